This design comes from an exercise in tuning for small area and a short achievable clock period on the open sky130 flow, not from production work.
Where RTL was checked, it was by simulation tests only, not by an equivalence proof against the original.
Runs are listed by start time; runs that overlapped did not see each other's results, and the first one shown may already differ from the original design.
Some runs may be left out. An edit can pass the tests and still lose a function that they never use.
Only the layout flow was run in runs 2 and 3; the RTL was not checked for function there.

`flow/run.sh`:
```
#!/bin/bash
# synth_recipe.tcl (not shown) runs the flow's synth.tcl, then flattens the netlist and writes it again
# the make line also repeats each setting of config.mk as NAME=value (left out here)
make -C /OpenROAD-flow-scripts/flow DESIGN_CONFIG=/design/flow/config.mk WORK_HOME=/design/flow/orfs CLKGATE_MAP_FILE= SYNTH_SCRIPT=/design/flow/synth_recipe.tcl finish
```
`flow/config.mk`:
```
export PLATFORM = sky130hd
export DESIGN_NAME = cordic_top
export DESIGN_NICKNAME = cordic_top
export VERILOG_FILES = /design/flow/design.v
export SDC_FILE = /design/flow/constraint.sdc
export NUM_CORES = 4
export LEC_CHECK = 0
export ABC_CLOCK_PERIOD_IN_PS = 150000
export CAP_MARGIN = 20
export CORE_MARGIN = 2
export CORE_UTILIZATION = 40
export SLEW_MARGIN = 20
```
`flow/constraint.sdc`:
```
create_clock -name core_clock -period 200.0 [get_ports {clk}]
set_input_delay 40.0000 -clock core_clock [delete_from_list [all_inputs] [get_ports {clk}]]
set_output_delay 40.0000 -clock core_clock [all_outputs]
set_load 0.01 [all_outputs]
```
`flow/design.v`:
```
module preprocessing #(parameter WIDTH = 32)(
    input wire signed [WIDTH-1:0] angle, 
    output reg signed [WIDTH-1:0] angle_cordic,  
    output reg sine_sign ,  
    output reg cosine_sign   
) ;
localparam signed [WIDTH-1:0] PI = 32'h1921FB54 ;
localparam signed [WIDTH-1:0] TWO_PI = 32'h3243F6A8;
localparam signed [WIDTH-1:0] PI_2 = 32'h0C90FDAA;
localparam THREE_PI_2 = 32'h25B2F8FE ;
reg signed [WIDTH-1:0] angle_normalized ;  
always @(*) begin
    if (angle < 0 ) begin
        angle_normalized = angle + TWO_PI ;
    end else if (angle >= TWO_PI) begin 
        angle_normalized = angle - TWO_PI ;
    end else angle_normalized = angle ;
        if (angle_normalized <= PI_2) begin 
            angle_cordic = angle_normalized ;
            sine_sign = 0 ;
            cosine_sign = 0 ; 
        end else if (angle_normalized <= PI) begin
            angle_cordic = PI - angle_normalized ;
            sine_sign = 0 ;
            cosine_sign = 1 ;
        end else if (angle_normalized <= THREE_PI_2) begin 
            angle_cordic = angle_normalized - PI ;
            sine_sign = 1 ;
            cosine_sign = 1 ;
        end else begin 
            angle_cordic = TWO_PI - angle_normalized  ;
            sine_sign = 1 ;
            cosine_sign = 0 ;
        end
end
endmodule
module cordic_algorithm #(
parameter WIDTH = 32
)(
    input wire clk,
    input wire signed [WIDTH-1:0] angle_cordic,  
   input wire signed [WIDTH-1:0] x_start ,  
   input wire signed [WIDTH-1:0] y_start ,  
    input wire sine_sign ,  
    input wire cosine_sign ,  
    output reg signed [WIDTH-1:0] sine ,  
    output reg signed [WIDTH-1:0] cosine  
) ;
integer i ;
    reg signed [WIDTH-1:0] atan_table [0:WIDTH-1];
    initial begin
        atan_table[00] = 32'h06487ED5;
        atan_table[01] = 32'h03B58CE1;
        atan_table[02] = 32'h01F5B760;
        atan_table[03] = 32'h00FEADD5;
        atan_table[04] = 32'h007FD56F;
        atan_table[05] = 32'h003FFAAB;
        atan_table[06] = 32'h001FFF55;
        atan_table[07] = 32'h000FFFEB;
        atan_table[08] = 32'h0007FFFD;
        atan_table[09] = 32'h00040000;
        atan_table[10] = 32'h00020000;
        atan_table[11] = 32'h00010000;
        atan_table[12] = 32'h00008000;
        atan_table[13] = 32'h00004000;
        atan_table[14] = 32'h00002000;
        atan_table[15] = 32'h00001000;
        atan_table[16] = 32'h00000800;
        atan_table[17] = 32'h00000400;
        atan_table[18] = 32'h00000200;
        atan_table[19] = 32'h00000100;
        atan_table[20] = 32'h00000080;
        atan_table[21] = 32'h00000040;
        atan_table[22] = 32'h00000020;
        atan_table[23] = 32'h00000010;
        atan_table[24] = 32'h00000008;
        atan_table[25] = 32'h00000004;
        atan_table[26] = 32'h00000002;
        atan_table[27] = 32'h00000001;
        atan_table[28] = 32'h00000000;
        atan_table[29] = 32'h00000000;
        atan_table[30] = 32'h00000000;
        atan_table[31] = 32'h00000000;
    end
    reg signed [WIDTH-1:0] x_reg, y_reg, z_reg;
    reg signed [WIDTH-1:0] x_next, y_next, z_next;
        reg signed [WIDTH-1:0] x_prev, y_prev;
    integer j;
    always @(*) begin 
        x_next = x_start ;
        y_next = y_start ;
        z_next = angle_cordic ;
        for (i=0 ; i<WIDTH ; i=i+1) begin
            x_prev = x_next;
            y_prev = y_next;
            if (z_next >= 0) begin
                x_next = x_prev - (y_prev >>> i);
                y_next = y_prev + (x_prev >>> i);
                z_next = z_next - atan_table[i];
            end else begin 
                x_next = x_prev + (y_prev >>> i);
                y_next = y_prev - (x_prev >>> i);
                z_next = z_next + atan_table[i];
            end
        end
    end
    reg sine_sign_reg, cosine_sign_reg;
    always@(posedge clk) begin 
        x_reg <= x_next ;
        y_reg <= y_next ;
        z_reg <= z_next ;
        sine_sign_reg <= sine_sign ;
        cosine_sign_reg <= cosine_sign ;
    if (sine_sign_reg)begin
        sine <= -y_reg ;
    end else sine <= y_reg ;
        if (cosine_sign_reg) begin 
            cosine <= -x_reg ;
        end else cosine <= x_reg ;
    end 
endmodule
module cordic_top #(
    parameter WIDTH = 32
)(
    input  wire clk,
   input  wire signed [WIDTH-1:0] x_start,
   input  wire signed [WIDTH-1:0] y_start,
    input  wire signed [WIDTH-1:0] angle,  
    output wire signed [WIDTH-1:0] sine ,
    output wire signed [WIDTH-1:0] cosine
);
    wire signed [WIDTH-1:0] angle_cordic; 
    wire sine_sign, cosine_sign;
    preprocessing #(.WIDTH (WIDTH)) U0 (
        .angle(angle), 
        .angle_cordic(angle_cordic), 
        .sine_sign(sine_sign), 
        .cosine_sign(cosine_sign)
    );
    cordic_algorithm #(.WIDTH(WIDTH) ) U1 (
        .clk(clk),
        .angle_cordic(angle_cordic),
        .sine_sign(sine_sign), 
        .cosine_sign(cosine_sign),
        .x_start(x_start), 
        .y_start(y_start),
        .sine(sine),
        .cosine(cosine)
    );
endmodule
```
==> results.json, run 1 <==
{
  "post-route-util_pct": 43.22,
  "syn_area_per_cell_um2": 7.133,
  "ys_ff_latch": 130,
  "r2r_cells": 10,
  "grt_pass1_wl_mm": 703.2,
  "synthCells": 20318,
  "tns_ps": 0,
  "hold_end": "U1.sine[0]",
  "startpoint": "angle[25]",
  "cp-end-kind": "register",
  "drc": 0,
  "cp.arrival_ps": 190110,
  "drt_iter0_markers": 7802,
  "post-route-cell-area_um2": 156200,
  "yosysTopAreaCell": "ha_1",
  "timing.final.crit_share_pct": 94.87,
  "die_area_um2": 367100,
  "worst-path-buf-inv": 42,
  "row_count": 221,
  "cts-root-buf": "clkbuf_16",
  "r2r-end": "U1.cosine[31]",
  "worst_pin_slew_ps": 1138,
  "yosysTopAreaCellShare_pct": 25.57,
  "grt_pass1_vias": 131496,
  "synth_edf_count": 0,
  "yosys.cell_types.count": 133,
  "place.gp.congestion": 0.9537,
  "worstSetupStartpointType": "primary input",
  "placed_area_um2": 152200,
  "io_buffers": 160,
  "clk_pin_slew_ps": 80,
  "first_pass_iters": 6,
  "syn_to_final_growth_pct": 7.788,
  "die_w_um": 605.9,
  "nFillCells": 37470,
  "vias_per_cell": 5.498,
  "hpwl_mm": 386.4,
  "layout_commonest_cell": "ha_1",
  "r2r_setup_slack_ps": 196410,
  "maxCapViolCount": 0,
  "slew_headroom_pct": 23.85,
  "route.final.wire_length_mm": 449.2,
  "io_pins": 161,
  "fmax_mhz": 5.271,
  "synth_area_um2": 144900,
  "nets": 23529,
  "cp_max_fo": 43,
  "hp-start": "U1.y_reg[0]",
  "via_count": 138540,
  "grt_max_degree": 62,
  "overflow": 0,
  "crit_required_ps": 200380,
  "drive_gt1_share_pct": 5.010,
  "core-area_um2": 361400,
  "ys_async_sr_fraction_pct": 0,
  "critPathSlowestCell": "a2111oi_4",
  "wire_per_inst_um": 17.83,
  "cts.sink_count": 130,
  "clock_latency_ps": 480,
  "cp_slowest_stage_delay_ps": 710,
  "grt_use_total_pct": 23.37,
  "critical_path.top_delay_family": "compound AO/OA/AOI/OAI gates",
  "pre_cts_ws_ps": -2980,
  "clockBufferDepth": 2,
  "final_max_slew_viol_count": 0,
  "worst-setup-path-type": "in2reg",
  "fin_worst_skew_ps": 46.04,
  "setup_ws_ps": 10270,
  "finalSetupViolCount": 0,
  "path_depth": 1139,
  "multiInputGateArea_um2": 136300,
  "cts_made_buffers": 17,
  "ys_top_cells_by_area": "ha_1, xnor2_1, a21oi_1, xor2_1, inv_1",
  "ant_nets": 0,
  "status": "no timing/DRC/antenna violations",
  "cts_tree": "yes",
  "hold_path_depth": 0,
  "regArea_um2": 2604,
  "timing.final.crit_period_ps": 189730,
  "final_cell_mix": "ha_1, a21oi_1, xnor2_1",
  "cp_common_cell": "a21o_1",
  "ys.flop_type": "dfxtp_1",
  "yosysSeqAreaShare_pct": 1.796,
  "antenna_found_initial": 11,
  "hold_class": "reg2reg",
  "syn-num-nets": 23460,
  "chipHeight_um": 605.9,
  "cts_max_level": 4,
  "final_hold_viol_count": 0,
  "initial_core_util_pct": 40.10,
  "r2r_start": "U1.x_reg[2]",
  "critPathCapture": "U1.y_reg[31]",
  "ys_warn_count": 2
}
==> synthesized netlist by cell type, types with 221 or more instances <==
cell type  instances
nor3_1           433
a21oi_1         2148
ha_1            2962
nor2_1          1734
clkbuf_1         303
nand2_1         1304
o21ai_0         1263
nand3_1          221
xnor2_1         2095
xor2_1          1101
inv_1           1782
a21o_1           661
o21bai_1         815
or3_1            304
nor2b_1          237
o21a_1           316
nand2b_1         283
==> logic make-up (layout without fill, tap and decap cells) <==
group,after synthesis,after routing,synth area share (%)
compound gates,6289,6291,27.10
simple gates,5219,5222,17.09
xor+xnor,3252,3252,20.13
fa+ha+maj,3059,3059,26.82
buf+inv,2194,2271,5.729
mux,175,175,1.341
flops,130,130,1.796
other cells,0,2,0
==> layout make-up <==
type	count	area share [%]
multi-input cells	17999	87.25
clock inverters	14	0.1249
repair buffers	431	2.466
flip-flops and latches	130	1.667
clock buffers	18	0.2747
inverters	1808	4.373
diodes	2	0.003204
well taps	4794	3.840
==> metal layers <==
metal	GRT usage (%)	part of all wire (%)
met5	0	0.018
met4	9.082	4.5
met3	1.345	2.9
met2	43.74	50
met1	27.62	43
==> per-stage QoR <==
stage / hold WS, ps / instances
4_1_cts: 388.0 / 25063
5_1_grt: 399.4 / 25195
3_3_place_gp: 382.5 / 25029
3_5_place_dp: 386.9 / 25030
2_1_floorplan: 351.9 / 20318
6_report: 386.5 / 25196
==> timing repair <==
action | in CTS | in global routing
hold buffers | 0 | 0
setup buffers | 1 | 121
setup endpoints to repair | 37 | 64
pin swaps | 1 | 65
hold endpoints to repair | 0 | 0
resized for setup | 23 | 512
cloned | 0 | 10
Power of run 1 is not shown: the default activity estimate is doubtful for this run.
==> run 2: too many edits to list; what changed since run 1 <==
flow/design.v: 150 -> 10725 lines; modules unchanged: 0
  preprocessing: edited, 36 -> 21 lines
  cordic_dirs: new, 39 lines
  cordic_top: edited, 29 -> 10665 lines, shown in part
  removed: cordic_algorithm
==> module preprocessing as of run 2 <==
module preprocessing (
    input  wire signed [31:0] angle,
    output reg  signed [31:0] angle_cordic,
    output reg                sine_sign,
    output reg                cosine_sign
);
    localparam signed [31:0] PI         = 32'h1921FB54;
    localparam signed [31:0] TWO_PI     = 32'h3243F6A8;
    localparam signed [31:0] PI_2       = 32'h0C90FDAA;
    localparam signed [31:0] THREE_PI_2 = 32'h25B2F8FE;
    reg signed [31:0] n;
    always @(*) begin
        if (angle < 0)              n = angle + TWO_PI;
        else if (angle >= TWO_PI)   n = angle - TWO_PI;
        else                        n = angle;
        if (n <= PI_2)            begin angle_cordic = n;          sine_sign = 0; cosine_sign = 0; end
        else if (n <= PI)         begin angle_cordic = PI - n;     sine_sign = 0; cosine_sign = 1; end
        else if (n <= THREE_PI_2) begin angle_cordic = n - PI;     sine_sign = 1; cosine_sign = 1; end
        else                      begin angle_cordic = TWO_PI - n; sine_sign = 1; cosine_sign = 0; end
    end
endmodule
==> module cordic_dirs as of run 2 <==
module cordic_dirs #(parameter FIRST = 0) (
    input  wire [31:0] zk,
    output wire [31:0] d
);
    reg [31:0] z [0:9];
    reg [31:0] atan [0:8];
    integer i;
    always @(*) begin
        atan[0] = 32'h06487ED5;
        atan[1] = 32'h03B58CE1;
        atan[2] = 32'h01F5B760;
        atan[3] = 32'h00FEADD5;
        atan[4] = 32'h007FD56F;
        atan[5] = 32'h003FFAAB;
        atan[6] = 32'h001FFF55;
        atan[7] = 32'h000FFFEB;
        atan[8] = 32'h0007FFFD;
        for (i = 0; i <= 9; i = i + 1) z[i] = 32'd0;
        z[FIRST] = zk;
        for (i = FIRST; i < 9; i = i + 1)
            z[i+1] = z[i][31] ? z[i] + atan[i] : z[i] - atan[i];
    end
    genvar g;
    generate for (g = 0; g < 9; g = g + 1) begin : g_lo
        if (g >= FIRST) begin : g_d
            assign d[g] = ~z[g][31];
        end else begin : g_0
            assign d[g] = 1'b0;    
        end
    end endgenerate
    wire [31:0] z9 = z[9];
    wire hi = ~z9[31] & (|z9[30:19]);      
    wire lo =  z9[31] & ~(&z9[30:19]);     
    wire [19:0] t = hi ? 20'hFFFFF : lo ? 20'h00000 : {~z9[19], z9[18:0]};
    generate for (g = 9; g <= 27; g = g + 1) begin : g_hi
        assign d[g] = t[28-g];
    end endgenerate
    assign d[31:28] = {4{t[0]}};
endmodule
==> module cordic_top, changes in run 2, first 48 of 10693 lines <==
@@ -1,29 +1,10665 @@
-module cordic_top #(
-    parameter WIDTH = 32
-)(
-    input  wire clk,
-   input  wire signed [WIDTH-1:0] x_start,
-   input  wire signed [WIDTH-1:0] y_start,
-    input  wire signed [WIDTH-1:0] angle,  
-    output wire signed [WIDTH-1:0] sine ,
-    output wire signed [WIDTH-1:0] cosine
+module cordic_top (
+    input  wire        clk,
+    input  wire [31:0] x_start,
+    input  wire [31:0] y_start,
+    input  wire [31:0] angle,
+    output wire [31:0] sine,
+    output wire [31:0] cosine
 );
-    wire signed [WIDTH-1:0] angle_cordic; 
-    wire sine_sign, cosine_sign;
-    preprocessing #(.WIDTH (WIDTH)) U0 (
-        .angle(angle), 
-        .angle_cordic(angle_cordic), 
-        .sine_sign(sine_sign), 
-        .cosine_sign(cosine_sign)
-    );
-    cordic_algorithm #(.WIDTH(WIDTH) ) U1 (
-        .clk(clk),
-        .angle_cordic(angle_cordic),
-        .sine_sign(sine_sign), 
-        .cosine_sign(cosine_sign),
-        .x_start(x_start), 
-        .y_start(y_start),
-        .sine(sine),
-        .cosine(cosine)
-    );
+    wire [31:0] z0;
+    wire        sn0, cn0;
+    preprocessing U0 (.angle(angle), .angle_cordic(z0), .sine_sign(sn0), .cosine_sign(cn0));
+    wire [31:0] z1 = ~z0[31] ? z0 - 32'h06487ED5 : z0 + 32'h06487ED5;
+    wire [31:0] z2 = ~z1[31] ? z1 - 32'h03B58CE1 : z1 + 32'h03B58CE1;
+    wire [31:0] z3 = ~z2[31] ? z2 - 32'h01F5B760 : z2 + 32'h01F5B760;
+    wire [31:0] z4 = ~z3[31] ? z3 - 32'h00FEADD5 : z3 + 32'h00FEADD5;
+    wire [31:0] z5 = ~z4[31] ? z4 - 32'h007FD56F : z4 + 32'h007FD56F;
+    wire [31:0] xa0 = x_start, ya0 = y_start;
+    wire signed [31:0] xa1_sh = $signed(ya0) >>> 0;
+    wire signed [31:0] ya1_sh = $signed(xa0) >>> 0;
+    wire [31:0] xa1_b = xa1_sh ^ {32{~z0[31]}};
--- a/flow/config.mk
+++ b/flow/config.mk
@@ -5,7 +5,7 @@
 export SDC_FILE = /design/flow/constraint.sdc
 export NUM_CORES = 4
 export LEC_CHECK = 0
-export ABC_CLOCK_PERIOD_IN_PS = 150000
+export ABC_AREA = 1
 export CAP_MARGIN = 20
 export CORE_MARGIN = 2
 export CORE_UTILIZATION = 40
==> run 2 against run 1 <==
Effect of this change:
- still clean on timing, DRC and antenna
- sequential share of layout area is 1.3 points higher
- maximum frequency increased to 2.7 times the previous value
- synthesized cell count shrank 21%
- utilization is 0.62 points lower
- critical endpoint is now cosine[31]
- largest cell class unchanged
==> results.json, run 2 <==
{
  "cp_max_fo": 33,
  "ys.flop_type": "dfxtp_1",
  "muxShareOfSynthArea_pct": 0.06766,
  "r2r-end": "y_r2[17]",
  "via_count": 94837,
  "slew_headroom_pct": 28.36,
  "drive_gt1_share_pct": 2.515,
  "drc": 0,
  "grt_max_degree": 70,
  "layout_commonest_cell": "nand2_1",
  "cp-end-kind": "primary output",
  "clockBufferDepth": 2,
  "timing.final.crit_period_ps": 69130,
  "overflow": 0,
  "ctsResizeCount": 0,
  "chipHeight_um": 521.8,
  "synth_xor_area_share_pct": 21.87,
  "cts_max_level": 4,
  "cp_common_cell": "nand2_1",
  "ctsHoldBuffers": 0,
  "ys_ff_latch": 168,
  "first_pass_iters": 6,
  "r2r_cells": 410,
  "worst-path-buf-inv": 15,
  "final_cell_mix": "nand2_1, inv_1, ha_1",
  "grt_pass1_vias": 90193,
  "hold_path_depth": 0,
  "route.final.wire_length_mm": 269.0,
  "grt_pass1_wl_mm": 446.9,
  "hold_class": "reg2reg",
  "ys_async_sr_fraction_pct": 0,
  "crit_required_ps": 160000,
  "initial_core_util_pct": 40.11,
  "r2r_setup_slack_ps": 132220,
  "synthAdderAreaFrac_pct": 30.41,
  "syn_area_per_cell_um2": 6.681,
  "maxCapViolCount": 0,
  "cp_slowest_stage_delay_ps": 840,
  "synthCells": 16056,
  "syn-num-nets": 18569,
  "grt_use_total_pct": 19.51,
  "cts_tree": "yes",
  "synth_edf_count": 0,
  "worst-setup-path-type": "reg2out",
  "io_buffers": 160,
  "place.gp.congestion": 0.9551,
  "synth_area_um2": 107300,
  "rsz0062_at_grt": "false",
  "clk_pin_slew_ps": 90,
  "synth_top_family_by_area": "adder cells",
  "yosys.cell_types.count": 73,
  "tns_ps": 0,
  "nFillCells": 28577,
  "hpwl_mm": 240.3,
  "synth.top_cells.by_count": "nand2_1, inv_1, ha_1",
  "worstSetupStartpointType": "register",
  "syn_to_final_growth_pct": 6.221,
  "nets": 18682,
  "synth_compound_area_share_pct": 13.27,
  "fmax_mhz": 14.47,
  "cts_made_buffers": 17,
  "ys_top_cells_by_area": "ha_1, xor2_1, nand2_1, inv_1, xnor2_1",
  "timing.final.crit_share_pct": 34.57,
  "clock_latency_ps": 520,
  "ys_warn_count": 5,
  "final_hold_viol_count": 0,
  "wire_per_inst_um": 13.63,
  "yosysTopAreaCellShare_pct": 24.46,
  "yosysMostFrequentCell": "nand2_1",
  "yosysSeqAreaShare_pct": 3.135,
  "row_count": 190,
  "ant_nets": 0,
  "antenna_found_initial": 1,
  "vias_per_cell": 4.806,
  "die_area_um2": 272300,
  "die_w_um": 521.8,
  "cts.sink_count": 168,
  "synth-simple-area-share_pct": 19.50,
  "critPathSlowestCell": "dfxtp_1",
  "hp-start": "cn_r1",
  "worst_pin_slew_ps": 1069,
  "yosysTopAreaCell": "ha_1",
  "cp.arrival_ps": 29130,
  "core-area_um2": 267400,
  "critical_path.top_delay_family": "compound AO/OA/AOI/OAI gates",
  "hold_end": "cn_r2",
  "status": "no timing/DRC/antenna violations",
  "r2r_start": "z_r1[31]",
  "final_max_slew_viol_count": 0,
  "cts_post_setup_buffers_inserted": 0,
  "fin_worst_skew_ps": 25.85,
  "io_pins": 161,
  "finalSetupViolCount": 0,
  "cts-root-buf": "clkbuf_16",
  "drt_iter0_markers": 4312
}
-- run 2: cells by family after synthesis --
kind of cell | Yosys count
AND/OR/NAND/NOR | 4991
buffers and inverters | 3314
XOR/XNOR | 2676
AO/OA/AOI/OAI | 2484
adder cells (fa/ha/maj) | 2416
flip-flops | 168
multiplexers | 7
-- run 2: stage by stage --
| step | hold WS, ps | setup WS (ps) | instances | utilization, % | instance area, µm² |
|---|---|---|---|---|---|
| 2_1_floorplan | 309.6 | 130710 | 16056 | - | 107300 |
| 3_3_place_gp | 482.3 | 131270 | 19701 | 42.37 | 113300 |
| 3_5_place_dp | 481.0 | 130870 | 19701 | 42.37 | 113300 |
| 4_1_cts | 479.8 | 130210 | 19732 | 42.59 | 113900 |
| 5_1_grt | 486.3 | 124070 | 19734 | 42.60 | 113900 |
| 6_report | 497.1 | 130870 | 19735 | 42.60 | 113900 |
-- run 2: worst max path at each step --
| stage | end | depth (start not counted) | slack, ps | from |
|---|---|---|---|---|
| after CTS | cosine[31] | 204 | 130210 | d_r2[25] |
| after floorplan | sine[29] | 193 | 130710 | d_r2[25] |
| after global placement | cosine[31] | 204 | 131270 | d_r2[25] |
| after detailed placement | cosine[31] | 204 | 130870 | d_r2[25] |
| after global routing | y_r2[17] | 409 | 124070 | z_r1[31] |
| final | cosine[31] | 205 | 130870 | d_r2[25] |
-- run 2: cell type report --
type	count	area (µm²)	area share [%]
Timing Repair Buffer	233	2167	1.902
Sequential cell	168	3367	2.955
Inverter	3175	11920	10.46
Clock buffer	19	442.9	0.3887
Tap cell	3552	4444	3.901
Multi-Input combinational cell	12574	91450	80.27
Antenna cell	2	5.005	0.004393
Clock inverter	12	135.1	0.1186
-- run 2: layer usage --
layer,vias to the layer above,global-route usage [%],part of all wire [%],wire length (µm)
li1,51636,-,-,-
met1,41869,25.29,48,129100
met2,1142,35.66,48,129400
met3,190,0.8002,2.0,5279
met4,0,3.822,1.9,5232
met5,-,0,0,0
Power of run 2 is left out: the tool's default activity adds up to more than one toggle a clock period on the data nets, which glitch-free logic cannot reach.
==> inputs of run 3 (changes only) <==
--- a/flow/config.mk
+++ b/flow/config.mk
@@ -9,4 +9,4 @@
 export CAP_MARGIN = 20
 export CORE_MARGIN = 2
 export CORE_UTILIZATION = 40
-export SLEW_MARGIN = 20
+export SLEW_MARGIN = 60
==> run 3 against run 2 <==
Effect of this change:
- via count increased by 0.25%
- critical endpoint unchanged
- first-iteration DRC count decreased by 2.0%
- critical path depth unchanged
- critical path type unchanged
==> results.json, run 3 <==
{
  "wire_per_inst_um": 13.65,
  "synth.top_cells.by_count": "nand2_1, inv_1, ha_1",
  "fin_worst_skew_ps": 27.49,
  "chipHeight_um": 521.8,
  "hold_class": "reg2reg",
  "place.gp.congestion": 0.9551,
  "yosysSeqAreaShare_pct": 3.135,
  "critPathSlowestCell": "ha_1",
  "cts_max_level": 4,
  "cts_tree": "yes",
  "timing.final.crit_period_ps": 68760,
  "ctsHoldBuffers": 0,
  "io_pins": 161,
  "ys_warn_count": 5,
  "grt_max_degree": 64,
  "die_w_um": 521.8,
  "worst-setup-path-type": "reg2out",
  "drive_gt1_share_pct": 3.044,
  "pre_cts_ws_ps": 132240,
  "ys_top_cells_by_area": "ha_1, xor2_1, nand2_1, inv_1, xnor2_1",
  "yosysTopAreaCell": "ha_1",
  "row_count": 190,
  "cts.sink_count": 168,
  "cp.arrival_ps": 28760,
  "worst_pin_slew_ps": 654.7,
  "grt_pass1_vias": 90376,
  "cts_made_buffers": 17,
  "yosysTopAreaCellShare_pct": 24.46,
  "holdWs_ps": 494.3,
  "timing.final.crit_share_pct": 34.38,
  "worstSetupStartpointType": "register",
  "maxCapViolCount": 0,
  "final_cell_mix": "nand2_1, inv_1, ha_1",
  "grt_use_total_pct": 19.47,
  "clockBufferDepth": 2,
  "overflow": 0,
  "cp_max_fo": 33,
  "yosysMostFrequentCell": "nand2_1",
  "setup_ws_ps": 131240,
  "syn_area_per_cell_um2": 6.681,
  "fmax_mhz": 14.54,
  "layout_commonest_cell": "nand2_1",
  "route.final.wire_length_mm": 269.5,
  "status": "no timing/DRC/antenna violations",
  "crit_required_ps": 160000,
  "core-area_um2": 267400,
  "cts-root-buf": "clkbuf_16",
  "vias_per_cell": 4.814,
  "hpwl_mm": 240.6,
  "via_count": 95070,
  "slew_headroom_pct": 55.80,
  "final_max_slew_viol_count": 0,
  "ant_nets": 0,
  "finalSetupViolCount": 0,
  "rsz0062_at_grt": "false",
  "antenna_found_initial": 2,
  "ctsResizeCount": 0,
  "cp-end-kind": "primary output",
  "synth_edf_count": 0,
  "clock_latency_ps": 520,
  "cts_post_setup_buffers_inserted": 0,
  "final_hold_viol_count": 0,
  "grt_pass1_wl_mm": 446.5,
  "nets": 18695,
  "yosys.cell_types.count": 73,
  "synth_area_um2": 107300,
  "ys_async_sr_fraction_pct": 0,
  "syn_to_final_growth_pct": 6.864,
  "io_buffers": 160,
  "initial_core_util_pct": 40.11,
  "clk_pin_slew_ps": 90,
  "tns_ps": 0,
  "first_pass_iters": 6,
  "syn-num-nets": 18569,
  "synthCells": 16056,
  "drt_iter0_markers": 4225,
  "die_area_um2": 272300,
  "cp_common_cell": "nand2_1",
  "nFillCells": 28624,
  "ys_ff_latch": 168,
  "cp_slowest_stage_delay_ps": 530,
  "drc": 0,
  "ys.flop_type": "dfxtp_1"
}
==> run 3: cell counts after synthesis <==
Identical to the previous run, type by type.
==> run 3: path summary, 6_finish.rpt <==
kind                end  cells after the start  startpoint  slack (ps)
min reg2reg       cn_r2                      0       cn_r1         490
min               cn_r2                      0       cn_r1         490
max          cosine[31]                    205    d_r2[25]      131240
max reg2reg    y_r2[17]                    412    z_r1[31]      133640
==> run 3: logic make-up (layout without fill, tap and decap cells) <==
group | after synthesis | in the layout | synth area share [%]
AOI/OAI and AO/OA | 2484 | 2484 | 13.27
xor gates and xnor gates | 2676 | 2676 | 21.87
adders and majority gates | 2416 | 2416 | 30.41
buffers and inverters | 3314 | 3452 | 11.74
DFF | 168 | 168 | 3.136
muxes | 7 | 7 | 0.06766
other | 0 | 2 | 0
and+or+nand+nor | 4991 | 4991 | 19.50
==> run 3: worst max-delay path, delay by kind of cell, from the launching register on <==
kind / cells / cell delay, ps
compound gates: 52 / 10340
simple gates: 123 / 9570
fa+ha+maj: 7 / 2960
buf+inv: 14 / 2760
xor+xnor: 8 / 1760
flops: 1 / 450
mux: 1 / 330
==> run 3: area by class of cell <==
type,count,area [µm²],share of cell area (%)
antenna,2,5.005,0.004366
timing repair buffer,246,2365,2.063
clock buffer,19,452.9,0.3951
clock inverter,12,156.4,0.1364
tap,3552,4444,3.877
inverter,3175,11930,10.41
multi-input combinational,12574,91900,80.18
sequential,168,3368,2.938
==> run 3: routing by layer <==
layer / GRT usage, % / part of all wire (%) / vias to the layer above
met4: 4.342 / 2.3 / 0
met3: 0.8568 / 2.1 / 209
met5: 0 / 0 / -
li1: - / - / 51657
met1: 25.22 / 48 / 42050
met2: 35.35 / 48 / 1154
==> run 3: per-stage QoR <==
stage	instances	cell area, µm²	util [%]
floorplan	16056	107300	-
global placement	19701	113300	42.37
detailed placement	19714	113900	42.58
CTS	19745	114500	42.81
global route	19747	114600	42.86
finish	19748	114600	42.86
Power of run 3 is left out for the same reason.
==> inputs of run 4 (changes only) <==
--- a/flow/design.v
+++ b/flow/design.v
@@ -75,8 +75,8 @@
     wire [31:0] z4 = ~z3[31] ? z3 - 32'h00FEADD5 : z3 + 32'h00FEADD5;
     wire [31:0] z5 = ~z4[31] ? z4 - 32'h007FD56F : z4 + 32'h007FD56F;
     wire [31:0] xa0 = x_start, ya0 = y_start;
-    wire signed [31:0] xa1_sh = $signed(ya0) >>> 0;
-    wire signed [31:0] ya1_sh = $signed(xa0) >>> 0;
+    wire [31:0] xa1_sh = ya0;
+    wire [31:0] ya1_sh = xa0;
     wire [31:0] xa1_b = xa1_sh ^ {32{~z0[31]}};
     wire [31:0] ya1_b = ya1_sh ^ {32{~~z0[31]}};
     wire [31:0] xa1_p = xa0 ^ xa1_b;
@@ -407,8 +407,8 @@
     wire ya1_G4_31 = ya1_G3_31 | (ya1_P3_31 & ya1_G3_15);
     wire ya1_P4_31 = ya1_P3_31 & ya1_P3_15;
     wire [31:0] ya1 = ya1_p ^ {ya1_G4_30, ya1_G4_29, ya1_G4_28, ya1_G4_27, ya1_G4_26, ya1_G4_25, ya1_G4_24, ya1_G4_23, ya1_G4_22, ya1_G4_21, ya1_G4_20, ya1_G4_19, ya1_G4_18, ya1_G4_17, ya1_G4_16, ya1_G3_15, ya1_G3_14, ya1_G3_13, ya1_G3_12, ya1_G3_11, ya1_G3_10, ya1_G3_9, ya1_G3_8, ya1_G2_7, ya1_G2_6, ya1_G2_5, ya1_G2_4, ya1_G1_3, ya1_G1_2, ya1_G0_1, ya1_gc, ~~z0[31]};
-    wire signed [31:0] xa2_sh = $signed(ya1) >>> 1;
-    wire signed [31:0] ya2_sh = $signed(xa1) >>> 1;
+    wire [31:0] xa2_sh = {{1{ya1[31]}}, ya1[31:1]};
+    wire [31:0] ya2_sh = {{1{xa1[31]}}, xa1[31:1]};
     wire [31:0] xa2_b = xa2_sh ^ {32{~z1[31]}};
     wire [31:0] ya2_b = ya2_sh ^ {32{~~z1[31]}};
     wire [31:0] xa2_p = xa1 ^ xa2_b;
@@ -739,8 +739,8 @@
     wire ya2_G4_31 = ya2_G3_31 | (ya2_P3_31 & ya2_G3_15);
     wire ya2_P4_31 = ya2_P3_31 & ya2_P3_15;
     wire [31:0] ya2 = ya2_p ^ {ya2_G4_30, ya2_G4_29, ya2_G4_28, ya2_G4_27, ya2_G4_26, ya2_G4_25, ya2_G4_24, ya2_G4_23, ya2_G4_22, ya2_G4_21, ya2_G4_20, ya2_G4_19, ya2_G4_18, ya2_G4_17, ya2_G4_16, ya2_G3_15, ya2_G3_14, ya2_G3_13, ya2_G3_12, ya2_G3_11, ya2_G3_10, ya2_G3_9, ya2_G3_8, ya2_G2_7, ya2_G2_6, ya2_G2_5, ya2_G2_4, ya2_G1_3, ya2_G1_2, ya2_G0_1, ya2_gc, ~~z1[31]};
-    wire signed [31:0] xa3_sh = $signed(ya2) >>> 2;
-    wire signed [31:0] ya3_sh = $signed(xa2) >>> 2;
+    wire [31:0] xa3_sh = {{2{ya2[31]}}, ya2[31:2]};
+    wire [31:0] ya3_sh = {{2{xa2[31]}}, xa2[31:2]};
     wire [31:0] xa3_b = xa3_sh ^ {32{~z2[31]}};
     wire [31:0] ya3_b = ya3_sh ^ {32{~~z2[31]}};
     wire [31:0] xa3_p = xa2 ^ xa3_b;
@@ -1071,8 +1071,8 @@
     wire ya3_G4_31 = ya3_G3_31 | (ya3_P3_31 & ya3_G3_15);
     wire ya3_P4_31 = ya3_P3_31 & ya3_P3_15;
     wire [31:0] ya3 = ya3_p ^ {ya3_G4_30, ya3_G4_29, ya3_G4_28, ya3_G4_27, ya3_G4_26, ya3_G4_25, ya3_G4_24, ya3_G4_23, ya3_G4_22, ya3_G4_21, ya3_G4_20, ya3_G4_19, ya3_G4_18, ya3_G4_17, ya3_G4_16, ya3_G3_15, ya3_G3_14, ya3_G3_13, ya3_G3_12, ya3_G3_11, ya3_G3_10, ya3_G3_9, ya3_G3_8, ya3_G2_7, ya3_G2_6, ya3_G2_5, ya3_G2_4, ya3_G1_3, ya3_G1_2, ya3_G0_1, ya3_gc, ~~z2[31]};
-    wire signed [31:0] xa4_sh = $signed(ya3) >>> 3;
-    wire signed [31:0] ya4_sh = $signed(xa3) >>> 3;
+    wire [31:0] xa4_sh = {{3{ya3[31]}}, ya3[31:3]};
+    wire [31:0] ya4_sh = {{3{xa3[31]}}, xa3[31:3]};
     wire [31:0] xa4_b = xa4_sh ^ {32{~z3[31]}};
     wire [31:0] ya4_b = ya4_sh ^ {32{~~z3[31]}};
     wire [31:0] xa4_p = xa3 ^ xa4_b;
@@ -1403,8 +1403,8 @@
     wire ya4_G4_31 = ya4_G3_31 | (ya4_P3_31 & ya4_G3_15);
     wire ya4_P4_31 = ya4_P3_31 & ya4_P3_15;
     wire [31:0] ya4 = ya4_p ^ {ya4_G4_30, ya4_G4_29, ya4_G4_28, ya4_G4_27, ya4_G4_26, ya4_G4_25, ya4_G4_24, ya4_G4_23, ya4_G4_22, ya4_G4_21, ya4_G4_20, ya4_G4_19, ya4_G4_18, ya4_G4_17, ya4_G4_16, ya4_G3_15, ya4_G3_14, ya4_G3_13, ya4_G3_12, ya4_G3_11, ya4_G3_10, ya4_G3_9, ya4_G3_8, ya4_G2_7, ya4_G2_6, ya4_G2_5, ya4_G2_4, ya4_G1_3, ya4_G1_2, ya4_G0_1, ya4_gc, ~~z3[31]};
-    wire signed [31:0] xa5_sh = $signed(ya4) >>> 4;
-    wire signed [31:0] ya5_sh = $signed(xa4) >>> 4;
+    wire [31:0] xa5_sh = {{4{ya4[31]}}, ya4[31:4]};
+    wire [31:0] ya5_sh = {{4{xa4[31]}}, xa4[31:4]};
     wire [31:0] xa5_b = xa5_sh ^ {32{~z4[31]}};
     wire [31:0] ya5_b = ya5_sh ^ {32{~~z4[31]}};
     wire [31:0] xa5_p = xa4 ^ xa5_b;
@@ -1744,8 +1744,8 @@
     wire [31:0] d;
     cordic_dirs #(.FIRST(5)) U1 (.zk(z_r1), .d(d));
     wire [31:0] xb5 = x_r1, yb5 = y_r1;
-    wire signed [31:0] xb6_sh = $signed(yb5) >>> 5;
-    wire signed [31:0] yb6_sh = $signed(xb5) >>> 5;
+    wire [31:0] xb6_sh = {{5{yb5[31]}}, yb5[31:5]};
+    wire [31:0] yb6_sh = {{5{xb5[31]}}, xb5[31:5]};
     wire [31:0] xb6_b = xb6_sh ^ {32{d[5]}};
     wire [31:0] yb6_b = yb6_sh ^ {32{~d[5]}};
     wire [31:0] xb6_p = xb5 ^ xb6_b;
@@ -2076,8 +2076,8 @@
     wire yb6_G4_31 = yb6_G3_31 | (yb6_P3_31 & yb6_G3_15);
     wire yb6_P4_31 = yb6_P3_31 & yb6_P3_15;
     wire [31:0] yb6 = yb6_p ^ {yb6_G4_30, yb6_G4_29, yb6_G4_28, yb6_G4_27, yb6_G4_26, yb6_G4_25, yb6_G4_24, yb6_G4_23, yb6_G4_22, yb6_G4_21, yb6_G4_20, yb6_G4_19, yb6_G4_18, yb6_G4_17, yb6_G4_16, yb6_G3_15, yb6_G3_14, yb6_G3_13, yb6_G3_12, yb6_G3_11, yb6_G3_10, yb6_G3_9, yb6_G3_8, yb6_G2_7, yb6_G2_6, yb6_G2_5, yb6_G2_4, yb6_G1_3, yb6_G1_2, yb6_G0_1, yb6_gc, ~d[5]};
-    wire signed [31:0] xb7_sh = $signed(yb6) >>> 6;
-    wire signed [31:0] yb7_sh = $signed(xb6) >>> 6;
+    wire [31:0] xb7_sh = {{6{yb6[31]}}, yb6[31:6]};
+    wire [31:0] yb7_sh = {{6{xb6[31]}}, xb6[31:6]};
     wire [31:0] xb7_b = xb7_sh ^ {32{d[6]}};
     wire [31:0] yb7_b = yb7_sh ^ {32{~d[6]}};
     wire [31:0] xb7_p = xb6 ^ xb7_b;
@@ -2408,8 +2408,8 @@
     wire yb7_G4_31 = yb7_G3_31 | (yb7_P3_31 & yb7_G3_15);
     wire yb7_P4_31 = yb7_P3_31 & yb7_P3_15;
     wire [31:0] yb7 = yb7_p ^ {yb7_G4_30, yb7_G4_29, yb7_G4_28, yb7_G4_27, yb7_G4_26, yb7_G4_25, yb7_G4_24, yb7_G4_23, yb7_G4_22, yb7_G4_21, yb7_G4_20, yb7_G4_19, yb7_G4_18, yb7_G4_17, yb7_G4_16, yb7_G3_15, yb7_G3_14, yb7_G3_13, yb7_G3_12, yb7_G3_11, yb7_G3_10, yb7_G3_9, yb7_G3_8, yb7_G2_7, yb7_G2_6, yb7_G2_5, yb7_G2_4, yb7_G1_3, yb7_G1_2, yb7_G0_1, yb7_gc, ~d[6]};
-    wire signed [31:0] xb8_sh = $signed(yb7) >>> 7;
-    wire signed [31:0] yb8_sh = $signed(xb7) >>> 7;
+    wire [31:0] xb8_sh = {{7{yb7[31]}}, yb7[31:7]};
+    wire [31:0] yb8_sh = {{7{xb7[31]}}, xb7[31:7]};
     wire [31:0] xb8_b = xb8_sh ^ {32{d[7]}};
     wire [31:0] yb8_b = yb8_sh ^ {32{~d[7]}};
     wire [31:0] xb8_p = xb7 ^ xb8_b;
@@ -2740,8 +2740,8 @@
     wire yb8_G4_31 = yb8_G3_31 | (yb8_P3_31 & yb8_G3_15);
     wire yb8_P4_31 = yb8_P3_31 & yb8_P3_15;
     wire [31:0] yb8 = yb8_p ^ {yb8_G4_30, yb8_G4_29, yb8_G4_28, yb8_G4_27, yb8_G4_26, yb8_G4_25, yb8_G4_24, yb8_G4_23, yb8_G4_22, yb8_G4_21, yb8_G4_20, yb8_G4_19, yb8_G4_18, yb8_G4_17, yb8_G4_16, yb8_G3_15, yb8_G3_14, yb8_G3_13, yb8_G3_12, yb8_G3_11, yb8_G3_10, yb8_G3_9, yb8_G3_8, yb8_G2_7, yb8_G2_6, yb8_G2_5, yb8_G2_4, yb8_G1_3, yb8_G1_2, yb8_G0_1, yb8_gc, ~d[7]};
-    wire signed [31:0] xb9_sh = $signed(yb8) >>> 8;
-    wire signed [31:0] yb9_sh = $signed(xb8) >>> 8;
+    wire [31:0] xb9_sh = {{8{yb8[31]}}, yb8[31:8]};
+    wire [31:0] yb9_sh = {{8{xb8[31]}}, xb8[31:8]};
     wire [31:0] xb9_b = xb9_sh ^ {32{d[8]}};
     wire [31:0] yb9_b = yb9_sh ^ {32{~d[8]}};
     wire [31:0] xb9_p = xb8 ^ xb9_b;
@@ -3072,8 +3072,8 @@
     wire yb9_G4_31 = yb9_G3_31 | (yb9_P3_31 & yb9_G3_15);
     wire yb9_P4_31 = yb9_P3_31 & yb9_P3_15;
     wire [31:0] yb9 = yb9_p ^ {yb9_G4_30, yb9_G4_29, yb9_G4_28, yb9_G4_27, yb9_G4_26, yb9_G4_25, yb9_G4_24, yb9_G4_23, yb9_G4_22, yb9_G4_21, yb9_G4_20, yb9_G4_19, yb9_G4_18, yb9_G4_17, yb9_G4_16, yb9_G3_15, yb9_G3_14, yb9_G3_13, yb9_G3_12, yb9_G3_11, yb9_G3_10, yb9_G3_9, yb9_G3_8, yb9_G2_7, yb9_G2_6, yb9_G2_5, yb9_G2_4, yb9_G1_3, yb9_G1_2, yb9_G0_1, yb9_gc, ~d[8]};
-    wire signed [31:0] xb10_sh = $signed(yb9) >>> 9;
-    wire signed [31:0] yb10_sh = $signed(xb9) >>> 9;
+    wire [31:0] xb10_sh = {{9{yb9[31]}}, yb9[31:9]};
+    wire [31:0] yb10_sh = {{9{xb9[31]}}, xb9[31:9]};
     wire [31:0] xb10_b = xb10_sh ^ {32{d[9]}};
     wire [31:0] yb10_b = yb10_sh ^ {32{~d[9]}};
     wire [31:0] xb10_p = xb9 ^ xb10_b;
@@ -3404,8 +3404,8 @@
     wire yb10_G4_31 = yb10_G3_31 | (yb10_P3_31 & yb10_G3_15);
     wire yb10_P4_31 = yb10_P3_31 & yb10_P3_15;
     wire [31:0] yb10 = yb10_p ^ {yb10_G4_30, yb10_G4_29, yb10_G4_28, yb10_G4_27, yb10_G4_26, yb10_G4_25, yb10_G4_24, yb10_G4_23, yb10_G4_22, yb10_G4_21, yb10_G4_20, yb10_G4_19, yb10_G4_18, yb10_G4_17, yb10_G4_16, yb10_G3_15, yb10_G3_14, yb10_G3_13, yb10_G3_12, yb10_G3_11, yb10_G3_10, yb10_G3_9, yb10_G3_8, yb10_G2_7, yb10_G2_6, yb10_G2_5, yb10_G2_4, yb10_G1_3, yb10_G1_2, yb10_G0_1, yb10_gc, ~d[9]};
-    wire signed [31:0] xb11_sh = $signed(yb10) >>> 10;
-    wire signed [31:0] yb11_sh = $signed(xb10) >>> 10;
+    wire [31:0] xb11_sh = {{10{yb10[31]}}, yb10[31:10]};
+    wire [31:0] yb11_sh = {{10{xb10[31]}}, xb10[31:10]};
     wire [31:0] xb11_b = xb11_sh ^ {32{d[10]}};
     wire [31:0] yb11_b = yb11_sh ^ {32{~d[10]}};
     wire [31:0] xb11_p = xb10 ^ xb11_b;
@@ -3736,8 +3736,8 @@
     wire yb11_G4_31 = yb11_G3_31 | (yb11_P3_31 & yb11_G3_15);
     wire yb11_P4_31 = yb11_P3_31 & yb11_P3_15;
     wire [31:0] yb11 = yb11_p ^ {yb11_G4_30, yb11_G4_29, yb11_G4_28, yb11_G4_27, yb11_G4_26, yb11_G4_25, yb11_G4_24, yb11_G4_23, yb11_G4_22, yb11_G4_21, yb11_G4_20, yb11_G4_19, yb11_G4_18, yb11_G4_17, yb11_G4_16, yb11_G3_15, yb11_G3_14, yb11_G3_13, yb11_G3_12, yb11_G3_11, yb11_G3_10, yb11_G3_9, yb11_G3_8, yb11_G2_7, yb11_G2_6, yb11_G2_5, yb11_G2_4, yb11_G1_3, yb11_G1_2, yb11_G0_1, yb11_gc, ~d[10]};
-    wire signed [31:0] xb12_sh = $signed(yb11) >>> 11;
-    wire signed [31:0] yb12_sh = $signed(xb11) >>> 11;
+    wire [31:0] xb12_sh = {{11{yb11[31]}}, yb11[31:11]};
+    wire [31:0] yb12_sh = {{11{xb11[31]}}, xb11[31:11]};
     wire [31:0] xb12_b = xb12_sh ^ {32{d[11]}};
     wire [31:0] yb12_b = yb12_sh ^ {32{~d[11]}};
     wire [31:0] xb12_p = xb11 ^ xb12_b;
@@ -4068,8 +4068,8 @@
     wire yb12_G4_31 = yb12_G3_31 | (yb12_P3_31 & yb12_G3_15);
     wire yb12_P4_31 = yb12_P3_31 & yb12_P3_15;
     wire [31:0] yb12 = yb12_p ^ {yb12_G4_30, yb12_G4_29, yb12_G4_28, yb12_G4_27, yb12_G4_26, yb12_G4_25, yb12_G4_24, yb12_G4_23, yb12_G4_22, yb12_G4_21, yb12_G4_20, yb12_G4_19, yb12_G4_18, yb12_G4_17, yb12_G4_16, yb12_G3_15, yb12_G3_14, yb12_G3_13, yb12_G3_12, yb12_G3_11, yb12_G3_10, yb12_G3_9, yb12_G3_8, yb12_G2_7, yb12_G2_6, yb12_G2_5, yb12_G2_4, yb12_G1_3, yb12_G1_2, yb12_G0_1, yb12_gc, ~d[11]};
-    wire signed [31:0] xb13_sh = $signed(yb12) >>> 12;
-    wire signed [31:0] yb13_sh = $signed(xb12) >>> 12;
+    wire [31:0] xb13_sh = {{12{yb12[31]}}, yb12[31:12]};
+    wire [31:0] yb13_sh = {{12{xb12[31]}}, xb12[31:12]};
     wire [31:0] xb13_b = xb13_sh ^ {32{d[12]}};
     wire [31:0] yb13_b = yb13_sh ^ {32{~d[12]}};
     wire [31:0] xb13_p = xb12 ^ xb13_b;
@@ -4400,8 +4400,8 @@
     wire yb13_G4_31 = yb13_G3_31 | (yb13_P3_31 & yb13_G3_15);
     wire yb13_P4_31 = yb13_P3_31 & yb13_P3_15;
     wire [31:0] yb13 = yb13_p ^ {yb13_G4_30, yb13_G4_29, yb13_G4_28, yb13_G4_27, yb13_G4_26, yb13_G4_25, yb13_G4_24, yb13_G4_23, yb13_G4_22, yb13_G4_21, yb13_G4_20, yb13_G4_19, yb13_G4_18, yb13_G4_17, yb13_G4_16, yb13_G3_15, yb13_G3_14, yb13_G3_13, yb13_G3_12, yb13_G3_11, yb13_G3_10, yb13_G3_9, yb13_G3_8, yb13_G2_7, yb13_G2_6, yb13_G2_5, yb13_G2_4, yb13_G1_3, yb13_G1_2, yb13_G0_1, yb13_gc, ~d[12]};
-    wire signed [31:0] xb14_sh = $signed(yb13) >>> 13;
-    wire signed [31:0] yb14_sh = $signed(xb13) >>> 13;
+    wire [31:0] xb14_sh = {{13{yb13[31]}}, yb13[31:13]};
+    wire [31:0] yb14_sh = {{13{xb13[31]}}, xb13[31:13]};
     wire [31:0] xb14_b = xb14_sh ^ {32{d[13]}};
     wire [31:0] yb14_b = yb14_sh ^ {32{~d[13]}};
     wire [31:0] xb14_p = xb13 ^ xb14_b;
@@ -4732,8 +4732,8 @@
     wire yb14_G4_31 = yb14_G3_31 | (yb14_P3_31 & yb14_G3_15);
     wire yb14_P4_31 = yb14_P3_31 & yb14_P3_15;
     wire [31:0] yb14 = yb14_p ^ {yb14_G4_30, yb14_G4_29, yb14_G4_28, yb14_G4_27, yb14_G4_26, yb14_G4_25, yb14_G4_24, yb14_G4_23, yb14_G4_22, yb14_G4_21, yb14_G4_20, yb14_G4_19, yb14_G4_18, yb14_G4_17, yb14_G4_16, yb14_G3_15, yb14_G3_14, yb14_G3_13, yb14_G3_12, yb14_G3_11, yb14_G3_10, yb14_G3_9, yb14_G3_8, yb14_G2_7, yb14_G2_6, yb14_G2_5, yb14_G2_4, yb14_G1_3, yb14_G1_2, yb14_G0_1, yb14_gc, ~d[13]};
-    wire signed [31:0] xb15_sh = $signed(yb14) >>> 14;
-    wire signed [31:0] yb15_sh = $signed(xb14) >>> 14;
+    wire [31:0] xb15_sh = {{14{yb14[31]}}, yb14[31:14]};
+    wire [31:0] yb15_sh = {{14{xb14[31]}}, xb14[31:14]};
     wire [31:0] xb15_b = xb15_sh ^ {32{d[14]}};
     wire [31:0] yb15_b = yb15_sh ^ {32{~d[14]}};
     wire [31:0] xb15_p = xb14 ^ xb15_b;
@@ -5064,8 +5064,8 @@
     wire yb15_G4_31 = yb15_G3_31 | (yb15_P3_31 & yb15_G3_15);
     wire yb15_P4_31 = yb15_P3_31 & yb15_P3_15;
     wire [31:0] yb15 = yb15_p ^ {yb15_G4_30, yb15_G4_29, yb15_G4_28, yb15_G4_27, yb15_G4_26, yb15_G4_25, yb15_G4_24, yb15_G4_23, yb15_G4_22, yb15_G4_21, yb15_G4_20, yb15_G4_19, yb15_G4_18, yb15_G4_17, yb15_G4_16, yb15_G3_15, yb15_G3_14, yb15_G3_13, yb15_G3_12, yb15_G3_11, yb15_G3_10, yb15_G3_9, yb15_G3_8, yb15_G2_7, yb15_G2_6, yb15_G2_5, yb15_G2_4, yb15_G1_3, yb15_G1_2, yb15_G0_1, yb15_gc, ~d[14]};
-    wire signed [31:0] xb16_sh = $signed(yb15) >>> 15;
-    wire signed [31:0] yb16_sh = $signed(xb15) >>> 15;
+    wire [31:0] xb16_sh = {{15{yb15[31]}}, yb15[31:15]};
+    wire [31:0] yb16_sh = {{15{xb15[31]}}, xb15[31:15]};
     wire [31:0] xb16_b = xb16_sh ^ {32{d[15]}};
     wire [31:0] yb16_b = yb16_sh ^ {32{~d[15]}};
     wire [31:0] xb16_p = xb15 ^ xb16_b;
@@ -5396,8 +5396,8 @@
     wire yb16_G4_31 = yb16_G3_31 | (yb16_P3_31 & yb16_G3_15);
     wire yb16_P4_31 = yb16_P3_31 & yb16_P3_15;
     wire [31:0] yb16 = yb16_p ^ {yb16_G4_30, yb16_G4_29, yb16_G4_28, yb16_G4_27, yb16_G4_26, yb16_G4_25, yb16_G4_24, yb16_G4_23, yb16_G4_22, yb16_G4_21, yb16_G4_20, yb16_G4_19, yb16_G4_18, yb16_G4_17, yb16_G4_16, yb16_G3_15, yb16_G3_14, yb16_G3_13, yb16_G3_12, yb16_G3_11, yb16_G3_10, yb16_G3_9, yb16_G3_8, yb16_G2_7, yb16_G2_6, yb16_G2_5, yb16_G2_4, yb16_G1_3, yb16_G1_2, yb16_G0_1, yb16_gc, ~d[15]};
-    wire signed [31:0] xb17_sh = $signed(yb16) >>> 16;
-    wire signed [31:0] yb17_sh = $signed(xb16) >>> 16;
+    wire [31:0] xb17_sh = {{16{yb16[31]}}, yb16[31:16]};
+    wire [31:0] yb17_sh = {{16{xb16[31]}}, xb16[31:16]};
     wire [31:0] xb17_b = xb17_sh ^ {32{d[16]}};
     wire [31:0] yb17_b = yb17_sh ^ {32{~d[16]}};
     wire [31:0] xb17_p = xb16 ^ xb17_b;
@@ -5728,8 +5728,8 @@
     wire yb17_G4_31 = yb17_G3_31 | (yb17_P3_31 & yb17_G3_15);
     wire yb17_P4_31 = yb17_P3_31 & yb17_P3_15;
     wire [31:0] yb17 = yb17_p ^ {yb17_G4_30, yb17_G4_29, yb17_G4_28, yb17_G4_27, yb17_G4_26, yb17_G4_25, yb17_G4_24, yb17_G4_23, yb17_G4_22, yb17_G4_21, yb17_G4_20, yb17_G4_19, yb17_G4_18, yb17_G4_17, yb17_G4_16, yb17_G3_15, yb17_G3_14, yb17_G3_13, yb17_G3_12, yb17_G3_11, yb17_G3_10, yb17_G3_9, yb17_G3_8, yb17_G2_7, yb17_G2_6, yb17_G2_5, yb17_G2_4, yb17_G1_3, yb17_G1_2, yb17_G0_1, yb17_gc, ~d[16]};
-    wire signed [31:0] xb18_sh = $signed(yb17) >>> 17;
-    wire signed [31:0] yb18_sh = $signed(xb17) >>> 17;
+    wire [31:0] xb18_sh = {{17{yb17[31]}}, yb17[31:17]};
+    wire [31:0] yb18_sh = {{17{xb17[31]}}, xb17[31:17]};
     wire [31:0] xb18_b = xb18_sh ^ {32{d[17]}};
     wire [31:0] yb18_b = yb18_sh ^ {32{~d[17]}};
     wire [31:0] xb18_p = xb17 ^ xb18_b;
@@ -6060,8 +6060,8 @@
     wire yb18_G4_31 = yb18_G3_31 | (yb18_P3_31 & yb18_G3_15);
     wire yb18_P4_31 = yb18_P3_31 & yb18_P3_15;
     wire [31:0] yb18 = yb18_p ^ {yb18_G4_30, yb18_G4_29, yb18_G4_28, yb18_G4_27, yb18_G4_26, yb18_G4_25, yb18_G4_24, yb18_G4_23, yb18_G4_22, yb18_G4_21, yb18_G4_20, yb18_G4_19, yb18_G4_18, yb18_G4_17, yb18_G4_16, yb18_G3_15, yb18_G3_14, yb18_G3_13, yb18_G3_12, yb18_G3_11, yb18_G3_10, yb18_G3_9, yb18_G3_8, yb18_G2_7, yb18_G2_6, yb18_G2_5, yb18_G2_4, yb18_G1_3, yb18_G1_2, yb18_G0_1, yb18_gc, ~d[17]};
-    wire signed [31:0] xb19_sh = $signed(yb18) >>> 18;
-    wire signed [31:0] yb19_sh = $signed(xb18) >>> 18;
+    wire [31:0] xb19_sh = {{18{yb18[31]}}, yb18[31:18]};
+    wire [31:0] yb19_sh = {{18{xb18[31]}}, xb18[31:18]};
     wire [31:0] xb19_b = xb19_sh ^ {32{d[18]}};
     wire [31:0] yb19_b = yb19_sh ^ {32{~d[18]}};
     wire [31:0] xb19_p = xb18 ^ xb19_b;
@@ -6392,8 +6392,8 @@
     wire yb19_G4_31 = yb19_G3_31 | (yb19_P3_31 & yb19_G3_15);
     wire yb19_P4_31 = yb19_P3_31 & yb19_P3_15;
     wire [31:0] yb19 = yb19_p ^ {yb19_G4_30, yb19_G4_29, yb19_G4_28, yb19_G4_27, yb19_G4_26, yb19_G4_25, yb19_G4_24, yb19_G4_23, yb19_G4_22, yb19_G4_21, yb19_G4_20, yb19_G4_19, yb19_G4_18, yb19_G4_17, yb19_G4_16, yb19_G3_15, yb19_G3_14, yb19_G3_13, yb19_G3_12, yb19_G3_11, yb19_G3_10, yb19_G3_9, yb19_G3_8, yb19_G2_7, yb19_G2_6, yb19_G2_5, yb19_G2_4, yb19_G1_3, yb19_G1_2, yb19_G0_1, yb19_gc, ~d[18]};
-    wire signed [31:0] xb20_sh = $signed(yb19) >>> 19;
-    wire signed [31:0] yb20_sh = $signed(xb19) >>> 19;
+    wire [31:0] xb20_sh = {{19{yb19[31]}}, yb19[31:19]};
+    wire [31:0] yb20_sh = {{19{xb19[31]}}, xb19[31:19]};
     wire [31:0] xb20_b = xb20_sh ^ {32{d[19]}};
     wire [31:0] yb20_b = yb20_sh ^ {32{~d[19]}};
     wire [31:0] xb20_p = xb19 ^ xb20_b;
@@ -6724,8 +6724,8 @@
     wire yb20_G4_31 = yb20_G3_31 | (yb20_P3_31 & yb20_G3_15);
     wire yb20_P4_31 = yb20_P3_31 & yb20_P3_15;
     wire [31:0] yb20 = yb20_p ^ {yb20_G4_30, yb20_G4_29, yb20_G4_28, yb20_G4_27, yb20_G4_26, yb20_G4_25, yb20_G4_24, yb20_G4_23, yb20_G4_22, yb20_G4_21, yb20_G4_20, yb20_G4_19, yb20_G4_18, yb20_G4_17, yb20_G4_16, yb20_G3_15, yb20_G3_14, yb20_G3_13, yb20_G3_12, yb20_G3_11, yb20_G3_10, yb20_G3_9, yb20_G3_8, yb20_G2_7, yb20_G2_6, yb20_G2_5, yb20_G2_4, yb20_G1_3, yb20_G1_2, yb20_G0_1, yb20_gc, ~d[19]};
-    wire signed [31:0] xb21_sh = $signed(yb20) >>> 20;
-    wire signed [31:0] yb21_sh = $signed(xb20) >>> 20;
+    wire [31:0] xb21_sh = {{20{yb20[31]}}, yb20[31:20]};
+    wire [31:0] yb21_sh = {{20{xb20[31]}}, xb20[31:20]};
     wire [31:0] xb21_b = xb21_sh ^ {32{d[20]}};
     wire [31:0] yb21_b = yb21_sh ^ {32{~d[20]}};
     wire [31:0] xb21_p = xb20 ^ xb21_b;
@@ -7056,8 +7056,8 @@
     wire yb21_G4_31 = yb21_G3_31 | (yb21_P3_31 & yb21_G3_15);
     wire yb21_P4_31 = yb21_P3_31 & yb21_P3_15;
     wire [31:0] yb21 = yb21_p ^ {yb21_G4_30, yb21_G4_29, yb21_G4_28, yb21_G4_27, yb21_G4_26, yb21_G4_25, yb21_G4_24, yb21_G4_23, yb21_G4_22, yb21_G4_21, yb21_G4_20, yb21_G4_19, yb21_G4_18, yb21_G4_17, yb21_G4_16, yb21_G3_15, yb21_G3_14, yb21_G3_13, yb21_G3_12, yb21_G3_11, yb21_G3_10, yb21_G3_9, yb21_G3_8, yb21_G2_7, yb21_G2_6, yb21_G2_5, yb21_G2_4, yb21_G1_3, yb21_G1_2, yb21_G0_1, yb21_gc, ~d[20]};
-    wire signed [31:0] xb22_sh = $signed(yb21) >>> 21;
-    wire signed [31:0] yb22_sh = $signed(xb21) >>> 21;
+    wire [31:0] xb22_sh = {{21{yb21[31]}}, yb21[31:21]};
+    wire [31:0] yb22_sh = {{21{xb21[31]}}, xb21[31:21]};
     wire [31:0] xb22_b = xb22_sh ^ {32{d[21]}};
     wire [31:0] yb22_b = yb22_sh ^ {32{~d[21]}};
     wire [31:0] xb22_p = xb21 ^ xb22_b;
@@ -7388,8 +7388,8 @@
     wire yb22_G4_31 = yb22_G3_31 | (yb22_P3_31 & yb22_G3_15);
     wire yb22_P4_31 = yb22_P3_31 & yb22_P3_15;
     wire [31:0] yb22 = yb22_p ^ {yb22_G4_30, yb22_G4_29, yb22_G4_28, yb22_G4_27, yb22_G4_26, yb22_G4_25, yb22_G4_24, yb22_G4_23, yb22_G4_22, yb22_G4_21, yb22_G4_20, yb22_G4_19, yb22_G4_18, yb22_G4_17, yb22_G4_16, yb22_G3_15, yb22_G3_14, yb22_G3_13, yb22_G3_12, yb22_G3_11, yb22_G3_10, yb22_G3_9, yb22_G3_8, yb22_G2_7, yb22_G2_6, yb22_G2_5, yb22_G2_4, yb22_G1_3, yb22_G1_2, yb22_G0_1, yb22_gc, ~d[21]};
-    wire signed [31:0] xb23_sh = $signed(yb22) >>> 22;
-    wire signed [31:0] yb23_sh = $signed(xb22) >>> 22;
+    wire [31:0] xb23_sh = {{22{yb22[31]}}, yb22[31:22]};
+    wire [31:0] yb23_sh = {{22{xb22[31]}}, xb22[31:22]};
     wire [31:0] xb23_b = xb23_sh ^ {32{d[22]}};
     wire [31:0] yb23_b = yb23_sh ^ {32{~d[22]}};
     wire [31:0] xb23_p = xb22 ^ xb23_b;
@@ -7720,8 +7720,8 @@
     wire yb23_G4_31 = yb23_G3_31 | (yb23_P3_31 & yb23_G3_15);
     wire yb23_P4_31 = yb23_P3_31 & yb23_P3_15;
     wire [31:0] yb23 = yb23_p ^ {yb23_G4_30, yb23_G4_29, yb23_G4_28, yb23_G4_27, yb23_G4_26, yb23_G4_25, yb23_G4_24, yb23_G4_23, yb23_G4_22, yb23_G4_21, yb23_G4_20, yb23_G4_19, yb23_G4_18, yb23_G4_17, yb23_G4_16, yb23_G3_15, yb23_G3_14, yb23_G3_13, yb23_G3_12, yb23_G3_11, yb23_G3_10, yb23_G3_9, yb23_G3_8, yb23_G2_7, yb23_G2_6, yb23_G2_5, yb23_G2_4, yb23_G1_3, yb23_G1_2, yb23_G0_1, yb23_gc, ~d[22]};
-    wire signed [31:0] xb24_sh = $signed(yb23) >>> 23;
-    wire signed [31:0] yb24_sh = $signed(xb23) >>> 23;
+    wire [31:0] xb24_sh = {{23{yb23[31]}}, yb23[31:23]};
+    wire [31:0] yb24_sh = {{23{xb23[31]}}, xb23[31:23]};
     wire [31:0] xb24_b = xb24_sh ^ {32{d[23]}};
     wire [31:0] yb24_b = yb24_sh ^ {32{~d[23]}};
     wire [31:0] xb24_p = xb23 ^ xb24_b;
@@ -8052,8 +8052,8 @@
     wire yb24_G4_31 = yb24_G3_31 | (yb24_P3_31 & yb24_G3_15);
     wire yb24_P4_31 = yb24_P3_31 & yb24_P3_15;
     wire [31:0] yb24 = yb24_p ^ {yb24_G4_30, yb24_G4_29, yb24_G4_28, yb24_G4_27, yb24_G4_26, yb24_G4_25, yb24_G4_24, yb24_G4_23, yb24_G4_22, yb24_G4_21, yb24_G4_20, yb24_G4_19, yb24_G4_18, yb24_G4_17, yb24_G4_16, yb24_G3_15, yb24_G3_14, yb24_G3_13, yb24_G3_12, yb24_G3_11, yb24_G3_10, yb24_G3_9, yb24_G3_8, yb24_G2_7, yb24_G2_6, yb24_G2_5, yb24_G2_4, yb24_G1_3, yb24_G1_2, yb24_G0_1, yb24_gc, ~d[23]};
-    wire signed [31:0] xb25_sh = $signed(yb24) >>> 24;
-    wire signed [31:0] yb25_sh = $signed(xb24) >>> 24;
+    wire [31:0] xb25_sh = {{24{yb24[31]}}, yb24[31:24]};
+    wire [31:0] yb25_sh = {{24{xb24[31]}}, xb24[31:24]};
     wire [31:0] xb25_b = xb25_sh ^ {32{d[24]}};
     wire [31:0] yb25_b = yb25_sh ^ {32{~d[24]}};
     wire [31:0] xb25_p = xb24 ^ xb25_b;
@@ -8392,8 +8392,8 @@
         sn_r2 <= sn_r1; cn_r2 <= cn_r1;
     end
     wire [31:0] xc25 = x_r2, yc25 = y_r2;
-    wire signed [31:0] xc26_sh = $signed(yc25) >>> 25;
-    wire signed [31:0] yc26_sh = $signed(xc25) >>> 25;
+    wire [31:0] xc26_sh = {{25{yc25[31]}}, yc25[31:25]};
+    wire [31:0] yc26_sh = {{25{xc25[31]}}, xc25[31:25]};
     wire [31:0] xc26_b = xc26_sh ^ {32{d_r2[25]}};
     wire [31:0] yc26_b = yc26_sh ^ {32{~d_r2[25]}};
     wire [31:0] xc26_p = xc25 ^ xc26_b;
@@ -8724,8 +8724,8 @@
     wire yc26_G4_31 = yc26_G3_31 | (yc26_P3_31 & yc26_G3_15);
     wire yc26_P4_31 = yc26_P3_31 & yc26_P3_15;
     wire [31:0] yc26 = yc26_p ^ {yc26_G4_30, yc26_G4_29, yc26_G4_28, yc26_G4_27, yc26_G4_26, yc26_G4_25, yc26_G4_24, yc26_G4_23, yc26_G4_22, yc26_G4_21, yc26_G4_20, yc26_G4_19, yc26_G4_18, yc26_G4_17, yc26_G4_16, yc26_G3_15, yc26_G3_14, yc26_G3_13, yc26_G3_12, yc26_G3_11, yc26_G3_10, yc26_G3_9, yc26_G3_8, yc26_G2_7, yc26_G2_6, yc26_G2_5, yc26_G2_4, yc26_G1_3, yc26_G1_2, yc26_G0_1, yc26_gc, ~d_r2[25]};
-    wire signed [31:0] xc27_sh = $signed(yc26) >>> 26;
-    wire signed [31:0] yc27_sh = $signed(xc26) >>> 26;
+    wire [31:0] xc27_sh = {{26{yc26[31]}}, yc26[31:26]};
+    wire [31:0] yc27_sh = {{26{xc26[31]}}, xc26[31:26]};
     wire [31:0] xc27_b = xc27_sh ^ {32{d_r2[26]}};
     wire [31:0] yc27_b = yc27_sh ^ {32{~d_r2[26]}};
     wire [31:0] xc27_p = xc26 ^ xc27_b;
@@ -9056,8 +9056,8 @@
     wire yc27_G4_31 = yc27_G3_31 | (yc27_P3_31 & yc27_G3_15);
     wire yc27_P4_31 = yc27_P3_31 & yc27_P3_15;
     wire [31:0] yc27 = yc27_p ^ {yc27_G4_30, yc27_G4_29, yc27_G4_28, yc27_G4_27, yc27_G4_26, yc27_G4_25, yc27_G4_24, yc27_G4_23, yc27_G4_22, yc27_G4_21, yc27_G4_20, yc27_G4_19, yc27_G4_18, yc27_G4_17, yc27_G4_16, yc27_G3_15, yc27_G3_14, yc27_G3_13, yc27_G3_12, yc27_G3_11, yc27_G3_10, yc27_G3_9, yc27_G3_8, yc27_G2_7, yc27_G2_6, yc27_G2_5, yc27_G2_4, yc27_G1_3, yc27_G1_2, yc27_G0_1, yc27_gc, ~d_r2[26]};
-    wire signed [31:0] xc28_sh = $signed(yc27) >>> 27;
-    wire signed [31:0] yc28_sh = $signed(xc27) >>> 27;
+    wire [31:0] xc28_sh = {{27{yc27[31]}}, yc27[31:27]};
+    wire [31:0] yc28_sh = {{27{xc27[31]}}, xc27[31:27]};
     wire [31:0] xc28_b = xc28_sh ^ {32{d_r2[27]}};
     wire [31:0] yc28_b = yc28_sh ^ {32{~d_r2[27]}};
     wire [31:0] xc28_p = xc27 ^ xc28_b;
@@ -9388,8 +9388,8 @@
     wire yc28_G4_31 = yc28_G3_31 | (yc28_P3_31 & yc28_G3_15);
     wire yc28_P4_31 = yc28_P3_31 & yc28_P3_15;
     wire [31:0] yc28 = yc28_p ^ {yc28_G4_30, yc28_G4_29, yc28_G4_28, yc28_G4_27, yc28_G4_26, yc28_G4_25, yc28_G4_24, yc28_G4_23, yc28_G4_22, yc28_G4_21, yc28_G4_20, yc28_G4_19, yc28_G4_18, yc28_G4_17, yc28_G4_16, yc28_G3_15, yc28_G3_14, yc28_G3_13, yc28_G3_12, yc28_G3_11, yc28_G3_10, yc28_G3_9, yc28_G3_8, yc28_G2_7, yc28_G2_6, yc28_G2_5, yc28_G2_4, yc28_G1_3, yc28_G1_2, yc28_G0_1, yc28_gc, ~d_r2[27]};
-    wire signed [31:0] xc29_sh = $signed(yc28) >>> 28;
-    wire signed [31:0] yc29_sh = $signed(xc28) >>> 28;
+    wire [31:0] xc29_sh = {{28{yc28[31]}}, yc28[31:28]};
+    wire [31:0] yc29_sh = {{28{xc28[31]}}, xc28[31:28]};
     wire [31:0] xc29_b = xc29_sh ^ {32{d_r2[28]}};
     wire [31:0] yc29_b = yc29_sh ^ {32{~d_r2[28]}};
     wire [31:0] xc29_p = xc28 ^ xc29_b;
@@ -9720,8 +9720,8 @@
     wire yc29_G4_31 = yc29_G3_31 | (yc29_P3_31 & yc29_G3_15);
     wire yc29_P4_31 = yc29_P3_31 & yc29_P3_15;
     wire [31:0] yc29 = yc29_p ^ {yc29_G4_30, yc29_G4_29, yc29_G4_28, yc29_G4_27, yc29_G4_26, yc29_G4_25, yc29_G4_24, yc29_G4_23, yc29_G4_22, yc29_G4_21, yc29_G4_20, yc29_G4_19, yc29_G4_18, yc29_G4_17, yc29_G4_16, yc29_G3_15, yc29_G3_14, yc29_G3_13, yc29_G3_12, yc29_G3_11, yc29_G3_10, yc29_G3_9, yc29_G3_8, yc29_G2_7, yc29_G2_6, yc29_G2_5, yc29_G2_4, yc29_G1_3, yc29_G1_2, yc29_G0_1, yc29_gc, ~d_r2[28]};
-    wire signed [31:0] xc30_sh = $signed(yc29) >>> 29;
-    wire signed [31:0] yc30_sh = $signed(xc29) >>> 29;
+    wire [31:0] xc30_sh = {{29{yc29[31]}}, yc29[31:29]};
+    wire [31:0] yc30_sh = {{29{xc29[31]}}, xc29[31:29]};
     wire [31:0] xc30_b = xc30_sh ^ {32{d_r2[29]}};
     wire [31:0] yc30_b = yc30_sh ^ {32{~d_r2[29]}};
     wire [31:0] xc30_p = xc29 ^ xc30_b;
@@ -10052,8 +10052,8 @@
     wire yc30_G4_31 = yc30_G3_31 | (yc30_P3_31 & yc30_G3_15);
     wire yc30_P4_31 = yc30_P3_31 & yc30_P3_15;
     wire [31:0] yc30 = yc30_p ^ {yc30_G4_30, yc30_G4_29, yc30_G4_28, yc30_G4_27, yc30_G4_26, yc30_G4_25, yc30_G4_24, yc30_G4_23, yc30_G4_22, yc30_G4_21, yc30_G4_20, yc30_G4_19, yc30_G4_18, yc30_G4_17, yc30_G4_16, yc30_G3_15, yc30_G3_14, yc30_G3_13, yc30_G3_12, yc30_G3_11, yc30_G3_10, yc30_G3_9, yc30_G3_8, yc30_G2_7, yc30_G2_6, yc30_G2_5, yc30_G2_4, yc30_G1_3, yc30_G1_2, yc30_G0_1, yc30_gc, ~d_r2[29]};
-    wire signed [31:0] xc31_sh = $signed(yc30) >>> 30;
-    wire signed [31:0] yc31_sh = $signed(xc30) >>> 30;
+    wire [31:0] xc31_sh = {{30{yc30[31]}}, yc30[31:30]};
+    wire [31:0] yc31_sh = {{30{xc30[31]}}, xc30[31:30]};
     wire [31:0] xc31_b = xc31_sh ^ {32{d_r2[30]}};
     wire [31:0] yc31_b = yc31_sh ^ {32{~d_r2[30]}};
     wire [31:0] xc31_p = xc30 ^ xc31_b;
--- a/flow/config.mk
+++ b/flow/config.mk
@@ -9,4 +9,4 @@
 export CAP_MARGIN = 20
 export CORE_MARGIN = 2
 export CORE_UTILIZATION = 40
-export SLEW_MARGIN = 60
+export SLEW_MARGIN = 20
==> run 4 against run 3 <==
Effect of this change:
- still clean
- utilization fell by 0.26 points
- clock-buffer cell count did not move
- maximum frequency fell by 0.42%
- non-clock buffer count fell by 14
- synthesized area did not move
- setup slack got worse by 290 ps
- register-to-register slack got worse by 780 ps
- flip-flop and latch count did not move
- critical endpoint unchanged
- highest routed layer unchanged
==> results.json, run 4 <==
{
  "yosysTopAreaCell": "ha_1",
  "status": "no timing/DRC/antenna violations",
  "cp_max_fo": 33,
  "nFillCells": 28573,
  "hold_class": "reg2reg",
  "yosys.cell_types.count": 73,
  "die_w_um": 521.8,
  "clk_pin_slew_ps": 90,
  "syn_area_per_cell_um2": 6.681,
  "synth_edf_count": 0,
  "fmax_mhz": 14.48,
  "yosysMostFrequentCell": "nand2_1",
  "clock_latency_ps": 520,
  "grt_pass1_wl_mm": 451.8,
  "cts_max_level": 4,
  "tns_ps": 0,
  "ctsHoldBuffers": 0,
  "cp-end-kind": "primary output",
  "regArea_um2": 3367,
  "grt_pass1_vias": 91007,
  "initial_core_util_pct": 40.11,
  "nets": 18681,
  "final_hold_viol_count": 0,
  "syn_to_final_growth_pct": 6.224,
  "r2r_cells": 404,
  "worst_pin_slew_ps": 1148,
  "io_pins": 161,
  "grt_max_degree": 66,
  "clockBufferDepth": 2,
  "ant_nets": 0,
  "cp_common_cell": "nand2_1",
  "critPathSlowestCell": "dfxtp_1",
  "final_max_slew_viol_count": 0,
  "cp.arrival_ps": 29050,
  "cts_tree": "yes",
  "maxCapViolCount": 0,
  "startpoint": "d_r2[25]",
  "cts_made_buffers": 17,
  "overflow": 0,
  "hold_path_depth": 0,
  "cts_post_setup_buffers_inserted": 0,
  "vias_per_cell": 4.811,
  "drt_iter0_markers": 3956,
  "slew_headroom_pct": 22.94,
  "layout_commonest_cell": "nand2_1",
  "timing.final.crit_period_ps": 69060,
  "chipHeight_um": 521.8,
  "synth_area_um2": 107300,
  "hp-start": "sn_r1",
  "drc": 0,
  "row_count": 190,
  "io_buffers": 160,
  "antenna_found_initial": 5,
  "ys_async_sr_fraction_pct": 0,
  "post-route-util_pct": 42.60,
  "via_count": 94936,
  "synth.top_cells.by_count": "nand2_1, inv_1, ha_1",
  "yosysSeqAreaShare_pct": 3.135,
  "final_cell_mix": "nand2_1, inv_1, ha_1",
  "hpwl_mm": 242.2,
  "fin_worst_skew_ps": 22.84,
  "ys_warn_count": 5,
  "syn-num-nets": 18569,
  "first_pass_iters": 6,
  "die_area_um2": 272300,
  "rsz0062_at_grt": "false",
  "ys_top_cells_by_area": "ha_1, xor2_1, nand2_1, inv_1, xnor2_1",
  "wire_per_inst_um": 13.71,
  "r2r_start": "z_r1[31]",
  "cts.sink_count": 168,
  "route.final.wire_length_mm": 270.5,
  "worst-setup-path-type": "reg2out",
  "ys.flop_type": "dfxtp_1",
  "ctsResizeCount": 0,
  "drive_gt1_share_pct": 2.522,
  "cts-root-buf": "clkbuf_16",
  "finalSetupViolCount": 0,
  "synthCells": 16056,
  "place.gp.congestion": 0.9158,
  "grt_use_total_pct": 19.74,
  "multiInputGateArea_um2": 91460,
  "ys_ff_latch": 168,
  "cp_slowest_stage_delay_ps": 870,
  "yosysTopAreaCellShare_pct": 24.46,
  "core-area_um2": 267400,
  "crit_required_ps": 160000,
  "timing.final.crit_share_pct": 34.53,
  "worstSetupStartpointType": "register"
}
[run 4: worst paths after layout]
check / endpoint / slack (ps)
max: cosine[31] / 130950
min reg2reg: sn_r2 / 500
max reg2reg: y_r2[17] / 132860
min: sn_r2 / 500
[run 4: routing by layer]
layer  GRT usage [%]  vias up  share of wire, %
met5               0        -                 0
met4           4.503        0               2.3
met3          0.8238      215               1.7
met2           35.75     1037                48
met1           25.63    42005                48
li1                -    51679                 -
[run 4: layout make-up]
cell class	count	share of cell area [%]
Antenna cell	2	0.004393
Timing Repair Buffer	232	1.883
Sequential cell	168	2.955
Inverter	3175	10.46
Clock buffer	19	0.3887
Tap cell	3552	3.901
Clock inverter	12	0.1384
Multi-Input combinational cell	12574	80.27
[run 4: per-stage QoR]
stage	hold WS (ps)	setup WS (ps)	instance area, µm²	std cells
2_1_floorplan	309.6	130710	107300	16056
3_3_place_gp	503.3	131370	113300	19700
3_5_place_dp	508.9	131050	113300	19700
4_1_cts	506.3	130410	113900	19731
5_1_grt	528.8	125030	113900	19733
6_report	504.6	130950	113900	19734
[run 4: logic make-up after synthesis]
family | share of synthesized area, %
fa+ha+maj | 30.41
buf+inv | 11.74
flops | 3.136
compound gates | 13.27
mux | 0.06766
simple gates | 19.50
xor+xnor | 21.87
[run 4: worst max-delay path, delay by kind of cell (launching register included)]
family | cells | cell delay [ps]
xor+xnor | 8 | 1700
fa+ha+maj | 7 | 3040
flops | 1 | 870
buf+inv | 13 | 3430
simple gates | 123 | 9640
compound gates | 52 | 9800
Power of run 4 is left out for the same reason.
==> inputs of run 5 (changes only) <==
--- a/flow/config.mk
+++ b/flow/config.mk
@@ -8,5 +8,5 @@
 export ABC_AREA = 1
 export CAP_MARGIN = 20
 export CORE_MARGIN = 2
-export CORE_UTILIZATION = 40
+export CORE_UTILIZATION = 65
 export SLEW_MARGIN = 20
==> run 5 against run 4 <==
Effect of this change:
- still clean
- setup slack worse by 80 ps
- first-iteration DRC count grew 26%
- via count rose by 1.0%
- clock-buffer cell count is 2 lower
- critical path depth unchanged
- die area down 38%
- synthesized area is the same
- utilization up 26 points
- final cell count down 6.9%
==> results.json, run 5 <==
{
  "rsz0062_at_grt": "false",
  "ys_async_sr_fraction_pct": 0,
  "row_count": 149,
  "worstSetupStartpointType": "register",
  "die_w_um": 410.2,
  "synth_area_um2": 107300,
  "post-route-util_pct": 68.24,
  "cts_max_level": 4,
  "cp_slowest_stage_delay_ps": 860,
  "status": "no timing/DRC/antenna violations",
  "fin_worst_skew_ps": 16.79,
  "syn_area_per_cell_um2": 6.681,
  "fmax_mhz": 14.46,
  "route.final.wire_length_mm": 253.2,
  "overflow": 0,
  "timing.final.crit_period_ps": 69130,
  "regArea_um2": 3367,
  "drive_gt1_share_pct": 2.479,
  "tns_ps": 0,
  "synth_edf_count": 0,
  "yosysTopAreaCellShare_pct": 24.46,
  "die_area_um2": 168300,
  "cts_post_setup_buffers_inserted": 0,
  "ctsResizeCount": 0,
  "cp-end-kind": "primary output",
  "cp_max_fo": 33,
  "ant_nets": 0,
  "grt_pass1_wl_mm": 427.5,
  "initial_core_util_pct": 65.23,
  "grt_pass1_vias": 90179,
  "io_buffers": 160,
  "drt_iter0_markers": 4988,
  "synthCells": 16056,
  "maxCapViolCount": 0,
  "ctsHoldBuffers": 0,
  "clock_latency_ps": 520,
  "worst-setup-path-type": "reg2out",
  "antenna_found_initial": 1,
  "final_hold_viol_count": 0,
  "finalSetupViolCount": 0,
  "ys_warn_count": 5,
  "place.gp.congestion": 0.9745,
  "ys_top_cells_by_area": "ha_1, xor2_1, nand2_1, inv_1, xnor2_1",
  "nFillCells": 15683,
  "clk_pin_slew_ps": 90,
  "cts.sink_count": 168,
  "ys.flop_type": "dfxtp_1",
  "synth.top_cells.by_count": "nand2_1, inv_1, ha_1",
  "core-area_um2": 164400,
  "syn_to_final_growth_pct": 4.606,
  "grt_use_total_pct": 29.69,
  "cp_common_cell": "nand2_1",
  "multiInputGateArea_um2": 91430,
  "yosys.cell_types.count": 73,
  "io_pins": 161,
  "yosysSeqAreaShare_pct": 3.135,
  "yosysMostFrequentCell": "nand2_1",
  "syn-num-nets": 18569,
  "grt_max_degree": 65,
  "worst_pin_slew_ps": 1039,
  "ys_ff_latch": 168,
  "final_cell_mix": "nand2_1, inv_1, ha_1",
  "slew_headroom_pct": 30.27,
  "cp.arrival_ps": 29140,
  "via_count": 95904,
  "clockBufferDepth": 2,
  "final_max_slew_viol_count": 0,
  "cts_tree": "yes",
  "cts-root-buf": "clkbuf_16",
  "vias_per_cell": 5.222,
  "drc": 0,
  "hpwl_mm": 224.2,
  "layout_commonest_cell": "nand2_1",
  "hold_class": "reg2reg",
  "timing.final.crit_share_pct": 34.57,
  "critPathSlowestCell": "dfxtp_1",
  "nets": 18677,
  "first_pass_iters": 6,
  "yosysTopAreaCell": "ha_1",
  "cts_made_buffers": 17,
  "chipHeight_um": 410.2,
  "crit_required_ps": 160000,
  "wire_per_inst_um": 13.79
}
[run 5: cell counts after synthesis]
No cell type changed its count.
[run 5: layout make-up]
type                    count  share of cell area, %
clock inverters            15                 0.1762
multi-input cells       12574                  81.49
repair buffers            228                  1.889
inverters                3175                  10.62
clock buffers              17                 0.3791
diodes                      1               0.002230
well taps                2189                  2.441
flip-flops and latches    168                  3.001
[run 5: cells by family (layout without fill, tap and decap cells)]
kind of cell,Yosys count,count (layout),share of synthesized area [%]
other,0,1,0
buffers and inverters,3314,3435,11.74
xor gates and xnor gates,2676,2676,21.87
muxes,7,7,0.06766
AOI/OAI and AO/OA,2484,2484,13.27
and+or+nand+nor,4991,4991,19.50
DFF,168,168,3.136
adders and majority gates,2416,2416,30.41
[run 5: path summary, 6_finish.rpt]
kind	startpoint	to	slack, ps	cells past startpoint
min	sn_r1	sn_r2	340	0
max	d_r2[25]	cosine[31]	130870	203
max reg2reg	z_r1[31]	x_r2[17]	132570	394
min reg2reg	sn_r1	sn_r2	340	0
[run 5: critical path: cells and delay by family (launching register included)]
kind	cells	cell delay [ps]
adder cells (fa/ha/maj)	7	3090
flip-flops	1	860
buffers and inverters	12	2870
AO/OA/AOI/OAI	53	10340
AND/OR/NAND/NOR	124	10050
XOR/XNOR	7	1330
[run 5: routing by layer]
layer	wire, µm	global-route usage (%)
met1	125200	40.64
met2	114700	50.93
met3	7380	1.460
met4	5874	7.182
met5	0	0
[run 5: through the flow]
step	worst slack (ps)	hold slack [ps]	cells	cell area, µm²
global placement	131290	315.7	18333	111600
finish	130870	338.2	18367	112200
detailed placement	130900	319.3	18333	111600
CTS	130260	339.4	18365	112200
floorplan	130710	309.6	16056	107300
global route	125090	347.7	18366	112200
Power of run 5 is left out for the same reason.
==> inputs of run 6 (changes only) <==
==> flow/flow/run.sh (new file) <==
#!/bin/bash
# Standard ORFS layout, with the repair_timing passes that ORFS already runs
# (after CTS and after global routing) asked for extra setup margin, so that
# they size and buffer the long datapath below the 200 ns clock.
set -euo pipefail
MARGIN=145
sed -e "s/\"\${@:-finish}\"/SETUP_SLACK_MARGIN=$MARGIN \"\${@:-finish}\"/" standard.sh > standard_margin.sh
grep -q "SETUP_SLACK_MARGIN=$MARGIN" standard_margin.sh
bash standard_margin.sh > standard.log 2>&1
==> flow/standard.sh (new file) <==
#!/bin/bash
# synth_recipe.tcl (not shown) runs the flow's synth.tcl, then flattens the netlist and writes it again
# the make line also repeats each setting of config.mk as NAME=value (left out here)
make -C /OpenROAD-flow-scripts/flow DESIGN_CONFIG=/design/flow/config.mk WORK_HOME=/design/flow/orfs CLKGATE_MAP_FILE= SYNTH_SCRIPT=/design/flow/synth_recipe.tcl "${@:-finish}"
--- a/flow/config.mk
+++ b/flow/config.mk
@@ -8,5 +8,5 @@
 export ABC_AREA = 1
 export CAP_MARGIN = 20
 export CORE_MARGIN = 2
-export CORE_UTILIZATION = 65
+export CORE_UTILIZATION = 40
 export SLEW_MARGIN = 20
removed: flow/run.sh
==> run 6 against run 5 <==
Effect of this change:
- final cell count up 17%
- synthesized cell count unchanged
- maximum frequency up 5.4%
- global-route usage down 7.5 points
- clock-buffer cell count unchanged
- utilization down 16 points
- critical path depth down 8
- sequential share of layout area down 0.56 points
- cell area up 24%
- flip-flop and latch count unchanged
==> results.json, run 6 <==
{
  "hold_class": "reg2reg",
  "grt_pass1_wl_mm": 503.1,
  "die_area_um2": 272300,
  "critPathSlowestCell": "o31ai_4",
  "via_count": 108359,
  "grt_pass1_vias": 101784,
  "cts_made_buffers": 17,
  "ys_async_sr_fraction_pct": 0,
  "worst_pin_slew_ps": 1367,
  "yosysTopAreaCellShare_pct": 24.46,
  "io_buffers": 160,
  "ant_nets": 0,
  "core-area_um2": 267400,
  "vias_per_cell": 5.064,
  "worstSetupStartpointType": "register",
  "synth_edf_count": 0,
  "cp_max_fo": 5,
  "nets": 20339,
  "ys_warn_count": 5,
  "yosysSeqAreaShare_pct": 3.135,
  "grt_max_degree": 52,
  "fin_worst_skew_ps": 32.61,
  "initial_core_util_pct": 40.11,
  "cp_common_cell": "buf_4",
  "row_count": 190,
  "ys_ff_latch": 168,
  "hold_path_depth": 0,
  "synth.top_cells.by_count": "nand2_1, inv_1, ha_1",
  "drt_iter0_markers": 5637,
  "timing.final.crit_share_pct": 32.80,
  "yosysTopAreaCell": "ha_1",
  "syn-num-nets": 18569,
  "wire_per_inst_um": 15.95,
  "cp.arrival_ps": 25600,
  "syn_area_per_cell_um2": 6.681,
  "status": "no timing/DRC/antenna violations",
  "tns_ps": 0,
  "worst-path-buf-inv": 74,
  "yosysMostFrequentCell": "nand2_1",
  "clockBufferDepth": 2,
  "drc": 0,
  "hpwl_mm": 246.0,
  "yosys.cell_types.count": 73,
  "timing.final.crit_period_ps": 65600,
  "cts_tree": "yes",
  "path_depth": 195,
  "cts.sink_count": 168,
  "cts-root-buf": "clkbuf_16",
  "ys_top_cells_by_area": "ha_1, xor2_1, nand2_1, inv_1, xnor2_1",
  "nFillCells": 25500,
  "worst-setup-path-type": "reg2out",
  "route.final.wire_length_mm": 341.4,
  "r2r_cells": 430,
  "synthCells": 16056,
  "layout_commonest_cell": "inv_1",
  "maxCapViolCount": 0,
  "antenna_found_initial": 15,
  "final_hold_viol_count": 0,
  "cp_slowest_stage_delay_ps": 660,
  "ys.flop_type": "dfxtp_1",
  "first_pass_iters": 17,
  "clk_pin_slew_ps": 110,
  "die_w_um": 521.8,
  "rsz0062_at_grt": "true",
  "fmax_mhz": 15.24,
  "synth_area_um2": 107300,
  "critical_path.top_delay_family": "buffers and inverters",
  "chipHeight_um": 521.8,
  "final_max_slew_viol_count": 0,
  "syn_to_final_growth_pct": 29.34,
  "cp-end-kind": "primary output",
  "overflow": 0,
  "drive_gt1_share_pct": 23.62,
  "grt_use_total_pct": 22.19,
  "slew_headroom_pct": 8.190,
  "final_cell_mix": "inv_1, nand2_1, ha_1",
  "io_pins": 161,
  "cts_max_level": 4,
  "crit_required_ps": 160000,
  "place.gp.congestion": 0.9403,
  "ctsHoldBuffers": 0,
  "clock_latency_ps": 550,
  "finalSetupViolCount": 0
}
[run 6: layer usage]
metal | wire length, µm | GRT usage, %
met5 | 55 | 0
met4 | 17830 | 8.675
met3 | 14050 | 1.548
met2 | 168700 | 41.29
met1 | 140800 | 26.22
[run 6: path summary, 6_finish.rpt]
check                           startpoint  endpoint  slack (ps)
worst max-delay path              d_r2[25]  sine[31]      134400
worst min-delay path                 sn_r1     sn_r2         490
worst max register to register    z_r1[31]  y_r2[23]      146940
worst min register to register       sn_r1     sn_r2         490
[run 6: kinds of logic after synthesis]
kind of cell,after synthesis,synth area share [%]
buffers and inverters,3314,11.74
xor gates and xnor gates,2676,21.87
DFF,168,3.136
and+or+nand+nor,4991,19.50
muxes,7,0.06766
AOI/OAI and AO/OA,2484,13.27
adders and majority gates,2416,30.41
[run 6: area by class of cell]
cell class / count / area, µm² / area share, %
clock buffer: 17 / 425.4 / 0.3066
timing repair inverter: 8 / 50.05 / 0.03607
antenna: 9 / 22.52 / 0.01623
sequential: 168 / 3379 / 2.436
inverter: 3175 / 12160 / 8.764
multi-input combinational: 12586 / 102400 / 73.81
clock inverter: 15 / 157.7 / 0.1136
timing repair buffer: 1870 / 15690 / 11.31
tap: 3552 / 4444 / 3.203
[run 6: stage by stage]
stage / worst slack [ps] / cell area, µm² / utilization [%] / hold WS (ps) / instances
4_1_cts: 137170 / 126000 / 47.10 / 488.6 / 20697
6_report: 134400 / 138700 / 51.88 / 491.5 / 21400
3_5_place_dp: 132640 / 114200 / 42.70 / 491.7 / 19688
5_1_grt: 133190 / 138700 / 51.87 / 493.2 / 21398
3_3_place_gp: 132890 / 114200 / 42.70 / 484.9 / 19688
2_1_floorplan: 136530 / 108400 / - / 309.6 / 16056
[run 6: repair_timing]
item | in CTS | in global routing
pin swaps | 505 | 1287
cloned | 33 | 14
gates resized for setup | 1205 | 1875
endpoints found under the setup margin | 223 | 187
buffers inserted | 944 | 679
Power of run 6 is left out for the same reason.
## Run 7: large edit since run 6, in outline
flow/design.v: 10725 -> 10930 lines; modules unchanged: 0
  preprocessing: edited, 21 -> 24 lines
  cordic_dirs_fast: new, 75 lines
  cordic_dirs_hi: new, 13 lines
  cordic_dirs: edited, 39 -> 34 lines
  cordic_top: edited, 10665 -> 7364 lines, shown in part
  cordic_iter0: new, 342 lines
  cordic_iter1: new, 342 lines, not shown
  cordic_iter2: new, 342 lines, not shown
  cordic_iter3: new, 342 lines, not shown
  cordic_iter4: new, 342 lines, not shown
  cordic_iter26: new, 342 lines, not shown
  cordic_iter27: new, 342 lines, not shown
  cordic_iter28: new, 342 lines, not shown
  cordic_iter29: new, 342 lines, not shown
  cordic_iter30: new, 342 lines, not shown
==> module preprocessing as of run 7 <==
module preprocessing (
    input  wire signed [31:0] angle,
    output wire signed [31:0] angle_cordic,
    output wire               sine_sign,
    output wire               cosine_sign
);
    localparam signed [31:0] PI         = 32'h1921FB54;
    localparam signed [31:0] TWO_PI     = 32'h3243F6A8;
    localparam signed [31:0] PI_2       = 32'h0C90FDAA;
    localparam signed [31:0] THREE_PI_2 = 32'h25B2F8FE;
    wire neg = angle[31];
    wire big = ~neg & (angle >= TWO_PI);
    wire signed [31:0] off = neg ? TWO_PI : big ? -TWO_PI : 32'sd0;
    wire signed [31:0] n = angle + off;
    wire q0 = (n <= PI_2);
    wire q1 = ~q0 & (n <= PI);
    wire q2 = ~q0 & ~q1 & (n <= THREE_PI_2);
    wire q3 = ~q0 & ~q1 & ~q2;
    wire m = q1 | q3;                                     
    wire [31:0] c = q1 ? PI + 32'sd1 : q2 ? -PI : q3 ? TWO_PI + 32'sd1 : 32'sd0;
    assign angle_cordic = (n ^ {32{m}}) + c;
    assign sine_sign   = q2 | q3;
    assign cosine_sign = q1 | q2;
endmodule
==> module cordic_dirs_fast as of run 7 <==
module cordic_dirs_fast (
    input  wire [31:0] z0,
    output wire [31:0] d
);
    wire signed [31:0] zg0 = z0;
    assign d[0] = ~zg0[31];
    assign d[1] = d[0] ? (zg0 >= 32'sh06487ED5) : (zg0 >= 32'shF9B7812B);
    wire zg0_c00 = (zg0 >= 32'shF601F44A);
    wire zg0_c01 = (zg0 >= 32'shFD6D0E0C);
    wire zg0_c10 = (zg0 >= 32'sh0292F1F4);
    wire zg0_c11 = (zg0 >= 32'sh09FE0BB6);
    assign d[2] = d[0] ? (d[1] ? zg0_c11 : zg0_c10) : (d[1] ? zg0_c01 : zg0_c00);
    reg signed [31:0] zg0_k;
    always @(*) begin
        case (d[2:0])
            3'd0: zg0_k = 32'sh0BF3C316;
            3'd1: zg0_k = 32'shFF62C56C;
            3'd2: zg0_k = 32'sh0488A954;
            3'd3: zg0_k = 32'shF7F7ABAA;
            3'd4: zg0_k = 32'sh08085456;
            3'd5: zg0_k = 32'shFB7756AC;
            3'd6: zg0_k = 32'sh009D3A94;
            3'd7: zg0_k = 32'shF40C3CEA;
            default: zg0_k = 32'sd0;
        endcase
    end
    wire signed [31:0] zg1 = zg0 + zg0_k;
    assign d[3] = ~zg1[31];
    assign d[4] = d[3] ? (zg1 >= 32'sh00FEADD5) : (zg1 >= 32'shFF01522B);
    wire zg1_c00 = (zg1 >= 32'shFE817CBC);
    wire zg1_c01 = (zg1 >= 32'shFF81279A);
    wire zg1_c10 = (zg1 >= 32'sh007ED866);
    wire zg1_c11 = (zg1 >= 32'sh017E8344);
    assign d[5] = d[3] ? (d[4] ? zg1_c11 : zg1_c10) : (d[4] ? zg1_c01 : zg1_c00);
    reg signed [31:0] zg1_k;
    always @(*) begin
        case (d[5:3])
            3'd0: zg1_k = 32'sh01BE7DEF;
            3'd1: zg1_k = 32'shFFC12245;
            3'd2: zg1_k = 32'sh00BED311;
            3'd3: zg1_k = 32'shFEC17767;
            3'd4: zg1_k = 32'sh013E8899;
            3'd5: zg1_k = 32'shFF412CEF;
            3'd6: zg1_k = 32'sh003EDDBB;
            3'd7: zg1_k = 32'shFE418211;
            default: zg1_k = 32'sd0;
        endcase
    end
    wire signed [31:0] zg2 = zg1 + zg1_k;
    assign d[6] = ~zg2[31];
    assign d[7] = d[6] ? (zg2 >= 32'sh001FFF55) : (zg2 >= 32'shFFE000AB);
    wire zg2_c00 = (zg2 >= 32'shFFD000C0);
    wire zg2_c01 = (zg2 >= 32'shFFF00096);
    wire zg2_c10 = (zg2 >= 32'sh000FFF6A);
    wire zg2_c11 = (zg2 >= 32'sh002FFF40);
    assign d[8] = d[6] ? (d[7] ? zg2_c11 : zg2_c10) : (d[7] ? zg2_c01 : zg2_c00);
    reg signed [31:0] zg2_k;
    always @(*) begin
        case (d[8:6])
            3'd0: zg2_k = 32'sh0037FF3D;
            3'd1: zg2_k = 32'shFFF80093;
            3'd2: zg2_k = 32'sh0017FF67;
            3'd3: zg2_k = 32'shFFD800BD;
            3'd4: zg2_k = 32'sh0027FF43;
            3'd5: zg2_k = 32'shFFE80099;
            3'd6: zg2_k = 32'sh0007FF6D;
            3'd7: zg2_k = 32'shFFC800C3;
            default: zg2_k = 32'sd0;
        endcase
    end
    wire signed [31:0] zg3 = zg2 + zg2_k;
    wire [31:9] dh;
    cordic_dirs_hi U0 (.z9(zg3), .d(dh));
    assign d[31:9] = dh;
endmodule
==> module cordic_dirs_hi as of run 7 <==
module cordic_dirs_hi (
    input  wire [31:0] z9,
    output wire [31:9] d
);
    wire hi = ~z9[31] & (|z9[30:19]);      
    wire lo =  z9[31] & ~(&z9[30:19]);     
    wire [19:0] t = hi ? 20'hFFFFF : lo ? 20'h00000 : {~z9[19], z9[18:0]};
    genvar g;
    generate for (g = 9; g <= 27; g = g + 1) begin : g_hi
        assign d[g] = t[28-g];
    end endgenerate
    assign d[31:28] = {4{t[0]}};
endmodule
==> module cordic_dirs, changes in run 7 <==
@@ -28,12 +28,7 @@
             assign d[g] = 1'b0;    
         end
     end endgenerate
-    wire [31:0] z9 = z[9];
-    wire hi = ~z9[31] & (|z9[30:19]);      
-    wire lo =  z9[31] & ~(&z9[30:19]);     
-    wire [19:0] t = hi ? 20'hFFFFF : lo ? 20'h00000 : {~z9[19], z9[18:0]};
-    generate for (g = 9; g <= 27; g = g + 1) begin : g_hi
-        assign d[g] = t[28-g];
-    end endgenerate
-    assign d[31:28] = {4{t[0]}};
+    wire [31:9] dh;
+    cordic_dirs_hi U0 (.z9(z[9]), .d(dh));
+    assign d[31:9] = dh;
 endmodule
==> module cordic_top, changes in run 7, first 36 of 4055 lines <==
@@ -9,1680 +9,28 @@
     wire [31:0] z0;
     wire        sn0, cn0;
     preprocessing U0 (.angle(angle), .angle_cordic(z0), .sine_sign(sn0), .cosine_sign(cn0));
-    wire [31:0] z1 = ~z0[31] ? z0 - 32'h06487ED5 : z0 + 32'h06487ED5;
-    wire [31:0] z2 = ~z1[31] ? z1 - 32'h03B58CE1 : z1 + 32'h03B58CE1;
-    wire [31:0] z3 = ~z2[31] ? z2 - 32'h01F5B760 : z2 + 32'h01F5B760;
-    wire [31:0] z4 = ~z3[31] ? z3 - 32'h00FEADD5 : z3 + 32'h00FEADD5;
-    wire [31:0] z5 = ~z4[31] ? z4 - 32'h007FD56F : z4 + 32'h007FD56F;
+    wire [31:0] dall;
+    cordic_dirs_fast U1 (.z0(z0), .d(dall));
     wire [31:0] xa0 = x_start, ya0 = y_start;
-    wire [31:0] xa1_sh = ya0;
-    wire [31:0] ya1_sh = xa0;
-    wire [31:0] xa1_b = xa1_sh ^ {32{~z0[31]}};
-    wire [31:0] ya1_b = ya1_sh ^ {32{~~z0[31]}};
-    wire [31:0] xa1_p = xa0 ^ xa1_b;
-    wire [31:0] xa1_g = xa0 & xa1_b;
-    wire xa1_gc = xa1_g[0] | (xa1_p[0] & ~z0[31]);
-    wire xa1_G0_1 = xa1_g[1] | (xa1_p[1] & xa1_gc);
-    wire xa1_P0_1 = xa1_p[1] & xa1_p[0];
-    wire xa1_G0_3 = xa1_g[3] | (xa1_p[3] & xa1_g[2]);
-    wire xa1_P0_3 = xa1_p[3] & xa1_p[2];
-    wire xa1_G0_5 = xa1_g[5] | (xa1_p[5] & xa1_g[4]);
-    wire xa1_P0_5 = xa1_p[5] & xa1_p[4];
-    wire xa1_G0_7 = xa1_g[7] | (xa1_p[7] & xa1_g[6]);
-    wire xa1_P0_7 = xa1_p[7] & xa1_p[6];
-    wire xa1_G0_9 = xa1_g[9] | (xa1_p[9] & xa1_g[8]);
-    wire xa1_P0_9 = xa1_p[9] & xa1_p[8];
-    wire xa1_G0_11 = xa1_g[11] | (xa1_p[11] & xa1_g[10]);
-    wire xa1_P0_11 = xa1_p[11] & xa1_p[10];
-    wire xa1_G0_13 = xa1_g[13] | (xa1_p[13] & xa1_g[12]);
-    wire xa1_P0_13 = xa1_p[13] & xa1_p[12];
-    wire xa1_G0_15 = xa1_g[15] | (xa1_p[15] & xa1_g[14]);
-    wire xa1_P0_15 = xa1_p[15] & xa1_p[14];
-    wire xa1_G0_17 = xa1_g[17] | (xa1_p[17] & xa1_g[16]);
==> module cordic_iter0 as of run 7 <==
module cordic_iter0 (
    input  wire [31:0] xi,
    input  wire [31:0] yi,
    input  wire        d,
    output wire [31:0] xo_w,
    output wire [31:0] yo_w
);
    wire [31:0] xo_sh = yi;
    wire [31:0] yo_sh = xi;
    wire [31:0] xo_b = xo_sh ^ {32{d}};
    wire [31:0] yo_b = yo_sh ^ {32{~d}};
    wire [31:0] xo_p = xi ^ xo_b;
    wire [31:0] xo_g = xi & xo_b;
    wire xo_gc = xo_g[0] | (xo_p[0] & d);
    wire xo_G0_1 = xo_g[1] | (xo_p[1] & xo_gc);
    wire xo_P0_1 = xo_p[1] & xo_p[0];
    wire xo_G0_3 = xo_g[3] | (xo_p[3] & xo_g[2]);
    wire xo_P0_3 = xo_p[3] & xo_p[2];
    wire xo_G0_5 = xo_g[5] | (xo_p[5] & xo_g[4]);
    wire xo_P0_5 = xo_p[5] & xo_p[4];
    wire xo_G0_7 = xo_g[7] | (xo_p[7] & xo_g[6]);
    wire xo_P0_7 = xo_p[7] & xo_p[6];
    wire xo_G0_9 = xo_g[9] | (xo_p[9] & xo_g[8]);
    wire xo_P0_9 = xo_p[9] & xo_p[8];
    wire xo_G0_11 = xo_g[11] | (xo_p[11] & xo_g[10]);
    wire xo_P0_11 = xo_p[11] & xo_p[10];
    wire xo_G0_13 = xo_g[13] | (xo_p[13] & xo_g[12]);
    wire xo_P0_13 = xo_p[13] & xo_p[12];
    wire xo_G0_15 = xo_g[15] | (xo_p[15] & xo_g[14]);
    wire xo_P0_15 = xo_p[15] & xo_p[14];
    wire xo_G0_17 = xo_g[17] | (xo_p[17] & xo_g[16]);
    wire xo_P0_17 = xo_p[17] & xo_p[16];
    wire xo_G0_19 = xo_g[19] | (xo_p[19] & xo_g[18]);
    wire xo_P0_19 = xo_p[19] & xo_p[18];
    wire xo_G0_21 = xo_g[21] | (xo_p[21] & xo_g[20]);
    wire xo_P0_21 = xo_p[21] & xo_p[20];
    wire xo_G0_23 = xo_g[23] | (xo_p[23] & xo_g[22]);
    wire xo_P0_23 = xo_p[23] & xo_p[22];
    wire xo_G0_25 = xo_g[25] | (xo_p[25] & xo_g[24]);
    wire xo_P0_25 = xo_p[25] & xo_p[24];
    wire xo_G0_27 = xo_g[27] | (xo_p[27] & xo_g[26]);
    wire xo_P0_27 = xo_p[27] & xo_p[26];
    wire xo_G0_29 = xo_g[29] | (xo_p[29] & xo_g[28]);
    wire xo_P0_29 = xo_p[29] & xo_p[28];
    wire xo_G0_31 = xo_g[31] | (xo_p[31] & xo_g[30]);
    wire xo_P0_31 = xo_p[31] & xo_p[30];
    wire xo_G1_2 = xo_g[2] | (xo_p[2] & xo_G0_1);
    wire xo_P1_2 = xo_p[2] & xo_P0_1;
    wire xo_G1_3 = xo_G0_3 | (xo_P0_3 & xo_G0_1);
    wire xo_P1_3 = xo_P0_3 & xo_P0_1;
    wire xo_G1_6 = xo_g[6] | (xo_p[6] & xo_G0_5);
    wire xo_P1_6 = xo_p[6] & xo_P0_5;
    wire xo_G1_7 = xo_G0_7 | (xo_P0_7 & xo_G0_5);
    wire xo_P1_7 = xo_P0_7 & xo_P0_5;
    wire xo_G1_10 = xo_g[10] | (xo_p[10] & xo_G0_9);
    wire xo_P1_10 = xo_p[10] & xo_P0_9;
    wire xo_G1_11 = xo_G0_11 | (xo_P0_11 & xo_G0_9);
    wire xo_P1_11 = xo_P0_11 & xo_P0_9;
    wire xo_G1_14 = xo_g[14] | (xo_p[14] & xo_G0_13);
    wire xo_P1_14 = xo_p[14] & xo_P0_13;
    wire xo_G1_15 = xo_G0_15 | (xo_P0_15 & xo_G0_13);
    wire xo_P1_15 = xo_P0_15 & xo_P0_13;
    wire xo_G1_18 = xo_g[18] | (xo_p[18] & xo_G0_17);
    wire xo_P1_18 = xo_p[18] & xo_P0_17;
    wire xo_G1_19 = xo_G0_19 | (xo_P0_19 & xo_G0_17);
    wire xo_P1_19 = xo_P0_19 & xo_P0_17;
    wire xo_G1_22 = xo_g[22] | (xo_p[22] & xo_G0_21);
    wire xo_P1_22 = xo_p[22] & xo_P0_21;
    wire xo_G1_23 = xo_G0_23 | (xo_P0_23 & xo_G0_21);
    wire xo_P1_23 = xo_P0_23 & xo_P0_21;
    wire xo_G1_26 = xo_g[26] | (xo_p[26] & xo_G0_25);
    wire xo_P1_26 = xo_p[26] & xo_P0_25;
    wire xo_G1_27 = xo_G0_27 | (xo_P0_27 & xo_G0_25);
    wire xo_P1_27 = xo_P0_27 & xo_P0_25;
    wire xo_G1_30 = xo_g[30] | (xo_p[30] & xo_G0_29);
    wire xo_P1_30 = xo_p[30] & xo_P0_29;
    wire xo_G1_31 = xo_G0_31 | (xo_P0_31 & xo_G0_29);
    wire xo_P1_31 = xo_P0_31 & xo_P0_29;
    wire xo_G2_4 = xo_g[4] | (xo_p[4] & xo_G1_3);
    wire xo_P2_4 = xo_p[4] & xo_P1_3;
    wire xo_G2_5 = xo_G0_5 | (xo_P0_5 & xo_G1_3);
    wire xo_P2_5 = xo_P0_5 & xo_P1_3;
    wire xo_G2_6 = xo_G1_6 | (xo_P1_6 & xo_G1_3);
    wire xo_P2_6 = xo_P1_6 & xo_P1_3;
    wire xo_G2_7 = xo_G1_7 | (xo_P1_7 & xo_G1_3);
    wire xo_P2_7 = xo_P1_7 & xo_P1_3;
    wire xo_G2_12 = xo_g[12] | (xo_p[12] & xo_G1_11);
    wire xo_P2_12 = xo_p[12] & xo_P1_11;
    wire xo_G2_13 = xo_G0_13 | (xo_P0_13 & xo_G1_11);
    wire xo_P2_13 = xo_P0_13 & xo_P1_11;
    wire xo_G2_14 = xo_G1_14 | (xo_P1_14 & xo_G1_11);
    wire xo_P2_14 = xo_P1_14 & xo_P1_11;
    wire xo_G2_15 = xo_G1_15 | (xo_P1_15 & xo_G1_11);
    wire xo_P2_15 = xo_P1_15 & xo_P1_11;
    wire xo_G2_20 = xo_g[20] | (xo_p[20] & xo_G1_19);
    wire xo_P2_20 = xo_p[20] & xo_P1_19;
    wire xo_G2_21 = xo_G0_21 | (xo_P0_21 & xo_G1_19);
    wire xo_P2_21 = xo_P0_21 & xo_P1_19;
    wire xo_G2_22 = xo_G1_22 | (xo_P1_22 & xo_G1_19);
    wire xo_P2_22 = xo_P1_22 & xo_P1_19;
    wire xo_G2_23 = xo_G1_23 | (xo_P1_23 & xo_G1_19);
    wire xo_P2_23 = xo_P1_23 & xo_P1_19;
    wire xo_G2_28 = xo_g[28] | (xo_p[28] & xo_G1_27);
    wire xo_P2_28 = xo_p[28] & xo_P1_27;
    wire xo_G2_29 = xo_G0_29 | (xo_P0_29 & xo_G1_27);
    wire xo_P2_29 = xo_P0_29 & xo_P1_27;
    wire xo_G2_30 = xo_G1_30 | (xo_P1_30 & xo_G1_27);
    wire xo_P2_30 = xo_P1_30 & xo_P1_27;
    wire xo_G2_31 = xo_G1_31 | (xo_P1_31 & xo_G1_27);
    wire xo_P2_31 = xo_P1_31 & xo_P1_27;
    wire xo_G3_8 = xo_g[8] | (xo_p[8] & xo_G2_7);
    wire xo_P3_8 = xo_p[8] & xo_P2_7;
    wire xo_G3_9 = xo_G0_9 | (xo_P0_9 & xo_G2_7);
    wire xo_P3_9 = xo_P0_9 & xo_P2_7;
    wire xo_G3_10 = xo_G1_10 | (xo_P1_10 & xo_G2_7);
    wire xo_P3_10 = xo_P1_10 & xo_P2_7;
    wire xo_G3_11 = xo_G1_11 | (xo_P1_11 & xo_G2_7);
    wire xo_P3_11 = xo_P1_11 & xo_P2_7;
    wire xo_G3_12 = xo_G2_12 | (xo_P2_12 & xo_G2_7);
    wire xo_P3_12 = xo_P2_12 & xo_P2_7;
    wire xo_G3_13 = xo_G2_13 | (xo_P2_13 & xo_G2_7);
    wire xo_P3_13 = xo_P2_13 & xo_P2_7;
    wire xo_G3_14 = xo_G2_14 | (xo_P2_14 & xo_G2_7);
    wire xo_P3_14 = xo_P2_14 & xo_P2_7;
    wire xo_G3_15 = xo_G2_15 | (xo_P2_15 & xo_G2_7);
    wire xo_P3_15 = xo_P2_15 & xo_P2_7;
    wire xo_G3_24 = xo_g[24] | (xo_p[24] & xo_G2_23);
    wire xo_P3_24 = xo_p[24] & xo_P2_23;
    wire xo_G3_25 = xo_G0_25 | (xo_P0_25 & xo_G2_23);
    wire xo_P3_25 = xo_P0_25 & xo_P2_23;
    wire xo_G3_26 = xo_G1_26 | (xo_P1_26 & xo_G2_23);
    wire xo_P3_26 = xo_P1_26 & xo_P2_23;
    wire xo_G3_27 = xo_G1_27 | (xo_P1_27 & xo_G2_23);
    wire xo_P3_27 = xo_P1_27 & xo_P2_23;
    wire xo_G3_28 = xo_G2_28 | (xo_P2_28 & xo_G2_23);
    wire xo_P3_28 = xo_P2_28 & xo_P2_23;
    wire xo_G3_29 = xo_G2_29 | (xo_P2_29 & xo_G2_23);
    wire xo_P3_29 = xo_P2_29 & xo_P2_23;
    wire xo_G3_30 = xo_G2_30 | (xo_P2_30 & xo_G2_23);
    wire xo_P3_30 = xo_P2_30 & xo_P2_23;
    wire xo_G3_31 = xo_G2_31 | (xo_P2_31 & xo_G2_23);
    wire xo_P3_31 = xo_P2_31 & xo_P2_23;
    wire xo_G4_16 = xo_g[16] | (xo_p[16] & xo_G3_15);
    wire xo_P4_16 = xo_p[16] & xo_P3_15;
    wire xo_G4_17 = xo_G0_17 | (xo_P0_17 & xo_G3_15);
    wire xo_P4_17 = xo_P0_17 & xo_P3_15;
    wire xo_G4_18 = xo_G1_18 | (xo_P1_18 & xo_G3_15);
    wire xo_P4_18 = xo_P1_18 & xo_P3_15;
    wire xo_G4_19 = xo_G1_19 | (xo_P1_19 & xo_G3_15);
    wire xo_P4_19 = xo_P1_19 & xo_P3_15;
    wire xo_G4_20 = xo_G2_20 | (xo_P2_20 & xo_G3_15);
    wire xo_P4_20 = xo_P2_20 & xo_P3_15;
    wire xo_G4_21 = xo_G2_21 | (xo_P2_21 & xo_G3_15);
    wire xo_P4_21 = xo_P2_21 & xo_P3_15;
    wire xo_G4_22 = xo_G2_22 | (xo_P2_22 & xo_G3_15);
    wire xo_P4_22 = xo_P2_22 & xo_P3_15;
    wire xo_G4_23 = xo_G2_23 | (xo_P2_23 & xo_G3_15);
    wire xo_P4_23 = xo_P2_23 & xo_P3_15;
    wire xo_G4_24 = xo_G3_24 | (xo_P3_24 & xo_G3_15);
    wire xo_P4_24 = xo_P3_24 & xo_P3_15;
    wire xo_G4_25 = xo_G3_25 | (xo_P3_25 & xo_G3_15);
    wire xo_P4_25 = xo_P3_25 & xo_P3_15;
    wire xo_G4_26 = xo_G3_26 | (xo_P3_26 & xo_G3_15);
    wire xo_P4_26 = xo_P3_26 & xo_P3_15;
    wire xo_G4_27 = xo_G3_27 | (xo_P3_27 & xo_G3_15);
    wire xo_P4_27 = xo_P3_27 & xo_P3_15;
    wire xo_G4_28 = xo_G3_28 | (xo_P3_28 & xo_G3_15);
    wire xo_P4_28 = xo_P3_28 & xo_P3_15;
    wire xo_G4_29 = xo_G3_29 | (xo_P3_29 & xo_G3_15);
    wire xo_P4_29 = xo_P3_29 & xo_P3_15;
    wire xo_G4_30 = xo_G3_30 | (xo_P3_30 & xo_G3_15);
    wire xo_P4_30 = xo_P3_30 & xo_P3_15;
    wire xo_G4_31 = xo_G3_31 | (xo_P3_31 & xo_G3_15);
    wire xo_P4_31 = xo_P3_31 & xo_P3_15;
    wire [31:0] xo = xo_p ^ {xo_G4_30, xo_G4_29, xo_G4_28, xo_G4_27, xo_G4_26, xo_G4_25, xo_G4_24, xo_G4_23, xo_G4_22, xo_G4_21, xo_G4_20, xo_G4_19, xo_G4_18, xo_G4_17, xo_G4_16, xo_G3_15, xo_G3_14, xo_G3_13, xo_G3_12, xo_G3_11, xo_G3_10, xo_G3_9, xo_G3_8, xo_G2_7, xo_G2_6, xo_G2_5, xo_G2_4, xo_G1_3, xo_G1_2, xo_G0_1, xo_gc, d};
    wire [31:0] yo_p = yi ^ yo_b;
    wire [31:0] yo_g = yi & yo_b;
    wire yo_gc = yo_g[0] | (yo_p[0] & ~d);
    wire yo_G0_1 = yo_g[1] | (yo_p[1] & yo_gc);
    wire yo_P0_1 = yo_p[1] & yo_p[0];
    wire yo_G0_3 = yo_g[3] | (yo_p[3] & yo_g[2]);
    wire yo_P0_3 = yo_p[3] & yo_p[2];
    wire yo_G0_5 = yo_g[5] | (yo_p[5] & yo_g[4]);
    wire yo_P0_5 = yo_p[5] & yo_p[4];
    wire yo_G0_7 = yo_g[7] | (yo_p[7] & yo_g[6]);
    wire yo_P0_7 = yo_p[7] & yo_p[6];
    wire yo_G0_9 = yo_g[9] | (yo_p[9] & yo_g[8]);
    wire yo_P0_9 = yo_p[9] & yo_p[8];
    wire yo_G0_11 = yo_g[11] | (yo_p[11] & yo_g[10]);
    wire yo_P0_11 = yo_p[11] & yo_p[10];
    wire yo_G0_13 = yo_g[13] | (yo_p[13] & yo_g[12]);
    wire yo_P0_13 = yo_p[13] & yo_p[12];
    wire yo_G0_15 = yo_g[15] | (yo_p[15] & yo_g[14]);
    wire yo_P0_15 = yo_p[15] & yo_p[14];
    wire yo_G0_17 = yo_g[17] | (yo_p[17] & yo_g[16]);
    wire yo_P0_17 = yo_p[17] & yo_p[16];
    wire yo_G0_19 = yo_g[19] | (yo_p[19] & yo_g[18]);
    wire yo_P0_19 = yo_p[19] & yo_p[18];
    wire yo_G0_21 = yo_g[21] | (yo_p[21] & yo_g[20]);
    wire yo_P0_21 = yo_p[21] & yo_p[20];
    wire yo_G0_23 = yo_g[23] | (yo_p[23] & yo_g[22]);
    wire yo_P0_23 = yo_p[23] & yo_p[22];
    wire yo_G0_25 = yo_g[25] | (yo_p[25] & yo_g[24]);
    wire yo_P0_25 = yo_p[25] & yo_p[24];
    wire yo_G0_27 = yo_g[27] | (yo_p[27] & yo_g[26]);
    wire yo_P0_27 = yo_p[27] & yo_p[26];
    wire yo_G0_29 = yo_g[29] | (yo_p[29] & yo_g[28]);
    wire yo_P0_29 = yo_p[29] & yo_p[28];
    wire yo_G0_31 = yo_g[31] | (yo_p[31] & yo_g[30]);
    wire yo_P0_31 = yo_p[31] & yo_p[30];
    wire yo_G1_2 = yo_g[2] | (yo_p[2] & yo_G0_1);
    wire yo_P1_2 = yo_p[2] & yo_P0_1;
    wire yo_G1_3 = yo_G0_3 | (yo_P0_3 & yo_G0_1);
    wire yo_P1_3 = yo_P0_3 & yo_P0_1;
    wire yo_G1_6 = yo_g[6] | (yo_p[6] & yo_G0_5);
    wire yo_P1_6 = yo_p[6] & yo_P0_5;
    wire yo_G1_7 = yo_G0_7 | (yo_P0_7 & yo_G0_5);
    wire yo_P1_7 = yo_P0_7 & yo_P0_5;
    wire yo_G1_10 = yo_g[10] | (yo_p[10] & yo_G0_9);
    wire yo_P1_10 = yo_p[10] & yo_P0_9;
    wire yo_G1_11 = yo_G0_11 | (yo_P0_11 & yo_G0_9);
    wire yo_P1_11 = yo_P0_11 & yo_P0_9;
    wire yo_G1_14 = yo_g[14] | (yo_p[14] & yo_G0_13);
    wire yo_P1_14 = yo_p[14] & yo_P0_13;
    wire yo_G1_15 = yo_G0_15 | (yo_P0_15 & yo_G0_13);
    wire yo_P1_15 = yo_P0_15 & yo_P0_13;
    wire yo_G1_18 = yo_g[18] | (yo_p[18] & yo_G0_17);
    wire yo_P1_18 = yo_p[18] & yo_P0_17;
    wire yo_G1_19 = yo_G0_19 | (yo_P0_19 & yo_G0_17);
    wire yo_P1_19 = yo_P0_19 & yo_P0_17;
    wire yo_G1_22 = yo_g[22] | (yo_p[22] & yo_G0_21);
    wire yo_P1_22 = yo_p[22] & yo_P0_21;
    wire yo_G1_23 = yo_G0_23 | (yo_P0_23 & yo_G0_21);
    wire yo_P1_23 = yo_P0_23 & yo_P0_21;
    wire yo_G1_26 = yo_g[26] | (yo_p[26] & yo_G0_25);
    wire yo_P1_26 = yo_p[26] & yo_P0_25;
    wire yo_G1_27 = yo_G0_27 | (yo_P0_27 & yo_G0_25);
    wire yo_P1_27 = yo_P0_27 & yo_P0_25;
    wire yo_G1_30 = yo_g[30] | (yo_p[30] & yo_G0_29);
    wire yo_P1_30 = yo_p[30] & yo_P0_29;
    wire yo_G1_31 = yo_G0_31 | (yo_P0_31 & yo_G0_29);
    wire yo_P1_31 = yo_P0_31 & yo_P0_29;
    wire yo_G2_4 = yo_g[4] | (yo_p[4] & yo_G1_3);
    wire yo_P2_4 = yo_p[4] & yo_P1_3;
    wire yo_G2_5 = yo_G0_5 | (yo_P0_5 & yo_G1_3);
    wire yo_P2_5 = yo_P0_5 & yo_P1_3;
    wire yo_G2_6 = yo_G1_6 | (yo_P1_6 & yo_G1_3);
    wire yo_P2_6 = yo_P1_6 & yo_P1_3;
    wire yo_G2_7 = yo_G1_7 | (yo_P1_7 & yo_G1_3);
    wire yo_P2_7 = yo_P1_7 & yo_P1_3;
    wire yo_G2_12 = yo_g[12] | (yo_p[12] & yo_G1_11);
    wire yo_P2_12 = yo_p[12] & yo_P1_11;
    wire yo_G2_13 = yo_G0_13 | (yo_P0_13 & yo_G1_11);
    wire yo_P2_13 = yo_P0_13 & yo_P1_11;
    wire yo_G2_14 = yo_G1_14 | (yo_P1_14 & yo_G1_11);
    wire yo_P2_14 = yo_P1_14 & yo_P1_11;
    wire yo_G2_15 = yo_G1_15 | (yo_P1_15 & yo_G1_11);
    wire yo_P2_15 = yo_P1_15 & yo_P1_11;
    wire yo_G2_20 = yo_g[20] | (yo_p[20] & yo_G1_19);
    wire yo_P2_20 = yo_p[20] & yo_P1_19;
    wire yo_G2_21 = yo_G0_21 | (yo_P0_21 & yo_G1_19);
    wire yo_P2_21 = yo_P0_21 & yo_P1_19;
    wire yo_G2_22 = yo_G1_22 | (yo_P1_22 & yo_G1_19);
    wire yo_P2_22 = yo_P1_22 & yo_P1_19;
    wire yo_G2_23 = yo_G1_23 | (yo_P1_23 & yo_G1_19);
    wire yo_P2_23 = yo_P1_23 & yo_P1_19;
    wire yo_G2_28 = yo_g[28] | (yo_p[28] & yo_G1_27);
    wire yo_P2_28 = yo_p[28] & yo_P1_27;
    wire yo_G2_29 = yo_G0_29 | (yo_P0_29 & yo_G1_27);
    wire yo_P2_29 = yo_P0_29 & yo_P1_27;
    wire yo_G2_30 = yo_G1_30 | (yo_P1_30 & yo_G1_27);
    wire yo_P2_30 = yo_P1_30 & yo_P1_27;
    wire yo_G2_31 = yo_G1_31 | (yo_P1_31 & yo_G1_27);
    wire yo_P2_31 = yo_P1_31 & yo_P1_27;
    wire yo_G3_8 = yo_g[8] | (yo_p[8] & yo_G2_7);
    wire yo_P3_8 = yo_p[8] & yo_P2_7;
    wire yo_G3_9 = yo_G0_9 | (yo_P0_9 & yo_G2_7);
    wire yo_P3_9 = yo_P0_9 & yo_P2_7;
    wire yo_G3_10 = yo_G1_10 | (yo_P1_10 & yo_G2_7);
    wire yo_P3_10 = yo_P1_10 & yo_P2_7;
    wire yo_G3_11 = yo_G1_11 | (yo_P1_11 & yo_G2_7);
    wire yo_P3_11 = yo_P1_11 & yo_P2_7;
    wire yo_G3_12 = yo_G2_12 | (yo_P2_12 & yo_G2_7);
    wire yo_P3_12 = yo_P2_12 & yo_P2_7;
    wire yo_G3_13 = yo_G2_13 | (yo_P2_13 & yo_G2_7);
    wire yo_P3_13 = yo_P2_13 & yo_P2_7;
    wire yo_G3_14 = yo_G2_14 | (yo_P2_14 & yo_G2_7);
    wire yo_P3_14 = yo_P2_14 & yo_P2_7;
    wire yo_G3_15 = yo_G2_15 | (yo_P2_15 & yo_G2_7);
    wire yo_P3_15 = yo_P2_15 & yo_P2_7;
    wire yo_G3_24 = yo_g[24] | (yo_p[24] & yo_G2_23);
    wire yo_P3_24 = yo_p[24] & yo_P2_23;
    wire yo_G3_25 = yo_G0_25 | (yo_P0_25 & yo_G2_23);
    wire yo_P3_25 = yo_P0_25 & yo_P2_23;
    wire yo_G3_26 = yo_G1_26 | (yo_P1_26 & yo_G2_23);
    wire yo_P3_26 = yo_P1_26 & yo_P2_23;
    wire yo_G3_27 = yo_G1_27 | (yo_P1_27 & yo_G2_23);
    wire yo_P3_27 = yo_P1_27 & yo_P2_23;
    wire yo_G3_28 = yo_G2_28 | (yo_P2_28 & yo_G2_23);
    wire yo_P3_28 = yo_P2_28 & yo_P2_23;
    wire yo_G3_29 = yo_G2_29 | (yo_P2_29 & yo_G2_23);
    wire yo_P3_29 = yo_P2_29 & yo_P2_23;
    wire yo_G3_30 = yo_G2_30 | (yo_P2_30 & yo_G2_23);
    wire yo_P3_30 = yo_P2_30 & yo_P2_23;
    wire yo_G3_31 = yo_G2_31 | (yo_P2_31 & yo_G2_23);
    wire yo_P3_31 = yo_P2_31 & yo_P2_23;
    wire yo_G4_16 = yo_g[16] | (yo_p[16] & yo_G3_15);
    wire yo_P4_16 = yo_p[16] & yo_P3_15;
    wire yo_G4_17 = yo_G0_17 | (yo_P0_17 & yo_G3_15);
    wire yo_P4_17 = yo_P0_17 & yo_P3_15;
    wire yo_G4_18 = yo_G1_18 | (yo_P1_18 & yo_G3_15);
    wire yo_P4_18 = yo_P1_18 & yo_P3_15;
    wire yo_G4_19 = yo_G1_19 | (yo_P1_19 & yo_G3_15);
    wire yo_P4_19 = yo_P1_19 & yo_P3_15;
    wire yo_G4_20 = yo_G2_20 | (yo_P2_20 & yo_G3_15);
    wire yo_P4_20 = yo_P2_20 & yo_P3_15;
    wire yo_G4_21 = yo_G2_21 | (yo_P2_21 & yo_G3_15);
    wire yo_P4_21 = yo_P2_21 & yo_P3_15;
    wire yo_G4_22 = yo_G2_22 | (yo_P2_22 & yo_G3_15);
    wire yo_P4_22 = yo_P2_22 & yo_P3_15;
    wire yo_G4_23 = yo_G2_23 | (yo_P2_23 & yo_G3_15);
    wire yo_P4_23 = yo_P2_23 & yo_P3_15;
    wire yo_G4_24 = yo_G3_24 | (yo_P3_24 & yo_G3_15);
    wire yo_P4_24 = yo_P3_24 & yo_P3_15;
    wire yo_G4_25 = yo_G3_25 | (yo_P3_25 & yo_G3_15);
    wire yo_P4_25 = yo_P3_25 & yo_P3_15;
    wire yo_G4_26 = yo_G3_26 | (yo_P3_26 & yo_G3_15);
    wire yo_P4_26 = yo_P3_26 & yo_P3_15;
    wire yo_G4_27 = yo_G3_27 | (yo_P3_27 & yo_G3_15);
    wire yo_P4_27 = yo_P3_27 & yo_P3_15;
    wire yo_G4_28 = yo_G3_28 | (yo_P3_28 & yo_G3_15);
    wire yo_P4_28 = yo_P3_28 & yo_P3_15;
    wire yo_G4_29 = yo_G3_29 | (yo_P3_29 & yo_G3_15);
    wire yo_P4_29 = yo_P3_29 & yo_P3_15;
    wire yo_G4_30 = yo_G3_30 | (yo_P3_30 & yo_G3_15);
    wire yo_P4_30 = yo_P3_30 & yo_P3_15;
    wire yo_G4_31 = yo_G3_31 | (yo_P3_31 & yo_G3_15);
    wire yo_P4_31 = yo_P3_31 & yo_P3_15;
    wire [31:0] yo = yo_p ^ {yo_G4_30, yo_G4_29, yo_G4_28, yo_G4_27, yo_G4_26, yo_G4_25, yo_G4_24, yo_G4_23, yo_G4_22, yo_G4_21, yo_G4_20, yo_G4_19, yo_G4_18, yo_G4_17, yo_G4_16, yo_G3_15, yo_G3_14, yo_G3_13, yo_G3_12, yo_G3_11, yo_G3_10, yo_G3_9, yo_G3_8, yo_G2_7, yo_G2_6, yo_G2_5, yo_G2_4, yo_G1_3, yo_G1_2, yo_G0_1, yo_gc, ~d};
    assign xo_w = xo;
    assign yo_w = yo;
endmodule
removed: flow/flow/run.sh
removed: flow/standard.sh
==> flow/run.sh (new file) <==
#!/bin/bash
# synth_recipe.tcl (not shown) runs the flow's synth.tcl, then flattens the netlist and writes it again
# the make line also repeats each setting of config.mk as NAME=value (left out here)
make -C /OpenROAD-flow-scripts/flow DESIGN_CONFIG=/design/flow/config.mk WORK_HOME=/design/flow/orfs CLKGATE_MAP_FILE= SYNTH_SCRIPT=/design/flow/synth_recipe.tcl finish
--- a/flow/config.mk
+++ b/flow/config.mk
@@ -10,3 +10,4 @@
 export CORE_MARGIN = 2
 export CORE_UTILIZATION = 40
 export SLEW_MARGIN = 20
+export SYNTH_HIERARCHICAL = 1
==> run 7 against run 6 <==
Effect of this change:
- flip-flop and latch count shrank 9
- maximum frequency shrank 2.5%
- utilization shrank 9.4 points
- register-to-register slack lost 14000 ps
- via count shrank 0.65%
- sequential share of layout area grew 0.19 points
- die area grew 6.9%
- synthesized area grew 7.0%
- clock-buffer cell count grew 1
- final cell count grew 5.1%
- synthesized cell count grew 16%
- routed wire length shrank 11%
==> results.json, run 7 <==
{
  "finalSetupViolCount": 0,
  "synthCells": 18621,
  "hpwl_mm": 270.5,
  "fin_worst_skew_ps": 24.15,
  "grt_pass1_vias": 102478,
  "antenna_found_initial": 4,
  "route.final.wire_length_mm": 302.4,
  "nFillCells": 30923,
  "post-route-cell-area_um2": 121200,
  "first_pass_iters": 7,
  "grt_pass1_wl_mm": 504.6,
  "cts.sink_count": 159,
  "ys_warn_count": 8,
  "worst_pin_slew_ps": 1006,
  "routed.top_layer": "met4",
  "fmax_mhz": 14.87,
  "worstSetupStartpointType": "register",
  "worst-setup-path-type": "reg2reg",
  "cp-end-kind": "register",
  "cp_slowest_stage_delay_ps": 710,
  "met3_length_mm": 6.331,
  "io_pins": 161,
  "rsz0062_at_grt": "false",
  "route.met2.wl_mm": 148.4,
  "synth_area_um2": 114800,
  "ctsHoldBuffers": 0,
  "final_hold_viol_count": 0,
  "ant_nets": 0,
  "nets": 21065,
  "syn_area_per_cell_um2": 6.163,
  "syn_to_final_growth_pct": 5.624,
  "hold_class": "reg2reg",
  "grt_max_degree": 75,
  "cts_made_buffers": 17,
  "cts_max_level": 4,
  "cp.arrival_ps": 67610,
  "vias_per_cell": 4.788,
  "setup_ws_ps": 132750,
  "met1_length_mm": 142.1,
  "timing.final.crit_period_ps": 67250,
  "chipHeight_um": 539.6,
  "clockBufferDepth": 2,
  "grt_use_total_pct": 20.52,
  "io_buffers": 160,
  "pre_cts_ws_ps": 132760,
  "via_count": 107651,
  "place.gp.congestion": 0.9120,
  "timing.final.crit_share_pct": 33.63,
  "maxCapViolCount": 0,
  "syn-num-nets": 20979,
  "drt_iter0_markers": 5050,
  "overflow": 0,
  "drc": 0,
  "final_max_slew_viol_count": 0,
  "tns_ps": 0,
  "cts_post_setup_buffers_inserted": 0,
  "cp_max_fo": 54,
  "core-area_um2": 285200,
  "cts_tree": "yes",
  "ctsResizeCount": 0,
  "initial_core_util_pct": 40.24,
  "row_count": 196,
  "wire_per_inst_um": 13.45,
  "slew_headroom_pct": 31.17,
  "status": "no timing/DRC/antenna violations",
  "clk_pin_slew_ps": 70,
  "layout_commonest_cell": "nand2_1",
  "die_w_um": 539.6,
  "placed_area_um2": 120600,
  "cts-root-buf": "clkbuf_16",
  "die_area_um2": 291200,
  "critPathSlowestCell": "o31ai_1",
  "drive_gt1_share_pct": 4.952,
  "clock_latency_ps": 490,
  "crit_required_ps": 200360,
  "final_cell_mix": "nand2_1, inv_1, ha_1",
  "cp_common_cell": "nand2_1"
}
==> run 7: layout make-up <==
| type | count | area [µm²] | share of cell area (%) |
|---|---|---|---|
| inverters | 3684 | 13840 | 11.41 |
| clock inverters | 14 | 126.4 | 0.1043 |
| flip-flops and latches | 159 | 3187 | 2.629 |
| multi-input cells | 14622 | 96820 | 79.87 |
| diodes | 3 | 7.507 | 0.006193 |
| clock buffers | 18 | 429.2 | 0.3541 |
| repair buffers | 223 | 2102 | 1.734 |
| well taps | 3762 | 4707 | 3.883 |
==> run 7: critical path: cells and delay by family, from the launching register on <==
family | cells | cell delay [ps]
AOI/OAI and AO/OA | 112 | 24460
and+or+nand+nor | 260 | 21920
adders and majority gates | 28 | 10470
xor gates and xnor gates | 31 | 7050
buffers and inverters | 23 | 2710
DFF | 1 | 320
muxes | 1 | 150
==> run 7: worst paths after layout <==
check	from	cells past startpoint	endpoint	slack, ps
worst max-delay path	d_r1[5]	455	y_r2[17]	132750
worst min-delay path	d_r1[27]	0	d_r2[27]	340
worst min register to register	d_r1[27]	0	d_r2[27]	340
worst max register to register	d_r1[5]	455	y_r2[17]	132750
==> run 7: per-stage QoR <==
stage / instances / hold slack, ps / utilization [%]
final: 22485 / 338.0 / 42.50
after global routing: 22484 / 354.1 / 42.50
after CTS: 22480 / 344.6 / 42.47
after detailed placement: 22448 / 315.4 / 42.27
after global placement: 22448 / 313.2 / 42.27
after floorplan: 18621 / 309.6 / -
==> run 7: layer usage <==
metal,GRT usage (%),up-vias
met5,0,-
met4,3.656,0
met3,0.9250,239
met2,38.29,1167
met1,26.03,47781
li1,-,58464
Power of run 7 is left out for the same reason.
==> inputs of run 8 (changes only) <==
==> flow/design.v (replaced) <==
module preprocessing (
    input  wire signed [31:0] angle,
    output wire signed [31:0] angle_cordic,
    output wire               sine_sign,
    output wire               cosine_sign
);
    localparam signed [31:0] PI         = 32'h1921FB54;
    localparam signed [31:0] TWO_PI     = 32'h3243F6A8;
    localparam signed [31:0] PI_2       = 32'h0C90FDAA;
    localparam signed [31:0] THREE_PI_2 = 32'h25B2F8FE;
    wire neg = angle[31];
    wire big = ~neg & (angle >= TWO_PI);
    wire signed [31:0] off = neg ? TWO_PI : big ? -TWO_PI : 32'sd0;
    wire signed [31:0] n = angle + off;
    wire q0 = (n <= PI_2);
    wire q1 = ~q0 & (n <= PI);
    wire q2 = ~q0 & ~q1 & (n <= THREE_PI_2);
    wire q3 = ~q0 & ~q1 & ~q2;
    wire m = q1 | q3;                                     
    wire [31:0] c = q1 ? PI + 32'sd1 : q2 ? -PI : q3 ? TWO_PI + 32'sd1 : 32'sd0;
    assign angle_cordic = (n ^ {32{m}}) + c;
    assign sine_sign   = q2 | q3;
    assign cosine_sign = q1 | q2;
endmodule
module cordic_dirs_fast (
    input  wire [31:0] z0,
    output wire [31:0] d
);
    wire signed [31:0] zg0 = z0;
    assign d[0] = ~zg0[31];
    assign d[1] = d[0] ? (zg0 >= 32'sh06487ED5) : (zg0 >= 32'shF9B7812B);
    wire c0_00 = (zg0 >= 32'shF601F44A);
    wire c0_01 = (zg0 >= 32'shFD6D0E0C);
    wire c0_10 = (zg0 >= 32'sh0292F1F4);
    wire c0_11 = (zg0 >= 32'sh09FE0BB6);
    assign d[2] = d[0] ? (d[1] ? c0_11 : c0_10) : (d[1] ? c0_01 : c0_00);
    reg signed [31:0] k0;
    always @(*) begin
        case (d[2:0])
            3'd0: k0 = 32'sh0BF3C316;
            3'd1: k0 = 32'shFF62C56C;
            3'd2: k0 = 32'sh0488A954;
            3'd3: k0 = 32'shF7F7ABAA;
            3'd4: k0 = 32'sh08085456;
            3'd5: k0 = 32'shFB7756AC;
            3'd6: k0 = 32'sh009D3A94;
            3'd7: k0 = 32'shF40C3CEA;
            default: k0 = 32'sd0;
        endcase
    end
    wire signed [31:0] zg1 = zg0 + k0;
    assign d[3] = ~zg1[31];
    assign d[4] = d[3] ? (zg1 >= 32'sh00FEADD5) : (zg1 >= 32'shFF01522B);
    wire c1_00 = (zg1 >= 32'shFE817CBC);
    wire c1_01 = (zg1 >= 32'shFF81279A);
    wire c1_10 = (zg1 >= 32'sh007ED866);
    wire c1_11 = (zg1 >= 32'sh017E8344);
    assign d[5] = d[3] ? (d[4] ? c1_11 : c1_10) : (d[4] ? c1_01 : c1_00);
    reg signed [31:0] k1;
    always @(*) begin
        case (d[5:3])
            3'd0: k1 = 32'sh01BE7DEF;
            3'd1: k1 = 32'shFFC12245;
            3'd2: k1 = 32'sh00BED311;
            3'd3: k1 = 32'shFEC17767;
            3'd4: k1 = 32'sh013E8899;
            3'd5: k1 = 32'shFF412CEF;
            3'd6: k1 = 32'sh003EDDBB;
            3'd7: k1 = 32'shFE418211;
            default: k1 = 32'sd0;
        endcase
    end
    wire signed [31:0] zg2 = zg1 + k1;
    assign d[6] = ~zg2[31];
    assign d[7] = d[6] ? (zg2 >= 32'sh001FFF55) : (zg2 >= 32'shFFE000AB);
    wire c2_00 = (zg2 >= 32'shFFD000C0);
    wire c2_01 = (zg2 >= 32'shFFF00096);
    wire c2_10 = (zg2 >= 32'sh000FFF6A);
    wire c2_11 = (zg2 >= 32'sh002FFF40);
    assign d[8] = d[6] ? (d[7] ? c2_11 : c2_10) : (d[7] ? c2_01 : c2_00);
    reg signed [31:0] k2;
    always @(*) begin
        case (d[8:6])
            3'd0: k2 = 32'sh0037FF3D;
            3'd1: k2 = 32'shFFF80093;
            3'd2: k2 = 32'sh0017FF67;
            3'd3: k2 = 32'shFFD800BD;
            3'd4: k2 = 32'sh0027FF43;
            3'd5: k2 = 32'shFFE80099;
            3'd6: k2 = 32'sh0007FF6D;
            3'd7: k2 = 32'shFFC800C3;
            default: k2 = 32'sd0;
        endcase
    end
    wire signed [31:0] zg3 = zg2 + k2;
    wire [31:9] dh;
    cordic_dirs_hi U0 (.z9(zg3), .d(dh));
    assign d[31:9] = dh;
endmodule
module cordic_dirs_front (
    input  wire [31:0] z0,
    output wire [5:0]  d,
    output wire [31:0] z6
);
    wire signed [31:0] zg0 = z0;
    assign d[0] = ~zg0[31];
    assign d[1] = d[0] ? (zg0 >= 32'sh06487ED5) : (zg0 >= 32'shF9B7812B);
    wire c0_00 = (zg0 >= 32'shF601F44A);
    wire c0_01 = (zg0 >= 32'shFD6D0E0C);
    wire c0_10 = (zg0 >= 32'sh0292F1F4);
    wire c0_11 = (zg0 >= 32'sh09FE0BB6);
    assign d[2] = d[0] ? (d[1] ? c0_11 : c0_10) : (d[1] ? c0_01 : c0_00);
    reg signed [31:0] k0;
    always @(*) begin
        case (d[2:0])
            3'd0: k0 = 32'sh0BF3C316;
            3'd1: k0 = 32'shFF62C56C;
            3'd2: k0 = 32'sh0488A954;
            3'd3: k0 = 32'shF7F7ABAA;
            3'd4: k0 = 32'sh08085456;
            3'd5: k0 = 32'shFB7756AC;
            3'd6: k0 = 32'sh009D3A94;
            3'd7: k0 = 32'shF40C3CEA;
            default: k0 = 32'sd0;
        endcase
    end
    wire signed [31:0] zg1 = zg0 + k0;
    assign d[3] = ~zg1[31];
    assign d[4] = d[3] ? (zg1 >= 32'sh00FEADD5) : (zg1 >= 32'shFF01522B);
    wire c1_00 = (zg1 >= 32'shFE817CBC);
    wire c1_01 = (zg1 >= 32'shFF81279A);
    wire c1_10 = (zg1 >= 32'sh007ED866);
    wire c1_11 = (zg1 >= 32'sh017E8344);
    assign d[5] = d[3] ? (d[4] ? c1_11 : c1_10) : (d[4] ? c1_01 : c1_00);
    reg signed [31:0] k1;
    always @(*) begin
        case (d[5:3])
            3'd0: k1 = 32'sh01BE7DEF;
            3'd1: k1 = 32'shFFC12245;
            3'd2: k1 = 32'sh00BED311;
            3'd3: k1 = 32'shFEC17767;
            3'd4: k1 = 32'sh013E8899;
            3'd5: k1 = 32'shFF412CEF;
            3'd6: k1 = 32'sh003EDDBB;
            3'd7: k1 = 32'shFE418211;
            default: k1 = 32'sd0;
        endcase
    end
    wire signed [31:0] zg2 = zg1 + k1;
    assign z6 = zg2;
endmodule
module cordic_dirs_back (
    input  wire [31:0] z6,
    output wire [31:6] d
);
    wire signed [31:0] zg2 = z6;
    assign d[6] = ~zg2[31];
    assign d[7] = d[6] ? (zg2 >= 32'sh001FFF55) : (zg2 >= 32'shFFE000AB);
    wire c2_00 = (zg2 >= 32'shFFD000C0);
    wire c2_01 = (zg2 >= 32'shFFF00096);
    wire c2_10 = (zg2 >= 32'sh000FFF6A);
    wire c2_11 = (zg2 >= 32'sh002FFF40);
    assign d[8] = d[6] ? (d[7] ? c2_11 : c2_10) : (d[7] ? c2_01 : c2_00);
    reg signed [31:0] k2;
    always @(*) begin
        case (d[8:6])
            3'd0: k2 = 32'sh0037FF3D;
            3'd1: k2 = 32'shFFF80093;
            3'd2: k2 = 32'sh0017FF67;
            3'd3: k2 = 32'shFFD800BD;
            3'd4: k2 = 32'sh0027FF43;
            3'd5: k2 = 32'shFFE80099;
            3'd6: k2 = 32'sh0007FF6D;
            3'd7: k2 = 32'shFFC800C3;
            default: k2 = 32'sd0;
        endcase
    end
    wire signed [31:0] zg3 = zg2 + k2;
    wire [31:9] dh;
    cordic_dirs_hi U0 (.z9(zg3), .d(dh));
    assign d[31:9] = dh;
endmodule
module cordic_dirs_hi (
    input  wire [31:0] z9,
    output wire [31:9] d
);
    wire hi = ~z9[31] & (|z9[30:19]);      
    wire lo =  z9[31] & ~(&z9[30:19]);     
    wire [19:0] t = hi ? 20'hFFFFF : lo ? 20'h00000 : {~z9[19], z9[18:0]};
    genvar g;
    generate for (g = 9; g <= 27; g = g + 1) begin : g_hi
        assign d[g] = t[28-g];
    end endgenerate
    assign d[31:28] = {4{t[0]}};
endmodule
module cordic_dirs #(parameter FIRST = 0) (
    input  wire [31:0] zk,
    output wire [31:0] d
);
    reg [31:0] z [0:9];
    reg [31:0] atan [0:8];
    integer i;
    always @(*) begin
        atan[0] = 32'h06487ED5;
        atan[1] = 32'h03B58CE1;
        atan[2] = 32'h01F5B760;
        atan[3] = 32'h00FEADD5;
        atan[4] = 32'h007FD56F;
        atan[5] = 32'h003FFAAB;
        atan[6] = 32'h001FFF55;
        atan[7] = 32'h000FFFEB;
        atan[8] = 32'h0007FFFD;
        for (i = 0; i <= 9; i = i + 1) z[i] = 32'd0;
        z[FIRST] = zk;
        for (i = FIRST; i < 9; i = i + 1)
            z[i+1] = z[i][31] ? z[i] + atan[i] : z[i] - atan[i];
    end
    genvar g;
    generate for (g = 0; g < 9; g = g + 1) begin : g_lo
        if (g >= FIRST) begin : g_d
            assign d[g] = ~z[g][31];
        end else begin : g_0
            assign d[g] = 1'b0;    
        end
    end endgenerate
    wire [31:9] dh;
    cordic_dirs_hi U0 (.z9(z[9]), .d(dh));
    assign d[31:9] = dh;
endmodule
module cordic_top (
    input  wire        clk,
    input  wire [31:0] x_start,
    input  wire [31:0] y_start,
    input  wire [31:0] angle,
    output wire [31:0] sine,
    output wire [31:0] cosine
);
    wire [31:0] z0;
    wire        sn0, cn0;
    preprocessing U0 (.angle(angle), .angle_cordic(z0), .sine_sign(sn0), .cosine_sign(cn0));
    wire [5:0]  dall;
    wire [31:0] z6;
    cordic_dirs_front U1 (.z0(z0), .d(dall), .z6(z6));
    wire [31:0] x0 = x_start, y0 = y_start;
    wire [31:0] x1_sh = y0;
    wire [31:0] y1_sh = x0;
    wire [31:0] x1_b = x1_sh ^ {32{dall[0]}};
    wire [31:0] y1_b = y1_sh ^ {32{~dall[0]}};
    wire [31:0] x1;
    add32_sk x1_add (.a(x0), .b(x1_b), .ci(dall[0]), .s(x1));
    wire [31:0] y1;
    add32_sk y1_add (.a(y0), .b(y1_b), .ci(~dall[0]), .s(y1));
    wire [31:0] x2_sh = {{1{y1[31]}}, y1[31:1]};
    wire [31:0] y2_sh = {{1{x1[31]}}, x1[31:1]};
    wire [31:0] x2_b = x2_sh ^ {32{dall[1]}};
    wire [31:0] y2_b = y2_sh ^ {32{~dall[1]}};
    wire [31:0] x2;
    add32_sk x2_add (.a(x1), .b(x2_b), .ci(dall[1]), .s(x2));
    wire [31:0] y2;
    add32_sk y2_add (.a(y1), .b(y2_b), .ci(~dall[1]), .s(y2));
    wire [31:0] x3_sh = {{2{y2[31]}}, y2[31:2]};
    wire [31:0] y3_sh = {{2{x2[31]}}, x2[31:2]};
    wire [31:0] x3_b = x3_sh ^ {32{dall[2]}};
    wire [31:0] y3_b = y3_sh ^ {32{~dall[2]}};
    wire [31:0] x3;
    add32_sk x3_add (.a(x2), .b(x3_b), .ci(dall[2]), .s(x3));
    wire [31:0] y3;
    add32_sk y3_add (.a(y2), .b(y3_b), .ci(~dall[2]), .s(y3));
    wire [31:0] x4_sh = {{3{y3[31]}}, y3[31:3]};
    wire [31:0] y4_sh = {{3{x3[31]}}, x3[31:3]};
    wire [31:0] x4_b = x4_sh ^ {32{dall[3]}};
    wire [31:0] y4_b = y4_sh ^ {32{~dall[3]}};
    wire [31:0] x4;
    add32_sk x4_add (.a(x3), .b(x4_b), .ci(dall[3]), .s(x4));
    wire [31:0] y4;
    add32_sk y4_add (.a(y3), .b(y4_b), .ci(~dall[3]), .s(y4));
    wire [31:0] x5_sh = {{4{y4[31]}}, y4[31:4]};
    wire [31:0] y5_sh = {{4{x4[31]}}, x4[31:4]};
    wire [31:0] x5_b = x5_sh ^ {32{dall[4]}};
    wire [31:0] y5_b = y5_sh ^ {32{~dall[4]}};
    wire [31:0] x5;
    add32_sk x5_add (.a(x4), .b(x5_b), .ci(dall[4]), .s(x5));
    wire [31:0] y5;
    add32_sk y5_add (.a(y4), .b(y5_b), .ci(~dall[4]), .s(y5));
    wire [31:0] x6_sh = {{5{y5[31]}}, y5[31:5]};
    wire [31:0] y6_sh = {{5{x5[31]}}, x5[31:5]};
    wire [31:0] x6_b = x6_sh ^ {32{dall[5]}};
    wire [31:0] y6_b = y6_sh ^ {32{~dall[5]}};
    wire [31:0] x6;
    add32_sk x6_add (.a(x5), .b(x6_b), .ci(dall[5]), .s(x6));
    wire [31:0] y6;
    add32_sk y6_add (.a(y5), .b(y6_b), .ci(~dall[5]), .s(y6));
    reg [31:0] x_r1, y_r1, z6_r1;
    reg        sn_r1, cn_r1;
    always @(posedge clk) begin
        x_r1 <= x6; y_r1 <= y6; z6_r1 <= z6;
        sn_r1 <= sn0; cn_r1 <= cn0;
    end
    wire [31:6] db;
    cordic_dirs_back U2 (.z6(z6_r1), .d(db));
    wire [31:6] d1 = {db};
    wire [31:0] x7_sh = {{6{y_r1[31]}}, y_r1[31:6]};
    wire [31:0] y7_sh = {{6{x_r1[31]}}, x_r1[31:6]};
    wire [31:0] x7_b = x7_sh ^ {32{d1[6]}};
    wire [31:0] y7_b = y7_sh ^ {32{~d1[6]}};
    wire [31:0] x7;
    add32_sk x7_add (.a(x_r1), .b(x7_b), .ci(d1[6]), .s(x7));
    wire [31:0] y7;
    add32_sk y7_add (.a(y_r1), .b(y7_b), .ci(~d1[6]), .s(y7));
    wire [31:0] x8_sh = {{7{y7[31]}}, y7[31:7]};
    wire [31:0] y8_sh = {{7{x7[31]}}, x7[31:7]};
    wire [31:0] x8_b = x8_sh ^ {32{d1[7]}};
    wire [31:0] y8_b = y8_sh ^ {32{~d1[7]}};
    wire [31:0] x8;
    add32_sk x8_add (.a(x7), .b(x8_b), .ci(d1[7]), .s(x8));
    wire [31:0] y8;
    add32_sk y8_add (.a(y7), .b(y8_b), .ci(~d1[7]), .s(y8));
    wire [31:0] x9_sh = {{8{y8[31]}}, y8[31:8]};
    wire [31:0] y9_sh = {{8{x8[31]}}, x8[31:8]};
    wire [31:0] x9_b = x9_sh ^ {32{d1[8]}};
    wire [31:0] y9_b = y9_sh ^ {32{~d1[8]}};
    wire [31:0] x9;
    add32_sk x9_add (.a(x8), .b(x9_b), .ci(d1[8]), .s(x9));
    wire [31:0] y9;
    add32_sk y9_add (.a(y8), .b(y9_b), .ci(~d1[8]), .s(y9));
    wire [31:0] x10_sh = {{9{y9[31]}}, y9[31:9]};
    wire [31:0] y10_sh = {{9{x9[31]}}, x9[31:9]};
    wire [31:0] x10_b = x10_sh ^ {32{d1[9]}};
    wire [31:0] y10_b = y10_sh ^ {32{~d1[9]}};
    wire [31:0] x10;
    add32_sk x10_add (.a(x9), .b(x10_b), .ci(d1[9]), .s(x10));
    wire [31:0] y10;
    add32_sk y10_add (.a(y9), .b(y10_b), .ci(~d1[9]), .s(y10));
    wire [31:0] x11_sh = {{10{y10[31]}}, y10[31:10]};
    wire [31:0] y11_sh = {{10{x10[31]}}, x10[31:10]};
    wire [31:0] x11_b = x11_sh ^ {32{d1[10]}};
    wire [31:0] y11_b = y11_sh ^ {32{~d1[10]}};
    wire [31:0] x11;
    add32_sk x11_add (.a(x10), .b(x11_b), .ci(d1[10]), .s(x11));
    wire [31:0] y11;
    add32_sk y11_add (.a(y10), .b(y11_b), .ci(~d1[10]), .s(y11));
    wire [31:0] x12_sh = {{11{y11[31]}}, y11[31:11]};
    wire [31:0] y12_sh = {{11{x11[31]}}, x11[31:11]};
    wire [31:0] x12_b = x12_sh ^ {32{d1[11]}};
    wire [31:0] y12_b = y12_sh ^ {32{~d1[11]}};
    wire [31:0] x12;
    add32_sk x12_add (.a(x11), .b(x12_b), .ci(d1[11]), .s(x12));
    wire [31:0] y12;
    add32_sk y12_add (.a(y11), .b(y12_b), .ci(~d1[11]), .s(y12));
    wire [31:0] x13_sh = {{12{y12[31]}}, y12[31:12]};
    wire [31:0] y13_sh = {{12{x12[31]}}, x12[31:12]};
    wire [31:0] x13_b = x13_sh ^ {32{d1[12]}};
    wire [31:0] y13_b = y13_sh ^ {32{~d1[12]}};
    wire [31:0] x13;
    add32_sk x13_add (.a(x12), .b(x13_b), .ci(d1[12]), .s(x13));
    wire [31:0] y13;
    add32_sk y13_add (.a(y12), .b(y13_b), .ci(~d1[12]), .s(y13));
    wire [31:0] x14_sh = {{13{y13[31]}}, y13[31:13]};
    wire [31:0] y14_sh = {{13{x13[31]}}, x13[31:13]};
    wire [31:0] x14_b = x14_sh ^ {32{d1[13]}};
    wire [31:0] y14_b = y14_sh ^ {32{~d1[13]}};
    wire [31:0] x14;
    add32_sk x14_add (.a(x13), .b(x14_b), .ci(d1[13]), .s(x14));
    wire [31:0] y14;
    add32_sk y14_add (.a(y13), .b(y14_b), .ci(~d1[13]), .s(y14));
    wire [31:0] x15_sh = {{14{y14[31]}}, y14[31:14]};
    wire [31:0] y15_sh = {{14{x14[31]}}, x14[31:14]};
    wire [31:0] x15_b = x15_sh ^ {32{d1[14]}};
    wire [31:0] y15_b = y15_sh ^ {32{~d1[14]}};
    wire [31:0] x15;
    add32_sk x15_add (.a(x14), .b(x15_b), .ci(d1[14]), .s(x15));
    wire [31:0] y15;
    add32_sk y15_add (.a(y14), .b(y15_b), .ci(~d1[14]), .s(y15));
    wire [31:0] x16_sh = {{15{y15[31]}}, y15[31:15]};
    wire [31:0] y16_sh = {{15{x15[31]}}, x15[31:15]};
    wire [31:0] x16_b = x16_sh ^ {32{d1[15]}};
    wire [31:0] y16_b = y16_sh ^ {32{~d1[15]}};
    wire [31:0] x16;
    add32_sk x16_add (.a(x15), .b(x16_b), .ci(d1[15]), .s(x16));
    wire [31:0] y16;
    add32_sk y16_add (.a(y15), .b(y16_b), .ci(~d1[15]), .s(y16));
    wire [31:0] x17_sh = {{16{y16[31]}}, y16[31:16]};
    wire [31:0] y17_sh = {{16{x16[31]}}, x16[31:16]};
    wire [31:0] x17_b = x17_sh ^ {32{d1[16]}};
    wire [31:0] y17_b = y17_sh ^ {32{~d1[16]}};
    wire [31:0] x17;
    add32_sk x17_add (.a(x16), .b(x17_b), .ci(d1[16]), .s(x17));
    wire [31:0] y17;
    add32_sk y17_add (.a(y16), .b(y17_b), .ci(~d1[16]), .s(y17));
    wire [31:0] x18_sh = {{17{y17[31]}}, y17[31:17]};
    wire [31:0] y18_sh = {{17{x17[31]}}, x17[31:17]};
    wire [31:0] x18_b = x18_sh ^ {32{d1[17]}};
    wire [31:0] y18_b = y18_sh ^ {32{~d1[17]}};
    wire [31:0] x18;
    add32_sk x18_add (.a(x17), .b(x18_b), .ci(d1[17]), .s(x18));
    wire [31:0] y18;
    add32_sk y18_add (.a(y17), .b(y18_b), .ci(~d1[17]), .s(y18));
    wire [31:0] x19_sh = {{18{y18[31]}}, y18[31:18]};
    wire [31:0] y19_sh = {{18{x18[31]}}, x18[31:18]};
    wire [31:0] x19_b = x19_sh ^ {32{d1[18]}};
    wire [31:0] y19_b = y19_sh ^ {32{~d1[18]}};
    wire [31:0] x19;
    add32_sk x19_add (.a(x18), .b(x19_b), .ci(d1[18]), .s(x19));
    wire [31:0] y19;
    add32_sk y19_add (.a(y18), .b(y19_b), .ci(~d1[18]), .s(y19));
    wire [31:0] x20_sh = {{19{y19[31]}}, y19[31:19]};
    wire [31:0] y20_sh = {{19{x19[31]}}, x19[31:19]};
    wire [31:0] x20_b = x20_sh ^ {32{d1[19]}};
    wire [31:0] y20_b = y20_sh ^ {32{~d1[19]}};
    wire [31:0] x20;
    add32_sk x20_add (.a(x19), .b(x20_b), .ci(d1[19]), .s(x20));
    wire [31:0] y20;
    add32_sk y20_add (.a(y19), .b(y20_b), .ci(~d1[19]), .s(y20));
    wire [31:0] x21_sh = {{20{y20[31]}}, y20[31:20]};
    wire [31:0] y21_sh = {{20{x20[31]}}, x20[31:20]};
    wire [31:0] x21_b = x21_sh ^ {32{d1[20]}};
    wire [31:0] y21_b = y21_sh ^ {32{~d1[20]}};
    wire [31:0] x21;
    add32_sk x21_add (.a(x20), .b(x21_b), .ci(d1[20]), .s(x21));
    wire [31:0] y21;
    add32_sk y21_add (.a(y20), .b(y21_b), .ci(~d1[20]), .s(y21));
    wire [31:0] x22_sh = {{21{y21[31]}}, y21[31:21]};
    wire [31:0] y22_sh = {{21{x21[31]}}, x21[31:21]};
    wire [31:0] x22_b = x22_sh ^ {32{d1[21]}};
    wire [31:0] y22_b = y22_sh ^ {32{~d1[21]}};
    wire [31:0] x22;
    add32_sk x22_add (.a(x21), .b(x22_b), .ci(d1[21]), .s(x22));
    wire [31:0] y22;
    add32_sk y22_add (.a(y21), .b(y22_b), .ci(~d1[21]), .s(y22));
    wire [31:0] x23_sh = {{22{y22[31]}}, y22[31:22]};
    wire [31:0] y23_sh = {{22{x22[31]}}, x22[31:22]};
    wire [31:0] x23_b = x23_sh ^ {32{d1[22]}};
    wire [31:0] y23_b = y23_sh ^ {32{~d1[22]}};
    wire [31:0] x23;
    add32_sk x23_add (.a(x22), .b(x23_b), .ci(d1[22]), .s(x23));
    wire [31:0] y23;
    add32_sk y23_add (.a(y22), .b(y23_b), .ci(~d1[22]), .s(y23));
    wire [31:0] x24_sh = {{23{y23[31]}}, y23[31:23]};
    wire [31:0] y24_sh = {{23{x23[31]}}, x23[31:23]};
    wire [31:0] x24_b = x24_sh ^ {32{d1[23]}};
    wire [31:0] y24_b = y24_sh ^ {32{~d1[23]}};
    wire [31:0] x24;
    add32_sk x24_add (.a(x23), .b(x24_b), .ci(d1[23]), .s(x24));
    wire [31:0] y24;
    add32_sk y24_add (.a(y23), .b(y24_b), .ci(~d1[23]), .s(y24));
    reg [31:0] x_r2, y_r2;
    reg [28:24] d_r2;
    reg        sn_r2, cn_r2;
    always @(posedge clk) begin
        x_r2 <= x24; y_r2 <= y24;
        d_r2 <= d1[28:24];
        sn_r2 <= sn_r1; cn_r2 <= cn_r1;
    end
    wire [31:24] d2 = {{3{d_r2[28]}}, d_r2};
    wire [10:0] xt_r24 = {2'b00, x_r2[8:0]};
    wire [22:0] xt_u = x_r2[31:9];
    wire [10:0] yt_r24 = {2'b00, y_r2[8:0]};
    wire [22:0] yt_u = y_r2[31:9];
    wire xt_mo = &xt_u[14:0];      
    wire xt_mz = ~|xt_u[14:0];     
    wire [7:0] xt_t  = xt_u[22:15];
    wire [7:0] xt_tp = xt_t + 1'b1;
    wire [7:0] xt_tm = xt_t - 1'b1;
    wire yt_mo = &yt_u[14:0];      
    wire yt_mz = ~|yt_u[14:0];     
    wire [7:0] yt_t  = yt_u[22:15];
    wire [7:0] yt_tp = yt_t + 1'b1;
    wire [7:0] yt_tm = yt_t - 1'b1;
    wire [7:0] rx25_tx_t = (xt_r24[10:9] == 2'b01 && xt_mo) ? xt_tp :
                       (xt_r24[10:9] == 2'b11 && xt_mz) ? xt_tm : xt_t;
    wire [10:0] rx25_tx = {{3{rx25_tx_t[7]}}, rx25_tx_t[7:0]};
    wire [7:0] ry25_ty_t = (yt_r24[10:9] == 2'b01 && yt_mo) ? yt_tp :
                       (yt_r24[10:9] == 2'b11 && yt_mz) ? yt_tm : yt_t;
    wire [10:0] ry25_ty = {{3{ry25_ty_t[7]}}, ry25_ty_t[7:0]};
    wire [10:0] rx25_b = ry25_ty ^ {11{d2[24]}};
    wire [10:0] ry25_b = rx25_tx ^ {11{~d2[24]}};
    wire [10:0] rx25;
    add11_sk rx25_add (.a(xt_r24), .b(rx25_b), .ci(d2[24]), .s(rx25));
    wire [10:0] ry25;
    add11_sk ry25_add (.a(yt_r24), .b(ry25_b), .ci(~d2[24]), .s(ry25));
    wire [7:0] rx26_tx_t = (rx25[10:9] == 2'b01 && xt_mo) ? xt_tp :
                       (rx25[10:9] == 2'b11 && xt_mz) ? xt_tm : xt_t;
    wire [10:0] rx26_tx = {{4{rx26_tx_t[7]}}, rx26_tx_t[7:1]};
    wire [7:0] ry26_ty_t = (ry25[10:9] == 2'b01 && yt_mo) ? yt_tp :
                       (ry25[10:9] == 2'b11 && yt_mz) ? yt_tm : yt_t;
    wire [10:0] ry26_ty = {{4{ry26_ty_t[7]}}, ry26_ty_t[7:1]};
    wire [10:0] rx26_b = ry26_ty ^ {11{d2[25]}};
    wire [10:0] ry26_b = rx26_tx ^ {11{~d2[25]}};
    wire [10:0] rx26;
    add11_sk rx26_add (.a(rx25), .b(rx26_b), .ci(d2[25]), .s(rx26));
    wire [10:0] ry26;
    add11_sk ry26_add (.a(ry25), .b(ry26_b), .ci(~d2[25]), .s(ry26));
    wire [7:0] rx27_tx_t = (rx26[10:9] == 2'b01 && xt_mo) ? xt_tp :
                       (rx26[10:9] == 2'b11 && xt_mz) ? xt_tm : xt_t;
    wire [10:0] rx27_tx = {{5{rx27_tx_t[7]}}, rx27_tx_t[7:2]};
    wire [7:0] ry27_ty_t = (ry26[10:9] == 2'b01 && yt_mo) ? yt_tp :
                       (ry26[10:9] == 2'b11 && yt_mz) ? yt_tm : yt_t;
    wire [10:0] ry27_ty = {{5{ry27_ty_t[7]}}, ry27_ty_t[7:2]};
    wire [10:0] rx27_b = ry27_ty ^ {11{d2[26]}};
    wire [10:0] ry27_b = rx27_tx ^ {11{~d2[26]}};
    wire [10:0] rx27;
    add11_sk rx27_add (.a(rx26), .b(rx27_b), .ci(d2[26]), .s(rx27));
    wire [10:0] ry27;
    add11_sk ry27_add (.a(ry26), .b(ry27_b), .ci(~d2[26]), .s(ry27));
    wire [7:0] rx28_tx_t = (rx27[10:9] == 2'b01 && xt_mo) ? xt_tp :
                       (rx27[10:9] == 2'b11 && xt_mz) ? xt_tm : xt_t;
    wire [10:0] rx28_tx = {{6{rx28_tx_t[7]}}, rx28_tx_t[7:3]};
    wire [7:0] ry28_ty_t = (ry27[10:9] == 2'b01 && yt_mo) ? yt_tp :
                       (ry27[10:9] == 2'b11 && yt_mz) ? yt_tm : yt_t;
    wire [10:0] ry28_ty = {{6{ry28_ty_t[7]}}, ry28_ty_t[7:3]};
    wire [10:0] rx28_b = ry28_ty ^ {11{d2[27]}};
    wire [10:0] ry28_b = rx28_tx ^ {11{~d2[27]}};
    wire [10:0] rx28;
    add11_sk rx28_add (.a(rx27), .b(rx28_b), .ci(d2[27]), .s(rx28));
    wire [10:0] ry28;
    add11_sk ry28_add (.a(ry27), .b(ry28_b), .ci(~d2[27]), .s(ry28));
    wire [7:0] rx29_tx_t = (rx28[10:9] == 2'b01 && xt_mo) ? xt_tp :
                       (rx28[10:9] == 2'b11 && xt_mz) ? xt_tm : xt_t;
    wire [10:0] rx29_tx = {{7{rx29_tx_t[7]}}, rx29_tx_t[7:4]};
    wire [7:0] ry29_ty_t = (ry28[10:9] == 2'b01 && yt_mo) ? yt_tp :
                       (ry28[10:9] == 2'b11 && yt_mz) ? yt_tm : yt_t;
    wire [10:0] ry29_ty = {{7{ry29_ty_t[7]}}, ry29_ty_t[7:4]};
    wire [10:0] rx29_b = ry29_ty ^ {11{d2[28]}};
    wire [10:0] ry29_b = rx29_tx ^ {11{~d2[28]}};
    wire [10:0] rx29;
    add11_sk rx29_add (.a(rx28), .b(rx29_b), .ci(d2[28]), .s(rx29));
    wire [10:0] ry29;
    add11_sk ry29_add (.a(ry28), .b(ry29_b), .ci(~d2[28]), .s(ry29));
    wire [7:0] rx30_tx_t = (rx29[10:9] == 2'b01 && xt_mo) ? xt_tp :
                       (rx29[10:9] == 2'b11 && xt_mz) ? xt_tm : xt_t;
    wire [10:0] rx30_tx = {{8{rx30_tx_t[7]}}, rx30_tx_t[7:5]};
    wire [7:0] ry30_ty_t = (ry29[10:9] == 2'b01 && yt_mo) ? yt_tp :
                       (ry29[10:9] == 2'b11 && yt_mz) ? yt_tm : yt_t;
    wire [10:0] ry30_ty = {{8{ry30_ty_t[7]}}, ry30_ty_t[7:5]};
    wire [10:0] rx30_b = ry30_ty ^ {11{d2[29]}};
    wire [10:0] ry30_b = rx30_tx ^ {11{~d2[29]}};
    wire [10:0] rx30;
    add11_sk rx30_add (.a(rx29), .b(rx30_b), .ci(d2[29]), .s(rx30));
    wire [10:0] ry30;
    add11_sk ry30_add (.a(ry29), .b(ry30_b), .ci(~d2[29]), .s(ry30));
    wire [7:0] rx31_tx_t = (rx30[10:9] == 2'b01 && xt_mo) ? xt_tp :
                       (rx30[10:9] == 2'b11 && xt_mz) ? xt_tm : xt_t;
    wire [10:0] rx31_tx = {{9{rx31_tx_t[7]}}, rx31_tx_t[7:6]};
    wire [7:0] ry31_ty_t = (ry30[10:9] == 2'b01 && yt_mo) ? yt_tp :
                       (ry30[10:9] == 2'b11 && yt_mz) ? yt_tm : yt_t;
    wire [10:0] ry31_ty = {{9{ry31_ty_t[7]}}, ry31_ty_t[7:6]};
    wire [10:0] rx31_b = ry31_ty ^ {11{d2[30]}};
    wire [10:0] ry31_b = rx31_tx ^ {11{~d2[30]}};
    wire [10:0] rx31;
    add11_sk rx31_add (.a(rx30), .b(rx31_b), .ci(d2[30]), .s(rx31));
    wire [10:0] ry31;
    add11_sk ry31_add (.a(ry30), .b(ry31_b), .ci(~d2[30]), .s(ry31));
    wire [7:0] rx32_tx_t = (rx31[10:9] == 2'b01 && xt_mo) ? xt_tp :
                       (rx31[10:9] == 2'b11 && xt_mz) ? xt_tm : xt_t;
    wire [10:0] rx32_tx = {{10{rx32_tx_t[7]}}, rx32_tx_t[7:7]};
    wire [7:0] ry32_ty_t = (ry31[10:9] == 2'b01 && yt_mo) ? yt_tp :
                       (ry31[10:9] == 2'b11 && yt_mz) ? yt_tm : yt_t;
    wire [10:0] ry32_ty = {{10{ry32_ty_t[7]}}, ry32_ty_t[7:7]};
    wire [10:0] rx32_b = ry32_ty ^ {11{d2[31]}};
    wire [10:0] ry32_b = rx32_tx ^ {11{~d2[31]}};
    wire [10:0] rx32;
    add11_sk rx32_add (.a(rx31), .b(rx32_b), .ci(d2[31]), .s(rx32));
    wire [10:0] ry32;
    add11_sk ry32_add (.a(ry31), .b(ry32_b), .ci(~d2[31]), .s(ry32));
    wire [22:0] cos_v_hi = xt_u + {{21{rx32[10]}}, rx32[10:9]};
    wire [31:0] cos_v_v = {cos_v_hi, rx32[8:0]};
    wire [31:0] cos_v = (cos_v_v ^ {32{cn_r2}}) + {31'd0, cn_r2};
    wire [22:0] sin_v_hi = yt_u + {{21{ry32[10]}}, ry32[10:9]};
    wire [31:0] sin_v_v = {sin_v_hi, ry32[8:0]};
    wire [31:0] sin_v = (sin_v_v ^ {32{sn_r2}}) + {31'd0, sn_r2};
    assign cosine = cos_v;
    assign sine   = sin_v;
endmodule
module add32_sk (
    input  wire [31:0] a,
    input  wire [31:0] b,
    input  wire        ci,
    output wire [31:0] s
);
    wire [31:0] p = a ^ b;
    wire [31:0] g0 = (a & b) | {31'd0, p[0] & ci};
    wire [31:0] g1 = g0 | (p & {g0[30], 1'b0, g0[28], 1'b0, g0[26], 1'b0, g0[24], 1'b0, g0[22], 1'b0, g0[20], 1'b0, g0[18], 1'b0, g0[16], 1'b0, g0[14], 1'b0, g0[12], 1'b0, g0[10], 1'b0, g0[8], 1'b0, g0[6], 1'b0, g0[4], 1'b0, g0[2], 1'b0, g0[0], 1'b0});
    wire [31:0] p1 = p & {p[30], 1'b1, p[28], 1'b1, p[26], 1'b1, p[24], 1'b1, p[22], 1'b1, p[20], 1'b1, p[18], 1'b1, p[16], 1'b1, p[14], 1'b1, p[12], 1'b1, p[10], 1'b1, p[8], 1'b1, p[6], 1'b1, p[4], 1'b1, p[2], 1'b1, p[0], 1'b1};
    wire [31:0] g2 = g1 | (p1 & {g1[29], g1[29], 1'b0, 1'b0, g1[25], g1[25], 1'b0, 1'b0, g1[21], g1[21], 1'b0, 1'b0, g1[17], g1[17], 1'b0, 1'b0, g1[13], g1[13], 1'b0, 1'b0, g1[9], g1[9], 1'b0, 1'b0, g1[5], g1[5], 1'b0, 1'b0, g1[1], g1[1], 1'b0, 1'b0});
    wire [31:0] p2 = p1 & {p1[29], p1[29], 1'b1, 1'b1, p1[25], p1[25], 1'b1, 1'b1, p1[21], p1[21], 1'b1, 1'b1, p1[17], p1[17], 1'b1, 1'b1, p1[13], p1[13], 1'b1, 1'b1, p1[9], p1[9], 1'b1, 1'b1, p1[5], p1[5], 1'b1, 1'b1, p1[1], p1[1], 1'b1, 1'b1};
    wire [31:0] g3 = g2 | (p2 & {g2[27], g2[27], g2[27], g2[27], 1'b0, 1'b0, 1'b0, 1'b0, g2[19], g2[19], g2[19], g2[19], 1'b0, 1'b0, 1'b0, 1'b0, g2[11], g2[11], g2[11], g2[11], 1'b0, 1'b0, 1'b0, 1'b0, g2[3], g2[3], g2[3], g2[3], 1'b0, 1'b0, 1'b0, 1'b0});
    wire [31:0] p3 = p2 & {p2[27], p2[27], p2[27], p2[27], 1'b1, 1'b1, 1'b1, 1'b1, p2[19], p2[19], p2[19], p2[19], 1'b1, 1'b1, 1'b1, 1'b1, p2[11], p2[11], p2[11], p2[11], 1'b1, 1'b1, 1'b1, 1'b1, p2[3], p2[3], p2[3], p2[3], 1'b1, 1'b1, 1'b1, 1'b1};
    wire [31:0] g4 = g3 | (p3 & {g3[23], g3[23], g3[23], g3[23], g3[23], g3[23], g3[23], g3[23], 1'b0, 1'b0, 1'b0, 1'b0, 1'b0, 1'b0, 1'b0, 1'b0, g3[7], g3[7], g3[7], g3[7], g3[7], g3[7], g3[7], g3[7], 1'b0, 1'b0, 1'b0, 1'b0, 1'b0, 1'b0, 1'b0, 1'b0});
    wire [31:0] p4 = p3 & {p3[23], p3[23], p3[23], p3[23], p3[23], p3[23], p3[23], p3[23], 1'b1, 1'b1, 1'b1, 1'b1, 1'b1, 1'b1, 1'b1, 1'b1, p3[7], p3[7], p3[7], p3[7], p3[7], p3[7], p3[7], p3[7], 1'b1, 1'b1, 1'b1, 1'b1, 1'b1, 1'b1, 1'b1, 1'b1};
    wire [31:0] g5 = g4 | (p4 & {g4[15], g4[15], g4[15], g4[15], g4[15], g4[15], g4[15], g4[15], g4[15], g4[15], g4[15], g4[15], g4[15], g4[15], g4[15], g4[15], 1'b0, 1'b0, 1'b0, 1'b0, 1'b0, 1'b0, 1'b0, 1'b0, 1'b0, 1'b0, 1'b0, 1'b0, 1'b0, 1'b0, 1'b0, 1'b0});
    wire [31:0] p5 = p4 & {p4[15], p4[15], p4[15], p4[15], p4[15], p4[15], p4[15], p4[15], p4[15], p4[15], p4[15], p4[15], p4[15], p4[15], p4[15], p4[15], 1'b1, 1'b1, 1'b1, 1'b1, 1'b1, 1'b1, 1'b1, 1'b1, 1'b1, 1'b1, 1'b1, 1'b1, 1'b1, 1'b1, 1'b1, 1'b1};
    assign s = p ^ {g5[30:0], ci};
endmodule
module add11_sk (
    input  wire [10:0] a,
    input  wire [10:0] b,
    input  wire        ci,
    output wire [10:0] s
);
    wire [10:0] p = a ^ b;
    wire [10:0] g0 = (a & b) | {10'd0, p[0] & ci};
    wire [10:0] g1 = g0 | (p & {1'b0, g0[8], 1'b0, g0[6], 1'b0, g0[4], 1'b0, g0[2], 1'b0, g0[0], 1'b0});
    wire [10:0] p1 = p & {1'b1, p[8], 1'b1, p[6], 1'b1, p[4], 1'b1, p[2], 1'b1, p[0], 1'b1};
    wire [10:0] g2 = g1 | (p1 & {g1[9], 1'b0, 1'b0, g1[5], g1[5], 1'b0, 1'b0, g1[1], g1[1], 1'b0, 1'b0});
    wire [10:0] p2 = p1 & {p1[9], 1'b1, 1'b1, p1[5], p1[5], 1'b1, 1'b1, p1[1], p1[1], 1'b1, 1'b1};
    wire [10:0] g3 = g2 | (p2 & {1'b0, 1'b0, 1'b0, g2[3], g2[3], g2[3], g2[3], 1'b0, 1'b0, 1'b0, 1'b0});
    wire [10:0] p3 = p2 & {1'b1, 1'b1, 1'b1, p2[3], p2[3], p2[3], p2[3], 1'b1, 1'b1, 1'b1, 1'b1};
    wire [10:0] g4 = g3 | (p3 & {g3[7], g3[7], g3[7], 1'b0, 1'b0, 1'b0, 1'b0, 1'b0, 1'b0, 1'b0, 1'b0});
    wire [10:0] p4 = p3 & {p3[7], p3[7], p3[7], 1'b1, 1'b1, 1'b1, 1'b1, 1'b1, 1'b1, 1'b1, 1'b1};
    assign s = p ^ {g4[9:0], ci};
endmodule
--- a/flow/config.mk
+++ b/flow/config.mk
@@ -10,4 +10,3 @@
 export CORE_MARGIN = 2
 export CORE_UTILIZATION = 40
 export SLEW_MARGIN = 20
-export SYNTH_HIERARCHICAL = 1
==> run 8 against run 7 <==
Effect of this change:
- utilization up 0.37 points
- setup slack worse by 1800 ps
- hold slack worse by 6.2 ps
- flip-flop and latch count up 10
- routed wire length down 26%
- final cell count down 30%
- synthesized area down 22%
- via count down 30%
- clock-buffer cell count down 1
- register-to-register slack better by 1400 ps
- synthesized cell count down 32%
==> results.json, run 8 <==
{
  "cts_max_level": 4,
  "antenna_found_initial": 16,
  "hold_class": "reg2reg",
  "via_count": 75822,
  "wire_per_inst_um": 14.13,
  "clock_latency_ps": 540,
  "cts_tree": "yes",
  "final_max_slew_viol_count": 0,
  "synth_top_family_by_area": "adder cells",
  "cts_post_setup_buffers_inserted": 0,
  "synth_xor_area_share_pct": 24.63,
  "route.final.wire_length_mm": 223.8,
  "cp.arrival_ps": 29030,
  "critPathCapture": "sine[31]",
  "synthAdderAreaFrac_pct": 30.26,
  "grt_pass1_wl_mm": 370.2,
  "status": "no timing/DRC/antenna violations",
  "grt_max_degree": 54,
  "r2r_setup_slack_ps": 134190,
  "place.gp.congestion": 0.9686,
  "finalSetupViolCount": 0,
  "yosys.cell_types.count": 82,
  "cp-end-kind": "primary output",
  "tns_ps": 0,
  "placed_area_um2": 94870,
  "timing.final.crit_period_ps": 69030,
  "die_w_um": 477.8,
  "synth_edf_count": 0,
  "vias_per_cell": 4.786,
  "initial_core_util_pct": 40.31,
  "cp_common_cell": "nand2_1",
  "ys_top_cells_by_area": "ha_1, xor2_1, inv_1, nand2_1, xnor2_1",
  "yosysTopAreaCellShare_pct": 23.44,
  "critPathSlowestCell": "nor3_1",
  "yosysMostFrequentCell": "inv_1",
  "syn_area_per_cell_um2": 7.049,
  "syn-num-nets": 14821,
  "drt_iter0_markers": 3202,
  "die_area_um2": 228300,
  "timing.final.crit_share_pct": 34.51,
  "fmax_mhz": 14.49,
  "cts-root-buf": "clkbuf_16",
  "overflow": 0,
  "synth_compound_area_share_pct": 11.84,
  "cp_slowest_stage_delay_ps": 760,
  "syn_to_final_growth_pct": 6.345,
  "muxShareOfSynthArea_pct": 0.06829,
  "yosysSeqAreaShare_pct": 3.768,
  "ys_async_sr_fraction_pct": 0,
  "ctsResizeCount": 0,
  "startpoint": "d_r2[24]",
  "clockBufferDepth": 2,
  "io_pins": 161,
  "cp_max_fo": 22,
  "drive_gt1_share_pct": 4.613,
  "io_buffers": 160,
  "grt_pass1_vias": 72699,
  "ys_ff_latch": 169,
  "layout_commonest_cell": "inv_1",
  "chipHeight_um": 477.8,
  "nFillCells": 23425,
  "maxCapViolCount": 0,
  "worst_pin_slew_ps": 1011,
  "crit_required_ps": 160000,
  "clk_pin_slew_ps": 80,
  "synth_area_um2": 89780,
  "ys_warn_count": 3,
  "core-area_um2": 222700,
  "post-route-cell-area_um2": 95480,
  "synth-simple-area-share_pct": 18.61,
  "ctsHoldBuffers": 0,
  "drc": 0,
  "row_count": 173,
  "r2r_cells": 356,
  "nets": 14926,
  "synth.top_cells.by_count": "inv_1, nand2_1, ha_1",
  "yosysTopAreaCell": "ha_1",
  "ys.flop_type": "dfxtp_1",
  "synthCells": 12736,
  "cts.sink_count": 169,
  "r2r_start": "z6_r1[31]",
  "worstSetupStartpointType": "register",
  "slew_headroom_pct": 32.06,
  "first_pass_iters": 5,
  "fin_worst_skew_ps": 27.36,
  "final_cell_mix": "inv_1, nand2_1, ha_1",
  "rsz0062_at_grt": "false",
  "ant_nets": 0,
  "cts_made_buffers": 17,
  "grt_use_total_pct": 19.49,
  "worst-setup-path-type": "reg2out",
  "hpwl_mm": 201.1,
  "final_hold_viol_count": 0,
  "r2r-end": "y_r2[17]"
}
run 8: layout make-up:
class / count / area (µm²) / share of cell area, %
multi-input combinational: 10062 / 76770 / 80.41
inverter: 2368 / 8910 / 9.332
tap: 2975 / 3722 / 3.899
sequential: 169 / 3390 / 3.550
timing repair buffer: 223 / 2074 / 2.173
clock buffer: 17 / 425.4 / 0.4456
clock inverter: 15 / 151.4 / 0.1586
antenna: 13 / 32.53 / 0.03407
run 8: worst min-delay path by stage:
stage | from | to | slack, ps | cells past startpoint
2_1_floorplan | cn_r1 | cn_r2 | 310 | 0
3_3_place_gp | sn_r1 | sn_r2 | 310 | 0
5_1_grt | sn_r1 | sn_r2 | 340 | 0
4_1_cts | sn_r1 | sn_r2 | 340 | 0
6_report | sn_r1 | sn_r2 | 330 | 0
3_5_place_dp | sn_r1 | sn_r2 | 320 | 0
run 8: per-stage QoR:
step	worst slack, ps	hold slack (ps)	cells	utilization, %
floorplan	135450	309.6	12736	-
global placement	131810	314.1	15797	42.59
detailed placement	131430	319.7	15797	42.59
CTS	130790	335.1	15829	42.85
global route	127250	344.4	15842	42.87
finish	130980	331.8	15842	42.87
run 8: critical path: cells and delay by family, from the launching register on:
family / cells / cell delay [ps]
compound gates: 45 / 7990
simple gates: 63 / 7880
fa+ha+maj: 15 / 6360
xor+xnor: 14 / 3210
buf+inv: 13 / 2150
flops: 1 / 630
mux: 1 / 190
run 8: routing by layer:
layer / part of all wire (%) / GRT usage (%) / vias up
met3: 2.4 / 1.135 / 220
met5: 0 / 0 / -
li1: - / - / 40830
met2: 49 / 35.66 / 918
met1: 46 / 24.64 / 33854
met4: 2.5 / 4.993 / 0
run 8: cell families after synthesis:
logic type               Yosys count
buffers and inverters           2505
multiplexers                       6
adder cells (fa/ha/maj)         1988
flip-flops                       169
XOR/XNOR                        2462
AND/OR/NAND/NOR                 3822
AO/OA/AOI/OAI                   1784
Power of run 8 is left out for the same reason.
==> inputs of run 9 (changes only) <==
--- a/flow/design.v
+++ b/flow/design.v
@@ -443,130 +443,126 @@
     add32_sk x24_add (.a(x23), .b(x24_b), .ci(d1[23]), .s(x24));
     wire [31:0] y24;
     add32_sk y24_add (.a(y23), .b(y24_b), .ci(~d1[23]), .s(y24));
+    wire [31:0] x25_sh = {{24{y24[31]}}, y24[31:24]};
+    wire [31:0] y25_sh = {{24{x24[31]}}, x24[31:24]};
+    wire [31:0] x25_b = x25_sh ^ {32{d1[24]}};
+    wire [31:0] y25_b = y25_sh ^ {32{~d1[24]}};
+    wire [31:0] x25;
+    add32_sk x25_add (.a(x24), .b(x25_b), .ci(d1[24]), .s(x25));
+    wire [31:0] y25;
+    add32_sk y25_add (.a(y24), .b(y25_b), .ci(~d1[24]), .s(y25));
     reg [31:0] x_r2, y_r2;
-    reg [28:24] d_r2;
+    reg [28:25] d_r2;
     reg        sn_r2, cn_r2;
     always @(posedge clk) begin
-        x_r2 <= x24; y_r2 <= y24;
-        d_r2 <= d1[28:24];
+        x_r2 <= x25; y_r2 <= y25;
+        d_r2 <= d1[28:25];
         sn_r2 <= sn_r1; cn_r2 <= cn_r1;
     end
-    wire [31:24] d2 = {{3{d_r2[28]}}, d_r2};
-    wire [10:0] xt_r24 = {2'b00, x_r2[8:0]};
-    wire [22:0] xt_u = x_r2[31:9];
-    wire [10:0] yt_r24 = {2'b00, y_r2[8:0]};
-    wire [22:0] yt_u = y_r2[31:9];
-    wire xt_mo = &xt_u[14:0];      
-    wire xt_mz = ~|xt_u[14:0];     
-    wire [7:0] xt_t  = xt_u[22:15];
-    wire [7:0] xt_tp = xt_t + 1'b1;
-    wire [7:0] xt_tm = xt_t - 1'b1;
-    wire yt_mo = &yt_u[14:0];      
-    wire yt_mz = ~|yt_u[14:0];     
-    wire [7:0] yt_t  = yt_u[22:15];
-    wire [7:0] yt_tp = yt_t + 1'b1;
-    wire [7:0] yt_tm = yt_t - 1'b1;
-    wire [7:0] rx25_tx_t = (xt_r24[10:9] == 2'b01 && xt_mo) ? xt_tp :
-                       (xt_r24[10:9] == 2'b11 && xt_mz) ? xt_tm : xt_t;
-    wire [10:0] rx25_tx = {{3{rx25_tx_t[7]}}, rx25_tx_t[7:0]};
-    wire [7:0] ry25_ty_t = (yt_r24[10:9] == 2'b01 && yt_mo) ? yt_tp :
-                       (yt_r24[10:9] == 2'b11 && yt_mz) ? yt_tm : yt_t;
-    wire [10:0] ry25_ty = {{3{ry25_ty_t[7]}}, ry25_ty_t[7:0]};
-    wire [10:0] rx25_b = ry25_ty ^ {11{d2[24]}};
-    wire [10:0] ry25_b = rx25_tx ^ {11{~d2[24]}};
-    wire [10:0] rx25;
-    add11_sk rx25_add (.a(xt_r24), .b(rx25_b), .ci(d2[24]), .s(rx25));
-    wire [10:0] ry25;
-    add11_sk ry25_add (.a(yt_r24), .b(ry25_b), .ci(~d2[24]), .s(ry25));
-    wire [7:0] rx26_tx_t = (rx25[10:9] == 2'b01 && xt_mo) ? xt_tp :
-                       (rx25[10:9] == 2'b11 && xt_mz) ? xt_tm : xt_t;
-    wire [10:0] rx26_tx = {{4{rx26_tx_t[7]}}, rx26_tx_t[7:1]};
-    wire [7:0] ry26_ty_t = (ry25[10:9] == 2'b01 && yt_mo) ? yt_tp :
-                       (ry25[10:9] == 2'b11 && yt_mz) ? yt_tm : yt_t;
-    wire [10:0] ry26_ty = {{4{ry26_ty_t[7]}}, ry26_ty_t[7:1]};
-    wire [10:0] rx26_b = ry26_ty ^ {11{d2[25]}};
-    wire [10:0] ry26_b = rx26_tx ^ {11{~d2[25]}};
-    wire [10:0] rx26;
-    add11_sk rx26_add (.a(rx25), .b(rx26_b), .ci(d2[25]), .s(rx26));
-    wire [10:0] ry26;
-    add11_sk ry26_add (.a(ry25), .b(ry26_b), .ci(~d2[25]), .s(ry26));
-    wire [7:0] rx27_tx_t = (rx26[10:9] == 2'b01 && xt_mo) ? xt_tp :
-                       (rx26[10:9] == 2'b11 && xt_mz) ? xt_tm : xt_t;
-    wire [10:0] rx27_tx = {{5{rx27_tx_t[7]}}, rx27_tx_t[7:2]};
-    wire [7:0] ry27_ty_t = (ry26[10:9] == 2'b01 && yt_mo) ? yt_tp :
-                       (ry26[10:9] == 2'b11 && yt_mz) ? yt_tm : yt_t;
-    wire [10:0] ry27_ty = {{5{ry27_ty_t[7]}}, ry27_ty_t[7:2]};
-    wire [10:0] rx27_b = ry27_ty ^ {11{d2[26]}};
-    wire [10:0] ry27_b = rx27_tx ^ {11{~d2[26]}};
-    wire [10:0] rx27;
-    add11_sk rx27_add (.a(rx26), .b(rx27_b), .ci(d2[26]), .s(rx27));
-    wire [10:0] ry27;
-    add11_sk ry27_add (.a(ry26), .b(ry27_b), .ci(~d2[26]), .s(ry27));
-    wire [7:0] rx28_tx_t = (rx27[10:9] == 2'b01 && xt_mo) ? xt_tp :
-                       (rx27[10:9] == 2'b11 && xt_mz) ? xt_tm : xt_t;
-    wire [10:0] rx28_tx = {{6{rx28_tx_t[7]}}, rx28_tx_t[7:3]};
-    wire [7:0] ry28_ty_t = (ry27[10:9] == 2'b01 && yt_mo) ? yt_tp :
-                       (ry27[10:9] == 2'b11 && yt_mz) ? yt_tm : yt_t;
-    wire [10:0] ry28_ty = {{6{ry28_ty_t[7]}}, ry28_ty_t[7:3]};
-    wire [10:0] rx28_b = ry28_ty ^ {11{d2[27]}};
-    wire [10:0] ry28_b = rx28_tx ^ {11{~d2[27]}};
-    wire [10:0] rx28;
-    add11_sk rx28_add (.a(rx27), .b(rx28_b), .ci(d2[27]), .s(rx28));
-    wire [10:0] ry28;
-    add11_sk ry28_add (.a(ry27), .b(ry28_b), .ci(~d2[27]), .s(ry28));
-    wire [7:0] rx29_tx_t = (rx28[10:9] == 2'b01 && xt_mo) ? xt_tp :
-                       (rx28[10:9] == 2'b11 && xt_mz) ? xt_tm : xt_t;
-    wire [10:0] rx29_tx = {{7{rx29_tx_t[7]}}, rx29_tx_t[7:4]};
-    wire [7:0] ry29_ty_t = (ry28[10:9] == 2'b01 && yt_mo) ? yt_tp :
-                       (ry28[10:9] == 2'b11 && yt_mz) ? yt_tm : yt_t;
-    wire [10:0] ry29_ty = {{7{ry29_ty_t[7]}}, ry29_ty_t[7:4]};
-    wire [10:0] rx29_b = ry29_ty ^ {11{d2[28]}};
-    wire [10:0] ry29_b = rx29_tx ^ {11{~d2[28]}};
-    wire [10:0] rx29;
-    add11_sk rx29_add (.a(rx28), .b(rx29_b), .ci(d2[28]), .s(rx29));
-    wire [10:0] ry29;
-    add11_sk ry29_add (.a(ry28), .b(ry29_b), .ci(~d2[28]), .s(ry29));
-    wire [7:0] rx30_tx_t = (rx29[10:9] == 2'b01 && xt_mo) ? xt_tp :
-                       (rx29[10:9] == 2'b11 && xt_mz) ? xt_tm : xt_t;
-    wire [10:0] rx30_tx = {{8{rx30_tx_t[7]}}, rx30_tx_t[7:5]};
-    wire [7:0] ry30_ty_t = (ry29[10:9] == 2'b01 && yt_mo) ? yt_tp :
-                       (ry29[10:9] == 2'b11 && yt_mz) ? yt_tm : yt_t;
-    wire [10:0] ry30_ty = {{8{ry30_ty_t[7]}}, ry30_ty_t[7:5]};
-    wire [10:0] rx30_b = ry30_ty ^ {11{d2[29]}};
-    wire [10:0] ry30_b = rx30_tx ^ {11{~d2[29]}};
-    wire [10:0] rx30;
-    add11_sk rx30_add (.a(rx29), .b(rx30_b), .ci(d2[29]), .s(rx30));
-    wire [10:0] ry30;
-    add11_sk ry30_add (.a(ry29), .b(ry30_b), .ci(~d2[29]), .s(ry30));
-    wire [7:0] rx31_tx_t = (rx30[10:9] == 2'b01 && xt_mo) ? xt_tp :
-                       (rx30[10:9] == 2'b11 && xt_mz) ? xt_tm : xt_t;
-    wire [10:0] rx31_tx = {{9{rx31_tx_t[7]}}, rx31_tx_t[7:6]};
-    wire [7:0] ry31_ty_t = (ry30[10:9] == 2'b01 && yt_mo) ? yt_tp :
-                       (ry30[10:9] == 2'b11 && yt_mz) ? yt_tm : yt_t;
-    wire [10:0] ry31_ty = {{9{ry31_ty_t[7]}}, ry31_ty_t[7:6]};
-    wire [10:0] rx31_b = ry31_ty ^ {11{d2[30]}};
-    wire [10:0] ry31_b = rx31_tx ^ {11{~d2[30]}};
-    wire [10:0] rx31;
-    add11_sk rx31_add (.a(rx30), .b(rx31_b), .ci(d2[30]), .s(rx31));
-    wire [10:0] ry31;
-    add11_sk ry31_add (.a(ry30), .b(ry31_b), .ci(~d2[30]), .s(ry31));
-    wire [7:0] rx32_tx_t = (rx31[10:9] == 2'b01 && xt_mo) ? xt_tp :
-                       (rx31[10:9] == 2'b11 && xt_mz) ? xt_tm : xt_t;
-    wire [10:0] rx32_tx = {{10{rx32_tx_t[7]}}, rx32_tx_t[7:7]};
-    wire [7:0] ry32_ty_t = (ry31[10:9] == 2'b01 && yt_mo) ? yt_tp :
-                       (ry31[10:9] == 2'b11 && yt_mz) ? yt_tm : yt_t;
-    wire [10:0] ry32_ty = {{10{ry32_ty_t[7]}}, ry32_ty_t[7:7]};
-    wire [10:0] rx32_b = ry32_ty ^ {11{d2[31]}};
-    wire [10:0] ry32_b = rx32_tx ^ {11{~d2[31]}};
-    wire [10:0] rx32;
-    add11_sk rx32_add (.a(rx31), .b(rx32_b), .ci(d2[31]), .s(rx32));
-    wire [10:0] ry32;
-    add11_sk ry32_add (.a(ry31), .b(ry32_b), .ci(~d2[31]), .s(ry32));
-    wire [22:0] cos_v_hi = xt_u + {{21{rx32[10]}}, rx32[10:9]};
-    wire [31:0] cos_v_v = {cos_v_hi, rx32[8:0]};
+    wire [31:25] d2 = {{3{d_r2[28]}}, d_r2};
+    wire [9:0] xt_r25 = {2'b00, x_r2[7:0]};
+    wire [23:0] xt_u = x_r2[31:8];
+    wire [9:0] yt_r25 = {2'b00, y_r2[7:0]};
+    wire [23:0] yt_u = y_r2[31:8];
+    wire xt_mo = &xt_u[16:0];      
+    wire xt_mz = ~|xt_u[16:0];     
+    wire [6:0] xt_t  = xt_u[23:17];
+    wire [6:0] xt_tp = xt_t + 1'b1;
+    wire [6:0] xt_tm = xt_t - 1'b1;
+    wire yt_mo = &yt_u[16:0];      
+    wire yt_mz = ~|yt_u[16:0];     
+    wire [6:0] yt_t  = yt_u[23:17];
+    wire [6:0] yt_tp = yt_t + 1'b1;
+    wire [6:0] yt_tm = yt_t - 1'b1;
+    wire [6:0] rx26_tx_t = (xt_r25[9:8] == 2'b01 && xt_mo) ? xt_tp :
+                       (xt_r25[9:8] == 2'b11 && xt_mz) ? xt_tm : xt_t;
+    wire [9:0] rx26_tx = {{3{rx26_tx_t[6]}}, rx26_tx_t[6:0]};
+    wire [6:0] ry26_ty_t = (yt_r25[9:8] == 2'b01 && yt_mo) ? yt_tp :
+                       (yt_r25[9:8] == 2'b11 && yt_mz) ? yt_tm : yt_t;
+    wire [9:0] ry26_ty = {{3{ry26_ty_t[6]}}, ry26_ty_t[6:0]};
+    wire [9:0] rx26_b = ry26_ty ^ {10{d2[25]}};
+    wire [9:0] ry26_b = rx26_tx ^ {10{~d2[25]}};
+    wire [9:0] rx26;
+    add10_sk rx26_add (.a(xt_r25), .b(rx26_b), .ci(d2[25]), .s(rx26));
+    wire [9:0] ry26;
+    add10_sk ry26_add (.a(yt_r25), .b(ry26_b), .ci(~d2[25]), .s(ry26));
+    wire [6:0] rx27_tx_t = (rx26[9:8] == 2'b01 && xt_mo) ? xt_tp :
+                       (rx26[9:8] == 2'b11 && xt_mz) ? xt_tm : xt_t;
+    wire [9:0] rx27_tx = {{4{rx27_tx_t[6]}}, rx27_tx_t[6:1]};
+    wire [6:0] ry27_ty_t = (ry26[9:8] == 2'b01 && yt_mo) ? yt_tp :
+                       (ry26[9:8] == 2'b11 && yt_mz) ? yt_tm : yt_t;
+    wire [9:0] ry27_ty = {{4{ry27_ty_t[6]}}, ry27_ty_t[6:1]};
+    wire [9:0] rx27_b = ry27_ty ^ {10{d2[26]}};
+    wire [9:0] ry27_b = rx27_tx ^ {10{~d2[26]}};
+    wire [9:0] rx27;
+    add10_sk rx27_add (.a(rx26), .b(rx27_b), .ci(d2[26]), .s(rx27));
+    wire [9:0] ry27;
+    add10_sk ry27_add (.a(ry26), .b(ry27_b), .ci(~d2[26]), .s(ry27));
+    wire [6:0] rx28_tx_t = (rx27[9:8] == 2'b01 && xt_mo) ? xt_tp :
+                       (rx27[9:8] == 2'b11 && xt_mz) ? xt_tm : xt_t;
+    wire [9:0] rx28_tx = {{5{rx28_tx_t[6]}}, rx28_tx_t[6:2]};
+    wire [6:0] ry28_ty_t = (ry27[9:8] == 2'b01 && yt_mo) ? yt_tp :
+                       (ry27[9:8] == 2'b11 && yt_mz) ? yt_tm : yt_t;
+    wire [9:0] ry28_ty = {{5{ry28_ty_t[6]}}, ry28_ty_t[6:2]};
+    wire [9:0] rx28_b = ry28_ty ^ {10{d2[27]}};
+    wire [9:0] ry28_b = rx28_tx ^ {10{~d2[27]}};
+    wire [9:0] rx28;
+    add10_sk rx28_add (.a(rx27), .b(rx28_b), .ci(d2[27]), .s(rx28));
+    wire [9:0] ry28;
+    add10_sk ry28_add (.a(ry27), .b(ry28_b), .ci(~d2[27]), .s(ry28));
+    wire [6:0] rx29_tx_t = (rx28[9:8] == 2'b01 && xt_mo) ? xt_tp :
+                       (rx28[9:8] == 2'b11 && xt_mz) ? xt_tm : xt_t;
+    wire [9:0] rx29_tx = {{6{rx29_tx_t[6]}}, rx29_tx_t[6:3]};
+    wire [6:0] ry29_ty_t = (ry28[9:8] == 2'b01 && yt_mo) ? yt_tp :
+                       (ry28[9:8] == 2'b11 && yt_mz) ? yt_tm : yt_t;
+    wire [9:0] ry29_ty = {{6{ry29_ty_t[6]}}, ry29_ty_t[6:3]};
+    wire [9:0] rx29_b = ry29_ty ^ {10{d2[28]}};
+    wire [9:0] ry29_b = rx29_tx ^ {10{~d2[28]}};
+    wire [9:0] rx29;
+    add10_sk rx29_add (.a(rx28), .b(rx29_b), .ci(d2[28]), .s(rx29));
+    wire [9:0] ry29;
+    add10_sk ry29_add (.a(ry28), .b(ry29_b), .ci(~d2[28]), .s(ry29));
+    wire [6:0] rx30_tx_t = (rx29[9:8] == 2'b01 && xt_mo) ? xt_tp :
+                       (rx29[9:8] == 2'b11 && xt_mz) ? xt_tm : xt_t;
+    wire [9:0] rx30_tx = {{7{rx30_tx_t[6]}}, rx30_tx_t[6:4]};
+    wire [6:0] ry30_ty_t = (ry29[9:8] == 2'b01 && yt_mo) ? yt_tp :
+                       (ry29[9:8] == 2'b11 && yt_mz) ? yt_tm : yt_t;
+    wire [9:0] ry30_ty = {{7{ry30_ty_t[6]}}, ry30_ty_t[6:4]};
+    wire [9:0] rx30_b = ry30_ty ^ {10{d2[29]}};
+    wire [9:0] ry30_b = rx30_tx ^ {10{~d2[29]}};
+    wire [9:0] rx30;
+    add10_sk rx30_add (.a(rx29), .b(rx30_b), .ci(d2[29]), .s(rx30));
+    wire [9:0] ry30;
+    add10_sk ry30_add (.a(ry29), .b(ry30_b), .ci(~d2[29]), .s(ry30));
+    wire [6:0] rx31_tx_t = (rx30[9:8] == 2'b01 && xt_mo) ? xt_tp :
+                       (rx30[9:8] == 2'b11 && xt_mz) ? xt_tm : xt_t;
+    wire [9:0] rx31_tx = {{8{rx31_tx_t[6]}}, rx31_tx_t[6:5]};
+    wire [6:0] ry31_ty_t = (ry30[9:8] == 2'b01 && yt_mo) ? yt_tp :
+                       (ry30[9:8] == 2'b11 && yt_mz) ? yt_tm : yt_t;
+    wire [9:0] ry31_ty = {{8{ry31_ty_t[6]}}, ry31_ty_t[6:5]};
+    wire [9:0] rx31_b = ry31_ty ^ {10{d2[30]}};
+    wire [9:0] ry31_b = rx31_tx ^ {10{~d2[30]}};
+    wire [9:0] rx31;
+    add10_sk rx31_add (.a(rx30), .b(rx31_b), .ci(d2[30]), .s(rx31));
+    wire [9:0] ry31;
+    add10_sk ry31_add (.a(ry30), .b(ry31_b), .ci(~d2[30]), .s(ry31));
+    wire [6:0] rx32_tx_t = (rx31[9:8] == 2'b01 && xt_mo) ? xt_tp :
+                       (rx31[9:8] == 2'b11 && xt_mz) ? xt_tm : xt_t;
+    wire [9:0] rx32_tx = {{9{rx32_tx_t[6]}}, rx32_tx_t[6:6]};
+    wire [6:0] ry32_ty_t = (ry31[9:8] == 2'b01 && yt_mo) ? yt_tp :
+                       (ry31[9:8] == 2'b11 && yt_mz) ? yt_tm : yt_t;
+    wire [9:0] ry32_ty = {{9{ry32_ty_t[6]}}, ry32_ty_t[6:6]};
+    wire [9:0] rx32_b = ry32_ty ^ {10{d2[31]}};
+    wire [9:0] ry32_b = rx32_tx ^ {10{~d2[31]}};
+    wire [9:0] rx32;
+    add10_sk rx32_add (.a(rx31), .b(rx32_b), .ci(d2[31]), .s(rx32));
+    wire [9:0] ry32;
+    add10_sk ry32_add (.a(ry31), .b(ry32_b), .ci(~d2[31]), .s(ry32));
+    wire [23:0] cos_v_hi = xt_u + {{22{rx32[9]}}, rx32[9:8]};
+    wire [31:0] cos_v_v = {cos_v_hi, rx32[7:0]};
     wire [31:0] cos_v = (cos_v_v ^ {32{cn_r2}}) + {31'd0, cn_r2};
-    wire [22:0] sin_v_hi = yt_u + {{21{ry32[10]}}, ry32[10:9]};
-    wire [31:0] sin_v_v = {sin_v_hi, ry32[8:0]};
+    wire [23:0] sin_v_hi = yt_u + {{22{ry32[9]}}, ry32[9:8]};
+    wire [31:0] sin_v_v = {sin_v_hi, ry32[7:0]};
     wire [31:0] sin_v = (sin_v_v ^ {32{sn_r2}}) + {31'd0, sn_r2};
     assign cosine = cos_v;
     assign sine   = sin_v;
@@ -591,21 +587,21 @@
     wire [31:0] p5 = p4 & {p4[15], p4[15], p4[15], p4[15], p4[15], p4[15], p4[15], p4[15], p4[15], p4[15], p4[15], p4[15], p4[15], p4[15], p4[15], p4[15], 1'b1, 1'b1, 1'b1, 1'b1, 1'b1, 1'b1, 1'b1, 1'b1, 1'b1, 1'b1, 1'b1, 1'b1, 1'b1, 1'b1, 1'b1, 1'b1};
     assign s = p ^ {g5[30:0], ci};
 endmodule
-module add11_sk (
-    input  wire [10:0] a,
-    input  wire [10:0] b,
+module add10_sk (
+    input  wire [9:0] a,
+    input  wire [9:0] b,
     input  wire        ci,
-    output wire [10:0] s
+    output wire [9:0] s
 );
-    wire [10:0] p = a ^ b;
-    wire [10:0] g0 = (a & b) | {10'd0, p[0] & ci};
-    wire [10:0] g1 = g0 | (p & {1'b0, g0[8], 1'b0, g0[6], 1'b0, g0[4], 1'b0, g0[2], 1'b0, g0[0], 1'b0});
-    wire [10:0] p1 = p & {1'b1, p[8], 1'b1, p[6], 1'b1, p[4], 1'b1, p[2], 1'b1, p[0], 1'b1};
-    wire [10:0] g2 = g1 | (p1 & {g1[9], 1'b0, 1'b0, g1[5], g1[5], 1'b0, 1'b0, g1[1], g1[1], 1'b0, 1'b0});
-    wire [10:0] p2 = p1 & {p1[9], 1'b1, 1'b1, p1[5], p1[5], 1'b1, 1'b1, p1[1], p1[1], 1'b1, 1'b1};
-    wire [10:0] g3 = g2 | (p2 & {1'b0, 1'b0, 1'b0, g2[3], g2[3], g2[3], g2[3], 1'b0, 1'b0, 1'b0, 1'b0});
-    wire [10:0] p3 = p2 & {1'b1, 1'b1, 1'b1, p2[3], p2[3], p2[3], p2[3], 1'b1, 1'b1, 1'b1, 1'b1};
-    wire [10:0] g4 = g3 | (p3 & {g3[7], g3[7], g3[7], 1'b0, 1'b0, 1'b0, 1'b0, 1'b0, 1'b0, 1'b0, 1'b0});
-    wire [10:0] p4 = p3 & {p3[7], p3[7], p3[7], 1'b1, 1'b1, 1'b1, 1'b1, 1'b1, 1'b1, 1'b1, 1'b1};
-    assign s = p ^ {g4[9:0], ci};
+    wire [9:0] p = a ^ b;
+    wire [9:0] g0 = (a & b) | {9'd0, p[0] & ci};
+    wire [9:0] g1 = g0 | (p & {g0[8], 1'b0, g0[6], 1'b0, g0[4], 1'b0, g0[2], 1'b0, g0[0], 1'b0});
+    wire [9:0] p1 = p & {p[8], 1'b1, p[6], 1'b1, p[4], 1'b1, p[2], 1'b1, p[0], 1'b1};
+    wire [9:0] g2 = g1 | (p1 & {1'b0, 1'b0, g1[5], g1[5], 1'b0, 1'b0, g1[1], g1[1], 1'b0, 1'b0});
+    wire [9:0] p2 = p1 & {1'b1, 1'b1, p1[5], p1[5], 1'b1, 1'b1, p1[1], p1[1], 1'b1, 1'b1};
+    wire [9:0] g3 = g2 | (p2 & {1'b0, 1'b0, g2[3], g2[3], g2[3], g2[3], 1'b0, 1'b0, 1'b0, 1'b0});
+    wire [9:0] p3 = p2 & {1'b1, 1'b1, p2[3], p2[3], p2[3], p2[3], 1'b1, 1'b1, 1'b1, 1'b1};
+    wire [9:0] g4 = g3 | (p3 & {g3[7], g3[7], 1'b0, 1'b0, 1'b0, 1'b0, 1'b0, 1'b0, 1'b0, 1'b0});
+    wire [9:0] p4 = p3 & {p3[7], p3[7], 1'b1, 1'b1, 1'b1, 1'b1, 1'b1, 1'b1, 1'b1, 1'b1};
+    assign s = p ^ {g4[8:0], ci};
 endmodule
==> run 9 against run 8 <==
Effect of this change:
- critical path type unchanged
- routed wire length increased by 4.0%
- global-route usage decreased by 0.086 points
- first-iteration DRC count increased by 4.8%
- critical path depth decreased by 11
- still clean
- sequential share of layout area decreased by 0.15 points
- cell area increased by 3.7%
==> results.json, run 9 <==
{
  "initial_core_util_pct": 40.13,
  "cts_max_level": 4,
  "slew_headroom_pct": 31.59,
  "final_hold_viol_count": 0,
  "drt_iter0_markers": 3355,
  "yosys.cell_types.count": 74,
  "overflow": 0,
  "critPathSlowestCell": "ha_1",
  "cts.sink_count": 168,
  "yosysSeqAreaShare_pct": 3.611,
  "fmax_mhz": 14.93,
  "tns_ps": 0,
  "clk_pin_slew_ps": 110,
  "die_area_um2": 236700,
  "ys_ff_latch": 168,
  "via_count": 81694,
  "hold_end": "sn_r2",
  "post-route-cell-area_um2": 99050,
  "cp_max_fo": 24,
  "r2r_start": "z6_r1[31]",
  "worst-setup-path-type": "reg2out",
  "grt_max_degree": 45,
  "nets": 16016,
  "synth_edf_count": 0,
  "chipHeight_um": 486.5,
  "ys_top_cells_by_area": "ha_1, xor2_1, nand2_1, inv_1, xnor2_1",
  "cp.arrival_ps": 26980,
  "fin_worst_skew_ps": 36.33,
  "drive_gt1_share_pct": 2.967,
  "drc": 0,
  "core-area_um2": 232100,
  "synth.top_cells.by_count": "nand2_1, inv_1, ha_1",
  "first_pass_iters": 6,
  "syn_to_final_growth_pct": 6.355,
  "grt_pass1_wl_mm": 385.1,
  "route.final.wire_length_mm": 232.7,
  "hpwl_mm": 209.3,
  "ys_warn_count": 3,
  "syn-num-nets": 15916,
  "cts_post_setup_buffers_inserted": 0,
  "clockBufferDepth": 2,
  "cp_common_cell": "nand2_1",
  "worstSetupStartpointType": "register",
  "row_count": 177,
  "hold_path_depth": 0,
  "status": "no timing/DRC/antenna violations",
  "vias_per_cell": 4.815,
  "antenna_found_initial": 2,
  "io_pins": 161,
  "syn_area_per_cell_um2": 6.744,
  "r2r-end": "y_r2[17]",
  "cts_made_buffers": 17,
  "yosysMostFrequentCell": "nand2_1",
  "placed_area_um2": 98400,
  "yosysTopAreaCellShare_pct": 22.89,
  "ctsHoldBuffers": 0,
  "hp-start": "sn_r1",
  "layout_commonest_cell": "nand2_1",
  "final_max_slew_viol_count": 0,
  "finalSetupViolCount": 0,
  "r2r_cells": 378,
  "io_buffers": 160,
  "hold_class": "reg2reg",
  "ctsResizeCount": 0,
  "synth_area_um2": 93130,
  "synthCells": 13809,
  "timing.final.crit_period_ps": 66990,
  "cp-end-kind": "primary output",
  "rsz0062_at_grt": "false",
  "crit_required_ps": 160000,
  "r2r_setup_slack_ps": 134070,
  "final_cell_mix": "nand2_1, inv_1, ha_1",
  "place.gp.congestion": 0.9151,
  "cts_tree": "yes",
  "ys.flop_type": "dfxtp_1",
  "startpoint": "y_r2[25]",
  "timing.final.crit_share_pct": 33.49,
  "die_w_um": 486.5,
  "wire_per_inst_um": 13.71,
  "maxCapViolCount": 0,
  "grt_pass1_vias": 78136,
  "yosysTopAreaCell": "ha_1",
  "ys_async_sr_fraction_pct": 0,
  "ant_nets": 0,
  "cp_slowest_stage_delay_ps": 620,
  "cts-root-buf": "clkbuf_16",
  "clock_latency_ps": 530,
  "worst_pin_slew_ps": 1023,
  "grt_use_total_pct": 19.41
}
==> run 9: cell count changes after synthesis, moves of 29 or more <==
cell     before   now
nor4_1       27    57
a21oi_1     735   811
nand4_1     114   147
a21o_1      364   244
inv_1      2299  2585
nand2_1    2246  2798
nor2_1      467   522
nand2_2      47    18
nand3_1     533   653
xnor2_1     852   746
o21ai_0     362   426
nor3_1       79   122
xor2_1     1540  1645
==> run 9: area by class of cell <==
class	count	area (µm²)
Multi-Input combinational cell	10860	79270
Tap cell	3043	3807
Antenna cell	2	5.005
Timing Repair Buffer	218	2037
Fill cell	24805	133000
Inverter	2644	9932
Clock buffer	17	425.4
Clock inverter	15	206.4
Sequential cell	168	3369
==> run 9: metal layers <==
layer / up-vias / part of all wire, % / global-route usage, %
met1: 36129 / 47 / 24.82
met3: 246 / 2.4 / 1.155
met2: 1054 / 48 / 34.94
met4: 0 / 2.7 / 5.392
met5: - / 0 / 0
li1: 44265 / - / -
==> run 9: critical path, delay by kind of cell, from the launching register on <==
family          cells  cell delay [ps]
simple gates       55             7280
fa+ha+maj          15             6710
compound gates     44             7860
xor+xnor           12             2420
buf+inv            14             1730
flops               1              440
==> run 9: logic make-up (layout without fill, tap and decap cells) <==
kind of cell	count (synthesis)	count (layout)	share of synthesized area, %
and+or+nand+nor	4582	4582	20.98
buffers and inverters	2781	2894	11.35
xor gates and xnor gates	2421	2421	23.02
adders and majority gates	2010	2010	29.47
AOI/OAI and AO/OA	1844	1844	11.53
DFF	168	168	3.611
muxes	3	3	0.03359
other	0	2	0
==> run 9: through the flow <==
stage | hold slack [ps] | setup WS (ps) | cells | utilization [%]
2_1_floorplan | 309.6 | 137150 | 13809 | -
3_3_place_gp | 343.9 | 133270 | 16932 | 42.40
3_5_place_dp | 345.4 | 133240 | 16932 | 42.40
4_1_cts | 334.5 | 132640 | 16964 | 42.67
5_1_grt | 343.4 | 126920 | 16966 | 42.68
6_report | 328.2 | 133020 | 16967 | 42.68
==> run 9: how the worst max path moves through the flow <==
stage | end | slack [ps] | depth (start not counted)
2_1_floorplan | cosine[31] | 137150 | 141
3_3_place_gp | cosine[31] | 133270 | 138
3_5_place_dp | cosine[31] | 133240 | 138
4_1_cts | cosine[31] | 132640 | 138
5_1_grt | y_r2[17] | 126920 | 375
6_report | cosine[31] | 133020 | 140
Power of run 9 is left out for the same reason.
==> inputs of run 10 (changes only) <==
--- a/flow/design.v
+++ b/flow/design.v
@@ -443,127 +443,135 @@
     add32_sk x24_add (.a(x23), .b(x24_b), .ci(d1[23]), .s(x24));
     wire [31:0] y24;
     add32_sk y24_add (.a(y23), .b(y24_b), .ci(~d1[23]), .s(y24));
-    wire [31:0] x25_sh = {{24{y24[31]}}, y24[31:24]};
-    wire [31:0] y25_sh = {{24{x24[31]}}, x24[31:24]};
-    wire [31:0] x25_b = x25_sh ^ {32{d1[24]}};
-    wire [31:0] y25_b = y25_sh ^ {32{~d1[24]}};
-    wire [31:0] x25;
-    add32_sk x25_add (.a(x24), .b(x25_b), .ci(d1[24]), .s(x25));
-    wire [31:0] y25;
-    add32_sk y25_add (.a(y24), .b(y25_b), .ci(~d1[24]), .s(y25));
     reg [31:0] x_r2, y_r2;
-    reg [28:25] d_r2;
+    reg [28:24] d_r2;
     reg        sn_r2, cn_r2;
     always @(posedge clk) begin
-        x_r2 <= x25; y_r2 <= y25;
-        d_r2 <= d1[28:25];
+        x_r2 <= x24; y_r2 <= y24;
+        d_r2 <= d1[28:24];
         sn_r2 <= sn_r1; cn_r2 <= cn_r1;
     end
-    wire [31:25] d2 = {{3{d_r2[28]}}, d_r2};
-    wire [9:0] xt_r25 = {2'b00, x_r2[7:0]};
-    wire [23:0] xt_u = x_r2[31:8];
-    wire [9:0] yt_r25 = {2'b00, y_r2[7:0]};
-    wire [23:0] yt_u = y_r2[31:8];
-    wire xt_mo = &xt_u[16:0];      
-    wire xt_mz = ~|xt_u[16:0];     
-    wire [6:0] xt_t  = xt_u[23:17];
-    wire [6:0] xt_tp = xt_t + 1'b1;
-    wire [6:0] xt_tm = xt_t - 1'b1;
-    wire yt_mo = &yt_u[16:0];      
-    wire yt_mz = ~|yt_u[16:0];     
-    wire [6:0] yt_t  = yt_u[23:17];
-    wire [6:0] yt_tp = yt_t + 1'b1;
-    wire [6:0] yt_tm = yt_t - 1'b1;
-    wire [6:0] rx26_tx_t = (xt_r25[9:8] == 2'b01 && xt_mo) ? xt_tp :
-                       (xt_r25[9:8] == 2'b11 && xt_mz) ? xt_tm : xt_t;
-    wire [9:0] rx26_tx = {{3{rx26_tx_t[6]}}, rx26_tx_t[6:0]};
-    wire [6:0] ry26_ty_t = (yt_r25[9:8] == 2'b01 && yt_mo) ? yt_tp :
-                       (yt_r25[9:8] == 2'b11 && yt_mz) ? yt_tm : yt_t;
-    wire [9:0] ry26_ty = {{3{ry26_ty_t[6]}}, ry26_ty_t[6:0]};
-    wire [9:0] rx26_b = ry26_ty ^ {10{d2[25]}};
-    wire [9:0] ry26_b = rx26_tx ^ {10{~d2[25]}};
-    wire [9:0] rx26;
-    add10_sk rx26_add (.a(xt_r25), .b(rx26_b), .ci(d2[25]), .s(rx26));
-    wire [9:0] ry26;
-    add10_sk ry26_add (.a(yt_r25), .b(ry26_b), .ci(~d2[25]), .s(ry26));
-    wire [6:0] rx27_tx_t = (rx26[9:8] == 2'b01 && xt_mo) ? xt_tp :
-                       (rx26[9:8] == 2'b11 && xt_mz) ? xt_tm : xt_t;
-    wire [9:0] rx27_tx = {{4{rx27_tx_t[6]}}, rx27_tx_t[6:1]};
-    wire [6:0] ry27_ty_t = (ry26[9:8] == 2'b01 && yt_mo) ? yt_tp :
-                       (ry26[9:8] == 2'b11 && yt_mz) ? yt_tm : yt_t;
-    wire [9:0] ry27_ty = {{4{ry27_ty_t[6]}}, ry27_ty_t[6:1]};
-    wire [9:0] rx27_b = ry27_ty ^ {10{d2[26]}};
-    wire [9:0] ry27_b = rx27_tx ^ {10{~d2[26]}};
-    wire [9:0] rx27;
-    add10_sk rx27_add (.a(rx26), .b(rx27_b), .ci(d2[26]), .s(rx27));
-    wire [9:0] ry27;
-    add10_sk ry27_add (.a(ry26), .b(ry27_b), .ci(~d2[26]), .s(ry27));
-    wire [6:0] rx28_tx_t = (rx27[9:8] == 2'b01 && xt_mo) ? xt_tp :
-                       (rx27[9:8] == 2'b11 && xt_mz) ? xt_tm : xt_t;
-    wire [9:0] rx28_tx = {{5{rx28_tx_t[6]}}, rx28_tx_t[6:2]};
-    wire [6:0] ry28_ty_t = (ry27[9:8] == 2'b01 && yt_mo) ? yt_tp :
-                       (ry27[9:8] == 2'b11 && yt_mz) ? yt_tm : yt_t;
-    wire [9:0] ry28_ty = {{5{ry28_ty_t[6]}}, ry28_ty_t[6:2]};
-    wire [9:0] rx28_b = ry28_ty ^ {10{d2[27]}};
-    wire [9:0] ry28_b = rx28_tx ^ {10{~d2[27]}};
-    wire [9:0] rx28;
-    add10_sk rx28_add (.a(rx27), .b(rx28_b), .ci(d2[27]), .s(rx28));
-    wire [9:0] ry28;
-    add10_sk ry28_add (.a(ry27), .b(ry28_b), .ci(~d2[27]), .s(ry28));
-    wire [6:0] rx29_tx_t = (rx28[9:8] == 2'b01 && xt_mo) ? xt_tp :
-                       (rx28[9:8] == 2'b11 && xt_mz) ? xt_tm : xt_t;
-    wire [9:0] rx29_tx = {{6{rx29_tx_t[6]}}, rx29_tx_t[6:3]};
-    wire [6:0] ry29_ty_t = (ry28[9:8] == 2'b01 && yt_mo) ? yt_tp :
-                       (ry28[9:8] == 2'b11 && yt_mz) ? yt_tm : yt_t;
-    wire [9:0] ry29_ty = {{6{ry29_ty_t[6]}}, ry29_ty_t[6:3]};
-    wire [9:0] rx29_b = ry29_ty ^ {10{d2[28]}};
-    wire [9:0] ry29_b = rx29_tx ^ {10{~d2[28]}};
-    wire [9:0] rx29;
-    add10_sk rx29_add (.a(rx28), .b(rx29_b), .ci(d2[28]), .s(rx29));
-    wire [9:0] ry29;
-    add10_sk ry29_add (.a(ry28), .b(ry29_b), .ci(~d2[28]), .s(ry29));
-    wire [6:0] rx30_tx_t = (rx29[9:8] == 2'b01 && xt_mo) ? xt_tp :
-                       (rx29[9:8] == 2'b11 && xt_mz) ? xt_tm : xt_t;
-    wire [9:0] rx30_tx = {{7{rx30_tx_t[6]}}, rx30_tx_t[6:4]};
-    wire [6:0] ry30_ty_t = (ry29[9:8] == 2'b01 && yt_mo) ? yt_tp :
-                       (ry29[9:8] == 2'b11 && yt_mz) ? yt_tm : yt_t;
-    wire [9:0] ry30_ty = {{7{ry30_ty_t[6]}}, ry30_ty_t[6:4]};
-    wire [9:0] rx30_b = ry30_ty ^ {10{d2[29]}};
-    wire [9:0] ry30_b = rx30_tx ^ {10{~d2[29]}};
-    wire [9:0] rx30;
-    add10_sk rx30_add (.a(rx29), .b(rx30_b), .ci(d2[29]), .s(rx30));
-    wire [9:0] ry30;
-    add10_sk ry30_add (.a(ry29), .b(ry30_b), .ci(~d2[29]), .s(ry30));
-    wire [6:0] rx31_tx_t = (rx30[9:8] == 2'b01 && xt_mo) ? xt_tp :
-                       (rx30[9:8] == 2'b11 && xt_mz) ? xt_tm : xt_t;
-    wire [9:0] rx31_tx = {{8{rx31_tx_t[6]}}, rx31_tx_t[6:5]};
-    wire [6:0] ry31_ty_t = (ry30[9:8] == 2'b01 && yt_mo) ? yt_tp :
-                       (ry30[9:8] == 2'b11 && yt_mz) ? yt_tm : yt_t;
-    wire [9:0] ry31_ty = {{8{ry31_ty_t[6]}}, ry31_ty_t[6:5]};
-    wire [9:0] rx31_b = ry31_ty ^ {10{d2[30]}};
-    wire [9:0] ry31_b = rx31_tx ^ {10{~d2[30]}};
-    wire [9:0] rx31;
-    add10_sk rx31_add (.a(rx30), .b(rx31_b), .ci(d2[30]), .s(rx31));
-    wire [9:0] ry31;
-    add10_sk ry31_add (.a(ry30), .b(ry31_b), .ci(~d2[30]), .s(ry31));
-    wire [6:0] rx32_tx_t = (rx31[9:8] == 2'b01 && xt_mo) ? xt_tp :
-                       (rx31[9:8] == 2'b11 && xt_mz) ? xt_tm : xt_t;
-    wire [9:0] rx32_tx = {{9{rx32_tx_t[6]}}, rx32_tx_t[6:6]};
-    wire [6:0] ry32_ty_t = (ry31[9:8] == 2'b01 && yt_mo) ? yt_tp :
-                       (ry31[9:8] == 2'b11 && yt_mz) ? yt_tm : yt_t;
-    wire [9:0] ry32_ty = {{9{ry32_ty_t[6]}}, ry32_ty_t[6:6]};
-    wire [9:0] rx32_b = ry32_ty ^ {10{d2[31]}};
-    wire [9:0] ry32_b = rx32_tx ^ {10{~d2[31]}};
-    wire [9:0] rx32;
-    add10_sk rx32_add (.a(rx31), .b(rx32_b), .ci(d2[31]), .s(rx32));
-    wire [9:0] ry32;
-    add10_sk ry32_add (.a(ry31), .b(ry32_b), .ci(~d2[31]), .s(ry32));
-    wire [23:0] cos_v_hi = xt_u + {{22{rx32[9]}}, rx32[9:8]};
-    wire [31:0] cos_v_v = {cos_v_hi, rx32[7:0]};
-    wire [31:0] cos_v = (cos_v_v ^ {32{cn_r2}}) + {31'd0, cn_r2};
-    wire [23:0] sin_v_hi = yt_u + {{22{ry32[9]}}, ry32[9:8]};
-    wire [31:0] sin_v_v = {sin_v_hi, ry32[7:0]};
-    wire [31:0] sin_v = (sin_v_v ^ {32{sn_r2}}) + {31'd0, sn_r2};
+    wire [31:24] d2 = {{3{d_r2[28]}}, d_r2};
+    wire [10:0] xt_r24 = {2'b00, x_r2[8:0]};
+    wire [22:0] xt_u = x_r2[31:9];
+    wire [10:0] yt_r24 = {2'b00, y_r2[8:0]};
+    wire [22:0] yt_u = y_r2[31:9];
+    wire xt_mo = &xt_u[14:0];      
+    wire xt_mz = ~|xt_u[14:0];     
+    wire [7:0] xt_t  = xt_u[22:15];
+    wire [7:0] xt_tp = xt_t + 1'b1;
+    wire [7:0] xt_tm = xt_t - 1'b1;
+    wire yt_mo = &yt_u[14:0];      
+    wire yt_mz = ~|yt_u[14:0];     
+    wire [7:0] yt_t  = yt_u[22:15];
+    wire [7:0] yt_tp = yt_t + 1'b1;
+    wire [7:0] yt_tm = yt_t - 1'b1;
+    wire [7:0] rx25_tx_t = (xt_r24[10:9] == 2'b01 && xt_mo) ? xt_tp :
+                       (xt_r24[10:9] == 2'b11 && xt_mz) ? xt_tm : xt_t;
+    wire [10:0] rx25_tx = {{3{rx25_tx_t[7]}}, rx25_tx_t[7:0]};
+    wire [7:0] ry25_ty_t = (yt_r24[10:9] == 2'b01 && yt_mo) ? yt_tp :
+                       (yt_r24[10:9] == 2'b11 && yt_mz) ? yt_tm : yt_t;
+    wire [10:0] ry25_ty = {{3{ry25_ty_t[7]}}, ry25_ty_t[7:0]};
+    wire [10:0] rx25_b = ry25_ty ^ {11{d2[24]}};
+    wire [10:0] ry25_b = rx25_tx ^ {11{~d2[24]}};
+    wire [10:0] rx25;
+    add11_sk rx25_add (.a(xt_r24), .b(rx25_b), .ci(d2[24]), .s(rx25));
+    wire [10:0] ry25;
+    add11_sk ry25_add (.a(yt_r24), .b(ry25_b), .ci(~d2[24]), .s(ry25));
+    wire [7:0] rx26_tx_t = (rx25[10:9] == 2'b01 && xt_mo) ? xt_tp :
+                       (rx25[10:9] == 2'b11 && xt_mz) ? xt_tm : xt_t;
+    wire [10:0] rx26_tx = {{4{rx26_tx_t[7]}}, rx26_tx_t[7:1]};
+    wire [7:0] ry26_ty_t = (ry25[10:9] == 2'b01 && yt_mo) ? yt_tp :
+                       (ry25[10:9] == 2'b11 && yt_mz) ? yt_tm : yt_t;
+    wire [10:0] ry26_ty = {{4{ry26_ty_t[7]}}, ry26_ty_t[7:1]};
+    wire [10:0] rx26_b = ry26_ty ^ {11{d2[25]}};
+    wire [10:0] ry26_b = rx26_tx ^ {11{~d2[25]}};
+    wire [10:0] rx26;
+    add11_sk rx26_add (.a(rx25), .b(rx26_b), .ci(d2[25]), .s(rx26));
+    wire [10:0] ry26;
+    add11_sk ry26_add (.a(ry25), .b(ry26_b), .ci(~d2[25]), .s(ry26));
+    wire [7:0] rx27_tx_t = (rx26[10:9] == 2'b01 && xt_mo) ? xt_tp :
+                       (rx26[10:9] == 2'b11 && xt_mz) ? xt_tm : xt_t;
+    wire [10:0] rx27_tx = {{5{rx27_tx_t[7]}}, rx27_tx_t[7:2]};
+    wire [7:0] ry27_ty_t = (ry26[10:9] == 2'b01 && yt_mo) ? yt_tp :
+                       (ry26[10:9] == 2'b11 && yt_mz) ? yt_tm : yt_t;
+    wire [10:0] ry27_ty = {{5{ry27_ty_t[7]}}, ry27_ty_t[7:2]};
+    wire [10:0] rx27_b = ry27_ty ^ {11{d2[26]}};
+    wire [10:0] ry27_b = rx27_tx ^ {11{~d2[26]}};
+    wire [10:0] rx27;
+    add11_sk rx27_add (.a(rx26), .b(rx27_b), .ci(d2[26]), .s(rx27));
+    wire [10:0] ry27;
+    add11_sk ry27_add (.a(ry26), .b(ry27_b), .ci(~d2[26]), .s(ry27));
+    wire [7:0] rx28_tx_t = (rx27[10:9] == 2'b01 && xt_mo) ? xt_tp :
+                       (rx27[10:9] == 2'b11 && xt_mz) ? xt_tm : xt_t;
+    wire [10:0] rx28_tx = {{6{rx28_tx_t[7]}}, rx28_tx_t[7:3]};
+    wire [7:0] ry28_ty_t = (ry27[10:9] == 2'b01 && yt_mo) ? yt_tp :
+                       (ry27[10:9] == 2'b11 && yt_mz) ? yt_tm : yt_t;
+    wire [10:0] ry28_ty = {{6{ry28_ty_t[7]}}, ry28_ty_t[7:3]};
+    wire [10:0] rx28_b = ry28_ty ^ {11{d2[27]}};
+    wire [10:0] ry28_b = rx28_tx ^ {11{~d2[27]}};
+    wire [10:0] rx28;
+    add11_sk rx28_add (.a(rx27), .b(rx28_b), .ci(d2[27]), .s(rx28));
+    wire [10:0] ry28;
+    add11_sk ry28_add (.a(ry27), .b(ry28_b), .ci(~d2[27]), .s(ry28));
+    wire [7:0] rx29_tx_t = (rx28[10:9] == 2'b01 && xt_mo) ? xt_tp :
+                       (rx28[10:9] == 2'b11 && xt_mz) ? xt_tm : xt_t;
+    wire [10:0] rx29_tx = {{7{rx29_tx_t[7]}}, rx29_tx_t[7:4]};
+    wire [7:0] ry29_ty_t = (ry28[10:9] == 2'b01 && yt_mo) ? yt_tp :
+                       (ry28[10:9] == 2'b11 && yt_mz) ? yt_tm : yt_t;
+    wire [10:0] ry29_ty = {{7{ry29_ty_t[7]}}, ry29_ty_t[7:4]};
+    wire [10:0] rx29_b = ry29_ty ^ {11{d2[28]}};
+    wire [10:0] ry29_b = rx29_tx ^ {11{~d2[28]}};
+    wire [10:0] rx29;
+    add11_sk rx29_add (.a(rx28), .b(rx29_b), .ci(d2[28]), .s(rx29));
+    wire [10:0] ry29;
+    add11_sk ry29_add (.a(ry28), .b(ry29_b), .ci(~d2[28]), .s(ry29));
+    wire [7:0] rx30_tx_t = (rx29[10:9] == 2'b01 && xt_mo) ? xt_tp :
+                       (rx29[10:9] == 2'b11 && xt_mz) ? xt_tm : xt_t;
+    wire [10:0] rx30_tx = {{8{rx30_tx_t[7]}}, rx30_tx_t[7:5]};
+    wire [7:0] ry30_ty_t = (ry29[10:9] == 2'b01 && yt_mo) ? yt_tp :
+                       (ry29[10:9] == 2'b11 && yt_mz) ? yt_tm : yt_t;
+    wire [10:0] ry30_ty = {{8{ry30_ty_t[7]}}, ry30_ty_t[7:5]};
+    wire [10:0] rx30_b = ry30_ty ^ {11{d2[29]}};
+    wire [10:0] ry30_b = rx30_tx ^ {11{~d2[29]}};
+    wire [10:0] rx30;
+    add11_sk rx30_add (.a(rx29), .b(rx30_b), .ci(d2[29]), .s(rx30));
+    wire [10:0] ry30;
+    add11_sk ry30_add (.a(ry29), .b(ry30_b), .ci(~d2[29]), .s(ry30));
+    wire [7:0] rx31_tx_t = (rx30[10:9] == 2'b01 && xt_mo) ? xt_tp :
+                       (rx30[10:9] == 2'b11 && xt_mz) ? xt_tm : xt_t;
+    wire [10:0] rx31_tx = {{9{rx31_tx_t[7]}}, rx31_tx_t[7:6]};
+    wire [7:0] ry31_ty_t = (ry30[10:9] == 2'b01 && yt_mo) ? yt_tp :
+                       (ry30[10:9] == 2'b11 && yt_mz) ? yt_tm : yt_t;
+    wire [10:0] ry31_ty = {{9{ry31_ty_t[7]}}, ry31_ty_t[7:6]};
+    wire [10:0] rx31_b = ry31_ty ^ {11{d2[30]}};
+    wire [10:0] ry31_b = rx31_tx ^ {11{~d2[30]}};
+    wire [10:0] rx31;
+    add11_sk rx31_add (.a(rx30), .b(rx31_b), .ci(d2[30]), .s(rx31));
+    wire [10:0] ry31;
+    add11_sk ry31_add (.a(ry30), .b(ry31_b), .ci(~d2[30]), .s(ry31));
+    wire [7:0] rx32_tx_t = (rx31[10:9] == 2'b01 && xt_mo) ? xt_tp :
+                       (rx31[10:9] == 2'b11 && xt_mz) ? xt_tm : xt_t;
+    wire [10:0] rx32_tx = {{10{rx32_tx_t[7]}}, rx32_tx_t[7:7]};
+    wire [7:0] ry32_ty_t = (ry31[10:9] == 2'b01 && yt_mo) ? yt_tp :
+                       (ry31[10:9] == 2'b11 && yt_mz) ? yt_tm : yt_t;
+    wire [10:0] ry32_ty = {{10{ry32_ty_t[7]}}, ry32_ty_t[7:7]};
+    wire [10:0] rx32_b = ry32_ty ^ {11{d2[31]}};
+    wire [10:0] ry32_b = rx32_tx ^ {11{~d2[31]}};
+    wire [10:0] rx32;
+    add11_sk rx32_add (.a(rx31), .b(rx32_b), .ci(d2[31]), .s(rx32));
+    wire [10:0] ry32;
+    add11_sk ry32_add (.a(ry31), .b(ry32_b), .ci(~d2[31]), .s(ry32));
+    wire cos_v_z = ~|rx32[8:0];
+    wire [2:0] cos_v_e = {rx32[10], rx32[10:9]} - {2'b00, cn_r2 & cos_v_z};
+    wire [22:0] cos_v_hi = (xt_u + {{20{cos_v_e[2]}}, cos_v_e}) ^ {23{cn_r2}};
+    wire [8:0] cos_v_lo = (rx32[8:0] ^ {9{cn_r2}}) + {8'd0, cn_r2};
+    wire [31:0] cos_v = {cos_v_hi, cos_v_lo};
+    wire sin_v_z = ~|ry32[8:0];
+    wire [2:0] sin_v_e = {ry32[10], ry32[10:9]} - {2'b00, sn_r2 & sin_v_z};
+    wire [22:0] sin_v_hi = (yt_u + {{20{sin_v_e[2]}}, sin_v_e}) ^ {23{sn_r2}};
+    wire [8:0] sin_v_lo = (ry32[8:0] ^ {9{sn_r2}}) + {8'd0, sn_r2};
+    wire [31:0] sin_v = {sin_v_hi, sin_v_lo};
     assign cosine = cos_v;
     assign sine   = sin_v;
 endmodule
@@ -587,21 +595,21 @@
     wire [31:0] p5 = p4 & {p4[15], p4[15], p4[15], p4[15], p4[15], p4[15], p4[15], p4[15], p4[15], p4[15], p4[15], p4[15], p4[15], p4[15], p4[15], p4[15], 1'b1, 1'b1, 1'b1, 1'b1, 1'b1, 1'b1, 1'b1, 1'b1, 1'b1, 1'b1, 1'b1, 1'b1, 1'b1, 1'b1, 1'b1, 1'b1};
     assign s = p ^ {g5[30:0], ci};
 endmodule
-module add10_sk (
-    input  wire [9:0] a,
-    input  wire [9:0] b,
+module add11_sk (
+    input  wire [10:0] a,
+    input  wire [10:0] b,
     input  wire        ci,
-    output wire [9:0] s
+    output wire [10:0] s
 );
-    wire [9:0] p = a ^ b;
-    wire [9:0] g0 = (a & b) | {9'd0, p[0] & ci};
-    wire [9:0] g1 = g0 | (p & {g0[8], 1'b0, g0[6], 1'b0, g0[4], 1'b0, g0[2], 1'b0, g0[0], 1'b0});
-    wire [9:0] p1 = p & {p[8], 1'b1, p[6], 1'b1, p[4], 1'b1, p[2], 1'b1, p[0], 1'b1};
-    wire [9:0] g2 = g1 | (p1 & {1'b0, 1'b0, g1[5], g1[5], 1'b0, 1'b0, g1[1], g1[1], 1'b0, 1'b0});
-    wire [9:0] p2 = p1 & {1'b1, 1'b1, p1[5], p1[5], 1'b1, 1'b1, p1[1], p1[1], 1'b1, 1'b1};
-    wire [9:0] g3 = g2 | (p2 & {1'b0, 1'b0, g2[3], g2[3], g2[3], g2[3], 1'b0, 1'b0, 1'b0, 1'b0});
-    wire [9:0] p3 = p2 & {1'b1, 1'b1, p2[3], p2[3], p2[3], p2[3], 1'b1, 1'b1, 1'b1, 1'b1};
-    wire [9:0] g4 = g3 | (p3 & {g3[7], g3[7], 1'b0, 1'b0, 1'b0, 1'b0, 1'b0, 1'b0, 1'b0, 1'b0});
-    wire [9:0] p4 = p3 & {p3[7], p3[7], 1'b1, 1'b1, 1'b1, 1'b1, 1'b1, 1'b1, 1'b1, 1'b1};
-    assign s = p ^ {g4[8:0], ci};
+    wire [10:0] p = a ^ b;
+    wire [10:0] g0 = (a & b) | {10'd0, p[0] & ci};
+    wire [10:0] g1 = g0 | (p & {1'b0, g0[8], 1'b0, g0[6], 1'b0, g0[4], 1'b0, g0[2], 1'b0, g0[0], 1'b0});
+    wire [10:0] p1 = p & {1'b1, p[8], 1'b1, p[6], 1'b1, p[4], 1'b1, p[2], 1'b1, p[0], 1'b1};
+    wire [10:0] g2 = g1 | (p1 & {g1[9], 1'b0, 1'b0, g1[5], g1[5], 1'b0, 1'b0, g1[1], g1[1], 1'b0, 1'b0});
+    wire [10:0] p2 = p1 & {p1[9], 1'b1, 1'b1, p1[5], p1[5], 1'b1, 1'b1, p1[1], p1[1], 1'b1, 1'b1};
+    wire [10:0] g3 = g2 | (p2 & {1'b0, 1'b0, 1'b0, g2[3], g2[3], g2[3], g2[3], 1'b0, 1'b0, 1'b0, 1'b0});
+    wire [10:0] p3 = p2 & {1'b1, 1'b1, 1'b1, p2[3], p2[3], p2[3], p2[3], 1'b1, 1'b1, 1'b1, 1'b1};
+    wire [10:0] g4 = g3 | (p3 & {g3[7], g3[7], g3[7], 1'b0, 1'b0, 1'b0, 1'b0, 1'b0, 1'b0, 1'b0, 1'b0});
+    wire [10:0] p4 = p3 & {p3[7], p3[7], p3[7], 1'b1, 1'b1, 1'b1, 1'b1, 1'b1, 1'b1, 1'b1, 1'b1};
+    assign s = p ^ {g4[9:0], ci};
 endmodule
==> run 10 against run 9 <==
Effect of this change:
- still clean on timing, DRC and antenna
- synthesized area down 5.6%
- critical path depth grew 14
- setup slack got worse by 1700 ps
- utilization about the same
- hold slack improved by 240 ps
- flip-flop and latch count rose by 1
- critical path type unchanged
- critical endpoint is now sine[30]
- largest cell class unchanged
==> results.json, run 10 <==
{
  "met2_usage_pct": 35.73,
  "fin_worst_skew_ps": 40.76,
  "cts_made_buffers": 17,
  "place.gp.congestion": 0.8908,
  "ys_top_cells_by_area": "ha_1, xor2_1, nand2_1, inv_1, xnor2_1",
  "hp-start": "z6_r1[0]",
  "yosysTopAreaCell": "ha_1",
  "clockBufferDepth": 2,
  "post-route-util_pct": 42.68,
  "die_area_um2": 223400,
  "antenna_found_initial": 1,
  "status": "no timing/DRC/antenna violations",
  "ys_ff_latch": 169,
  "grt_use_total_pct": 18.71,
  "worstSetupStartpointType": "register",
  "drt_iter0_markers": 2826,
  "holdWs_ps": 569.9,
  "worst_pin_slew_ps": 1101,
  "first_pass_iters": 8,
  "met3_usage_pct": 0.9195,
  "crit_required_ps": 160000,
  "chipHeight_um": 472.7,
  "io_buffers": 160,
  "cp-end-kind": "primary output",
  "synthCells": 12453,
  "clk_pin_slew_ps": 80,
  "r2r_start": "z6_r1[31]",
  "cts_max_level": 4,
  "grt_pass1_vias": 70435,
  "vias_per_cell": 4.738,
  "syn_area_per_cell_um2": 7.056,
  "worst-path-buf-inv": 14,
  "r2r-end": "y_r2[17]",
  "core-area_um2": 219100,
  "rsz0062_at_grt": "false",
  "cp_common_cell": "nand2_1",
  "ctsHoldBuffers": 0,
  "drive_gt1_share_pct": 4.272,
  "grt_max_degree": 72,
  "ys.flop_type": "dfxtp_1",
  "worst-setup-path-type": "reg2out",
  "via_count": 73166,
  "finalSetupViolCount": 0,
  "cts-root-buf": "clkbuf_16",
  "cp_max_fo": 20,
  "grt-busiest-layer": "met2",
  "route.final.wire_length_mm": 210.3,
  "drc": 0,
  "cts_post_setup_buffers_inserted": 0,
  "cts.sink_count": 169,
  "yosys.cell_types.count": 81,
  "r2r_setup_slack_ps": 134390,
  "final_max_slew_viol_count": 0,
  "timing.final.crit_period_ps": 68710,
  "ctsResizeCount": 0,
  "synth_area_um2": 87870,
  "layout_commonest_cell": "inv_1",
  "io_pins": 161,
  "yosysTopAreaCellShare_pct": 23.98,
  "ys_warn_count": 3,
  "grt_pass1_wl_mm": 349.2,
  "slew_headroom_pct": 26.59,
  "nets": 14645,
  "critical_path.top_delay_family": "simple AND/OR/NAND/NOR gates",
  "hold_class": "reg2reg",
  "syn-num-nets": 14540,
  "ant_nets": 0,
  "r2r_cells": 354,
  "clock_latency_ps": 550,
  "hold_end": "d_r2[28]",
  "cts_tree": "yes",
  "ys_async_sr_fraction_pct": 0,
  "maxCapViolCount": 0,
  "fmax_mhz": 14.56,
  "final_hold_viol_count": 0,
  "syn_to_final_growth_pct": 6.401,
  "overflow": 0,
  "cp.arrival_ps": 28700,
  "wire_per_inst_um": 13.62,
  "cp_slowest_stage_delay_ps": 750,
  "yosysSeqAreaShare_pct": 3.850,
  "final_cell_mix": "inv_1, nand2_1, ha_1",
  "timing.final.crit_share_pct": 34.35,
  "tns_ps": 0,
  "grt_util_met1_pct": 23.09,
  "yosysMostFrequentCell": "nand2_1",
  "critPathSlowestCell": "dfxtp_1",
  "die_w_um": 472.7,
  "hold_path_depth": 1,
  "initial_core_util_pct": 40.11,
  "synth.top_cells.by_count": "nand2_1, inv_1, ha_1",
  "hpwl_mm": 190.3,
  "synth_edf_count": 0,
  "row_count": 172
}
==> run 10: changes by cell type in the layout (fill, tap and decap cells not counted), moves of 73 or more <==
cell / delta
inv_1: -336
nand2_1: -549
xnor2_1: +91
xor2_1: -131
nor2_1: -119
nand3_1: -198
a21o_1: +109
a21oi_1: -73
==> run 10: layer usage <==
layer  vias up  routed length [µm]
li1      39963                   -
met1     32276               96410
met2       783              106300
met3       142                4020
met4         2                3419
met5         -                 161
==> run 10: area by class of cell <==
class / instances / area, µm²
Inverter: 2300 / 8636
Sequential cell: 169 / 3390
Multi-Input combinational cell: 9848 / 75200
Antenna cell: 1 / 2.502
Tap cell: 2871 / 3592
Fill cell: 23029 / 125600
Clock inverter: 15 / 177.7
Timing Repair Buffer: 222 / 2067
Clock buffer: 17 / 425.4
==> run 10: cell families after synthesis <==
group	share of synthesized area [%]
simple gates	18.04
buf+inv	10.64
xor+xnor	24.44
fa+ha+maj	30.95
compound gates	12.04
flops	3.850
mux	0.03560
==> run 10: worst max path at each step <==
| stage | to | cells after the start | start | slack (ps) |
|---|---|---|---|---|
| after floorplan | cosine[31] | 157 | d_r2[24] | 136270 |
| after global placement | sine[30] | 157 | y_r2[31] | 131970 |
| final | sine[30] | 154 | y_r2[31] | 131300 |
| after detailed placement | sine[30] | 155 | y_r2[31] | 131950 |
| after CTS | sine[30] | 153 | y_r2[31] | 131260 |
| after global routing | y_r2[17] | 357 | z6_r1[31] | 127560 |
==> run 10: worst reg2reg max path: cells and delay by family (launching register included) <==
kind | cells | cell delay (ps)
flip-flops | 1 | 450
AND/OR/NAND/NOR | 111 | 9570
XOR/XNOR | 27 | 5210
multiplexers | 1 | 150
buffers and inverters | 22 | 2460
AO/OA/AOI/OAI | 166 | 37310
adder cells (fa/ha/maj) | 27 | 10320
==> run 10: metrics by stage <==
step	instance area [µm²]	instances	worst slack [ps]
6_report	93490	15443	131300
5_1_grt	93490	15443	127560
4_1_cts	93490	15442	131260
3_5_place_dp	92890	15410	131950
3_3_place_gp	92890	15410	131970
2_1_floorplan	87870	12453	136270
Power of run 10 is left out for the same reason.
==> inputs of run 11 (changes only) <==
--- a/flow/design.v
+++ b/flow/design.v
@@ -435,142 +435,146 @@
     add32_sk x23_add (.a(x22), .b(x23_b), .ci(d1[22]), .s(x23));
     wire [31:0] y23;
     add32_sk y23_add (.a(y22), .b(y23_b), .ci(~d1[22]), .s(y23));
-    wire [31:0] x24_sh = {{23{y23[31]}}, y23[31:23]};
-    wire [31:0] y24_sh = {{23{x23[31]}}, x23[31:23]};
-    wire [31:0] x24_b = x24_sh ^ {32{d1[23]}};
-    wire [31:0] y24_b = y24_sh ^ {32{~d1[23]}};
-    wire [31:0] x24;
-    add32_sk x24_add (.a(x23), .b(x24_b), .ci(d1[23]), .s(x24));
-    wire [31:0] y24;
-    add32_sk y24_add (.a(y23), .b(y24_b), .ci(~d1[23]), .s(y24));
     reg [31:0] x_r2, y_r2;
-    reg [28:24] d_r2;
+    reg [28:23] d_r2;
     reg        sn_r2, cn_r2;
     always @(posedge clk) begin
-        x_r2 <= x24; y_r2 <= y24;
-        d_r2 <= d1[28:24];
+        x_r2 <= x23; y_r2 <= y23;
+        d_r2 <= d1[28:23];
         sn_r2 <= sn_r1; cn_r2 <= cn_r1;
     end
-    wire [31:24] d2 = {{3{d_r2[28]}}, d_r2};
-    wire [10:0] xt_r24 = {2'b00, x_r2[8:0]};
-    wire [22:0] xt_u = x_r2[31:9];
-    wire [10:0] yt_r24 = {2'b00, y_r2[8:0]};
-    wire [22:0] yt_u = y_r2[31:9];
-    wire xt_mo = &xt_u[14:0];      
-    wire xt_mz = ~|xt_u[14:0];     
-    wire [7:0] xt_t  = xt_u[22:15];
-    wire [7:0] xt_tp = xt_t + 1'b1;
-    wire [7:0] xt_tm = xt_t - 1'b1;
-    wire yt_mo = &yt_u[14:0];      
-    wire yt_mz = ~|yt_u[14:0];     
-    wire [7:0] yt_t  = yt_u[22:15];
-    wire [7:0] yt_tp = yt_t + 1'b1;
-    wire [7:0] yt_tm = yt_t - 1'b1;
-    wire [7:0] rx25_tx_t = (xt_r24[10:9] == 2'b01 && xt_mo) ? xt_tp :
-                       (xt_r24[10:9] == 2'b11 && xt_mz) ? xt_tm : xt_t;
-    wire [10:0] rx25_tx = {{3{rx25_tx_t[7]}}, rx25_tx_t[7:0]};
-    wire [7:0] ry25_ty_t = (yt_r24[10:9] == 2'b01 && yt_mo) ? yt_tp :
-                       (yt_r24[10:9] == 2'b11 && yt_mz) ? yt_tm : yt_t;
-    wire [10:0] ry25_ty = {{3{ry25_ty_t[7]}}, ry25_ty_t[7:0]};
-    wire [10:0] rx25_b = ry25_ty ^ {11{d2[24]}};
-    wire [10:0] ry25_b = rx25_tx ^ {11{~d2[24]}};
-    wire [10:0] rx25;
-    add11_sk rx25_add (.a(xt_r24), .b(rx25_b), .ci(d2[24]), .s(rx25));
-    wire [10:0] ry25;
-    add11_sk ry25_add (.a(yt_r24), .b(ry25_b), .ci(~d2[24]), .s(ry25));
-    wire [7:0] rx26_tx_t = (rx25[10:9] == 2'b01 && xt_mo) ? xt_tp :
-                       (rx25[10:9] == 2'b11 && xt_mz) ? xt_tm : xt_t;
-    wire [10:0] rx26_tx = {{4{rx26_tx_t[7]}}, rx26_tx_t[7:1]};
-    wire [7:0] ry26_ty_t = (ry25[10:9] == 2'b01 && yt_mo) ? yt_tp :
-                       (ry25[10:9] == 2'b11 && yt_mz) ? yt_tm : yt_t;
-    wire [10:0] ry26_ty = {{4{ry26_ty_t[7]}}, ry26_ty_t[7:1]};
-    wire [10:0] rx26_b = ry26_ty ^ {11{d2[25]}};
-    wire [10:0] ry26_b = rx26_tx ^ {11{~d2[25]}};
-    wire [10:0] rx26;
-    add11_sk rx26_add (.a(rx25), .b(rx26_b), .ci(d2[25]), .s(rx26));
-    wire [10:0] ry26;
-    add11_sk ry26_add (.a(ry25), .b(ry26_b), .ci(~d2[25]), .s(ry26));
-    wire [7:0] rx27_tx_t = (rx26[10:9] == 2'b01 && xt_mo) ? xt_tp :
-                       (rx26[10:9] == 2'b11 && xt_mz) ? xt_tm : xt_t;
-    wire [10:0] rx27_tx = {{5{rx27_tx_t[7]}}, rx27_tx_t[7:2]};
-    wire [7:0] ry27_ty_t = (ry26[10:9] == 2'b01 && yt_mo) ? yt_tp :
-                       (ry26[10:9] == 2'b11 && yt_mz) ? yt_tm : yt_t;
-    wire [10:0] ry27_ty = {{5{ry27_ty_t[7]}}, ry27_ty_t[7:2]};
-    wire [10:0] rx27_b = ry27_ty ^ {11{d2[26]}};
-    wire [10:0] ry27_b = rx27_tx ^ {11{~d2[26]}};
-    wire [10:0] rx27;
-    add11_sk rx27_add (.a(rx26), .b(rx27_b), .ci(d2[26]), .s(rx27));
-    wire [10:0] ry27;
-    add11_sk ry27_add (.a(ry26), .b(ry27_b), .ci(~d2[26]), .s(ry27));
-    wire [7:0] rx28_tx_t = (rx27[10:9] == 2'b01 && xt_mo) ? xt_tp :
-                       (rx27[10:9] == 2'b11 && xt_mz) ? xt_tm : xt_t;
-    wire [10:0] rx28_tx = {{6{rx28_tx_t[7]}}, rx28_tx_t[7:3]};
-    wire [7:0] ry28_ty_t = (ry27[10:9] == 2'b01 && yt_mo) ? yt_tp :
-                       (ry27[10:9] == 2'b11 && yt_mz) ? yt_tm : yt_t;
-    wire [10:0] ry28_ty = {{6{ry28_ty_t[7]}}, ry28_ty_t[7:3]};
-    wire [10:0] rx28_b = ry28_ty ^ {11{d2[27]}};
-    wire [10:0] ry28_b = rx28_tx ^ {11{~d2[27]}};
-    wire [10:0] rx28;
-    add11_sk rx28_add (.a(rx27), .b(rx28_b), .ci(d2[27]), .s(rx28));
-    wire [10:0] ry28;
-    add11_sk ry28_add (.a(ry27), .b(ry28_b), .ci(~d2[27]), .s(ry28));
-    wire [7:0] rx29_tx_t = (rx28[10:9] == 2'b01 && xt_mo) ? xt_tp :
-                       (rx28[10:9] == 2'b11 && xt_mz) ? xt_tm : xt_t;
-    wire [10:0] rx29_tx = {{7{rx29_tx_t[7]}}, rx29_tx_t[7:4]};
-    wire [7:0] ry29_ty_t = (ry28[10:9] == 2'b01 && yt_mo) ? yt_tp :
-                       (ry28[10:9] == 2'b11 && yt_mz) ? yt_tm : yt_t;
-    wire [10:0] ry29_ty = {{7{ry29_ty_t[7]}}, ry29_ty_t[7:4]};
-    wire [10:0] rx29_b = ry29_ty ^ {11{d2[28]}};
-    wire [10:0] ry29_b = rx29_tx ^ {11{~d2[28]}};
-    wire [10:0] rx29;
-    add11_sk rx29_add (.a(rx28), .b(rx29_b), .ci(d2[28]), .s(rx29));
-    wire [10:0] ry29;
-    add11_sk ry29_add (.a(ry28), .b(ry29_b), .ci(~d2[28]), .s(ry29));
-    wire [7:0] rx30_tx_t = (rx29[10:9] == 2'b01 && xt_mo) ? xt_tp :
-                       (rx29[10:9] == 2'b11 && xt_mz) ? xt_tm : xt_t;
-    wire [10:0] rx30_tx = {{8{rx30_tx_t[7]}}, rx30_tx_t[7:5]};
-    wire [7:0] ry30_ty_t = (ry29[10:9] == 2'b01 && yt_mo) ? yt_tp :
-                       (ry29[10:9] == 2'b11 && yt_mz) ? yt_tm : yt_t;
-    wire [10:0] ry30_ty = {{8{ry30_ty_t[7]}}, ry30_ty_t[7:5]};
-    wire [10:0] rx30_b = ry30_ty ^ {11{d2[29]}};
-    wire [10:0] ry30_b = rx30_tx ^ {11{~d2[29]}};
-    wire [10:0] rx30;
-    add11_sk rx30_add (.a(rx29), .b(rx30_b), .ci(d2[29]), .s(rx30));
-    wire [10:0] ry30;
-    add11_sk ry30_add (.a(ry29), .b(ry30_b), .ci(~d2[29]), .s(ry30));
-    wire [7:0] rx31_tx_t = (rx30[10:9] == 2'b01 && xt_mo) ? xt_tp :
-                       (rx30[10:9] == 2'b11 && xt_mz) ? xt_tm : xt_t;
-    wire [10:0] rx31_tx = {{9{rx31_tx_t[7]}}, rx31_tx_t[7:6]};
-    wire [7:0] ry31_ty_t = (ry30[10:9] == 2'b01 && yt_mo) ? yt_tp :
-                       (ry30[10:9] == 2'b11 && yt_mz) ? yt_tm : yt_t;
-    wire [10:0] ry31_ty = {{9{ry31_ty_t[7]}}, ry31_ty_t[7:6]};
-    wire [10:0] rx31_b = ry31_ty ^ {11{d2[30]}};
-    wire [10:0] ry31_b = rx31_tx ^ {11{~d2[30]}};
-    wire [10:0] rx31;
-    add11_sk rx31_add (.a(rx30), .b(rx31_b), .ci(d2[30]), .s(rx31));
-    wire [10:0] ry31;
-    add11_sk ry31_add (.a(ry30), .b(ry31_b), .ci(~d2[30]), .s(ry31));
-    wire [7:0] rx32_tx_t = (rx31[10:9] == 2'b01 && xt_mo) ? xt_tp :
-                       (rx31[10:9] == 2'b11 && xt_mz) ? xt_tm : xt_t;
-    wire [10:0] rx32_tx = {{10{rx32_tx_t[7]}}, rx32_tx_t[7:7]};
-    wire [7:0] ry32_ty_t = (ry31[10:9] == 2'b01 && yt_mo) ? yt_tp :
-                       (ry31[10:9] == 2'b11 && yt_mz) ? yt_tm : yt_t;
-    wire [10:0] ry32_ty = {{10{ry32_ty_t[7]}}, ry32_ty_t[7:7]};
-    wire [10:0] rx32_b = ry32_ty ^ {11{d2[31]}};
-    wire [10:0] ry32_b = rx32_tx ^ {11{~d2[31]}};
-    wire [10:0] rx32;
-    add11_sk rx32_add (.a(rx31), .b(rx32_b), .ci(d2[31]), .s(rx32));
-    wire [10:0] ry32;
-    add11_sk ry32_add (.a(ry31), .b(ry32_b), .ci(~d2[31]), .s(ry32));
-    wire cos_v_z = ~|rx32[8:0];
-    wire [2:0] cos_v_e = {rx32[10], rx32[10:9]} - {2'b00, cn_r2 & cos_v_z};
-    wire [22:0] cos_v_hi = (xt_u + {{20{cos_v_e[2]}}, cos_v_e}) ^ {23{cn_r2}};
-    wire [8:0] cos_v_lo = (rx32[8:0] ^ {9{cn_r2}}) + {8'd0, cn_r2};
+    wire [31:23] d2 = {{3{d_r2[28]}}, d_r2};
+    wire [11:0] xt_r23 = {2'b00, x_r2[9:0]};
+    wire [21:0] xt_u = x_r2[31:10];
+    wire [11:0] yt_r23 = {2'b00, y_r2[9:0]};
+    wire [21:0] yt_u = y_r2[31:10];
+    wire xt_mo = &xt_u[12:0];      
+    wire xt_mz = ~|xt_u[12:0];     
+    wire [8:0] xt_t  = xt_u[21:13];
+    wire [8:0] xt_tp = xt_t + 1'b1;
+    wire [8:0] xt_tm = xt_t - 1'b1;
+    wire yt_mo = &yt_u[12:0];      
+    wire yt_mz = ~|yt_u[12:0];     
+    wire [8:0] yt_t  = yt_u[21:13];
+    wire [8:0] yt_tp = yt_t + 1'b1;
+    wire [8:0] yt_tm = yt_t - 1'b1;
+    wire [8:0] rx24_tx_t = (xt_r23[11:10] == 2'b01 && xt_mo) ? xt_tp :
+                       (xt_r23[11:10] == 2'b11 && xt_mz) ? xt_tm : xt_t;
+    wire [11:0] rx24_tx = {{3{rx24_tx_t[8]}}, rx24_tx_t[8:0]};
+    wire [8:0] ry24_ty_t = (yt_r23[11:10] == 2'b01 && yt_mo) ? yt_tp :
+                       (yt_r23[11:10] == 2'b11 && yt_mz) ? yt_tm : yt_t;
+    wire [11:0] ry24_ty = {{3{ry24_ty_t[8]}}, ry24_ty_t[8:0]};
+    wire [11:0] rx24_b = ry24_ty ^ {12{d2[23]}};
+    wire [11:0] ry24_b = rx24_tx ^ {12{~d2[23]}};
+    wire [11:0] rx24;
+    add12_sk rx24_add (.a(xt_r23), .b(rx24_b), .ci(d2[23]), .s(rx24));
+    wire [11:0] ry24;
+    add12_sk ry24_add (.a(yt_r23), .b(ry24_b), .ci(~d2[23]), .s(ry24));
+    wire [8:0] rx25_tx_t = (rx24[11:10] == 2'b01 && xt_mo) ? xt_tp :
+                       (rx24[11:10] == 2'b11 && xt_mz) ? xt_tm : xt_t;
+    wire [11:0] rx25_tx = {{4{rx25_tx_t[8]}}, rx25_tx_t[8:1]};
+    wire [8:0] ry25_ty_t = (ry24[11:10] == 2'b01 && yt_mo) ? yt_tp :
+                       (ry24[11:10] == 2'b11 && yt_mz) ? yt_tm : yt_t;
+    wire [11:0] ry25_ty = {{4{ry25_ty_t[8]}}, ry25_ty_t[8:1]};
+    wire [11:0] rx25_b = ry25_ty ^ {12{d2[24]}};
+    wire [11:0] ry25_b = rx25_tx ^ {12{~d2[24]}};
+    wire [11:0] rx25;
+    add12_sk rx25_add (.a(rx24), .b(rx25_b), .ci(d2[24]), .s(rx25));
+    wire [11:0] ry25;
+    add12_sk ry25_add (.a(ry24), .b(ry25_b), .ci(~d2[24]), .s(ry25));
+    wire [8:0] rx26_tx_t = (rx25[11:10] == 2'b01 && xt_mo) ? xt_tp :
+                       (rx25[11:10] == 2'b11 && xt_mz) ? xt_tm : xt_t;
+    wire [11:0] rx26_tx = {{5{rx26_tx_t[8]}}, rx26_tx_t[8:2]};
+    wire [8:0] ry26_ty_t = (ry25[11:10] == 2'b01 && yt_mo) ? yt_tp :
+                       (ry25[11:10] == 2'b11 && yt_mz) ? yt_tm : yt_t;
+    wire [11:0] ry26_ty = {{5{ry26_ty_t[8]}}, ry26_ty_t[8:2]};
+    wire [11:0] rx26_b = ry26_ty ^ {12{d2[25]}};
+    wire [11:0] ry26_b = rx26_tx ^ {12{~d2[25]}};
+    wire [11:0] rx26;
+    add12_sk rx26_add (.a(rx25), .b(rx26_b), .ci(d2[25]), .s(rx26));
+    wire [11:0] ry26;
+    add12_sk ry26_add (.a(ry25), .b(ry26_b), .ci(~d2[25]), .s(ry26));
+    wire [8:0] rx27_tx_t = (rx26[11:10] == 2'b01 && xt_mo) ? xt_tp :
+                       (rx26[11:10] == 2'b11 && xt_mz) ? xt_tm : xt_t;
+    wire [11:0] rx27_tx = {{6{rx27_tx_t[8]}}, rx27_tx_t[8:3]};
+    wire [8:0] ry27_ty_t = (ry26[11:10] == 2'b01 && yt_mo) ? yt_tp :
+                       (ry26[11:10] == 2'b11 && yt_mz) ? yt_tm : yt_t;
+    wire [11:0] ry27_ty = {{6{ry27_ty_t[8]}}, ry27_ty_t[8:3]};
+    wire [11:0] rx27_b = ry27_ty ^ {12{d2[26]}};
+    wire [11:0] ry27_b = rx27_tx ^ {12{~d2[26]}};
+    wire [11:0] rx27;
+    add12_sk rx27_add (.a(rx26), .b(rx27_b), .ci(d2[26]), .s(rx27));
+    wire [11:0] ry27;
+    add12_sk ry27_add (.a(ry26), .b(ry27_b), .ci(~d2[26]), .s(ry27));
+    wire [8:0] rx28_tx_t = (rx27[11:10] == 2'b01 && xt_mo) ? xt_tp :
+                       (rx27[11:10] == 2'b11 && xt_mz) ? xt_tm : xt_t;
+    wire [11:0] rx28_tx = {{7{rx28_tx_t[8]}}, rx28_tx_t[8:4]};
+    wire [8:0] ry28_ty_t = (ry27[11:10] == 2'b01 && yt_mo) ? yt_tp :
+                       (ry27[11:10] == 2'b11 && yt_mz) ? yt_tm : yt_t;
+    wire [11:0] ry28_ty = {{7{ry28_ty_t[8]}}, ry28_ty_t[8:4]};
+    wire [11:0] rx28_b = ry28_ty ^ {12{d2[27]}};
+    wire [11:0] ry28_b = rx28_tx ^ {12{~d2[27]}};
+    wire [11:0] rx28;
+    add12_sk rx28_add (.a(rx27), .b(rx28_b), .ci(d2[27]), .s(rx28));
+    wire [11:0] ry28;
+    add12_sk ry28_add (.a(ry27), .b(ry28_b), .ci(~d2[27]), .s(ry28));
+    wire [8:0] rx29_tx_t = (rx28[11:10] == 2'b01 && xt_mo) ? xt_tp :
+                       (rx28[11:10] == 2'b11 && xt_mz) ? xt_tm : xt_t;
+    wire [11:0] rx29_tx = {{8{rx29_tx_t[8]}}, rx29_tx_t[8:5]};
+    wire [8:0] ry29_ty_t = (ry28[11:10] == 2'b01 && yt_mo) ? yt_tp :
+                       (ry28[11:10] == 2'b11 && yt_mz) ? yt_tm : yt_t;
+    wire [11:0] ry29_ty = {{8{ry29_ty_t[8]}}, ry29_ty_t[8:5]};
+    wire [11:0] rx29_b = ry29_ty ^ {12{d2[28]}};
+    wire [11:0] ry29_b = rx29_tx ^ {12{~d2[28]}};
+    wire [11:0] rx29;
+    add12_sk rx29_add (.a(rx28), .b(rx29_b), .ci(d2[28]), .s(rx29));
+    wire [11:0] ry29;
+    add12_sk ry29_add (.a(ry28), .b(ry29_b), .ci(~d2[28]), .s(ry29));
+    wire [8:0] rx30_tx_t = (rx29[11:10] == 2'b01 && xt_mo) ? xt_tp :
+                       (rx29[11:10] == 2'b11 && xt_mz) ? xt_tm : xt_t;
+    wire [11:0] rx30_tx = {{9{rx30_tx_t[8]}}, rx30_tx_t[8:6]};
+    wire [8:0] ry30_ty_t = (ry29[11:10] == 2'b01 && yt_mo) ? yt_tp :
+                       (ry29[11:10] == 2'b11 && yt_mz) ? yt_tm : yt_t;
+    wire [11:0] ry30_ty = {{9{ry30_ty_t[8]}}, ry30_ty_t[8:6]};
+    wire [11:0] rx30_b = ry30_ty ^ {12{d2[29]}};
+    wire [11:0] ry30_b = rx30_tx ^ {12{~d2[29]}};
+    wire [11:0] rx30;
+    add12_sk rx30_add (.a(rx29), .b(rx30_b), .ci(d2[29]), .s(rx30));
+    wire [11:0] ry30;
+    add12_sk ry30_add (.a(ry29), .b(ry30_b), .ci(~d2[29]), .s(ry30));
+    wire [8:0] rx31_tx_t = (rx30[11:10] == 2'b01 && xt_mo) ? xt_tp :
+                       (rx30[11:10] == 2'b11 && xt_mz) ? xt_tm : xt_t;
+    wire [11:0] rx31_tx = {{10{rx31_tx_t[8]}}, rx31_tx_t[8:7]};
+    wire [8:0] ry31_ty_t = (ry30[11:10] == 2'b01 && yt_mo) ? yt_tp :
+                       (ry30[11:10] == 2'b11 && yt_mz) ? yt_tm : yt_t;
+    wire [11:0] ry31_ty = {{10{ry31_ty_t[8]}}, ry31_ty_t[8:7]};
+    wire [11:0] rx31_b = ry31_ty ^ {12{d2[30]}};
+    wire [11:0] ry31_b = rx31_tx ^ {12{~d2[30]}};
+    wire [11:0] rx31;
+    add12_sk rx31_add (.a(rx30), .b(rx31_b), .ci(d2[30]), .s(rx31));
+    wire [11:0] ry31;
+    add12_sk ry31_add (.a(ry30), .b(ry31_b), .ci(~d2[30]), .s(ry31));
+    wire [8:0] rx32_tx_t = (rx31[11:10] == 2'b01 && xt_mo) ? xt_tp :
+                       (rx31[11:10] == 2'b11 && xt_mz) ? xt_tm : xt_t;
+    wire [11:0] rx32_tx = {{11{rx32_tx_t[8]}}, rx32_tx_t[8:8]};
+    wire [8:0] ry32_ty_t = (ry31[11:10] == 2'b01 && yt_mo) ? yt_tp :
+                       (ry31[11:10] == 2'b11 && yt_mz) ? yt_tm : yt_t;
+    wire [11:0] ry32_ty = {{11{ry32_ty_t[8]}}, ry32_ty_t[8:8]};
+    wire [11:0] rx32_b = ry32_ty ^ {12{d2[31]}};
+    wire [11:0] ry32_b = rx32_tx ^ {12{~d2[31]}};
+    wire [11:0] rx32;
+    add12_sk rx32_add (.a(rx31), .b(rx32_b), .ci(d2[31]), .s(rx32));
+    wire [11:0] ry32;
+    add12_sk ry32_add (.a(ry31), .b(ry32_b), .ci(~d2[31]), .s(ry32));
+    wire cos_v_z = ~|rx32[9:0];
+    wire [2:0] cos_v_e = {rx32[11], rx32[11:10]} - {2'b00, cn_r2 & cos_v_z};
+    wire [21:0] cos_v_hi = (xt_u + {{19{cos_v_e[2]}}, cos_v_e}) ^ {22{cn_r2}};
+    wire [9:0] cos_v_lo = (rx32[9:0] ^ {10{cn_r2}}) + {9'd0, cn_r2};
     wire [31:0] cos_v = {cos_v_hi, cos_v_lo};
-    wire sin_v_z = ~|ry32[8:0];
-    wire [2:0] sin_v_e = {ry32[10], ry32[10:9]} - {2'b00, sn_r2 & sin_v_z};
-    wire [22:0] sin_v_hi = (yt_u + {{20{sin_v_e[2]}}, sin_v_e}) ^ {23{sn_r2}};
-    wire [8:0] sin_v_lo = (ry32[8:0] ^ {9{sn_r2}}) + {8'd0, sn_r2};
+    wire sin_v_z = ~|ry32[9:0];
+    wire [2:0] sin_v_e = {ry32[11], ry32[11:10]} - {2'b00, sn_r2 & sin_v_z};
+    wire [21:0] sin_v_hi = (yt_u + {{19{sin_v_e[2]}}, sin_v_e}) ^ {22{sn_r2}};
+    wire [9:0] sin_v_lo = (ry32[9:0] ^ {10{sn_r2}}) + {9'd0, sn_r2};
     wire [31:0] sin_v = {sin_v_hi, sin_v_lo};
     assign cosine = cos_v;
     assign sine   = sin_v;
@@ -595,21 +599,21 @@
     wire [31:0] p5 = p4 & {p4[15], p4[15], p4[15], p4[15], p4[15], p4[15], p4[15], p4[15], p4[15], p4[15], p4[15], p4[15], p4[15], p4[15], p4[15], p4[15], 1'b1, 1'b1, 1'b1, 1'b1, 1'b1, 1'b1, 1'b1, 1'b1, 1'b1, 1'b1, 1'b1, 1'b1, 1'b1, 1'b1, 1'b1, 1'b1};
     assign s = p ^ {g5[30:0], ci};
 endmodule
-module add11_sk (
-    input  wire [10:0] a,
-    input  wire [10:0] b,
+module add12_sk (
+    input  wire [11:0] a,
+    input  wire [11:0] b,
     input  wire        ci,
-    output wire [10:0] s
+    output wire [11:0] s
 );
-    wire [10:0] p = a ^ b;
-    wire [10:0] g0 = (a & b) | {10'd0, p[0] & ci};
-    wire [10:0] g1 = g0 | (p & {1'b0, g0[8], 1'b0, g0[6], 1'b0, g0[4], 1'b0, g0[2], 1'b0, g0[0], 1'b0});
-    wire [10:0] p1 = p & {1'b1, p[8], 1'b1, p[6], 1'b1, p[4], 1'b1, p[2], 1'b1, p[0], 1'b1};
-    wire [10:0] g2 = g1 | (p1 & {g1[9], 1'b0, 1'b0, g1[5], g1[5], 1'b0, 1'b0, g1[1], g1[1], 1'b0, 1'b0});
-    wire [10:0] p2 = p1 & {p1[9], 1'b1, 1'b1, p1[5], p1[5], 1'b1, 1'b1, p1[1], p1[1], 1'b1, 1'b1};
-    wire [10:0] g3 = g2 | (p2 & {1'b0, 1'b0, 1'b0, g2[3], g2[3], g2[3], g2[3], 1'b0, 1'b0, 1'b0, 1'b0});
-    wire [10:0] p3 = p2 & {1'b1, 1'b1, 1'b1, p2[3], p2[3], p2[3], p2[3], 1'b1, 1'b1, 1'b1, 1'b1};
-    wire [10:0] g4 = g3 | (p3 & {g3[7], g3[7], g3[7], 1'b0, 1'b0, 1'b0, 1'b0, 1'b0, 1'b0, 1'b0, 1'b0});
-    wire [10:0] p4 = p3 & {p3[7], p3[7], p3[7], 1'b1, 1'b1, 1'b1, 1'b1, 1'b1, 1'b1, 1'b1, 1'b1};
-    assign s = p ^ {g4[9:0], ci};
+    wire [11:0] p = a ^ b;
+    wire [11:0] g0 = (a & b) | {11'd0, p[0] & ci};
+    wire [11:0] g1 = g0 | (p & {g0[10], 1'b0, g0[8], 1'b0, g0[6], 1'b0, g0[4], 1'b0, g0[2], 1'b0, g0[0], 1'b0});
+    wire [11:0] p1 = p & {p[10], 1'b1, p[8], 1'b1, p[6], 1'b1, p[4], 1'b1, p[2], 1'b1, p[0], 1'b1};
+    wire [11:0] g2 = g1 | (p1 & {g1[9], g1[9], 1'b0, 1'b0, g1[5], g1[5], 1'b0, 1'b0, g1[1], g1[1], 1'b0, 1'b0});
+    wire [11:0] p2 = p1 & {p1[9], p1[9], 1'b1, 1'b1, p1[5], p1[5], 1'b1, 1'b1, p1[1], p1[1], 1'b1, 1'b1};
+    wire [11:0] g3 = g2 | (p2 & {1'b0, 1'b0, 1'b0, 1'b0, g2[3], g2[3], g2[3], g2[3], 1'b0, 1'b0, 1'b0, 1'b0});
+    wire [11:0] p3 = p2 & {1'b1, 1'b1, 1'b1, 1'b1, p2[3], p2[3], p2[3], p2[3], 1'b1, 1'b1, 1'b1, 1'b1};
+    wire [11:0] g4 = g3 | (p3 & {g3[7], g3[7], g3[7], g3[7], 1'b0, 1'b0, 1'b0, 1'b0, 1'b0, 1'b0, 1'b0, 1'b0});
+    wire [11:0] p4 = p3 & {p3[7], p3[7], p3[7], p3[7], 1'b1, 1'b1, 1'b1, 1'b1, 1'b1, 1'b1, 1'b1, 1'b1};
+    assign s = p ^ {g4[10:0], ci};
 endmodule
==> run 11 against run 10 <==
Effect of this change:
- still clean
- global-route usage increased by 0.73 points
- setup slack got worse by 2300 ps
- routed wire length increased by 2.5%
- die area decreased by 1.4%
- utilization increased by 0.26 points
- final cell count decreased by 2.7%
- critical path type unchanged
- highest routed layer is now met4
==> results.json, run 11 <==
{
  "drt_iter0_markers": 3130,
  "ys.flop_type": "dfxtp_1",
  "vias_per_cell": 4.807,
  "nets": 14235,
  "final_hold_viol_count": 0,
  "final_cell_mix": "inv_1, nand2_1, ha_1",
  "overflow": 0,
  "final_max_slew_viol_count": 0,
  "yosysTopAreaCellShare_pct": 23.94,
  "cts_max_level": 4,
  "route.final.wire_length_mm": 215.4,
  "rsz0062_at_grt": "false",
  "cp_max_fo": 19,
  "die_area_um2": 220400,
  "drive_gt1_share_pct": 4.341,
  "timing.final.crit_share_pct": 35.50,
  "cts_made_buffers": 17,
  "row_count": 170,
  "yosys.cell_types.count": 79,
  "yosysMostFrequentCell": "inv_1",
  "crit_required_ps": 160000,
  "maxCapViolCount": 0,
  "slew_headroom_pct": 28.26,
  "syn-num-nets": 14132,
  "core-area_um2": 215000,
  "first_pass_iters": 6,
  "cp.arrival_ps": 31000,
  "clk_pin_slew_ps": 80,
  "place.gp.congestion": 0.9197,
  "grt_max_degree": 53,
  "ys_top_cells_by_area": "ha_1, xor2_1, inv_1, nand2_1, xnor2_1",
  "synthCells": 12071,
  "worst-setup-path-type": "reg2out",
  "hold_class": "reg2reg",
  "tns_ps": 0,
  "ys_async_sr_fraction_pct": 0,
  "drc": 0,
  "synth_area_um2": 86660,
  "cts_post_setup_buffers_inserted": 0,
  "status": "no timing/DRC/antenna violations",
  "timing.final.crit_period_ps": 71000,
  "fmax_mhz": 14.08,
  "clock_latency_ps": 520,
  "syn_to_final_growth_pct": 6.537,
  "cp-end-kind": "primary output",
  "clockBufferDepth": 2,
  "wire_per_inst_um": 14.33,
  "yosysSeqAreaShare_pct": 3.927,
  "fin_worst_skew_ps": 27.91,
  "io_pins": 161,
  "cts.sink_count": 170,
  "ant_nets": 0,
  "ys_warn_count": 3,
  "finalSetupViolCount": 0,
  "fin_cells": 15032,
  "ys_ff_latch": 170,
  "synth_edf_count": 0,
  "cp_common_cell": "nand2_1",
  "ctsHoldBuffers": 0,
  "critPathSlowestCell": "dfxtp_1",
  "io_buffers": 160,
  "worst_pin_slew_ps": 1072,
  "grt_pass1_vias": 70094,
  "chipHeight_um": 469.5,
  "dp.cells": 14993,
  "synth.top_cells.by_count": "inv_1, nand2_1, ha_1",
  "syn_area_per_cell_um2": 7.180,
  "antenna_found_initial": 13,
  "cts-root-buf": "clkbuf_16",
  "grt_pass1_wl_mm": 355.3,
  "initial_core_util_pct": 40.30,
  "layout_commonest_cell": "inv_1",
  "hpwl_mm": 193.6,
  "ctsResizeCount": 0,
  "worstSetupStartpointType": "register",
  "cp_slowest_stage_delay_ps": 690,
  "cts_tree": "yes",
  "yosysTopAreaCell": "ha_1",
  "grt_use_total_pct": 19.44,
  "die_w_um": 469.5,
  "via_count": 72265
}
-- run 11: cell types whose count changed after synthesis, moves of 32 or more --
cell | before | now
nand2_1 | 2251 | 1902
a21o_1 | 353 | 472
xor2_1 | 1515 | 1633
inv_1 | 2249 | 2142
or2_2 | 233 | 161
o21ai_0 | 390 | 337
nand3_2 | 9 | 45
inv_2 | 45 | 77
-- run 11: cells by family after synthesis --
logic type | synth area share, %
xor+xnor | 25.13
buf+inv | 10.40
compound gates | 12.76
fa+ha+maj | 31.01
mux | 0.04909
flops | 3.927
simple gates | 16.73
-- run 11: worst max-delay path: cells and delay by family, from the launching register on --
family | cells | cell delay, ps
AOI/OAI and AO/OA | 57 | 10240
and+or+nand+nor | 88 | 9180
adders and majority gates | 13 | 5440
buffers and inverters | 17 | 2880
xor gates and xnor gates | 10 | 1970
DFF | 1 | 690
-- run 11: through the flow --
stage               hold WS (ps)  setup slack, ps  util, %  cell area, µm²
floorplan                  309.6           133980        -           86660
finish                     329.0           129000    42.94           92330
global route               334.0           125450    42.94           92330
global placement           311.7           129680    42.65           91730
detailed placement         314.6           129460    42.65           91730
CTS                        330.0           128830    42.93           92310
-- run 11: routing by layer --
layer,part of all wire [%],vias up,GRT usage [%],wire (µm)
met5,0,-,0,0
met4,2.5,0,4.777,5279
met3,2.1,192,0.9758,4417
met2,49,842,35.98,106000
met1,46,32328,24.44,99760
li1,-,38903,-,-
-- run 11: path summary, 6_finish.rpt --
check / startpoint / end / slack [ps] / cells after the start
worst max-delay path: y_r2[28] / cosine[31] / 129000 / 185
worst min-delay path: sn_r1 / sn_r2 / 330 / 0
worst max register to register: z6_r1[31] / x_r2[17] / 139090 / 345
worst min register to register: sn_r1 / sn_r2 / 330 / 0
-- run 11: cell type report --
type / count / area [µm²]
clock buffer: 18 / 439.2
multi-input combinational: 9541 / 74360
inverter: 2225 / 8357
timing repair buffer: 219 / 2044
tap: 2838 / 3551
antenna: 7 / 17.52
sequential: 170 / 3410
clock inverter: 14 / 147.6
fill: 22586 / 122700
Power of run 11 is left out for the same reason.
==> inputs of run 12 (changes only) <==
==> flow/design.v: back to that of run 10 <==
--- a/flow/config.mk
+++ b/flow/config.mk
@@ -8,5 +8,6 @@
 export ABC_AREA = 1
 export CAP_MARGIN = 20
 export CORE_MARGIN = 2
-export CORE_UTILIZATION = 40
+export CORE_UTILIZATION = 55
+export PLACE_DENSITY = 0.8
 export SLEW_MARGIN = 20
==> run 12 against run 11 <==
Effect of this change:
- via count up 4.5%
- synthesized area up 1.4%
- synthesized cell count up 3.2%
- non-clock buffer count down 1
- critical path depth down 33
- utilization up 15 points
- cell area up 0.18%
==> results.json, run 12 <==
{
  "grt_pass1_wl_mm": 338.8,
  "antenna_found_initial": 3,
  "cp_max_fo": 20,
  "r2r_start": "z6_r1[31]",
  "worst-setup-path-type": "reg2out",
  "cts_post_setup_buffers_inserted": 0,
  "slew_headroom_pct": 31.38,
  "cts_tree": "yes",
  "io_buffers": 160,
  "worst_pin_slew_ps": 1029,
  "place.gp.congestion": 0.9566,
  "syn_area_per_cell_um2": 7.056,
  "post-route-cell-area_um2": 92500,
  "final_cell_mix": "inv_1, nand2_1, ha_1",
  "yosysMostFrequentCell": "nand2_1",
  "die_w_um": 403.7,
  "clk_pin_slew_ps": 90,
  "via_count": 75552,
  "grt_use_total_pct": 24.63,
  "ctsResizeCount": 0,
  "clock_latency_ps": 540,
  "core-area_um2": 158600,
  "nets": 14641,
  "die_area_um2": 163000,
  "grt_pass1_vias": 72764,
  "ys_async_sr_fraction_pct": 0,
  "cp_common_cell": "nand2_1",
  "cts_made_buffers": 17,
  "crit_required_ps": 160000,
  "drc": 0,
  "status": "no timing/DRC/antenna violations",
  "ys.flop_type": "dfxtp_1",
  "synth.top_cells.by_count": "nand2_1, inv_1, ha_1",
  "drt_iter0_markers": 3799,
  "diodes": 0,
  "synth_edf_count": 0,
  "ant_nets": 0,
  "first_pass_iters": 6,
  "maxCapViolCount": 0,
  "hpwl_mm": 181.4,
  "timing.final.crit_period_ps": 68590,
  "fin_worst_skew_ps": 22.36,
  "holdWs_ps": 441.4,
  "rsz0062_at_grt": "false",
  "wire_per_inst_um": 13.81,
  "syn_to_final_growth_pct": 5.264,
  "route.final.wire_length_mm": 202.2,
  "cts.sink_count": 169,
  "timing.final.crit_share_pct": 34.30,
  "ys_ff_latch": 169,
  "yosysTopAreaCellShare_pct": 23.98,
  "syn-num-nets": 14540,
  "final_hold_viol_count": 0,
  "layout_commonest_cell": "inv_1",
  "final_max_slew_viol_count": 0,
  "io_pins": 161,
  "startpoint": "x_r2[31]",
  "yosysSeqAreaShare_pct": 3.850,
  "nFillCells": 14791,
  "hp-start": "sn_r1",
  "row_count": 146,
  "overflow": 0,
  "cts-root-buf": "clkbuf_16",
  "drive_gt1_share_pct": 4.241,
  "placed_area_um2": 91840,
  "ctsHoldBuffers": 0,
  "finalSetupViolCount": 0,
  "cp-end-kind": "primary output",
  "cts_max_level": 4,
  "synth_area_um2": 87870,
  "synthCells": 12453,
  "ys_top_cells_by_area": "ha_1, xor2_1, nand2_1, inv_1, xnor2_1",
  "chipHeight_um": 403.7,
  "vias_per_cell": 5.161,
  "grt_max_degree": 69,
  "cp.arrival_ps": 28590,
  "initial_core_util_pct": 55.42,
  "yosysTopAreaCell": "ha_1",
  "fmax_mhz": 14.58,
  "critPathSlowestCell": "dfxtp_1",
  "yosys.cell_types.count": 81,
  "cp_slowest_stage_delay_ps": 610,
  "hold_class": "reg2reg",
  "tns_ps": 0,
  "ys_warn_count": 3,
  "clockBufferDepth": 2,
  "worstSetupStartpointType": "register"
}
[run 12: cell types whose count changed in the layout (fill, tap and decap cells not counted), moves of 28 or more]
| cell | before | now |
|---|---|---|
| inv_2 | 77 | 45 |
| o21ai_1 | 50 | 20 |
| o21ai_0 | 336 | 390 |
| nand3_1 | 427 | 455 |
| nand2_1 | 1895 | 2246 |
| a21o_1 | 472 | 353 |
| nand3_2 | 44 | 9 |
| xor2_1 | 1629 | 1513 |
| or2_2 | 161 | 233 |
| inv_1 | 2142 | 2249 |
[run 12: per-stage QoR]
stage | util (%) | worst slack (ps) | instances
6_report | 58.33 | 131410 | 14639
5_1_grt | 58.33 | 127580 | 14639
3_5_place_dp | 57.92 | 132310 | 14606
3_3_place_gp | 57.92 | 132790 | 14606
2_1_floorplan | - | 136270 | 12453
4_1_cts | 58.32 | 131640 | 14638
[run 12: worst paths after layout]
kind / end / slack [ps] / depth (start not counted)
setup / recovery: cosine[31] / 131410 / 152
hold / removal: sn_r2 / 440 / 0
setup reg to reg: x_r2[17] / 133860 / 338
hold reg to reg: sn_r2 / 440 / 0
[run 12: cells by family after synthesis]
logic type / Yosys count / synth area share, %
and+or+nand+nor: 3673 / 18.04
DFF: 169 / 3.850
buffers and inverters: 2436 / 10.64
AOI/OAI and AO/OA: 1778 / 12.04
adders and majority gates: 1990 / 30.95
muxes: 3 / 0.03560
xor gates and xnor gates: 2404 / 24.44
[run 12: layout make-up]
cell class              count  area [µm²]  share of cell area [%]
clock buffers              17       425.4                  0.4599
multi-input cells        9848       75200                   81.30
flip-flops and latches    169        3390                   3.664
well taps                2072        2592                   2.803
clock inverters            15       196.4                  0.2124
inverters                2300        8636                   9.336
repair buffers            218        2057                   2.224
[run 12: metal layers]
metal / part of all wire, % / GRT usage (%) / up-vias / routed length (µm)
li1: - / - / 39994 / -
met1: 42 / 28.21 / 33884 / 85170
met2: 51 / 47.24 / 1288 / 102800
met3: 3.1 / 1.590 / 384 / 6215
met4: 3.9 / 9.446 / 2 / 7982
met5: 0.0035 / 0 / - / 7
[run 12: critical path, delay by kind of cell (launching register included)]
| family | cells | cell delay (ps) |
|---|---|---|
| xor gates and xnor gates | 8 | 1330 |
| buffers and inverters | 15 | 2730 |
| DFF | 1 | 610 |
| and+or+nand+nor | 68 | 8910 |
| AOI/OAI and AO/OA | 45 | 8550 |
| adders and majority gates | 16 | 5860 |
Power of run 12 is left out for the same reason.
==> inputs of run 13 (changes only) <==
--- a/flow/config.mk
+++ b/flow/config.mk
@@ -8,6 +8,6 @@
 export ABC_AREA = 1
 export CAP_MARGIN = 20
 export CORE_MARGIN = 2
-export CORE_UTILIZATION = 55
-export PLACE_DENSITY = 0.8
+export CORE_UTILIZATION = 50
+export PLACE_DENSITY = 0.7
 export SLEW_MARGIN = 20
==> run 13 against run 12 <==
Effect of this change:
- synthesized area is the same
- utilization is 5.0 points lower
- still clean
- die area up 9.9%
- largest cell class unchanged
==> results.json, run 13 <==
{
  "status": "no timing/DRC/antenna violations",
  "worst-setup-path-type": "reg2out",
  "synth.top_cells.by_count": "nand2_1, inv_1, ha_1",
  "initial_core_util_pct": 50.44,
  "cts_max_level": 4,
  "cp_max_fo": 20,
  "cts_post_setup_buffers_inserted": 0,
  "die_w_um": 423.2,
  "timing.final.crit_period_ps": 69520,
  "row_count": 153,
  "hold_class": "reg2reg",
  "yosys.cell_types.count": 81,
  "crit_required_ps": 160000,
  "cp_common_cell": "nand2_1",
  "cp.arrival_ps": 29520,
  "tns_ps": 0,
  "cts.sink_count": 169,
  "place.gp.congestion": 0.9255,
  "ys_ff_latch": 169,
  "drive_gt1_share_pct": 4.287,
  "cts-root-buf": "clkbuf_16",
  "drt_iter0_markers": 3538,
  "route.final.wire_length_mm": 236.6,
  "cts_tree": "yes",
  "cts_made_buffers": 17,
  "critical_path.top_delay_family": "compound AO/OA/AOI/OAI gates",
  "critPathSlowestCell": "dfxtp_1",
  "io_pins": 161,
  "grt_pass1_wl_mm": 384.5,
  "via_count": 77214,
  "clock_latency_ps": 560,
  "wire_per_inst_um": 15.88,
  "first_pass_iters": 6,
  "die_area_um2": 179100,
  "worst_pin_slew_ps": 1062,
  "core-area_um2": 174200,
  "fin_worst_skew_ps": 30.57,
  "r2r-end": "x_r2[17]",
  "grt_pass1_vias": 76493,
  "ys_top_cells_by_area": "ha_1, xor2_1, nand2_1, inv_1, xnor2_1",
  "rsz0062_at_grt": "false",
  "drc": 0,
  "hold_end": "sn_r2",
  "hp-start": "sn_r1",
  "diodes": 0,
  "r2r_setup_slack_ps": 132290,
  "ys_async_sr_fraction_pct": 0,
  "synthCells": 12453,
  "path_depth": 154,
  "yosysSeqAreaShare_pct": 3.850,
  "syn_area_per_cell_um2": 7.056,
  "r2r_cells": 337,
  "ys_warn_count": 3,
  "ctsResizeCount": 0,
  "ant_nets": 0,
  "grt_max_degree": 74,
  "io_buffers": 160,
  "syn-num-nets": 14540,
  "nets": 14647,
  "synth_edf_count": 0,
  "synth_area_um2": 87870,
  "final_cell_mix": "inv_1, nand2_1, ha_1",
  "timing.final.crit_share_pct": 34.76,
  "overflow": 0,
  "grt_use_total_pct": 26.07,
  "yosysTopAreaCell": "ha_1",
  "chipHeight_um": 423.2,
  "ys.flop_type": "dfxtp_1",
  "worst-path-buf-inv": 18,
  "cp_slowest_stage_delay_ps": 1010,
  "yosysMostFrequentCell": "nand2_1",
  "hold_path_depth": 0,
  "cp-end-kind": "primary output",
  "slew_headroom_pct": 28.68,
  "clockBufferDepth": 2,
  "layout_commonest_cell": "inv_1",
  "vias_per_cell": 5.183,
  "ctsHoldBuffers": 0,
  "syn_to_final_growth_pct": 5.687,
  "clk_pin_slew_ps": 90,
  "maxCapViolCount": 0,
  "antenna_found_initial": 2,
  "finalSetupViolCount": 0,
  "fmax_mhz": 14.38,
  "final_max_slew_viol_count": 0,
  "worstSetupStartpointType": "register",
  "yosysTopAreaCellShare_pct": 23.98,
  "r2r_start": "z6_r1[31]",
  "final_hold_viol_count": 0,
  "hpwl_mm": 212.1
}
==> run 13: layout make-up <==
| type | count | area (µm²) |
|---|---|---|
| Clock buffer | 17 | 425.4 |
| Clock inverter | 15 | 214.0 |
| Fill cell | 16976 | 81340 |
| Inverter | 2300 | 8636 |
| Multi-Input combinational cell | 9848 | 75200 |
| Sequential cell | 169 | 3390 |
| Tap cell | 2325 | 2909 |
| Timing Repair Buffer | 224 | 2090 |
==> run 13: routing by layer <==
metal  routed length [µm]  part of all wire, %  up-vias  GRT usage, %
met5                    0                    0        -             0
met4                 7934                  3.4        0         8.339
met3                 6312                  2.7      316         1.915
met2               119500                   51     1214         49.22
met1               102800                   43    35703         30.87
li1                     -                    -    39981             -
==> run 13: logic make-up (layout without fill, tap and decap cells) <==
| family | after synthesis | after routing | synth area share, % |
|---|---|---|---|
| flip-flops | 169 | 169 | 3.850 |
| AND/OR/NAND/NOR | 3673 | 3673 | 18.04 |
| AO/OA/AOI/OAI | 1778 | 1778 | 12.04 |
| buffers and inverters | 2436 | 2556 | 10.64 |
| adder cells (fa/ha/maj) | 1990 | 1990 | 30.95 |
| multiplexers | 3 | 3 | 0.03560 |
| XOR/XNOR | 2404 | 2404 | 24.44 |
==> run 13: worst max path at each step <==
stage	startpoint	to	slack (ps)
floorplan	d_r2[24]	cosine[31]	136270
global placement	d_r2[24]	cosine[30]	131510
detailed placement	d_r2[24]	cosine[31]	131150
CTS	d_r2[24]	cosine[31]	130480
global route	z6_r1[31]	x_r2[17]	126270
finish	d_r2[24]	cosine[31]	130480
==> run 13: stage by stage <==
step,cell area [µm²],worst slack [ps],utilization (%),hold slack (ps),std cells
2_1_floorplan,87870,136270,-,309.6,12453
3_3_place_gp,92220,131510,52.94,319.1,14866
3_5_place_dp,92220,131150,52.94,328.8,14866
4_1_cts,92860,130480,53.31,342.5,14898
5_1_grt,92870,126270,53.31,352.6,14898
6_report,92870,130480,53.31,343.3,14898
==> run 13: worst register-to-register path: cells and delay by family (launching register included) <==
family | cells | cell delay, ps
xor gates and xnor gates | 29 | 6710
AOI/OAI and AO/OA | 173 | 40500
buffers and inverters | 18 | 2250
DFF | 1 | 460
and+or+nand+nor | 91 | 7670
adders and majority gates | 26 | 10060
Power of run 13 is left out for the same reason.

## port drivers added, routing unchanged
The flow's constraints put no driver on any port. The routed layouts listed below were extracted and timed again, unchanged, in two steps. Step 1, drivers: a clkbuf_16 drives clk and a buf_2 each remaining input, both assumed. Step 2, shift: input delay + t, output delay - t, t = (earliest + latest rising clock arrival at the registers) / 2. This alone moves slack from input paths to output paths. a / b / c = no drivers / after step 1 / after step 2; a / b = the first two.
run | shift t [ns] | slack for setup (ns) | worst setup path after step 2 | pins driven straight from the clock port
run 1 | 0.533 | 10.268 / 10.318 / 9.785 | input to register | 1
run 2 | 0.597 | 130.870 / 130.778 / 131.374 | register to output | 1
run 3 | 0.595 | 131.238 / 131.146 / 131.741 | register to output | 1
run 4 | 0.597 | 130.945 / 130.857 / 131.454 | register to output | 1
run 5 | 0.595 | 130.865 / 130.779 / 131.374 | register to output | 1
run 6 | 0.631 | 134.398 / 134.305 / 134.936 | register to output | 1
run 7 | 0.562 | 132.749 / 132.749 / 132.749 | register to register | 1
run 8 | 0.610 | 130.975 / 130.886 / 131.496 | register to output | 1
run 9 | 0.586 | 133.015 / 132.945 / 133.531 | register to output | 1
run 10 | 0.607 | 131.295 / 131.217 / 131.824 | register to output | 1
run 11 | 0.590 | 128.996 / 128.909 / 129.499 | register to output | 1
run 12 | 0.608 | 131.410 / 131.335 / 131.943 | register to output | 1
run 13 | 0.626 | 130.482 / 130.403 / 131.029 | register to output | 1
After both steps setup and hold are still met in every run listed. The setup slack of run 1, which loses most, moves by +0.050 ns with the drivers and by -0.483 ns with both steps.
